Source: an optimization exercise on an open RTL-to-GDS flow (aim: small area). Production flows keep margins and buffers that such runs may drop.
RTL that was checked went through simulation tests only; none was proved equivalent to the original.
Order is by start time. A run may have started before the one above it ended, and the first run may already hold edits.
Some runs may be left out. An edit can pass the tests and still lose a function that they never use.
Function not checked in runs 2 to 4: the RTL went through the layout flow alone.
The clock input has no modelled driver; a real chip could not lean on it and would need a root buffer or a full tree.

==> design.v <==
`timescale 1ns / 1ps
module uart_tx #(
    parameter   CLK_FREQ      = 125_000_000,
    parameter   BAUD_RATE     = 115_200,
    parameter   CLKS_PER_BIT  = CLK_FREQ / BAUD_RATE
  )
  (
   input wire       iClk, iRst,
   input wire       iTxStart,
   input wire [7:0] iTxByte, 
   output wire      oTxSerial,
   output wire      oTxBusy,
   output wire      oTxDone
   );
  localparam sIDLE         = 3'b000;
  localparam sTX_START     = 3'b001;
  localparam sTX_DATA      = 3'b010;
  localparam sTX_STOP      = 3'b011;
  localparam sDONE         = 3'b100;
  reg [2:0] rFSM_Current, wFSM_Next; 
  reg [$clog2(CLKS_PER_BIT):0]   rCnt_Current, wCnt_Next;
  reg [2:0] rBit_Current, wBit_Next;
  reg [7:0] rTxData_Current, wTxData_Next;
  always @(posedge iClk)
  begin
    if (iRst==1)
      begin
        rFSM_Current <= sIDLE;
        rCnt_Current <= 0;
        rBit_Current <= 0;
        rTxData_Current <= 0;
      end
    else
      begin
        rFSM_Current <= wFSM_Next;
        rCnt_Current <= wCnt_Next;
        rBit_Current <= wBit_Next;
        rTxData_Current <= wTxData_Next;
      end
  end
  always @(*)
    begin
      case (rFSM_Current)
        sIDLE :
          begin
            wCnt_Next = 0;
            wBit_Next = 0;
            if (iTxStart == 1)
              begin
                wFSM_Next = sTX_START;
                wTxData_Next = iTxByte;    
              end
            else
             begin    
                wFSM_Next = sIDLE;
                wTxData_Next = rTxData_Current;
             end
          end 
        sTX_START :
            begin
              wTxData_Next = rTxData_Current;
              wBit_Next = 0;
              if (rCnt_Current < (CLKS_PER_BIT - 1) )
                begin
                  wFSM_Next = sTX_START;
                  wCnt_Next = rCnt_Current + 1;
                end
              else
                begin
                  wFSM_Next = sTX_DATA;
                  wCnt_Next = 0;
                end
            end 
          sTX_DATA :
            begin
              if (rCnt_Current < (CLKS_PER_BIT - 1) )
                begin
                  wFSM_Next = sTX_DATA;
                  wCnt_Next = rCnt_Current + 1;
                  wTxData_Next = rTxData_Current;
                  wBit_Next = rBit_Current;
                end
              else
                begin
                  wCnt_Next = 0;
                  if (rBit_Current != 7)
                    begin
                      wFSM_Next = sTX_DATA;
                      wBit_Next = rBit_Current + 1;
                      wTxData_Next = { 1'b0, rTxData_Current[7:1] };  
                    end
                  else
                    begin
                      wFSM_Next = sTX_STOP;
                      wBit_Next = 0;
                      wTxData_Next = rTxData_Current;
                    end
                end
            end  
          sTX_STOP :
            begin
              wTxData_Next = rTxData_Current;
              wBit_Next = 0;
              if (rCnt_Current < (CLKS_PER_BIT - 1) )
                begin
                  wFSM_Next = sTX_STOP;
                  wCnt_Next = rCnt_Current + 1;
                end
              else
                begin
                  wFSM_Next = sDONE;
                  wCnt_Next = 0;
                end
            end 
          sDONE :
            begin
              wTxData_Next = rTxData_Current;
              wBit_Next = 0;
              wCnt_Next = 0;
              wFSM_Next = sIDLE;
            end
          default :
            begin
              wFSM_Next = sIDLE;
              wCnt_Next = 0;
              wBit_Next = 0;
              wTxData_Next = 0;
            end 
        endcase
    end
  reg rTxSerial;
  always @(*)
  begin
    if (rFSM_Current == sTX_START)
      rTxSerial = 0;
    else if (rFSM_Current == sTX_DATA)
      rTxSerial = rTxData_Current[0];
    else
      rTxSerial = 1;
  end
  assign oTxSerial = rTxSerial;
  assign oTxBusy = ( (rFSM_Current == sIDLE) || (rFSM_Current == sDONE) ) ? 0 : 1;
  assign oTxDone = (rFSM_Current == sDONE) ? 1 : 0;
endmodule
`timescale 1ns / 1ps
module uart_rx #(
    parameter   CLK_FREQ      = 125_000_000,
    parameter   BAUD_RATE     = 115_200,
    parameter   CLKS_PER_BIT  = CLK_FREQ / BAUD_RATE
    )
    (
    input wire        iClk, iRst,
    input wire        iRxSerial,
    output wire [7:0] oRxByte, 
    output wire       oRxDone
    );
    localparam sIDLE         = 3'b000;
    localparam sSTART        = 3'b001;
    localparam sDATA         = 3'b010;
    localparam sSTOP         = 3'b011;
    localparam sDONE         = 3'b100;
    reg [2:0] rFSM_Current, wFSM_Next; 
    reg [$clog2(CLKS_PER_BIT):0]   rCnt_Current, wCnt_Next;
    reg [2:0] rBit_Current, wBit_Next;
    reg [7:0] rRxData_Current, rRxData_Next;
    reg rRxDone;
    reg rRx1, rRx2;
    always @(posedge iClk)
    begin
        rRx1 <= iRxSerial;
        rRx2 <= rRx1;
    end
    always @(posedge iClk)
    begin
        if (iRst==1)
        begin
            rFSM_Current <= sIDLE;
            rCnt_Current <= 0;
            rBit_Current <= 0;
            rRxData_Current <= 0;
            rRxDone <= 0;
        end
        else
        begin
            rFSM_Current <= wFSM_Next;
            rCnt_Current <= wCnt_Next;
            rBit_Current <= wBit_Next;
             rRxDone     <= (wFSM_Next == sDONE);
            rRxData_Current <= rRxData_Next;
        end
    end
  always @(*)
        begin
            wFSM_Next = rFSM_Current;
            wCnt_Next = rCnt_Current;
            wBit_Next = rBit_Current;
            rRxData_Next = rRxData_Current;
            case (rFSM_Current)
            sIDLE :
            begin
                wCnt_Next = 0;
                wBit_Next = 0;
                rRxData_Next = rRxData_Current;
                if (!rRx2)  
                begin
                    wFSM_Next = sSTART;
                end
                else
                begin    
                    wFSM_Next = sIDLE;
                end
            end 
            sSTART :
                begin
                    if (rCnt_Current < (CLKS_PER_BIT - 1) )
                    begin
                        wFSM_Next = sSTART;
                        wCnt_Next = rCnt_Current + 1;
                    end
                    else
                    begin
                        wFSM_Next = sDATA;
                        wCnt_Next = 0;
                    end
                end 
            sDATA :
                    begin
                    if (rCnt_Current < CLKS_PER_BIT - 1)
                    begin
                        wCnt_Next = rCnt_Current + 1; 
                        wFSM_Next = sDATA;
                        if (rCnt_Current == (CLKS_PER_BIT - 1) / 4)  
                        begin
                            rRxData_Next = { rRx2, rRxData_Current[7:1] };
                        end
                    end
                    else
                        if (rCnt_Current == CLKS_PER_BIT - 1)  
                        begin
                            wCnt_Next = 0;  
                            if (rBit_Current < 7)
                            begin
                                wFSM_Next = sDATA;
                                wBit_Next = rBit_Current + 1;
                            end
                            else 
                            begin
                                wFSM_Next = sSTOP;
                                wBit_Next = 0;
                            end
                        end
                end  
            sSTOP :
            begin
                if (rCnt_Current < (CLKS_PER_BIT - 1) )
                begin
                    wFSM_Next = sSTOP;
                    wCnt_Next = rCnt_Current + 1;
                end
              else
                begin
                  wFSM_Next = sDONE;
                  wCnt_Next = 0;
                end
            end 
          sDONE :
            begin
              rRxData_Next = rRxData_Current;
              wBit_Next = 0;
              wCnt_Next = 0;
              wFSM_Next = sIDLE;
            end
          default :
            begin
              wFSM_Next = sIDLE;
              wCnt_Next = 0;
              wBit_Next = 0;
              rRxData_Next = 0;
            end 
        endcase
    end
  assign oRxByte = rRxData_Current;
  assign oRxDone = rRxDone;
endmodule
`timescale 1ns / 1ps
module uart_top #(
    parameter   NBYTES        = 12,
    parameter   CLK_FREQ      = 125_000_000,
    parameter   BAUD_RATE     = 115_200
  )  
  (
    input   wire   iClk, iRst,
    input   wire   iRx,
    output  wire   oTx
  );
  reg [NBYTES*8-1:0] rBuffer;
  localparam s_IDLE         = 3'b000;
  localparam s_WAIT_RX      = 3'b001;
  localparam s_TX           = 3'b010;
  localparam s_WAIT_TX      = 3'b011;
  localparam s_DONE         = 3'b100;
  reg [2:0]   rFSM;
  reg         rTxStart;
  reg [7:0]   rTxByte;
  wire        wTxBusy, wTxDone;
  uart_tx #(.CLK_FREQ(CLK_FREQ), .BAUD_RATE(BAUD_RATE)) UART_TX_INST (
    .iClk(iClk), .iRst(iRst),
    .iTxStart(rTxStart), .iTxByte(rTxByte),
    .oTxSerial(oTx), .oTxBusy(wTxBusy), .oTxDone(wTxDone)
  );
  wire [7:0] wRxByte;
  wire       wRxDone;
  uart_rx #(.CLK_FREQ(CLK_FREQ), .BAUD_RATE(BAUD_RATE)) UART_RX_INST (
    .iClk(iClk), .iRst(iRst),
    .iRxSerial(iRx), .oRxByte(wRxByte), .oRxDone(wRxDone)
  );
  reg [$clog2(NBYTES):0] rCnt;
  always @(posedge iClk) begin
    if (iRst == 1) begin
      rFSM <= s_IDLE;
      rTxStart <= 0;
      rCnt <= 0;
      rTxByte <= 0;
      rBuffer <= 0;
    end else begin
      case (rFSM)
        s_IDLE: begin
          rFSM <= s_WAIT_RX;
          rCnt <= 0;
        end
        s_WAIT_RX: begin
          if (wRxDone && rCnt < NBYTES) begin
            rBuffer <= {rBuffer[NBYTES*8-9:0], wRxByte};  
            rCnt <= rCnt + 1;
          end
          else if (rCnt == NBYTES) begin
            rFSM <= s_TX;
            rCnt <= 0;
          end
        end
        s_TX: begin
          rTxStart <= 0;
          if (rCnt < NBYTES && !wTxBusy) begin
            rFSM <= s_WAIT_TX;
            rTxStart <= 1;
            rTxByte <= rBuffer[NBYTES*8-1:NBYTES*8-8];
            rBuffer <= {rBuffer[NBYTES*8-9:0], 8'b0};
            rCnt <= rCnt + 1;
          end else if (rCnt == NBYTES) begin
            rFSM <= s_DONE;
            rTxStart <= 0;
            rCnt <= 0;
          end
        end
        s_WAIT_TX: begin
         rTxStart <= 0;  
          if (wTxDone) begin
            rFSM <= s_TX;
            rTxStart <= 0;
          end
        end
        s_DONE: begin
          rFSM <= s_IDLE;  
        end
        default: rFSM <= s_IDLE;
      endcase
    end
  end
endmodule
==> run.sh <==
#!/bin/bash
# synth_recipe.tcl (not shown) runs the flow's synth.tcl, then flattens the netlist and writes it again
# the make line also repeats each setting of config.mk as NAME=value (left out here)
make -C /OpenROAD-flow-scripts/flow DESIGN_CONFIG=/design/flow/config.mk WORK_HOME=/design/flow/orfs CLKGATE_MAP_FILE= SYNTH_SCRIPT=/design/flow/synth_recipe.tcl finish
==> config.mk <==
export PLATFORM = sky130hd
export DESIGN_NAME = uart_top
export DESIGN_NICKNAME = uart_top
export VERILOG_FILES = /design/flow/design.v
export SDC_FILE = /design/flow/constraint.sdc
export NUM_CORES = 4
export LEC_CHECK = 0
export CAP_MARGIN = 20
export CORE_MARGIN = 2
export CORE_UTILIZATION = 40
export SLEW_MARGIN = 20
==> constraint.sdc <==
create_clock -name core_clock -period 8.0 [get_ports {iClk}]
set_input_delay 1.6000 -clock core_clock [delete_from_list [all_inputs] [get_ports {iClk}]]
set_output_delay 1.6000 -clock core_clock [all_outputs]
set_load 0.01 [all_outputs]
==> flow_summary.yaml, run 1 <==
outcome:
  outcome: "complete, no violations"
clock_tree:
  clk_root_buffer_cell: "sky130_fd_sc_hd__clkbuf_16"
  cts-root-to-sink-buffers: 2
  clock_transition_at_the_registers_of_the_reported_paths_ps: 60
  cts_setup_buffers: 0
  cts.sinks: 168
  cts_tree: "built"
  clock_latency_late_sink_ps: 420
  cts_buffers: 17
  htree_levels: 4
  post_cts.resized_instances: 0
  hold_fix_buffers_cts: 0
place:
  placement.io_buffers: 3
  gp_congestion: 0.773
  place_hpwl_mm: 7.28
floorplan:
  io-pin-count: 4
  floorplan.initialDensity_pct: 40.8
  placementRows: 47
  die_area_um2: 17900
  coreArea_um2: 16500
  die_h_um: 134
  die_width_um: 134
drt:
  drt_first_iter_violations: 407
  detailroute.via_count: 5093
  detail_route.drc_violations: 0
  detail_route.wl_per_cell_um: 12.2
  route.antenna.remaining_nets: 0
  route.final.wire_length_mm: 12.1
  drt-pass1-iter-count: 4
  detail_route.vias_per_cell: 5.15
synthesis:
  dominant_cells_by_area_after_synthesis: "sky130_fd_sc_hd__dfxtp_1 50%, sky130_fd_sc_hd__nand2_1 11%, sky130_fd_sc_hd__a21oi_1 7.8%, sky130_fd_sc_hd__mux2i_1 3.9%, sky130_fd_sc_hd__clkbuf_1 2.4%"
  synth.lib_cells_used.distinct: 65
  avgSynthCellArea_um2: 8.57
  synth-simple-area-share_pct: 21.8
  synth-edff-count: 0
  ys_top_cells_by_count: "206 x sky130_fd_sc_hd__nand2_1, 168 x sky130_fd_sc_hd__dfxtp_1, 105 x sky130_fd_sc_hd__a21oi_1"
  yosysTopAreaCell: "sky130_fd_sc_hd__dfxtp_1"
  largest_family_of_logic_cells_by_synthesized_area: "simple AND/OR/NAND/NOR gates"
  syn-num-nets: 798
  synth.ff_latch_count: 168
  synth-seq-area-share_pct: 49.9
  fraction_of_the_mapped_netlist_area_in_compound_gates_pct: 16.8
  yosys.cell_count.top_type: "sky130_fd_sc_hd__nand2_1"
  yosys-mux-area-fraction_pct: 4.03
  synth_cells: 787
  syn-cell-area_um2: 6750
  yosys.area_share.adder_pct: 1.48
  async_reset_ff_share_pct: 0
  synth_top_cell_area_share_pct: 49.9
  fraction_of_synthesized_cell_area_in_xor_and_xnor_cells_pct: 1.43
  yosys_most_used_dff: "sky130_fd_sc_hd__dfxtp_1"
  yosys_warnings: 3
sta:
  setup_tns_ps: 0
  post-route-min-period_ps: 3790
  finalClockSkew_ps: 6.16
  actual_slew_at_the_worst_max_slew_pin_ps: 1100
  final-max-slew-violation-count: 0
  timing.final.hold_violations: 0
  finalCritPeriodShare_pct: 47.4
  rsz0062_at_grt: "no"
  max_freq_mhz: 264
  timing.slew.headroom_pct: 26.5
  report.final.setup_viol: 0
layout:
  final_layout_size_suffix_gt1_share_pct: 7.02
  final_net_count: 768
  diodes: 0
  layout-area-overhead-vs-synth_pct: 10.2
worst_setup_path:
  critical_path.slowest_cell: "sky130_fd_sc_hd__dfxtp_1"
  crit_chain: "nand2b_1 -> nor2_1 -> o21bai_1 -> clkdlybuf4s50_1"
  cp_max_fo: 19
  ff2ff_path_depth: 5
  regToRegEndpoint: "rBuffer[7]"
  cp-start-kind: "flip-flop"
  cpPeakStageDelay_ps: 810
  timing_worst_setup_path_type: "flip-flop to output port"
  required_ps: 6400
  setup.reg_to_reg.worst_slack_ps: 5350
  setup.worst_path.end_class: "output port"
  timing.critical_path.arrival_ps: 2190
  timing.rr.start: "UART_TX_INST.rFSM_Current[1]"
hold_path:
  min_to: "UART_RX_INST.rRx2"
  min_path_type: "flip-flop to flip-flop"
  min_delay_path_depth: 0
  worst_hold_startpoint: "UART_RX_INST.rRx1"
global_route:
  grt-ovfl-total: 0
  grt_first_pass_wirelength_mm: 21.0
  maximum_number_of_pins_on_one_net_before_global_route_repair: 113
  grt_pass1_vias: 4679
  number_of_antenna_violations_at_the_first_check_in_global_routing: 0
  grtUsageTotal_pct: 14.2
flow_run:
  timing.max_cap.violations: 0
stage by stage:
| step | instances | hold slack [ps] | setup slack, ps | cell area, um^2 | utilization [%] |
|---|---|---|---|---|---|
| 2_1_floorplan | 787 | 310 | 5240 | 6750 | - |
| 3_5_place_dp | 958 | 318 | 4670 | 6840 | 41.4 |
| 6_report | 989 | 331 | 4210 | 7430 | 45.0 |
| 5_1_grt | 989 | 337 | 4090 | 7430 | 45.0 |
| 4_1_cts | 989 | 332 | 4190 | 7430 | 45.0 |
| 3_3_place_gp | 958 | 320 | 4700 | 6840 | 41.4 |
state kept, by name, indices dropped and copies added, names as in the netlist:
name,count
rTxByte,8
UART_TX_INST.rFSM_Current,3
UART_RX_INST.rRxData_Current,8
UART_TX_INST.rCnt_Current,12
UART_TX_INST.rBit_Current,3
rFSM,3
UART_RX_INST.rFSM_Current,3
UART_TX_INST.rTxData_Current,8
UART_RX_INST.rRx2,1
UART_RX_INST.rCnt_Current,12
rBuffer,96
rCnt,5
UART_RX_INST.rRx1,1
UART_RX_INST.rBit_Current,3
rTxStart,1
UART_RX_INST.rRxDone,1
placed cells by master (no fill, tap or decap), types with 9 or more instances in the layout:
cell and instances:
sky130_fd_sc_hd__a21oi_1 105, sky130_fd_sc_hd__clkbuf_16 17, sky130_fd_sc_hd__dfxtp_1 168, sky130_fd_sc_hd__inv_1 12, sky130_fd_sc_hd__mux2i_1 26, sky130_fd_sc_hd__nand2_1 206
sky130_fd_sc_hd__nand2b_1 16, sky130_fd_sc_hd__nand3_1 15, sky130_fd_sc_hd__nand3b_1 12, sky130_fd_sc_hd__nor2_1 34, sky130_fd_sc_hd__nor3_1 10, sky130_fd_sc_hd__o21ai_0 9
worst max-delay path, delay by kind of cell, from the launching register on:
| kind | cells | cell delay [ps] |
|---|---|---|
| flip-flops | 1 | 810 |
| AND/OR/NAND/NOR | 2 | 390 |
| AO/OA/AOI/OAI | 1 | 80 |
| buffers and inverters | 1 | 480 |
cells by family after synthesis:
| logic type | Yosys count |
|---|---|
| DFF | 168 |
| xor gates and xnor gates | 11 |
| muxes | 27 |
| other | 1 |
| adders and majority gates | 8 |
| AOI/OAI and AO/OA | 176 |
| and+or+nand+nor | 327 |
| buffers and inverters | 69 |
metal layers:
metal	up-vias	global-route usage, %	part of all wire, %
met5	-	0	0
met4	0	5.85	1.6
met3	13	4.12	2.7
met2	47	23.3	47
met1	2398	17.6	49
li1	2635	-	-
cell type report:
class                      instances  area (um^2)
clock buffer                      23          478
clock inverter                     8          120
fill                            1589         9090
inverter                          12         45.0
multi-input combinational        550         3090
sequential                       168         3360
tap                              220          275
timing repair buffer               8         65.1
worst max path at each step:
stage / startpoint / slack (ps) / to / depth (start not counted)
6_report: UART_TX_INST.rFSM_Current[1] / 4210 / oTx / 4
5_1_grt: UART_TX_INST.rFSM_Current[1] / 4090 / oTx / 4
4_1_cts: UART_TX_INST.rFSM_Current[1] / 4190 / oTx / 4
3_5_place_dp: UART_TX_INST.rFSM_Current[1] / 4670 / oTx / 4
3_3_place_gp: UART_TX_INST.rFSM_Current[1] / 4700 / oTx / 4
2_1_floorplan: iRst / 5240 / UART_TX_INST.rTxData_Current[0] / 5
Power of run 1 is not shown: the default activity estimate is doubtful for this run.
==> inputs of run 2 (changes only) <==
==> design.v (replaced) <==
`timescale 1ns / 1ps
module uart_tx (
    input  wire iTxMode,    
    input  wire iStart,     
    input  wire iData,      
    input  wire iBit,       
    output wire oTxSerial
  );
  assign oTxSerial = ~iTxMode | (~iStart & (~iData | iBit));
endmodule
`timescale 1ns / 1ps
module uart_rx (
    input  wire iClk,
    input  wire iRxSerial,
    output wire oRxSync
  );
  reg rRx1, rRx2;
  always @(posedge iClk) begin
    rRx1 <= iRxSerial;
    rRx2 <= rRx1;
  end
  assign oRxSync = rRx2;
endmodule
`timescale 1ns / 1ps
module uart_top (
    input  wire iClk, iRst,
    input  wire iRx,
    output wire oTx
  );
  localparam BIT = 1085;            
  localparam SMP = BIT - 1 - 271;   
  wire wRx;
  uart_rx UART_RX_INST (.iClk(iClk), .iRxSerial(iRx), .oRxSync(wRx));
  reg        rTx;       
  reg        rAct;      
  reg [3:0]  rFrm;      
  reg [3:0]  rPh;       
  reg [10:0] rCnt;      
  reg [95:0] rBuf;
  wire wIdle  = ~rTx & ~rAct;
  wire wTerm  = (rCnt == 0);
  wire wStart = (rPh == 0);
  wire wStop  = (rPh == 9);
  wire wData  = ~wStart & ~wStop;
  wire wLast  = (rFrm == 11);
  wire wShift = wData & (rTx ? wTerm : (rCnt == SMP));
  always @(posedge iClk) begin
    if (wShift)
      rBuf <= {wRx, rBuf[95:1]};
  end
  always @(posedge iClk) begin
    if (iRst) begin
      rTx  <= 1'b0;
      rAct <= 1'b0;
      rFrm <= 4'd0;
    end else if (wIdle) begin
      rCnt <= BIT - 1;
      rPh  <= 4'd0;
      if (!wRx)
        rAct <= 1'b1;
    end else if (wTerm) begin
      if (!wStop) begin
        rPh  <= rPh + 4'd1;
        rCnt <= (rPh == 8) ? (rTx ? BIT + 2 : BIT) : BIT - 1;
      end else begin
        rPh  <= 4'd0;
        rCnt <= BIT - 1;
        rFrm <= rFrm + 4'd1;
        if (!rTx)
          rAct <= 1'b0;
        if (wLast) begin
          rTx  <= ~rTx;
          rFrm <= {4{~rTx}};
          if (!rTx) begin
            rPh  <= 4'd9;
            rCnt <= 11'd2;
          end
        end
      end
    end else begin
      rCnt <= rCnt - 11'd1;
    end
  end
  uart_tx UART_TX_INST (.iTxMode(rTx), .iStart(wStart), .iData(wData),
                        .iBit(rBuf[0]), .oTxSerial(oTx));
endmodule
==> flow_summary.yaml, run 2 <==
outcome:
  outcome: "complete, no violations"
synthesis:
  synth.ff_latch_count: 119
  yosys_warnings: 2
  synth-edff-count: 111
  synth-seq-area-share_pct: 82.2
  yosys.area_share.adder_pct: 1.77
  synth_cells: 231
  async_reset_ff_share_pct: 0
  ys_top_cells_by_count: "111 x sky130_fd_sc_hd__edfxtp_1, 11 x sky130_fd_sc_hd__inv_1, 10 x sky130_fd_sc_hd__nor2_1"
  dominant_cells_by_area_after_synthesis: "sky130_fd_sc_hd__edfxtp_1 78%, sky130_fd_sc_hd__dfxtp_1 3.8%, sky130_fd_sc_hd__ha_1 1.8%, sky130_fd_sc_hd__xnor2_1 1.6%, sky130_fd_sc_hd__o21ai_0 1.1%"
  yosysTopAreaCell: "sky130_fd_sc_hd__edfxtp_1"
  syn-num-nets: 240
  yosys.cell_count.top_type: "sky130_fd_sc_hd__edfxtp_1"
  yosys-mux-area-fraction_pct: 0.236
  synth-simple-area-share_pct: 7.24
  synth.lib_cells_used.distinct: 40
  fraction_of_the_mapped_netlist_area_in_compound_gates_pct: 4.98
  largest_family_of_logic_cells_by_synthesized_area: "simple AND/OR/NAND/NOR gates"
  yosys_most_used_dff: "sky130_fd_sc_hd__edfxtp_1"
  synth_top_cell_area_share_pct: 78.4
  syn-cell-area_um2: 4250
  fraction_of_synthesized_cell_area_in_xor_and_xnor_cells_pct: 2.06
  avgSynthCellArea_um2: 18.4
worst_setup_path:
  cpPeakStageDelay_ps: 550
  timing.critical_path.arrival_ps: 2050
  required_ps: 6400
  setup.worst_path.end_class: "output port"
  crit_chain: "inv_1 -> ha_1 -> nand2b_1 -> a21oi_1 -> o21ai_0 -> clkdlybuf4s50_1"
  cp_max_fo: 5
  ff2ff_path_depth: 6
  critical_path.slowest_cell: "sky130_fd_sc_hd__clkdlybuf4s50_1"
  timing_worst_setup_path_type: "flip-flop to output port"
  cp-start-kind: "flip-flop"
  setup.reg_to_reg.worst_slack_ps: 5270
clock_tree:
  cts-root-to-sink-buffers: 2
  cts_buffers: 17
  cts_setup_buffers: 0
  cts_tree: "built"
  post_cts.resized_instances: 0
  cts.sinks: 119
  clock_latency_late_sink_ps: 510
  hold_fix_buffers_cts: 0
  clk_root_buffer_cell: "sky130_fd_sc_hd__clkbuf_8"
  clock_transition_at_the_registers_of_the_reported_paths_ps: 50
  htree_levels: 4
sta:
  setup_tns_ps: 0
  report.final.setup_viol: 0
  rsz0062_at_grt: "no"
  timing.slew.headroom_pct: 44.4
  finalClockSkew_ps: 11.4
  final-max-slew-violation-count: 0
  post-route-min-period_ps: 3650
  max_freq_mhz: 274
  timing.final.hold_violations: 0
  actual_slew_at_the_worst_max_slew_pin_ps: 834
  finalCritPeriodShare_pct: 45.7
drt:
  wl_met1_mm: 3.20
  detail_route.drc_violations: 0
  detailroute.via_count: 1963
  route.final.wire_length_mm: 5.84
  routed-wl-met3_um: 201
  drt_first_iter_violations: 189
  detail_route.wl_per_cell_um: 14.6
  route.antenna.remaining_nets: 0
  routed-wl-met2_mm: 2.31
  detail_route.vias_per_cell: 4.92
  drt-pass1-iter-count: 4
  top_sig_layer: "met4"
global_route:
  grt-ovfl-total: 0
  grtUsageTotal_pct: 11.4
  grt_pass1_vias: 1825
  grt_first_pass_wirelength_mm: 9.43
  number_of_antenna_violations_at_the_first_check_in_global_routing: 0
  maximum_number_of_pins_on_one_net_before_global_route_repair: 97
layout:
  final_layout_size_suffix_gt1_share_pct: 12.5
  diodes: 0
  biggestRegsByFlops: "rBuf: 96 flops, rCnt: 11 flops"
  fillerInstances: 854
  multi_input_comb_area_um2: 704
  max_flop_register: "rBuf"
  layout.area.seq_um2: 3490
  layout.cells.most_common: "sky130_fd_sc_hd__edfxtp_1"
  layout_common_cells: "111 x sky130_fd_sc_hd__edfxtp_1, 16 x sky130_fd_sc_hd__clkbuf_16, 11 x sky130_fd_sc_hd__inv_1, 10 x sky130_fd_sc_hd__nor2_1, 9 x sky130_fd_sc_hd__o21ai_0"
  final_net_count: 259
  layout-area-overhead-vs-synth_pct: 16.9
  largest_reg_flops: 96
flow_run:
  timing.max_cap.violations: 0
place:
  placement.io_buffers: 3
  gp_congestion: 0.808
  place_hpwl_mm: 3.03
floorplan:
  io-pin-count: 4
  die_area_um2: 11500
  die_h_um: 107
  die_width_um: 107
  placementRows: 37
  coreArea_um2: 10300
  floorplan.initialDensity_pct: 41.2
hold_path:
  min_path_type: "flip-flop to flip-flop"
  min_delay_path_depth: 0
==> run 2: changes by cell type after synthesis, sizes merged, moves of 6 or more <==
cell     delta
o2bb2ai     -8
nor2       -23
a21oi     -101
buf        -13
edfxtp    +111
nand2b     -14
mux2i      -25
nand3      -12
nand3b     -12
nand2     -199
dfxtp     -160
a2111oi     -6
clkbuf     -40
==> run 2: cell type report <==
class	count	share of cell area, %
flip-flops and latches	119	70.3
repair buffers	4	0.831
well taps	136	3.43
inverters	11	0.831
multi-input cells	97	14.2
clock inverters	9	1.59
clock buffers	23	8.79
==> run 2: stage by stage <==
stage	utilization (%)	area (um^2)	std cells	hold slack [ps]	setup slack [ps]
2_1_floorplan	-	4250	231	310	2410
3_3_place_gp	43.1	4450	367	313	4820
3_5_place_dp	43.1	4450	367	315	4750
4_1_cts	48.1	4960	399	327	4290
5_1_grt	48.1	4970	399	336	4200
6_report	48.1	4970	399	325	4350
==> run 2: logic make-up after synthesis <==
kind of cell,count (synthesis)
fa+ha+maj,6
buf+inv,15
simple gates,49
compound gates,31
mux,1
xor+xnor,10
flops,119
==> run 2: worst paths after layout <==
path	start	endpoint
setup / recovery	rPh[0]	oTx
hold / removal	UART_RX_INST.rRx1	UART_RX_INST.rRx2
setup reg to reg	rCnt[0]	rBuf[72]
hold reg to reg	UART_RX_INST.rRx1	UART_RX_INST.rRx2
==> run 2: metal layers <==
metal | global-route usage, % | up-vias
met5 | 0 | -
met4 | 7.42 | 0
met3 | 5.47 | 10
met2 | 13.4 | 36
met1 | 16.4 | 979
li1 | - | 938
==> run 2: critical path, delay by kind of cell, from the launching register on <==
kind | cells | cell delay [ps]
AOI/OAI and AO/OA | 2 | 230
adders and majority gates | 1 | 210
buffers and inverters | 2 | 610
DFF | 1 | 410
and+or+nand+nor | 1 | 90
Power of run 2 is not shown: the default activity estimate is doubtful for this run.
==> inputs of run 3 (changes only) <==
--- a/config.mk
+++ b/config.mk
@@ -7,5 +7,7 @@
 export LEC_CHECK = 0
 export CAP_MARGIN = 20
 export CORE_MARGIN = 2
-export CORE_UTILIZATION = 40
+export CORE_UTILIZATION = 60
+export CTS_BUF_LIST = sky130_fd_sc_hd__clkbuf_4
+export CTS_CLUSTER_SIZE = 30
 export SLEW_MARGIN = 20
==> flow_summary.yaml, run 3 <==
worst_setup_path:
  setup.worst_path.end_class: "output port"
  required_ps: 6400
  timing.critical_path.arrival_ps: 2040
  timing.rr.start: "rCnt[0]"
  timing_worst_setup_path_type: "flip-flop to output port"
  regToRegEndpoint: "rBuf[71]"
  crit_start: "rPh[0]"
  ff2ff_path_depth: 6
  setup.reg_to_reg.worst_slack_ps: 5260
  cp_max_fo: 5
  cp-start-kind: "flip-flop"
synthesis:
  syn-num-nets: 240
  yosysTopAreaCell: "sky130_fd_sc_hd__edfxtp_1"
  avgSynthCellArea_um2: 18.4
  dominant_cells_by_area_after_synthesis: "sky130_fd_sc_hd__edfxtp_1 78%, sky130_fd_sc_hd__dfxtp_1 3.8%, sky130_fd_sc_hd__ha_1 1.8%, sky130_fd_sc_hd__xnor2_1 1.6%, sky130_fd_sc_hd__o21ai_0 1.1%"
  syn-cell-area_um2: 4250
  yosys_most_used_dff: "sky130_fd_sc_hd__edfxtp_1"
  synth.lib_cells_used.distinct: 40
  synth_top_cell_area_share_pct: 78.4
  yosys.cell_count.top_type: "sky130_fd_sc_hd__edfxtp_1"
  synth-seq-area-share_pct: 82.2
  async_reset_ff_share_pct: 0
  ys_top_cells_by_count: "111 x sky130_fd_sc_hd__edfxtp_1, 11 x sky130_fd_sc_hd__inv_1, 10 x sky130_fd_sc_hd__nor2_1"
  yosys_warnings: 2
  synth_cells: 231
  synth.ff_latch_count: 119
  synth-edff-count: 111
global_route:
  maximum_number_of_pins_on_one_net_before_global_route_repair: 97
  grt-ovfl-total: 0
  grt_first_pass_wirelength_mm: 9.37
  grt_pass1_vias: 1900
  number_of_antenna_violations_at_the_first_check_in_global_routing: 0
  grtUsageTotal_pct: 17.1
sta:
  post-route-min-period_ps: 3640
  timing.final.hold_violations: 0
  report.final.setup_viol: 0
  finalCritPeriodShare_pct: 45.5
  setup_tns_ps: 0
  final-max-slew-violation-count: 0
  actual_slew_at_the_worst_max_slew_pin_ps: 782
  timing.slew.headroom_pct: 47.9
  max_freq_mhz: 275
  rsz0062_at_grt: "no"
  finalClockSkew_ps: 13.6
layout:
  final_layout_size_suffix_gt1_share_pct: 14.8
  final_net_count: 259
  count_of_non_filler_cells_in_the_finished_layout: 359
  layout.cells.most_common: "sky130_fd_sc_hd__edfxtp_1"
  largest_reg_flops: 96
  max_flop_register: "rBuf"
  biggestRegsByFlops: "rBuf: 96 flops, rCnt: 11 flops"
  layout-area-overhead-vs-synth_pct: 11.2
  layout_common_cells: "111 x sky130_fd_sc_hd__edfxtp_1, 20 x sky130_fd_sc_hd__clkbuf_4, 11 x sky130_fd_sc_hd__inv_1, 10 x sky130_fd_sc_hd__nor2_1, 9 x sky130_fd_sc_hd__o21ai_0"
  diodes: 0
drt:
  detailroute.via_count: 1966
  drt-pass1-iter-count: 4
  detail_route.vias_per_cell: 5.48
  drt_first_iter_violations: 157
  route.antenna.remaining_nets: 0
  detail_route.wl_per_cell_um: 15.9
  detail_route.drc_violations: 0
  route.final.wire_length_mm: 5.72
hold_path:
  min_to: "UART_RX_INST.rRx2"
  worst_hold_startpoint: "UART_RX_INST.rRx1"
  min_delay_path_depth: 0
  min_path_type: "flip-flop to flip-flop"
clock_tree:
  cts.sinks: 119
  post_cts.resized_instances: 0
  htree_levels: 4
  hold_fix_buffers_cts: 0
  cts_buffers: 17
  cts_setup_buffers: 0
  cts-root-to-sink-buffers: 2
  cts_tree: "built"
  clk_root_buffer_cell: "sky130_fd_sc_hd__clkbuf_4"
  clock_transition_at_the_registers_of_the_reported_paths_ps: 100
  clock_latency_late_sink_ps: 480
floorplan:
  coreArea_um2: 6830
  io-pin-count: 4
  die_width_um: 88.2
  die_h_um: 88.2
  die_area_um2: 7770
  placementRows: 30
  floorplan.initialDensity_pct: 62.2
place:
  place_hpwl_mm: 3.22
  placement.io_buffers: 3
  placed_cells: 327
  gp_congestion: 0.800
outcome:
  outcome: "complete, no violations"
flow_run:
  timing.max_cap.violations: 0
run 3: cell counts after synthesis:
No cell type changed its count.
run 3: logic make-up after synthesis:
family,share of synthesized area [%]
flops,82.2
simple gates,7.24
compound gates,4.98
buf+inv,1.50
xor+xnor,2.06
fa+ha+maj,1.77
mux,0.236
run 3: how the worst max path moves through the flow:
stage          slack, ps      end
5_1_grt             4200      oTx
2_1_floorplan       2410  rBuf[0]
6_report            4360      oTx
4_1_cts             4320      oTx
3_5_place_dp        4740   rPh[1]
3_3_place_gp        4840   rPh[0]
run 3: layer usage:
| layer | up-vias | routed length, um | GRT usage, % |
|---|---|---|---|
| met5 | - | 0 | 0 |
| met4 | 0 | 159 | 7.71 |
| met3 | 18 | 238 | 7.63 |
| met2 | 39 | 2460 | 22.7 |
| met1 | 961 | 2860 | 24.6 |
| li1 | 948 | - | - |
run 3: worst max-delay path: stages, from the launching register on:
cell	delay [ps]
sky130_fd_sc_hd__edfxtp_1	420
sky130_fd_sc_hd__inv_1	60
sky130_fd_sc_hd__ha_1	200
sky130_fd_sc_hd__nand2b_1	100
sky130_fd_sc_hd__a21oi_1	70
sky130_fd_sc_hd__o21ai_0	150
sky130_fd_sc_hd__clkdlybuf4s50_1	560
run 3: cell type report:
type | count | area [um^2]
Timing Repair Buffer | 4 | 41.3
Sequential cell | 119 | 3490
Clock inverter | 12 | 175
Inverter | 11 | 41.3
Multi-Input combinational cell | 97 | 704
Clock buffer | 20 | 150
Fill cell | 453 | 2110
Tap cell | 96 | 120
run 3: stage by stage:
step / area, um^2 / setup slack (ps) / hold slack, ps / utilization (%)
after floorplan: 4250 / 2410 / 310 / -
after global placement: 4400 / 4840 / 313 / 64.4
after detailed placement: 4400 / 4740 / 314 / 64.4
after CTS: 4720 / 4320 / 337 / 69.1
after global routing: 4730 / 4200 / 351 / 69.2
final: 4730 / 4360 / 334 / 69.2
Power of run 3 is not shown: the default activity estimate is doubtful for this run.
==> inputs of run 4 (changes only) <==
--- a/config.mk
+++ b/config.mk
@@ -8,6 +8,6 @@
 export CAP_MARGIN = 20
 export CORE_MARGIN = 2
 export CORE_UTILIZATION = 60
-export CTS_BUF_LIST = sky130_fd_sc_hd__clkbuf_4
-export CTS_CLUSTER_SIZE = 30
+export CTS_BUF_LIST = sky130_fd_sc_hd__clkbuf_2 sky130_fd_sc_hd__clkbuf_4
+export CTS_CLUSTER_SIZE = 20
 export SLEW_MARGIN = 20
==> flow_summary.yaml, run 4 <==
place:
  gp_congestion: 0.800
  place_hpwl_mm: 3.22
  placement.io_buffers: 3
drt:
  route.final.wire_length_mm: 5.72
  detail_route.wl_per_cell_um: 15.9
  detail_route.vias_per_cell: 5.48
  detailroute.via_count: 1966
  route.antenna.remaining_nets: 0
  drt-pass1-iter-count: 4
  detail_route.drc_violations: 0
  drt_first_iter_violations: 157
worst_setup_path:
  timing.critical_path.arrival_ps: 2040
  required_ps: 6400
  ff2ff_path_depth: 6
  cp-start-kind: "flip-flop"
  setup.worst_path.end_class: "output port"
  timing_worst_setup_path_type: "flip-flop to output port"
  cp_max_fo: 5
sta:
  report.final.setup_viol: 0
  finalClockSkew_ps: 13.6
  actual_slew_at_the_worst_max_slew_pin_ps: 782
  rsz0062_at_grt: "no"
  max_freq_mhz: 275
  final-max-slew-violation-count: 0
  setup_tns_ps: 0
  timing.slew.headroom_pct: 47.9
  timing.final.hold_violations: 0
  post-route-min-period_ps: 3640
  finalCritPeriodShare_pct: 45.5
synthesis:
  synth-edff-count: 111
  synth_cells: 231
  synth_top_cell_area_share_pct: 78.4
  synth-seq-area-share_pct: 82.2
  async_reset_ff_share_pct: 0
  synth.lib_cells_used.distinct: 40
  avgSynthCellArea_um2: 18.4
  syn-num-nets: 240
  syn-cell-area_um2: 4250
  ys_top_cells_by_count: "111 x sky130_fd_sc_hd__edfxtp_1, 11 x sky130_fd_sc_hd__inv_1, 10 x sky130_fd_sc_hd__nor2_1"
  yosys.cell_count.top_type: "sky130_fd_sc_hd__edfxtp_1"
  yosys_warnings: 2
  yosysTopAreaCell: "sky130_fd_sc_hd__edfxtp_1"
  synth.ff_latch_count: 119
  yosys_most_used_dff: "sky130_fd_sc_hd__edfxtp_1"
  dominant_cells_by_area_after_synthesis: "sky130_fd_sc_hd__edfxtp_1 78%, sky130_fd_sc_hd__dfxtp_1 3.8%, sky130_fd_sc_hd__ha_1 1.8%, sky130_fd_sc_hd__xnor2_1 1.6%, sky130_fd_sc_hd__o21ai_0 1.1%"
global_route:
  grt_pass1_vias: 1900
  grt-ovfl-total: 0
  grt_first_pass_wirelength_mm: 9.37
  maximum_number_of_pins_on_one_net_before_global_route_repair: 97
  use_met3_pct: 7.63
  grtUsageTotal_pct: 17.1
  number_of_antenna_violations_at_the_first_check_in_global_routing: 0
  grtUsageMet1_pct: 24.6
  grt.busiest_layer: "met1"
  use_met2_pct: 22.7
floorplan:
  placementRows: 30
  io-pin-count: 4
  die_area_um2: 7770
  die_width_um: 88.2
  coreArea_um2: 6830
  die_h_um: 88.2
  floorplan.initialDensity_pct: 62.2
outcome:
  outcome: "complete, no violations"
layout:
  layout-area-overhead-vs-synth_pct: 11.2
  layout.cells.most_common: "sky130_fd_sc_hd__edfxtp_1"
  diodes: 0
  biggestRegsByFlops: "rBuf: 96 flops, rCnt: 11 flops"
  fillerInstances: 453
  layout_common_cells: "111 x sky130_fd_sc_hd__edfxtp_1, 20 x sky130_fd_sc_hd__clkbuf_4, 11 x sky130_fd_sc_hd__inv_1, 10 x sky130_fd_sc_hd__nor2_1, 9 x sky130_fd_sc_hd__o21ai_0"
  final_net_count: 259
  max_flop_register: "rBuf"
  final_layout_size_suffix_gt1_share_pct: 14.8
  largest_reg_flops: 96
clock_tree:
  cts.sinks: 119
  cts_buffers: 17
  post_cts.resized_instances: 0
  htree_levels: 4
  cts_setup_buffers: 0
  clock_latency_late_sink_ps: 480
  cts_tree: "built"
  clock_transition_at_the_registers_of_the_reported_paths_ps: 100
  cts-root-to-sink-buffers: 2
  hold_fix_buffers_cts: 0
  clk_root_buffer_cell: "sky130_fd_sc_hd__clkbuf_4"
hold_path:
  min_delay_path_depth: 0
  min_path_type: "flip-flop to flip-flop"
flow_run:
  timing.max_cap.violations: 0
==> run 4: cell type report <==
cell class              count  area (um^2)  share of cell area (%)
clock buffers              20          150                    3.18
multi-input cells          97          704                    14.9
well taps                  96          120                    2.54
repair buffers              4         41.3                   0.874
inverters                  11         41.3                   0.874
clock inverters            12          175                    3.71
flip-flops and latches    119         3490                    73.9
==> run 4: metrics by stage <==
stage	hold slack, ps	cell area, um^2	worst slack (ps)	std cells	util (%)
floorplan	310	4250	2410	231	-
global placement	313	4400	4840	327	64.4
detailed placement	314	4400	4740	327	64.4
CTS	337	4720	4320	359	69.1
global route	351	4730	4200	359	69.2
finish	334	4730	4360	359	69.2
==> run 4: worst max-delay path, cell delays in order, from the launching register on <==
cell,delay [ps]
sky130_fd_sc_hd__edfxtp_1,420
sky130_fd_sc_hd__inv_1,60
sky130_fd_sc_hd__ha_1,200
sky130_fd_sc_hd__nand2b_1,100
sky130_fd_sc_hd__a21oi_1,70
sky130_fd_sc_hd__o21ai_0,150
sky130_fd_sc_hd__clkdlybuf4s50_1,560
==> run 4: path summary, 6_finish.rpt <==
check                          from                 to  slack (ps)
hold reg to reg   UART_RX_INST.rRx1  UART_RX_INST.rRx2         330
setup / recovery             rPh[0]                oTx        4360
hold / removal    UART_RX_INST.rRx1  UART_RX_INST.rRx2         330
setup reg to reg            rCnt[0]           rBuf[71]        5260
==> run 4: routing by layer <==
metal,share of wire [%],wire (um),vias up
li1,-,-,948
met1,50,2860,961
met2,43,2460,39
met3,4.2,238,18
met4,2.8,159,0
met5,0,0,-
==> run 4: logic make-up after synthesis <==
group                    count (synthesis)  synth area share, %
flip-flops                             119                 82.2
AND/OR/NAND/NOR                         49                 7.24
AO/OA/AOI/OAI                           31                 4.98
buffers and inverters                   15                 1.50
XOR/XNOR                                10                 2.06
adder cells (fa/ha/maj)                  6                 1.77
multiplexers                             1                0.236
Power of run 4 is not shown: the default activity estimate is doubtful for this run.
==> inputs of run 5 (changes only) <==
==> design.v (replaced) <==
`timescale 1ns / 1ps
module uart_tx (
    input  wire iTxMode,    
    input  wire iStart,     
    input  wire iStop,      
    input  wire iBit,       
    output wire oTxSerial
  );
  assign oTxSerial = ~iTxMode | (~iStart & (iStop | iBit));
endmodule
`timescale 1ns / 1ps
module uart_rx (
    input  wire iClk,
    input  wire iRxSerial,
    output wire oRxSync
  );
  reg rRx1, rRx2;
  always @(posedge iClk) begin
    rRx1 <= iRxSerial;
    rRx2 <= rRx1;
  end
  assign oRxSync = rRx2;
endmodule
`timescale 1ns / 1ps
module uart_top (
    input  wire iClk, iRst,
    input  wire iRx,
    output wire oTx
  );
  localparam BIT = 1085;                  
  localparam [10:0] TERM = 11'b11001011101;   
  function [10:0] lfsr_next(input [10:0] s);
    lfsr_next = {s[9:0], s[10] ^ s[8]};
  endfunction
  function [10:0] lfsr_before(input integer k);
    integer i;
    reg [10:0] s;
    begin
      s = TERM;
      for (i = 0; i < k; i = i + 1)
        s = {s[0] ^ s[9], s[10:1]};
      lfsr_before = s;
    end
  endfunction
  localparam [10:0] L_IDLE = lfsr_before(BIT + 271);              
  localparam [10:0] L_BIT  = lfsr_before(BIT - 1);
  localparam [10:0] L_TXST = lfsr_before(BIT + 2);                
  localparam [10:0] L_RXST = lfsr_before((BIT - 272) + BIT);      
  localparam [10:0] L_RXLS = lfsr_before((BIT - 272) + BIT + 3);  
  wire wRx;
  uart_rx UART_RX_INST (.iClk(iClk), .iRxSerial(iRx), .oRxSync(wRx));
  reg        rTx;       
  reg [3:0]  rFrm;      
  reg [3:0]  rPh;       
  reg [10:0] rCnt;      
  reg [95:0] rBuf;
  wire wTerm = (rCnt == TERM);
  wire wPh0  = (rPh == 0);
  wire wPh9  = (rPh == 9);
  wire wPh8  = (rPh == 8);
  wire wIdle = ~rTx & wPh0;
  wire wLast = (rFrm == 11);
  wire wShift = wTerm & ~wPh0 & ~wPh9;
  reg [10:0] wLoad;
  always @(*) begin
    if (wIdle)
      wLoad = L_IDLE;
    else if (wPh8)
      wLoad = rTx ? L_TXST : wLast ? L_RXLS : L_RXST;
    else
      wLoad = L_BIT;
  end
  always @(posedge iClk) begin
    if (wShift)
      rBuf <= {wRx, rBuf[95:1]};
  end
  always @(posedge iClk) begin
    if (wIdle | wTerm)
      rCnt <= wLoad;
    else
      rCnt <= lfsr_next(rCnt);
  end
  always @(posedge iClk) begin
    if (iRst) begin
      rTx  <= 1'b0;
      rFrm <= 4'd0;
      rPh  <= 4'd0;
    end else if (wIdle ? ~wRx : wTerm) begin
      rPh <= wPh9 ? 4'd0 : rPh + 4'd1;
      if (wPh9) begin
        rFrm <= wLast ? 4'd0 : rFrm + 4'd1;
        if (wLast)
          rTx <= ~rTx;
      end
    end
  end
  uart_tx UART_TX_INST (.iTxMode(rTx), .iStart(wPh0), .iStop(wPh9),
                        .iBit(rBuf[0]), .oTxSerial(oTx));
endmodule
--- a/config.mk
+++ b/config.mk
@@ -7,7 +7,8 @@
 export LEC_CHECK = 0
 export CAP_MARGIN = 20
 export CORE_MARGIN = 2
-export CORE_UTILIZATION = 60
-export CTS_BUF_LIST = sky130_fd_sc_hd__clkbuf_2 sky130_fd_sc_hd__clkbuf_4
-export CTS_CLUSTER_SIZE = 20
+export CORE_UTILIZATION = 70
+export CTS_BUF_LIST = sky130_fd_sc_hd__clkbuf_8
+export CTS_CLUSTER_DIAMETER = 500
+export CTS_CLUSTER_SIZE = 60
 export SLEW_MARGIN = 20
==> flow_summary.yaml, run 5 <==
worst_setup_path:
  required_ps: 6400
  timing.critical_path.arrival_ps: 2120
  cp_max_fo: 11
  setup.worst_path.end_class: "output port"
  timing_worst_setup_path_type: "flip-flop to output port"
  crit_start: "rPh[0]"
  cpPeakStageDelay_ps: 570
  cp-start-kind: "flip-flop"
  ff2ff_path_depth: 4
  setup.reg_to_reg.worst_slack_ps: 5820
  timing.rr.start: "rCnt[4]"
  crit_chain: "inv_1 -> nand2_1 -> a21oi_1 -> o21ai_0 -> clkdlybuf4s50_1"
  critical_path.slowest_cell: "sky130_fd_sc_hd__dfxtp_1"
layout:
  largest_reg_flops: 96
  layout-area-overhead-vs-synth_pct: 13.6
  layout.cells.most_common: "sky130_fd_sc_hd__edfxtp_1"
  max_flop_register: "rBuf"
  final_net_count: 224
  diodes: 0
  final_layout_size_suffix_gt1_share_pct: 16.3
  biggestRegsByFlops: "rBuf: 96 flops, rCnt: 11 flops"
  layout_common_cells: "96 x sky130_fd_sc_hd__edfxtp_1, 22 x sky130_fd_sc_hd__dfxtp_1, 17 x sky130_fd_sc_hd__clkbuf_8, 12 x sky130_fd_sc_hd__nand2_1, 11 x sky130_fd_sc_hd__a21oi_1"
clock_tree:
  clock_transition_at_the_registers_of_the_reported_paths_ps: 60
  hold_fix_buffers_cts: 0
  clock_latency_late_sink_ps: 410
  cts_buffers: 17
  htree_levels: 4
  cts-root-to-sink-buffers: 2
  cts_setup_buffers: 0
  cts_tree: "built"
  post_cts.resized_instances: 0
  clk_root_buffer_cell: "sky130_fd_sc_hd__clkbuf_8"
  cts.sinks: 118
drt:
  drt-pass1-iter-count: 5
  route.antenna.remaining_nets: 0
  detail_route.vias_per_cell: 6.08
  drt_first_iter_violations: 159
  route.final.wire_length_mm: 6.17
  detail_route.drc_violations: 0
  detail_route.wl_per_cell_um: 20.2
  detailroute.via_count: 1853
flow_run:
  timing.max_cap.violations: 0
global_route:
  grt_pass1_vias: 1742
  grtUsageTotal_pct: 22.8
  grt-ovfl-total: 0
  maximum_number_of_pins_on_one_net_before_global_route_repair: 97
  number_of_antenna_violations_at_the_first_check_in_global_routing: 0
  grt_first_pass_wirelength_mm: 9.60
place:
  gp_congestion: 0.898
  placement.io_buffers: 3
  place_hpwl_mm: 3.13
floorplan:
  io-pin-count: 4
  die_h_um: 78.4
  die_area_um2: 6140
  placementRows: 27
  floorplan.initialDensity_pct: 71.2
  coreArea_um2: 5440
  die_width_um: 78.4
sta:
  finalClockSkew_ps: 8.70
  setup_tns_ps: 0
  max_freq_mhz: 269
  report.final.setup_viol: 0
  post-route-min-period_ps: 3720
  finalCritPeriodShare_pct: 46.5
  actual_slew_at_the_worst_max_slew_pin_ps: 819
  timing.final.hold_violations: 0
  timing.slew.headroom_pct: 45.4
  rsz0062_at_grt: "no"
  final-max-slew-violation-count: 0
synthesis:
  synth.lib_cells_used.distinct: 39
  ys_top_cells_by_count: "96 x sky130_fd_sc_hd__edfxtp_1, 22 x sky130_fd_sc_hd__dfxtp_1, 12 x sky130_fd_sc_hd__a21oi_1, 12 x sky130_fd_sc_hd__nand2_1, 6 x sky130_fd_sc_hd__o21ai_0"
  async_reset_ff_share_pct: 0
  synth_top_cell_area_share_pct: 74.4
  dominant_cells_by_area_after_synthesis: "sky130_fd_sc_hd__edfxtp_1 74%, sky130_fd_sc_hd__dfxtp_1 11%, sky130_fd_sc_hd__a21oi_1 1.6%, sky130_fd_sc_hd__nand2_1 1.2%, sky130_fd_sc_hd__o21ai_0 0.78%"
  syn-num-nets: 206
  synth-edff-count: 96
  synth.ff_latch_count: 118
  syn-cell-area_um2: 3870
  synth-seq-area-share_pct: 85.8
  yosys_warnings: 2
  yosys.cell_count.top_type: "sky130_fd_sc_hd__edfxtp_1"
  avgSynthCellArea_um2: 19.2
  yosys_most_used_dff: "sky130_fd_sc_hd__edfxtp_1"
  synth_cells: 202
  yosysTopAreaCell: "sky130_fd_sc_hd__edfxtp_1"
outcome:
  outcome: "complete, no violations"
hold_path:
  min_delay_path_depth: 0
  worst_hold_startpoint: "UART_RX_INST.rRx1"
  min_path_type: "flip-flop to flip-flop"
[run 5: cell count changes after synthesis, sizes merged, moves of 5 or more]
| cell | before | now |
|---|---|---|
| nor2 | 11 | 5 |
| dfxtp | 8 | 22 |
| inv | 11 | 4 |
| nand2 | 7 | 12 |
| a21oi | 5 | 12 |
| xnor2 | 8 | 2 |
| ha | 6 | 1 |
| edfxtp | 111 | 96 |
[run 5: critical path: cells and delay by family, from the launching register on]
kind	cells	cell delay, ps
and+or+nand+nor	1	140
buffers and inverters	2	760
DFF	1	570
AOI/OAI and AO/OA	2	260
[run 5: cell type report]
cell class,instances,area [um^2]
sequential,118,3320
timing repair buffer,4,41.3
tap,72,90.1
fill,254,1040
clock inverter,15,186
clock buffer,17,234
inverter,4,15.0
multi-input combinational,75,512
[run 5: logic make-up (layout without fill, tap and decap cells)]
kind of cell	after synthesis	in the layout	share of synthesized area [%]
fa+ha+maj	1	1	0.323
flops	118	118	85.8
compound gates	30	30	4.81
simple gates	42	42	7.33
xor+xnor	2	2	0.452
buf+inv	9	40	1.29
[run 5: final timing paths]
path / to
worst min register to register: UART_RX_INST.rRx2
worst max register to register: rBuf[70]
worst min-delay path: UART_RX_INST.rRx2
worst max-delay path: oTx
[run 5: per-stage QoR]
stage / util, % / cell area [um^2] / hold WS, ps / worst slack, ps / instances
floorplan: - / 3870 / 310 / 1970 / 202
global placement: 73.1 / 3980 / 310 / 4920 / 273
detailed placement: 73.1 / 3980 / 312 / 4790 / 273
CTS: 80.9 / 4400 / 330 / 4310 / 305
global route: 80.9 / 4400 / 327 / 4100 / 305
finish: 80.9 / 4400 / 328 / 4280 / 305
[run 5: routing by layer]
layer,GRT usage (%),wire [um]
met5,0,0
met4,8.95,100
met3,7.70,357
met2,33.7,2960
met1,32.1,2750
Power of run 5 is not shown: the default activity estimate is doubtful for this run.
==> inputs of run 6 (changes only) <==
--- a/config.mk
+++ b/config.mk
@@ -8,7 +8,7 @@
 export CAP_MARGIN = 20
 export CORE_MARGIN = 2
 export CORE_UTILIZATION = 70
-export CTS_BUF_LIST = sky130_fd_sc_hd__clkbuf_8
+export CTS_BUF_LIST = sky130_fd_sc_hd__clkbuf_4
 export CTS_CLUSTER_DIAMETER = 500
-export CTS_CLUSTER_SIZE = 60
+export CTS_CLUSTER_SIZE = 40
 export SLEW_MARGIN = 20
==> flow_summary.yaml, run 6 <==
outcome:
  outcome: "complete, no violations"
synthesis:
  synth.ff_latch_count: 118
  synth_top_cell_area_share_pct: 74.4
  yosys_warnings: 2
  synth-simple-area-share_pct: 7.33
  yosys-mux-area-fraction_pct: 0
  synth.lib_cells_used.distinct: 39
  dominant_cells_by_area_after_synthesis: "sky130_fd_sc_hd__edfxtp_1 74%, sky130_fd_sc_hd__dfxtp_1 11%, sky130_fd_sc_hd__a21oi_1 1.6%, sky130_fd_sc_hd__nand2_1 1.2%, sky130_fd_sc_hd__o21ai_0 0.78%"
  ys_top_cells_by_count: "96 x sky130_fd_sc_hd__edfxtp_1, 22 x sky130_fd_sc_hd__dfxtp_1, 12 x sky130_fd_sc_hd__a21oi_1, 12 x sky130_fd_sc_hd__nand2_1, 6 x sky130_fd_sc_hd__o21ai_0"
  synth-seq-area-share_pct: 85.8
  yosys.cell_count.top_type: "sky130_fd_sc_hd__edfxtp_1"
  yosys_most_used_dff: "sky130_fd_sc_hd__edfxtp_1"
  async_reset_ff_share_pct: 0
  synth_cells: 202
  fraction_of_synthesized_cell_area_in_xor_and_xnor_cells_pct: 0.452
  syn-cell-area_um2: 3870
  largest_family_of_logic_cells_by_synthesized_area: "simple AND/OR/NAND/NOR gates"
  avgSynthCellArea_um2: 19.2
  yosys.area_share.adder_pct: 0.323
  fraction_of_the_mapped_netlist_area_in_compound_gates_pct: 4.81
  yosysTopAreaCell: "sky130_fd_sc_hd__edfxtp_1"
  syn-num-nets: 206
  synth-edff-count: 96
sta:
  finalClockSkew_ps: 14.3
  timing.slew.headroom_pct: 47.4
  setup_tns_ps: 0
  post-route-min-period_ps: 3770
  rsz0062_at_grt: "no"
  timing.final.hold_violations: 0
  actual_slew_at_the_worst_max_slew_pin_ps: 789
  final-max-slew-violation-count: 0
  finalCritPeriodShare_pct: 47.1
  max_freq_mhz: 265
  report.final.setup_viol: 0
worst_setup_path:
  cp-start-kind: "flip-flop"
  critical_path.slowest_cell: "sky130_fd_sc_hd__dfxtp_1"
  cp.buffers_inverters: 2
  critical_path.top_delay_family: "buffers and inverters"
  cp_max_fo: 11
  setup.reg_to_reg.worst_slack_ps: 5850
  crit_chain: "inv_1 -> nand2_1 -> a21oi_1 -> o21ai_0 -> clkdlybuf4s50_1"
  cpPeakStageDelay_ps: 560
  timing.critical_path.arrival_ps: 2170
  required_ps: 6400
  setup.worst_path.end_class: "output port"
  timing_worst_setup_path_type: "flip-flop to output port"
layout:
  layout_common_cells: "96 x sky130_fd_sc_hd__edfxtp_1, 22 x sky130_fd_sc_hd__dfxtp_1, 18 x sky130_fd_sc_hd__clkbuf_4, 12 x sky130_fd_sc_hd__nand2_1, 11 x sky130_fd_sc_hd__a21oi_1"
  biggestRegsByFlops: "rBuf: 96 flops, rCnt: 11 flops"
  final_layout_size_suffix_gt1_share_pct: 16.7
  diodes: 0
  post-route-cell-area_um2: 4300
  layout-area-overhead-vs-synth_pct: 11.0
  layout.cells.most_common: "sky130_fd_sc_hd__edfxtp_1"
  max_flop_register: "rBuf"
  final_net_count: 224
  largest_reg_flops: 96
drt:
  route.antenna.remaining_nets: 0
  detail_route.wl_per_cell_um: 19.4
  drt-pass1-iter-count: 5
  route.final.wire_length_mm: 5.91
  detailroute.via_count: 1801
  detail_route.vias_per_cell: 5.90
  drt_first_iter_violations: 215
  detail_route.drc_violations: 0
hold_path:
  min_path_type: "flip-flop to flip-flop"
place:
  place_hpwl_mm: 3.13
  placement.io_buffers: 3
  cell_area_reported_after_detailed_placement_um2: 3980
  gp_congestion: 0.898
clock_tree:
  cts-root-to-sink-buffers: 2
  cts.sinks: 118
  hold_fix_buffers_cts: 0
  clock_transition_at_the_registers_of_the_reported_paths_ps: 100
  clk_root_buffer_cell: "sky130_fd_sc_hd__clkbuf_4"
  post_cts.resized_instances: 0
  cts_tree: "built"
  cts_setup_buffers: 0
  htree_levels: 4
  clock_latency_late_sink_ps: 490
  cts_buffers: 17
floorplan:
  die_width_um: 78.4
  die_h_um: 78.4
  io-pin-count: 4
  die_area_um2: 6140
  coreArea_um2: 5440
  placementRows: 27
  floorplan.initialDensity_pct: 71.2
global_route:
  number_of_antenna_violations_at_the_first_check_in_global_routing: 0
  grtUsageTotal_pct: 22.0
  grt_first_pass_wirelength_mm: 9.29
  grt_pass1_vias: 1723
  grt-ovfl-total: 0
  maximum_number_of_pins_on_one_net_before_global_route_repair: 97
flow_run:
  timing.max_cap.violations: 0
[run 6: cell count changes in the layout (fill, tap and decap cells not counted)]
| cell | before | now |
|---|---|---|
| sky130_fd_sc_hd__clkbuf_4 | 0 | 18 |
| sky130_fd_sc_hd__clkbuf_8 | 17 | 0 |
| sky130_fd_sc_hd__inv_1 | 5 | 4 |
[run 6: path summary, 6_finish.rpt]
| kind | from | to | cells after the start |
|---|---|---|---|
| hold reg to reg | UART_RX_INST.rRx1 | UART_RX_INST.rRx2 | 0 |
| setup reg to reg | rCnt[4] | rBuf[85] | 4 |
| hold / removal | UART_RX_INST.rRx1 | UART_RX_INST.rRx2 | 0 |
| setup / recovery | rPh[0] | oTx | 5 |
[run 6: worst register-to-register path, stage by stage (launching register included)]
cell and delay (ps):
sky130_fd_sc_hd__dfxtp_1 350, sky130_fd_sc_hd__nor3b_4 340, sky130_fd_sc_hd__nand3_4 240, sky130_fd_sc_hd__a21oi_4 180, sky130_fd_sc_hd__buf_6 620
[run 6: logic make-up (layout without fill, tap and decap cells)]
logic type | Yosys count | after routing
buffers and inverters | 9 | 40
flip-flops | 118 | 118
AO/OA/AOI/OAI | 30 | 30
AND/OR/NAND/NOR | 42 | 42
XOR/XNOR | 2 | 2
adder cells (fa/ha/maj) | 1 | 1
[run 6: metal layers]
layer  global-route usage, %  wire [um]  up-vias
li1                        -          -      833
met1                    30.8       2620      891
met2                    32.6       2840       71
met3                    6.78        398        6
met4                    9.65         53        0
met5                       0          0        -
[run 6: area by class of cell]
class / count / area (um^2)
sequential: 118 / 3320
fill: 268 / 1140
multi-input combinational: 75 / 512
clock inverter: 14 / 183
clock buffer: 18 / 135
tap: 72 / 90.1
timing repair buffer: 4 / 41.3
inverter: 4 / 15.0
[run 6: per-stage QoR]
stage          instances  setup WS (ps)  utilization [%]  hold slack (ps)
6_report             305           4230             79.0              338
5_1_grt              305           4040             79.0              335
4_1_cts              305           4220             79.0              339
3_5_place_dp         273           4790             73.1              312
3_3_place_gp         273           4920             73.1              310
2_1_floorplan        202           1970                -              310
Power of run 6 is not shown: the default activity estimate is doubtful for this run.
==> inputs of run 7 (changes only) <==
==> flow/run.sh (new file) <==
#!/bin/bash
# Standard ORFS layout, with clock tree synthesis told not to add dummy
# loads (cells that only balance the tree) and to use clkbuf_4 buffers,
# and with the smallest buffer on the ports.
set -euo pipefail
bash standard.sh \
  "CTS_ARGS=-sink_clustering_enable -repair_clock_nets -dont_use_dummy_load -buf_list sky130_fd_sc_hd__clkbuf_4" \
  "BUFFER_PORTS_ARGS=-buffer_cell sky130_fd_sc_hd__buf_1" \
  finish > standard.log 2>&1
==> standard.sh (new file) <==
#!/bin/bash
# synth_recipe.tcl (not shown) runs the flow's synth.tcl, then flattens the netlist and writes it again
# the make line also repeats each setting of config.mk as NAME=value (left out here)
make -C /OpenROAD-flow-scripts/flow DESIGN_CONFIG=/design/flow/config.mk WORK_HOME=/design/flow/orfs CLKGATE_MAP_FILE= SYNTH_SCRIPT=/design/flow/synth_recipe.tcl "${@:-finish}"
--- a/config.mk
+++ b/config.mk
@@ -8,7 +8,4 @@
 export CAP_MARGIN = 20
 export CORE_MARGIN = 2
 export CORE_UTILIZATION = 70
-export CTS_BUF_LIST = sky130_fd_sc_hd__clkbuf_4
-export CTS_CLUSTER_DIAMETER = 500
-export CTS_CLUSTER_SIZE = 40
 export SLEW_MARGIN = 20
removed: run.sh
==> flow_summary.yaml, run 7 <==
global_route:
  grt.busiest_layer: "met1"
  use_met2_pct: 26.4
  grt_first_pass_wirelength_mm: 8.22
  grt-ovfl-total: 0
  grtUsageTotal_pct: 19.4
  grtUsageMet1_pct: 28.2
  maximum_number_of_pins_on_one_net_before_global_route_repair: 97
  grt_pass1_vias: 1644
  use_met3_pct: 8.16
  number_of_antenna_violations_at_the_first_check_in_global_routing: 0
worst_setup_path:
  cp.buffers_inverters: 1
  crit_chain: "nor2_1 -> nand2_1 -> a21oi_1 -> o21ai_0 -> buf_1"
  setup.worst_path.end_class: "output port"
  timing_worst_setup_path_type: "flip-flop to output port"
  cpPeakStageDelay_ps: 390
  ff2ff_path_depth: 4
  depth_of_the_critical_timing_path_with_buffers_and_inverters_included: 5
  cp-start-kind: "flip-flop"
  cp_max_fo: 10
  critical_path.slowest_cell: "sky130_fd_sc_hd__dfxtp_1"
  timing.critical_path.arrival_ps: 1660
  critical_path.top_delay_family: "simple AND/OR/NAND/NOR gates"
  required_ps: 6400
clock_tree:
  post_cts.resized_instances: 0
  clk_root_buffer_cell: "sky130_fd_sc_hd__clkbuf_4"
  cts-root-to-sink-buffers: 2
  cts.sinks: 118
  cts_buffers: 17
  cts_setup_buffers: 0
  clock_transition_at_the_registers_of_the_reported_paths_ps: 90
  htree_levels: 4
  clock_latency_late_sink_ps: 480
  cts_tree: "built"
  hold_fix_buffers_cts: 0
floorplan:
  placementRows: 27
  die_width_um: 78.4
  die_area_um2: 6140
  die_h_um: 78.4
  floorplan.initialDensity_pct: 71.2
  io-pin-count: 4
  coreArea_um2: 5440
sta:
  holdWs_ps: 361
  finalClockSkew_ps: 30.4
  setup_tns_ps: 0
  max_freq_mhz: 307
  final_critical_path_setup_slack_ps: 4740
  finalCritPeriodShare_pct: 40.7
  report.final.setup_viol: 0
  timing.final.hold_violations: 0
  rsz0062_at_grt: "no"
  final-max-slew-violation-count: 0
  timing.slew.headroom_pct: 46.9
  actual_slew_at_the_worst_max_slew_pin_ps: 796
  post-route-min-period_ps: 3260
flow_run:
  timing.max_cap.violations: 0
synthesis:
  avgSynthCellArea_um2: 19.2
  yosys.cell_count.top_type: "sky130_fd_sc_hd__edfxtp_1"
  syn-num-nets: 206
  yosys_most_used_dff: "sky130_fd_sc_hd__edfxtp_1"
  synth.lib_cells_used.distinct: 39
  yosys_warnings: 2
  synth-edff-count: 96
  async_reset_ff_share_pct: 0
  syn-cell-area_um2: 3870
  synth_cells: 202
  synth.ff_latch_count: 118
  dominant_cells_by_area_after_synthesis: "sky130_fd_sc_hd__edfxtp_1 74%, sky130_fd_sc_hd__dfxtp_1 11%, sky130_fd_sc_hd__a21oi_1 1.6%, sky130_fd_sc_hd__nand2_1 1.2%, sky130_fd_sc_hd__o21ai_0 0.78%"
  synth_top_cell_area_share_pct: 74.4
  yosysTopAreaCell: "sky130_fd_sc_hd__edfxtp_1"
  ys_top_cells_by_count: "96 x sky130_fd_sc_hd__edfxtp_1, 22 x sky130_fd_sc_hd__dfxtp_1, 12 x sky130_fd_sc_hd__a21oi_1, 12 x sky130_fd_sc_hd__nand2_1, 6 x sky130_fd_sc_hd__o21ai_0"
  synth-seq-area-share_pct: 85.8
place:
  gp_congestion: 0.885
  placement.io_buffers: 3
  place_hpwl_mm: 2.86
  preCtsSetupSlack_ps: 5260
drt:
  route.antenna.remaining_nets: 0
  detail_route.vias_per_cell: 5.91
  drt_first_iter_violations: 156
  drt-pass1-iter-count: 5
  route.final.wire_length_mm: 5.19
  detail_route.wl_per_cell_um: 17.9
  detailroute.via_count: 1714
  detail_route.drc_violations: 0
layout:
  layout-area-overhead-vs-synth_pct: 5.59
  diodes: 0
  final_net_count: 224
  layout_common_cells: "96 x sky130_fd_sc_hd__edfxtp_1, 22 x sky130_fd_sc_hd__dfxtp_1, 17 x sky130_fd_sc_hd__clkbuf_4, 12 x sky130_fd_sc_hd__nand2_1, 11 x sky130_fd_sc_hd__a21oi_1"
  layout.cells.most_common: "sky130_fd_sc_hd__edfxtp_1"
  biggestRegsByFlops: "rBuf: 96 flops, rCnt: 11 flops"
  max_flop_register: "rBuf"
  final_layout_size_suffix_gt1_share_pct: 11.9
  largest_reg_flops: 96
outcome:
  outcome: "complete, no violations"
hold_path:
  min_path_type: "flip-flop to flip-flop"
  min_delay_path_depth: 0
-- run 7: layer usage --
layer / vias up / share of wire, %
met3: 8 / 5.5
li1: 819 / -
met5: - / 0
met4: 0 / 1.2
met1: 837 / 48
met2: 50 / 46
-- run 7: worst reg2reg max path, stage by stage (launching register included) --
cell and delay [ps]:
sky130_fd_sc_hd__dfxtp_1 340, sky130_fd_sc_hd__nor3b_4 320, sky130_fd_sc_hd__nand3_4 210, sky130_fd_sc_hd__a21oi_4 160, sky130_fd_sc_hd__buf_6 600
-- run 7: metrics by stage --
step | util [%] | cell area (um^2) | cells
floorplan | - | 3870 | 202
global placement | 72.8 | 3960 | 273
detailed placement | 72.8 | 3960 | 273
CTS | 75.1 | 4090 | 290
global route | 75.2 | 4090 | 290
finish | 75.2 | 4090 | 290
-- run 7: final timing paths --
kind	end	from	slack, ps
hold / removal	UART_RX_INST.rRx2	UART_RX_INST.rRx1	360
hold reg to reg	UART_RX_INST.rRx2	UART_RX_INST.rRx1	360
setup / recovery	oTx	rPh[1]	4740
setup reg to reg	rBuf[60]	rCnt[5]	5900
-- run 7: cell type report --
| type | count | area, um^2 |
|---|---|---|
| flip-flops and latches | 118 | 3320 |
| multi-input cells | 75 | 512 |
| clock buffers | 17 | 128 |
| repair buffers | 4 | 22.5 |
| well taps | 72 | 90.1 |
| inverters | 4 | 15.0 |
| fillers | 305 | 1350 |
-- run 7: cells by family after synthesis --
family / synth area share (%)
buffers and inverters: 1.29
adder cells (fa/ha/maj): 0.323
XOR/XNOR: 0.452
flip-flops: 85.8
AND/OR/NAND/NOR: 7.33
AO/OA/AOI/OAI: 4.81
Power of run 7 is not shown: the default activity estimate is doubtful for this run.
==> inputs of run 8 (changes only) <==
--- a/design.v
+++ b/design.v
@@ -27,8 +27,8 @@
     input  wire iRx,
     output wire oTx
   );
-  localparam BIT = 1085;                  
-  localparam [10:0] TERM = 11'b11001011101;   
+  localparam BIT = 1085;                       
+  localparam [10:0] TERM = 11'b11001011101;    
   function [10:0] lfsr_next(input [10:0] s);
     lfsr_next = {s[9:0], s[10] ^ s[8]};
   endfunction
@@ -50,17 +50,23 @@
   wire wRx;
   uart_rx UART_RX_INST (.iClk(iClk), .iRxSerial(iRx), .oRxSync(wRx));
   reg        rTx;       
-  reg [3:0]  rFrm;      
   reg [3:0]  rPh;       
   reg [10:0] rCnt;      
-  reg [95:0] rBuf;
-  wire wTerm = (rCnt == TERM);
-  wire wPh0  = (rPh == 0);
-  wire wPh9  = (rPh == 9);
-  wire wPh8  = (rPh == 8);
-  wire wIdle = ~rTx & wPh0;
-  wire wLast = (rFrm == 11);
-  wire wShift = wTerm & ~wPh0 & ~wPh9;
+  reg [3:0]  rFrm;      
+  reg [4:0]  rDistA;    
+  reg [1:0]  rDistB;    
+  reg [95:0] rRing;
+  reg        rHold;     
+  reg        rOut;      
+  wire wTerm  = (rCnt == TERM);
+  wire wPh0   = (rPh == 0);
+  wire wPh9   = (rPh == 9);
+  wire wPh8   = (rPh == 8);
+  wire wData  = ~wPh0 & ~wPh9;
+  wire wIdle  = ~rTx & wPh0;
+  wire wBump  = wTerm & wData;                
+  wire wMatch = ~|rDistA & ~|rDistB;
+  wire wLast  = (rFrm == 11);
   reg [10:0] wLoad;
   always @(*) begin
     if (wIdle)
@@ -71,10 +77,6 @@
       wLoad = L_BIT;
   end
   always @(posedge iClk) begin
-    if (wShift)
-      rBuf <= {wRx, rBuf[95:1]};
-  end
-  always @(posedge iClk) begin
     if (wIdle | wTerm)
       rCnt <= wLoad;
     else
@@ -83,8 +85,8 @@
   always @(posedge iClk) begin
     if (iRst) begin
       rTx  <= 1'b0;
+      rPh  <= 4'd0;
       rFrm <= 4'd0;
-      rPh  <= 4'd0;
     end else if (wIdle ? ~wRx : wTerm) begin
       rPh <= wPh9 ? 4'd0 : rPh + 4'd1;
       if (wPh9) begin
@@ -94,6 +96,30 @@
       end
     end
   end
+  always @(posedge iClk) begin
+    if (iRst) begin
+      rDistA <= 5'd0;
+      rDistB <= 2'd0;
+    end else if (!wBump) begin
+      rDistA <= {rDistA[3:0], rDistA[4] ^ rDistA[2] ^ ~|rDistA[3:0]};
+      rDistB <= {rDistB[0], ~|rDistB};
+    end
+  end
+  always @(posedge iClk) begin
+    rRing <= {(~rTx & wMatch) ? rHold : rRing[0], rRing[95:1]};
+  end
+  always @(posedge iClk) begin
+    if (~rTx) begin
+      if (wBump)
+        rHold <= wRx;                         
+    end else if (wMatch) begin
+      rHold <= wData ? rRing[2] : rRing[1];
+    end
+  end
+  always @(posedge iClk) begin
+    if (wTerm)
+      rOut <= rHold;
+  end
   uart_tx UART_TX_INST (.iTxMode(rTx), .iStart(wPh0), .iStop(wPh9),
-                        .iBit(rBuf[0]), .oTxSerial(oTx));
+                        .iBit(rOut), .oTxSerial(oTx));
 endmodule
--- a/flow/run.sh
+++ b/flow/run.sh
@@ -6,4 +6,5 @@
 bash standard.sh \
   "CTS_ARGS=-sink_clustering_enable -repair_clock_nets -dont_use_dummy_load -buf_list sky130_fd_sc_hd__clkbuf_4" \
   "BUFFER_PORTS_ARGS=-buffer_cell sky130_fd_sc_hd__buf_1" \
+  RECOVER_POWER=100 \
   finish > standard.log 2>&1
==> flow_summary.yaml, run 8 <==
drt:
  routed-wl-met3_um: 202
  drt-pass1-iter-count: 4
  detail_route.drc_violations: 0
  routed-wl-met2_mm: 2.22
  top_sig_layer: "met4"
  detail_route.wl_per_cell_um: 15.1
  detailroute.via_count: 1715
  route.final.wire_length_mm: 4.68
  wl_met1_mm: 2.16
  detail_route.vias_per_cell: 5.55
  drt_first_iter_violations: 86
  route.antenna.remaining_nets: 0
worst_setup_path:
  timing.critical_path.arrival_ps: 1660
  cp_max_fo: 10
  ff2ff_path_depth: 4
  timing_worst_setup_path_type: "flip-flop to output port"
  cp-start-kind: "flip-flop"
  crit_start: "rPh[1]"
  setup.reg_to_reg.worst_slack_ps: 5890
  required_ps: 6400
  timing.rr.start: "rPh[1]"
  setup.worst_path.end_class: "output port"
  regToRegEndpoint: "rDistA[0]"
synthesis:
  async_reset_ff_share_pct: 0
  yosys-mux-area-fraction_pct: 3.90
  avgSynthCellArea_um2: 13.9
  syn-num-nets: 246
  largest_family_of_logic_cells_by_synthesized_area: "simple AND/OR/NAND/NOR gates"
  yosys_most_used_dff: "sky130_fd_sc_hd__dfxtp_1"
  ys_top_cells_by_count: "125 x sky130_fd_sc_hd__dfxtp_1, 17 x sky130_fd_sc_hd__nor2_1, 12 x sky130_fd_sc_hd__mux2i_1"
  yosys_warnings: 2
  fraction_of_the_mapped_netlist_area_in_compound_gates_pct: 5.88
  synth.ff_latch_count: 127
  synth.lib_cells_used.distinct: 46
  synth_cells: 242
  synth-seq-area-share_pct: 76.2
  syn-cell-area_um2: 3360
  synth-simple-area-share_pct: 10.5
  fraction_of_synthesized_cell_area_in_xor_and_xnor_cells_pct: 0.521
  synth-edff-count: 2
  yosysTopAreaCell: "sky130_fd_sc_hd__dfxtp_1"
  yosys.cell_count.top_type: "sky130_fd_sc_hd__dfxtp_1"
  yosys.area_share.adder_pct: 0.372
  synth_top_cell_area_share_pct: 74.4
  dominant_cells_by_area_after_synthesis: "sky130_fd_sc_hd__dfxtp_1 74%, sky130_fd_sc_hd__mux2i_1 3.6%, sky130_fd_sc_hd__nor2_1 1.9%, sky130_fd_sc_hd__edfxtp_1 1.8%, sky130_fd_sc_hd__a21oi_1 1.2%"
place:
  placement.io_buffers: 3
  place_hpwl_mm: 3.07
  gp_congestion: 0.876
clock_tree:
  hold_fix_buffers_cts: 0
  clk_root_buffer_cell: "sky130_fd_sc_hd__clkbuf_4"
  post_cts.resized_instances: 0
  clock_latency_late_sink_ps: 480
  clock_transition_at_the_registers_of_the_reported_paths_ps: 90
  cts_tree: "built"
  cts-root-to-sink-buffers: 2
  cts_buffers: 17
  htree_levels: 4
  cts_setup_buffers: 0
  cts.sinks: 127
sta:
  timing.final.hold_violations: 0
  final-max-slew-violation-count: 0
  post-route-min-period_ps: 3260
  rsz0062_at_grt: "no"
  setup_tns_ps: 0
  actual_slew_at_the_worst_max_slew_pin_ps: 1040
  report.final.setup_viol: 0
  timing.slew.headroom_pct: 30.7
  holdWs_ps: 308
  finalClockSkew_ps: 34.5
  finalCritPeriodShare_pct: 40.8
  max_freq_mhz: 307
layout:
  biggestRegsByFlops: "rRing: 96 flops, rCnt: 11 flops, rDistA: 5 flops"
  layout_common_cells: "125 x sky130_fd_sc_hd__dfxtp_1, 17 x sky130_fd_sc_hd__nor2_1, 17 x sky130_fd_sc_hd__clkbuf_4, 12 x sky130_fd_sc_hd__mux2i_1"
  largest_reg_flops: 96
  max_flop_register: "rRing"
  layout-area-overhead-vs-synth_pct: 3.42
  diodes: 0
  fillerInstances: 301
  final_layout_size_suffix_gt1_share_pct: 11.0
  layout.core_utilization_pct: 74.2
  layout.cells.most_common: "sky130_fd_sc_hd__dfxtp_1"
  final_net_count: 261
floorplan:
  die_width_um: 73.3
  die_h_um: 73.3
  floorplan.initialDensity_pct: 71.7
  coreArea_um2: 4690
  placementRows: 25
  io-pin-count: 4
  die_area_um2: 5380
global_route:
  number_of_antenna_violations_at_the_first_check_in_global_routing: 0
  maximum_number_of_pins_on_one_net_before_global_route_repair: 17
  grt_pass1_vias: 1741
  grt-ovfl-total: 0
  grt_first_pass_wirelength_mm: 8.07
  grtUsageTotal_pct: 21.0
flow_run:
  timing.max_cap.violations: 0
hold_path:
  min_path_type: "flip-flop to flip-flop"
  min_delay_path_depth: 0
  worst_hold_startpoint: "rRing[59]"
  min_to: "rRing[58]"
outcome:
  outcome: "complete, no violations"
## run 8: changes by cell type after synthesis, sizes merged, moves of 2 or more
cell,previous run,this run
a211oi,3,1
a21oi,12,8
a31oi,0,2
and4,2,0
dfxtp,22,125
edfxtp,96,2
inv,4,8
mux2i,0,12
nand2,12,8
nand3,2,5
nor2,5,19
o22ai,0,2
o31ai,2,0
or3,1,4
## run 8: worst max-delay path by stage
stage               endpoint  slack, ps  cells past startpoint
finish                   oTx       4740                      4
CTS                      oTx       4740                      4
detailed placement       oTx       5250                      4
floorplan                oTx       5360                      4
global placement         oTx       5300                      4
global route             oTx       4610                      4
## run 8: through the flow
stage / worst slack (ps) / instances / instance area (um^2)
2_1_floorplan: 5360 / 242 / 3360
4_1_cts: 4740 / 309 / 3510
3_5_place_dp: 5250 / 292 / 3380
5_1_grt: 4610 / 309 / 3480
6_report: 4740 / 309 / 3480
3_3_place_gp: 5300 / 292 / 3380
## run 8: routing by layer
layer,vias to the layer above,track usage (%)
met5,-,0
met4,0,11.9
met3,9,8.37
met2,43,31.1
met1,825,26.1
li1,838,-
## run 8: final cells by class
| type | instances | area [um^2] | area share, % |
|---|---|---|---|
| Sequential cell | 127 | 2560 | 73.6 |
| Clock buffer | 17 | 128 | 3.67 |
| Multi-Input combinational cell | 100 | 681 | 19.6 |
| Inverter | 8 | 30.0 | 0.863 |
| Tap cell | 54 | 67.6 | 1.94 |
| Timing Repair Buffer | 3 | 11.3 | 0.324 |
## run 8: cells by family after synthesis
group / count (synthesis)
mux: 13
fa+ha+maj: 1
compound gates: 27
xor+xnor: 2
buf+inv: 15
simple gates: 57
flops: 127
## run 8: critical path, stage by stage, from the launching register on
cell	delay [ps]
sky130_fd_sc_hd__dfxtp_1	380
sky130_fd_sc_hd__or2_0	310
sky130_fd_sc_hd__nor3_1	240
sky130_fd_sc_hd__o21ai_0	130
sky130_fd_sc_hd__buf_1	150
Power of run 8 is not shown: the default activity estimate is doubtful for this run.
==> inputs of run 9 (changes only) <==
--- a/flow/run.sh
+++ b/flow/run.sh
@@ -6,5 +6,4 @@
 bash standard.sh \
   "CTS_ARGS=-sink_clustering_enable -repair_clock_nets -dont_use_dummy_load -buf_list sky130_fd_sc_hd__clkbuf_4" \
   "BUFFER_PORTS_ARGS=-buffer_cell sky130_fd_sc_hd__buf_1" \
-  RECOVER_POWER=100 \
   finish > standard.log 2>&1
==> flow_summary.yaml, run 9 <==
sta:
  finalClockSkew_ps: 34.2
  max_freq_mhz: 308
  post-route-min-period_ps: 3250
  finalCritPeriodShare_pct: 40.6
  actual_slew_at_the_worst_max_slew_pin_ps: 525
  setup_tns_ps: 0
  timing.final.hold_violations: 0
  rsz0062_at_grt: "no"
  timing.slew.headroom_pct: 65.0
  final-max-slew-violation-count: 0
  report.final.setup_viol: 0
synthesis:
  synth-seq-area-share_pct: 76.2
  synth.lib_cells_used.distinct: 46
  synth_cells: 242
  dominant_cells_by_area_after_synthesis: "sky130_fd_sc_hd__dfxtp_1 74%, sky130_fd_sc_hd__mux2i_1 3.6%, sky130_fd_sc_hd__nor2_1 1.9%, sky130_fd_sc_hd__edfxtp_1 1.8%, sky130_fd_sc_hd__a21oi_1 1.2%"
  yosys_warnings: 2
  yosys.cell_count.top_type: "sky130_fd_sc_hd__dfxtp_1"
  syn-cell-area_um2: 3360
  synth.ff_latch_count: 127
  yosys_most_used_dff: "sky130_fd_sc_hd__dfxtp_1"
  ys_top_cells_by_count: "125 x sky130_fd_sc_hd__dfxtp_1, 17 x sky130_fd_sc_hd__nor2_1, 12 x sky130_fd_sc_hd__mux2i_1"
  avgSynthCellArea_um2: 13.9
  yosysTopAreaCell: "sky130_fd_sc_hd__dfxtp_1"
  synth-edff-count: 2
  async_reset_ff_share_pct: 0
  syn-num-nets: 246
  synth_top_cell_area_share_pct: 74.4
worst_setup_path:
  cp_max_fo: 8
  timing.critical_path.arrival_ps: 1650
  setup.worst_path.end_class: "output port"
  required_ps: 6400
  timing_worst_setup_path_type: "flip-flop to output port"
  cp-start-kind: "flip-flop"
place:
  placed_cells: 292
  gp_congestion: 0.876
  placement.io_buffers: 3
  place_hpwl_mm: 3.07
global_route:
  maximum_number_of_pins_on_one_net_before_global_route_repair: 17
  number_of_antenna_violations_at_the_first_check_in_global_routing: 0
  grt_pass1_vias: 1741
  grt_first_pass_wirelength_mm: 8.07
  grtUsageTotal_pct: 21.0
  grt-ovfl-total: 0
clock_tree:
  cts_setup_buffers: 0
  cts_buffers: 17
  cts_tree: "built"
  hold_fix_buffers_cts: 0
  cts-root-to-sink-buffers: 2
  cts.sinks: 127
  post_cts.resized_instances: 0
  clk_root_buffer_cell: "sky130_fd_sc_hd__clkbuf_4"
  clock_transition_at_the_registers_of_the_reported_paths_ps: 90
  htree_levels: 4
  clock_latency_late_sink_ps: 480
layout:
  final_net_count: 261
  largest_reg_flops: 96
  layout.cells.most_common: "sky130_fd_sc_hd__dfxtp_1"
  diodes: 0
  final_layout_size_suffix_gt1_share_pct: 12.9
  count_of_non_filler_cells_in_the_finished_layout: 309
  fillerInstances: 293
  layout-area-overhead-vs-synth_pct: 4.35
  biggestRegsByFlops: "rRing: 96 flops, rCnt: 11 flops, rDistA: 5 flops"
  layout_common_cells: "125 x sky130_fd_sc_hd__dfxtp_1, 17 x sky130_fd_sc_hd__nor2_1, 17 x sky130_fd_sc_hd__clkbuf_4, 12 x sky130_fd_sc_hd__mux2i_1"
  max_flop_register: "rRing"
drt:
  drt-pass1-iter-count: 6
  detail_route.wl_per_cell_um: 15.2
  route.final.wire_length_mm: 4.69
  route.antenna.remaining_nets: 0
  detail_route.drc_violations: 0
  detailroute.via_count: 1702
  drt_first_iter_violations: 115
  detail_route.vias_per_cell: 5.51
floorplan:
  die_h_um: 73.3
  placementRows: 25
  floorplan.initialDensity_pct: 71.7
  io-pin-count: 4
  die_width_um: 73.3
  coreArea_um2: 4690
  die_area_um2: 5380
hold_path:
  min_path_type: "flip-flop to flip-flop"
outcome:
  outcome: "complete, no violations"
flow_run:
  timing.max_cap.violations: 0
-- run 9: cell counts after synthesis --
Identical to the previous run, type by type.
-- run 9: critical path: stages (launching register included) --
cell	delay (ps)
sky130_fd_sc_hd__dfxtp_1	520
sky130_fd_sc_hd__and4bb_4	320
sky130_fd_sc_hd__nor2_1	50
sky130_fd_sc_hd__o21ai_0	140
sky130_fd_sc_hd__buf_1	170
-- run 9: final timing paths --
check	depth (start not counted)	slack, ps	to	start
worst max-delay path	4	4750	oTx	rPh[3]
worst min-delay path	0	310	rRing[58]	rRing[59]
worst max register to register	4	6230	rCnt[4]	rCnt[8]
worst min register to register	0	310	rRing[58]	rRing[59]
-- run 9: area by class of cell --
cell class / instances / area (um^2) / share of cell area, %
Tap cell: 54 / 67.6 / 1.92
Sequential cell: 127 / 2560 / 73.0
Multi-Input combinational cell: 100 / 712 / 20.3
Inverter: 8 / 30.0 / 0.855
Timing Repair Buffer: 3 / 11.3 / 0.321
Clock buffer: 17 / 128 / 3.64
-- run 9: layer usage --
metal  vias up  routed length, um  GRT usage (%)
li1        841                  -              -
met4         0                 92           11.9
met1       816               2150           26.1
met3         8                211           8.37
met2        37               2230           31.1
met5         -                  0              0
-- run 9: logic make-up (layout without fill, tap and decap cells) --
| kind of cell | after synthesis | after routing | share of synthesized area, % |
|---|---|---|---|
| flip-flops | 127 | 127 | 76.2 |
| buffers and inverters | 15 | 28 | 2.68 |
| AND/OR/NAND/NOR | 57 | 57 | 10.5 |
| adder cells (fa/ha/maj) | 1 | 1 | 0.372 |
| AO/OA/AOI/OAI | 27 | 27 | 5.88 |
| multiplexers | 13 | 13 | 3.90 |
| XOR/XNOR | 2 | 2 | 0.521 |
-- run 9: per-stage QoR --
step | setup WS, ps | hold slack (ps) | utilization [%] | cell area, um^2
2_1_floorplan | 5360 | 310 | - | 3360
3_3_place_gp | 5300 | 314 | 72.1 | 3380
3_5_place_dp | 5250 | 312 | 72.1 | 3380
4_1_cts | 4740 | 308 | 74.8 | 3510
5_1_grt | 4620 | 301 | 74.8 | 3510
6_report | 4750 | 307 | 74.8 | 3510
Power of run 9 is not shown: the default activity estimate is doubtful for this run.
==> inputs of run 10 (changes only) <==
==> flow/run.sh (replaced) <==
#!/bin/bash
# Standard ORFS layout, with:
#  - clock tree synthesis told not to add dummy loads (cells that only
#    balance the tree) and to use clkbuf_4 buffers;
#  - the smallest buffer on the ports;
#  - before clock tree synthesis, every logic cell swapped for the smallest
#    cell of its family, then slew, capacitance and timing repaired
#    (flow/downsize.tcl);
#  - power recovery at global routing, which downsizes cells off the
#    critical paths.
set -euo pipefail
here=$(pwd)
bash standard.sh \
  "CTS_ARGS=-sink_clustering_enable -repair_clock_nets -dont_use_dummy_load -buf_list sky130_fd_sc_hd__clkbuf_4" \
  "BUFFER_PORTS_ARGS=-buffer_cell sky130_fd_sc_hd__buf_1" \
  "PRE_CTS_TCL=$here/flow/downsize.tcl" \
  RECOVER_POWER=100 \
  finish > standard.log 2>&1
==> flow/downsize.tcl (new file) <==
# Area recovery before clock tree synthesis: swap each logic cell for the
# smallest cell of its family (same function, lowest drive), then let
# repair_design and repair_timing restore any slew, capacitance or timing
# limit that the swap breaks.
set ds_count 0
set ds_saved 0.0
foreach inst [get_cells *] {
  set ref [get_property $inst ref_name]
  set lc [get_lib_cells -quiet $ref]
  if {$lc eq ""} { continue }
  set name [get_property $lc name]
  if {![regexp {^(sky130_fd_sc_hd__[a-z0-9]+)_([0-9]+)$} $name -> base drv]} { continue }
  if {[regexp {dfxtp|dfrtp|edfxtp|clkbuf|clkinv|tapvpwr|fill|decap|conb} $base]} { continue }
  set best $name
  set best_area [get_property $lc area]
  foreach c [get_lib_cells ${base}_*] {
    set cn [get_property $c name]
    if {![regexp "^${base}_\[0-9\]+\$" $cn]} { continue }
    if {[get_property $c dont_use]} { continue }
    set a [get_property $c area]
    if {$a < $best_area} { set best $cn; set best_area $a }
  }
  if {$best ne $name} {
    set ds_saved [expr {$ds_saved + [get_property $lc area] - $best_area}]
    replace_cell $inst $best
    incr ds_count
  }
}
puts "downsize: $ds_count cells swapped, [format %.1f $ds_saved] um2 saved"
estimate_parasitics -placement
repair_design
repair_timing -setup
==> flow_summary.yaml, run 10 <==
outcome:
  outcome: "complete, no violations"
floorplan:
  die_h_um: 73.3
  die_area_um2: 5380
  coreArea_um2: 4690
  io-pin-count: 4
  die_width_um: 73.3
  placementRows: 25
  floorplan.initialDensity_pct: 71.7
sta:
  actual_slew_at_the_worst_max_slew_pin_ps: 1030
  setup_tns_ps: 0
  rsz0062_at_grt: "no"
  post-route-min-period_ps: 3240
  final-max-slew-violation-count: 0
  finalClockSkew_ps: 34.6
  finalCritPeriodShare_pct: 40.5
  timing.slew.headroom_pct: 31.0
  max_freq_mhz: 308
  timing.final.hold_violations: 0
  report.final.setup_viol: 0
layout:
  largest_reg_flops: 96
  final_net_count: 261
  layout_common_cells: "125 x sky130_fd_sc_hd__dfxtp_1, 19 x sky130_fd_sc_hd__nor2_1, 17 x sky130_fd_sc_hd__clkbuf_4, 12 x sky130_fd_sc_hd__mux2i_1"
  diodes: 0
  biggestRegsByFlops: "rRing: 96 flops, rCnt: 11 flops, rDistA: 5 flops"
  final_layout_size_suffix_gt1_share_pct: 7.45
  layout.cells.most_common: "sky130_fd_sc_hd__dfxtp_1"
  max_flop_register: "rRing"
  multi_input_comb_area_um2: 644
  layout-area-overhead-vs-synth_pct: 2.34
  fillerInstances: 314
  layout.area.seq_um2: 2560
global_route:
  grt-ovfl-total: 0
  number_of_antenna_violations_at_the_first_check_in_global_routing: 0
  maximum_number_of_pins_on_one_net_before_global_route_repair: 17
  grtUsageTotal_pct: 21.2
  grt_first_pass_wirelength_mm: 8.16
  grt_pass1_vias: 1756
synthesis:
  yosys-mux-area-fraction_pct: 3.90
  largest_family_of_logic_cells_by_synthesized_area: "simple AND/OR/NAND/NOR gates"
  yosys_warnings: 2
  yosys.area_share.adder_pct: 0.372
  synth.ff_latch_count: 127
  synth-seq-area-share_pct: 76.2
  synth.lib_cells_used.distinct: 46
  synth-edff-count: 2
  yosys.cell_count.top_type: "sky130_fd_sc_hd__dfxtp_1"
  yosys_most_used_dff: "sky130_fd_sc_hd__dfxtp_1"
  avgSynthCellArea_um2: 13.9
  yosysTopAreaCell: "sky130_fd_sc_hd__dfxtp_1"
  synth_top_cell_area_share_pct: 74.4
  async_reset_ff_share_pct: 0
  fraction_of_the_mapped_netlist_area_in_compound_gates_pct: 5.88
  ys_top_cells_by_count: "125 x sky130_fd_sc_hd__dfxtp_1, 17 x sky130_fd_sc_hd__nor2_1, 12 x sky130_fd_sc_hd__mux2i_1"
  synth_cells: 242
  syn-cell-area_um2: 3360
  dominant_cells_by_area_after_synthesis: "sky130_fd_sc_hd__dfxtp_1 74%, sky130_fd_sc_hd__mux2i_1 3.6%, sky130_fd_sc_hd__nor2_1 1.9%, sky130_fd_sc_hd__edfxtp_1 1.8%, sky130_fd_sc_hd__a21oi_1 1.2%"
  synth-simple-area-share_pct: 10.5
  syn-num-nets: 246
  fraction_of_synthesized_cell_area_in_xor_and_xnor_cells_pct: 0.521
clock_tree:
  post_cts.resized_instances: 0
  cts.sinks: 127
  cts_buffers: 17
  cts_tree: "built"
  cts_setup_buffers: 0
  clock_latency_late_sink_ps: 480
  clock_transition_at_the_registers_of_the_reported_paths_ps: 90
  hold_fix_buffers_cts: 0
place:
  place_hpwl_mm: 3.07
  gp_congestion: 0.876
  placement.io_buffers: 3
worst_setup_path:
  cp_max_fo: 10
  required_ps: 6400
  timing.critical_path.arrival_ps: 1640
  setup.worst_path.end_class: "output port"
  cp-start-kind: "flip-flop"
  timing_worst_setup_path_type: "flip-flop to output port"
drt:
  detail_route.vias_per_cell: 5.52
  route.antenna.remaining_nets: 0
  detail_route.drc_violations: 0
  drt-pass1-iter-count: 4
  detail_route.wl_per_cell_um: 15.3
  drt_first_iter_violations: 86
  detailroute.via_count: 1705
  route.final.wire_length_mm: 4.73
hold_path:
  min_path_type: "flip-flop to flip-flop"
flow_run:
  timing.max_cap.violations: 0
[run 10: cell counts after synthesis]
No cell type changed its count.
[run 10: worst max-delay path, stage by stage, from the launching register on]
cell and delay (ps):
sky130_fd_sc_hd__dfxtp_1 380, sky130_fd_sc_hd__or2_0 310, sky130_fd_sc_hd__nor3_1 230, sky130_fd_sc_hd__o21ai_0 130, sky130_fd_sc_hd__buf_1 150
[run 10: worst paths after layout]
kind,startpoint,end,slack [ps],depth (start not counted)
setup / recovery,rPh[1],oTx,4760,4
hold / removal,rRing[59],rRing[58],310,0
setup reg to reg,rPh[1],rDistA[0],5920,4
hold reg to reg,rRing[59],rRing[58],310,0
[run 10: final cells by class]
cell class	instances	area share (%)
well taps	54	1.96
clock buffers	17	3.71
multi-input cells	100	18.7
repair buffers	3	0.327
flip-flops and latches	127	74.4
inverters	8	0.872
[run 10: cell families after synthesis]
logic type               Yosys count
XOR/XNOR                           2
adder cells (fa/ha/maj)            1
AND/OR/NAND/NOR                   57
buffers and inverters             15
multiplexers                      13
AO/OA/AOI/OAI                     27
flip-flops                       127
[run 10: layer usage]
layer	wire length [um]	track usage [%]	part of all wire [%]	vias to the layer above
met2	2240	31.3	47	40
li1	-	-	-	837
met1	2180	26.4	46	819
met5	0	0	0	-
met4	100	12.1	2.1	0
met3	206	8.37	4.4	9
[run 10: stage by stage]
step	std cells	setup slack, ps	utilization, %	hold slack, ps	area [um^2]
floorplan	242	5360	-	310	3360
global placement	292	5300	72.1	314	3380
detailed placement	292	5250	72.1	312	3380
CTS	309	4720	73.4	308	3440
global route	309	4610	73.4	301	3440
finish	309	4760	73.4	308	3440
Power of run 10 is not shown: the default activity estimate is doubtful for this run.
==> inputs of run 11 (changes only) <==
--- a/design.v
+++ b/design.v
@@ -28,7 +28,7 @@
     output wire oTx
   );
   localparam BIT = 1085;                       
-  localparam [10:0] TERM = 11'b11001011101;    
+  localparam [10:0] TERM = 11'b00101110111;    
   function [10:0] lfsr_next(input [10:0] s);
     lfsr_next = {s[9:0], s[10] ^ s[8]};
   endfunction
@@ -59,14 +59,14 @@
   reg        rHold;     
   reg        rOut;      
   wire wTerm  = (rCnt == TERM);
-  wire wPh0   = (rPh == 0);
-  wire wPh9   = (rPh == 9);
-  wire wPh8   = (rPh == 8);
-  wire wData  = ~wPh0 & ~wPh9;
+  wire wData  = |rPh[2:0];
+  wire wPh0   = ~rPh[3] & ~wData;
+  wire wPh9   = rPh[3] & ~wData;
+  wire wPh8   = rPh[2] & ~rPh[1] & ~rPh[0];
   wire wIdle  = ~rTx & wPh0;
   wire wBump  = wTerm & wData;                
   wire wMatch = ~|rDistA & ~|rDistB;
-  wire wLast  = (rFrm == 11);
+  wire wLast  = (rFrm == 4'b1010);
   reg [10:0] wLoad;
   always @(*) begin
     if (wIdle)
@@ -88,21 +88,18 @@
       rPh  <= 4'd0;
       rFrm <= 4'd0;
     end else if (wIdle ? ~wRx : wTerm) begin
-      rPh <= wPh9 ? 4'd0 : rPh + 4'd1;
+      rPh <= {rPh[2:0], (rPh[0] | ~rPh[2]) ^ rPh[3]};
       if (wPh9) begin
-        rFrm <= wLast ? 4'd0 : rFrm + 4'd1;
+        rFrm <= {rFrm[2], ~rFrm[3], rFrm[0], ~|rFrm[1:0]};
         if (wLast)
           rTx <= ~rTx;
       end
     end
   end
   always @(posedge iClk) begin
-    if (iRst) begin
-      rDistA <= 5'd0;
-      rDistB <= 2'd0;
-    end else if (!wBump) begin
-      rDistA <= {rDistA[3:0], rDistA[4] ^ rDistA[2] ^ ~|rDistA[3:0]};
-      rDistB <= {rDistB[0], ~|rDistB};
+    if (iRst | ~wBump) begin
+      rDistA <= {rDistA[3:0], rDistA[4] ^ rDistA[2] ^ ~|rDistA[3:0]} & {5{~iRst}};
+      rDistB <= {rDistB[0], ~|rDistB} & {2{~iRst}};
     end
   end
   always @(posedge iClk) begin
==> flow_summary.yaml, run 11 <==
global_route:
  grt_pass1_vias: 1469
  maximum_number_of_pins_on_one_net_before_global_route_repair: 19
  grt_first_pass_wirelength_mm: 7.18
  number_of_antenna_violations_at_the_first_check_in_global_routing: 0
  grt-ovfl-total: 0
  grtUsageTotal_pct: 20.2
layout:
  final_net_count: 235
  count_of_non_filler_cells_in_the_finished_layout: 282
  max_flop_register: "rRing"
  biggestRegsByFlops: "rRing: 96 flops, rCnt: 11 flops, rDistA: 5 flops"
  layout.cells.most_common: "sky130_fd_sc_hd__dfxtp_1"
  layout_common_cells: "118 x sky130_fd_sc_hd__dfxtp_1, 17 x sky130_fd_sc_hd__clkbuf_4, 12 x sky130_fd_sc_hd__nor2_1, 11 x sky130_fd_sc_hd__nand2_1, 9 x sky130_fd_sc_hd__edfxtp_1"
  diodes: 0
  largest_reg_flops: 96
  final_layout_size_suffix_gt1_share_pct: 8.26
  layout-area-overhead-vs-synth_pct: 4.95
  fillerInstances: 262
sta:
  finalCritPeriodShare_pct: 41.3
  report.final.setup_viol: 0
  final-max-slew-violation-count: 0
  finalClockSkew_ps: 35.0
  setup_tns_ps: 0
  rsz0062_at_grt: "no"
  post-route-min-period_ps: 3300
  actual_slew_at_the_worst_max_slew_pin_ps: 1150
  max_freq_mhz: 303
  timing.slew.headroom_pct: 22.4
  timing.final.hold_violations: 0
worst_setup_path:
  crit_chain: "or4b_1 -> nand3_1 -> buf_1"
  cpPeakStageDelay_ps: 600
  critical_path.top_delay_family: "simple AND/OR/NAND/NOR gates"
  cp-start-kind: "flip-flop"
  timing.critical_path.arrival_ps: 1700
  cp.buffers_inverters: 1
  required_ps: 6400
  cp_max_fo: 10
  timing_worst_setup_path_type: "flip-flop to output port"
  setup.worst_path.end_class: "output port"
  critical_path.slowest_cell: "sky130_fd_sc_hd__or4b_1"
synthesis:
  synth_cells: 215
  synth.ff_latch_count: 127
  avgSynthCellArea_um2: 14.8
  ys_top_cells_by_count: "118 x sky130_fd_sc_hd__dfxtp_1, 12 x sky130_fd_sc_hd__nor2_1, 11 x sky130_fd_sc_hd__nand2_1"
  dominant_cells_by_area_after_synthesis: "sky130_fd_sc_hd__dfxtp_1 74%, sky130_fd_sc_hd__edfxtp_1 8.5%, sky130_fd_sc_hd__nor2_1 1.4%, sky130_fd_sc_hd__nand2_1 1.3%, sky130_fd_sc_hd__mux2i_1 1.3%"
  syn-num-nets: 218
  yosysTopAreaCell: "sky130_fd_sc_hd__dfxtp_1"
  synth-edff-count: 9
  synth-seq-area-share_pct: 82.6
  synth.lib_cells_used.distinct: 34
  synth_top_cell_area_share_pct: 74.2
  yosys.cell_count.top_type: "sky130_fd_sc_hd__dfxtp_1"
  syn-cell-area_um2: 3190
  async_reset_ff_share_pct: 0
  yosys_most_used_dff: "sky130_fd_sc_hd__dfxtp_1"
  yosys_warnings: 2
drt:
  detailroute.via_count: 1478
  drt_first_iter_violations: 50
  route.final.wire_length_mm: 4.33
  detail_route.wl_per_cell_um: 15.4
  detail_route.drc_violations: 0
  drt-pass1-iter-count: 4
  route.antenna.remaining_nets: 0
  detail_route.vias_per_cell: 5.24
clock_tree:
  clock_transition_at_the_registers_of_the_reported_paths_ps: 100
  cts_tree: "built"
  cts_buffers: 17
  clock_latency_late_sink_ps: 480
  post_cts.resized_instances: 0
  cts_setup_buffers: 0
  cts.sinks: 127
  hold_fix_buffers_cts: 0
floorplan:
  coreArea_um2: 4380
  die_width_um: 71.5
  die_area_um2: 5110
  placementRows: 24
  io-pin-count: 4
  floorplan.initialDensity_pct: 72.7
  die_h_um: 71.5
hold_path:
  min_path_type: "flip-flop to flip-flop"
place:
  place_hpwl_mm: 2.69
  gp_congestion: 0.732
  placed_cells: 265
  placement.io_buffers: 3
flow_run:
  timing.max_cap.violations: 0
outcome:
  outcome: "complete, no violations"
==> run 11: cell count changes after synthesis, moves of 6 or more <==
cell,change
sky130_fd_sc_hd__dfxtp_1,-7
sky130_fd_sc_hd__edfxtp_1,+7
sky130_fd_sc_hd__mux2i_1,-8
sky130_fd_sc_hd__o21ai_0,-6
sky130_fd_sc_hd__inv_1,-7
==> run 11: final timing paths <==
kind             start  slack (ps)  depth (start not counted)         to
max             rPh[2]        4700                          3        oTx
min          rRing[91]         310                          0  rRing[90]
max reg2reg     rPh[2]        5630                          4    rFrm[1]
min reg2reg  rRing[91]         310                          0  rRing[90]
==> run 11: cell families after synthesis <==
family                    synth area share, %
muxes                                    1.61
xor gates and xnor gates                0.550
and+or+nand+nor                          10.2
buffers and inverters                   0.982
DFF                                      82.6
AOI/OAI and AO/OA                        4.05
==> run 11: cell type report <==
class | instances | area, um^2 | share of cell area [%]
Clock buffer | 17 | 128 | 3.82
Timing Repair Buffer | 3 | 11.3 | 0.337
Sequential cell | 127 | 2630 | 78.7
Multi-Input combinational cell | 82 | 503 | 15.0
Tap cell | 52 | 65.1 | 1.95
Inverter | 1 | 3.75 | 0.112
==> run 11: metrics by stage <==
step | hold slack (ps) | area, um^2 | utilization [%] | setup WS (ps)
global placement | 313 | 3230 | 73.8 | 5200
detailed placement | 312 | 3230 | 73.8 | 5160
CTS | 317 | 3340 | 76.3 | 4660
global route | 320 | 3340 | 76.3 | 4600
floorplan | 310 | 3190 | - | 5290
finish | 312 | 3340 | 76.3 | 4700
==> run 11: routing by layer <==
metal | track usage, % | part of all wire [%] | vias to the layer above
met5 | 0 | 0 | -
met3 | 9.70 | 4.3 | 9
met1 | 25.9 | 48 | 688
met2 | 27.7 | 45 | 33
met4 | 11.9 | 2.3 | 0
li1 | - | - | 748
Power of run 11 is not shown: the default activity estimate is doubtful for this run.
==> inputs of run 12 (changes only) <==
--- a/config.mk
+++ b/config.mk
@@ -7,5 +7,5 @@
 export LEC_CHECK = 0
 export CAP_MARGIN = 20
 export CORE_MARGIN = 2
-export CORE_UTILIZATION = 70
+export CORE_UTILIZATION = 85
 export SLEW_MARGIN = 20
==> flow_summary.yaml, run 12 <==
synthesis:
  syn-num-nets: 218
  synth.ff_latch_count: 127
  synth.lib_cells_used.distinct: 34
  synth-edff-count: 9
  yosys_warnings: 2
  synth_top_cell_area_share_pct: 74.2
  async_reset_ff_share_pct: 0
  syn-cell-area_um2: 3190
  dominant_cells_by_area_after_synthesis: "sky130_fd_sc_hd__dfxtp_1 74%, sky130_fd_sc_hd__edfxtp_1 8.5%, sky130_fd_sc_hd__nor2_1 1.4%, sky130_fd_sc_hd__nand2_1 1.3%, sky130_fd_sc_hd__mux2i_1 1.3%"
  ys_top_cells_by_count: "118 x sky130_fd_sc_hd__dfxtp_1, 12 x sky130_fd_sc_hd__nor2_1, 11 x sky130_fd_sc_hd__nand2_1"
  avgSynthCellArea_um2: 14.8
  synth-seq-area-share_pct: 82.6
  yosys.cell_count.top_type: "sky130_fd_sc_hd__dfxtp_1"
  yosys_most_used_dff: "sky130_fd_sc_hd__dfxtp_1"
  synth_cells: 215
  yosysTopAreaCell: "sky130_fd_sc_hd__dfxtp_1"
outcome:
  lastStage: "detailed placement"
  tool.error: "Error: detail_place.tcl, 38 bad optional access"
  outcome: "aborted with a tool error"
floorplan:
  die_width_um: 65.2
  placementRows: 22
  die_h_um: 65.2
  floorplan.initialDensity_pct: 87.7
  io-pin-count: 4
place:
  gp_congestion: 0.778
  placement.io_buffers: 3
## run 12: cell counts after synthesis
Identical to the previous run, type by type.
## run 12: metrics by stage
stage | hold slack [ps] | setup slack [ps]
3_3_place_gp | 313 | 5210
2_1_floorplan | 310 | 5290
## run 12: kinds of logic after synthesis
family / Yosys count / share of synthesized area [%]
simple gates: 56 / 10.2
mux: 5 / 1.61
xor+xnor: 2 / 0.550
flops: 127 / 82.6
compound gates: 19 / 4.05
buf+inv: 6 / 0.982
## run 12: worst max-delay path by stage
stage,start,slack [ps],endpoint,cells past startpoint
after floorplan,rPh[2],5290,oTx,3
after global placement,rPh[2],5210,oTx,3
==> inputs of run 13 (changes only) <==
--- a/config.mk
+++ b/config.mk
@@ -7,5 +7,5 @@
 export LEC_CHECK = 0
 export CAP_MARGIN = 20
 export CORE_MARGIN = 2
-export CORE_UTILIZATION = 85
+export CORE_UTILIZATION = 78
 export SLEW_MARGIN = 20
==> flow_summary.yaml, run 13 <==
synthesis:
  synth-seq-area-share_pct: 82.6
  synth_cells: 215
  syn-num-nets: 218
  synth_top_cell_area_share_pct: 74.2
  syn-cell-area_um2: 3190
  avgSynthCellArea_um2: 14.8
  synth-edff-count: 9
  yosys.cell_count.top_type: "sky130_fd_sc_hd__dfxtp_1"
  fraction_of_synthesized_cell_area_in_xor_and_xnor_cells_pct: 0.550
  yosys_most_used_dff: "sky130_fd_sc_hd__dfxtp_1"
  synth.ff_latch_count: 127
  ys_top_cells_by_count: "118 x sky130_fd_sc_hd__dfxtp_1, 12 x sky130_fd_sc_hd__nor2_1, 11 x sky130_fd_sc_hd__nand2_1"
  dominant_cells_by_area_after_synthesis: "sky130_fd_sc_hd__dfxtp_1 74%, sky130_fd_sc_hd__edfxtp_1 8.5%, sky130_fd_sc_hd__nor2_1 1.4%, sky130_fd_sc_hd__nand2_1 1.3%, sky130_fd_sc_hd__mux2i_1 1.3%"
  yosys.area_share.adder_pct: 0
  largest_family_of_logic_cells_by_synthesized_area: "simple AND/OR/NAND/NOR gates"
  fraction_of_the_mapped_netlist_area_in_compound_gates_pct: 4.05
  yosys-mux-area-fraction_pct: 1.61
  yosys_warnings: 2
  async_reset_ff_share_pct: 0
  synth.lib_cells_used.distinct: 34
  synth-simple-area-share_pct: 10.2
  yosysTopAreaCell: "sky130_fd_sc_hd__dfxtp_1"
clock_tree:
  hold_fix_buffers_cts: 0
  cts_buffers: 17
  cts.sinks: 127
  post_cts.resized_instances: 0
  cts_setup_buffers: 0
  clock_transition_at_the_registers_of_the_reported_paths_ps: 100
  clock_latency_late_sink_ps: 450
  cts_tree: "built"
layout:
  layout_common_cells: "118 x sky130_fd_sc_hd__dfxtp_1, 17 x sky130_fd_sc_hd__clkbuf_4, 12 x sky130_fd_sc_hd__nor2_1, 11 x sky130_fd_sc_hd__nand2_1, 9 x sky130_fd_sc_hd__edfxtp_1"
  biggestRegsByFlops: "rRing: 96 flops, rCnt: 11 flops, rDistA: 5 flops"
  final_layout_size_suffix_gt1_share_pct: 7.83
  fillerInstances: 204
  post-route-cell-area_um2: 3340
  largest_reg_flops: 96
  max_flop_register: "rRing"
  final_net_count: 235
  layout.core_utilization_pct: 84.1
  layout.cells.most_common: "sky130_fd_sc_hd__dfxtp_1"
  diodes: 0
  layout-area-overhead-vs-synth_pct: 4.87
sta:
  post-route-min-period_ps: 3330
  finalCritPeriodShare_pct: 41.7
  final_critical_path_setup_slack_ps: 4670
  actual_slew_at_the_worst_max_slew_pin_ps: 1260
  rsz0062_at_grt: "no"
  timing.slew.headroom_pct: 15.1
  max_freq_mhz: 300
  report.final.setup_viol: 0
  timing.final.hold_violations: 0
  final-max-slew-violation-count: 0
  finalClockSkew_ps: 22.2
  setup_tns_ps: 0
worst_setup_path:
  required_ps: 6400
  setup.worst_path.end_class: "output port"
  ff2ff_path_depth: 4
  timing.rr.start: "rPh[2]"
  cp_max_fo: 10
  timing_worst_setup_path_type: "flip-flop to output port"
  critical_path.slowest_cell: "sky130_fd_sc_hd__or4b_1"
  setup.reg_to_reg.worst_slack_ps: 5460
  crit_chain: "or4b_1 -> nand3_1 -> buf_1"
  regToRegEndpoint: "rFrm[3]"
  cpPeakStageDelay_ps: 600
  cp-start-kind: "flip-flop"
  timing.critical_path.arrival_ps: 1730
outcome:
  outcome: "complete, no violations"
drt:
  detailroute.via_count: 1491
  route.final.wire_length_mm: 4.38
  detail_route.wl_per_cell_um: 15.7
  detail_route.vias_per_cell: 5.33
  route.antenna.remaining_nets: 0
  drt_first_iter_violations: 89
  detail_route.drc_violations: 0
  drt-pass1-iter-count: 4
hold_path:
  worst_hold_startpoint: "rRing[18]"
  min_delay_path_depth: 0
  min_to: "rRing[17]"
  min_path_type: "flip-flop to flip-flop"
global_route:
  grt-ovfl-total: 0
  number_of_antenna_violations_at_the_first_check_in_global_routing: 0
  grt_first_pass_wirelength_mm: 6.93
  grt_pass1_vias: 1484
  grtUsageTotal_pct: 22.6
  maximum_number_of_pins_on_one_net_before_global_route_repair: 19
place:
  gp_congestion: 0.915
  cell_area_reported_after_detailed_placement_um2: 3230
  place_hpwl_mm: 2.77
  preCtsSetupSlack_ps: 5100
  placement.io_buffers: 3
floorplan:
  die_width_um: 67.9
  floorplan.initialDensity_pct: 80.2
  die_h_um: 67.9
  coreArea_um2: 3970
  io-pin-count: 4
  placementRows: 23
  die_area_um2: 4610
flow_run:
  timing.max_cap.violations: 0
[run 13: cell type report]
class | instances | area (um^2) | share of cell area (%)
Clock buffer | 17 | 128 | 3.82
Inverter | 1 | 3.75 | 0.112
Multi-Input combinational cell | 82 | 503 | 15.1
Sequential cell | 127 | 2630 | 78.8
Tap cell | 50 | 62.6 | 1.87
Timing Repair Buffer | 3 | 11.3 | 0.337
[run 13: worst max path at each step]
stage	from	endpoint	slack, ps	cells past startpoint
5_1_grt	rPh[2]	oTx	4520	3
3_3_place_gp	rPh[2]	oTx	5170	3
6_report	rPh[2]	oTx	4670	3
3_5_place_dp	iRst	rDistB[0]	5100	2
4_1_cts	rPh[2]	oTx	4600	3
2_1_floorplan	rPh[2]	oTx	5290	3
[run 13: stage by stage]
step	instances	hold slack [ps]
2_1_floorplan	215	310
3_3_place_gp	263	310
3_5_place_dp	263	312
4_1_cts	280	307
5_1_grt	280	315
6_report	280	310
[run 13: cell families after synthesis]
| family | Yosys count |
|---|---|
| buffers and inverters | 6 |
| and+or+nand+nor | 56 |
| AOI/OAI and AO/OA | 19 |
| muxes | 5 |
| DFF | 127 |
| xor gates and xnor gates | 2 |
[run 13: critical path: cells and delay by family (launching register included)]
| family | cells | cell delay (ps) |
|---|---|---|
| buffers and inverters | 1 | 160 |
| and+or+nand+nor | 2 | 730 |
| DFF | 1 | 400 |
[run 13: per-layer routing]
layer	vias to the layer above	GRT usage (%)	part of all wire, %
li1	754	-	-
met1	706	28.1	49
met2	25	32.2	46
met3	6	9.87	2.7
met4	0	14.8	2.1
met5	-	0	0
Power of run 13 is not shown: the default activity estimate is doubtful for this run.
==> inputs of run 14 (changes only) <==
--- a/flow/run.sh
+++ b/flow/run.sh
@@ -1,5 +1,8 @@
 #!/bin/bash
 # Standard ORFS layout, with:
+#  - synthesis as standard, except that ABC maps the logic for area
+#    (flow/abc_area.script in place of ORFS's abc_speed.script; the
+#    registers are mapped before ABC runs, so they are the standard ones);
 #  - clock tree synthesis told not to add dummy loads (cells that only
 #    balance the tree) and to use clkbuf_4 buffers;
 #  - the smallest buffer on the ports;
@@ -10,6 +13,10 @@
 #    critical paths.
 set -euo pipefail
 here=$(pwd)
+rm -rf "$here/scripts_area"
+cp -r "$FLOW_HOME/scripts" "$here/scripts_area"
+cp "$here/flow/abc_area.script" "$here/scripts_area/abc_speed.script"
+bash standard.sh "SCRIPTS_DIR=$here/scripts_area" synth > synth.log 2>&1
 bash standard.sh \
   "CTS_ARGS=-sink_clustering_enable -repair_clock_nets -dont_use_dummy_load -buf_list sky130_fd_sc_hd__clkbuf_4" \
   "BUFFER_PORTS_ARGS=-buffer_cell sky130_fd_sc_hd__buf_1" \
==> flow/abc_area.script (new file) <==
strash
dch
amap
topo
dnsize -c
--- a/config.mk
+++ b/config.mk
@@ -7,5 +7,5 @@
 export LEC_CHECK = 0
 export CAP_MARGIN = 20
 export CORE_MARGIN = 2
-export CORE_UTILIZATION = 78
+export CORE_UTILIZATION = 70
 export SLEW_MARGIN = 20
==> flow_summary.yaml, run 14 <==
hold_path:
  min_delay_path_depth: 0
  worst_hold_startpoint: "rRing[72]"
  min_path_type: "flip-flop to flip-flop"
  min_to: "rRing[71]"
layout:
  biggestRegsByFlops: "rRing: 96 flops, rCnt: 11 flops, rDistA: 5 flops"
  largest_reg_flops: 96
  layout.cells.most_common: "sky130_fd_sc_hd__dfxtp_1"
  fillerInstances: 264
  final_layout_size_suffix_gt1_share_pct: 7.14
  layout-area-overhead-vs-synth_pct: 6.60
  final_net_count: 243
  count_of_non_filler_cells_in_the_finished_layout: 290
  max_flop_register: "rRing"
  layout_common_cells: "118 x sky130_fd_sc_hd__dfxtp_1, 17 x sky130_fd_sc_hd__clkinv_1, 17 x sky130_fd_sc_hd__clkbuf_4, 12 x sky130_fd_sc_hd__nor2_1, 10 x sky130_fd_sc_hd__a21oi_1"
  layout.core_utilization_pct: 76.7
  diodes: 0
floorplan:
  die_width_um: 70.5
  placementRows: 24
  die_area_um2: 4960
  coreArea_um2: 4290
  floorplan.initialDensity_pct: 72.0
  die_h_um: 70.5
  io-pin-count: 4
clock_tree:
  clock_latency_late_sink_ps: 480
  cts_setup_buffers: 0
  post_cts.resized_instances: 0
  hold_fix_buffers_cts: 0
  cts.sinks: 127
  clock_transition_at_the_registers_of_the_reported_paths_ps: 100
  cts_tree: "built"
  cts_buffers: 17
synthesis:
  dominant_cells_by_area_after_synthesis: "sky130_fd_sc_hd__dfxtp_1 76%, sky130_fd_sc_hd__edfxtp_1 8.7%, sky130_fd_sc_hd__clkinv_1 2.1%, sky130_fd_sc_hd__a21oi_1 1.6%, sky130_fd_sc_hd__o21ai_0 1.5%"
  async_reset_ff_share_pct: 0
  synth-seq-area-share_pct: 85.1
  synth.ff_latch_count: 127
  synth_cells: 218
  synth-edff-count: 9
  yosys_most_used_dff: "sky130_fd_sc_hd__dfxtp_1"
  yosysTopAreaCell: "sky130_fd_sc_hd__dfxtp_1"
  ys_top_cells_by_count: "118 x sky130_fd_sc_hd__dfxtp_1, 17 x sky130_fd_sc_hd__clkinv_1, 12 x sky130_fd_sc_hd__nor2_1"
  avgSynthCellArea_um2: 14.2
  yosys_warnings: 2
  yosys.cell_count.top_type: "sky130_fd_sc_hd__dfxtp_1"
  synth_top_cell_area_share_pct: 76.4
  syn-cell-area_um2: 3090
  synth.lib_cells_used.distinct: 21
  syn-num-nets: 221
sta:
  finalClockSkew_ps: 34.7
  setup_tns_ps: 0
  actual_slew_at_the_worst_max_slew_pin_ps: 778
  timing.final.hold_violations: 0
  timing.slew.headroom_pct: 47.6
  post-route-min-period_ps: 3420
  final-max-slew-violation-count: 0
  rsz0062_at_grt: "no"
  max_freq_mhz: 293
  final_critical_path_setup_slack_ps: 4580
  finalCritPeriodShare_pct: 42.7
  report.final.setup_viol: 0
drt:
  drt_first_iter_violations: 83
  route.final.wire_length_mm: 4.05
  detail_route.wl_per_cell_um: 14.0
  detail_route.vias_per_cell: 5.19
  detailroute.via_count: 1506
  detail_route.drc_violations: 0
  drt-pass1-iter-count: 4
  route.antenna.remaining_nets: 0
worst_setup_path:
  setup.worst_path.end_class: "output port"
  critical_path.slowest_cell: "sky130_fd_sc_hd__dfxtp_1"
  crit_chain: "nor3_1 -> clkinv_1 -> nor2_1 -> a21oi_1 -> nand2_1 -> buf_1"
  cp-start-kind: "flip-flop"
  timing_worst_setup_path_type: "flip-flop to output port"
  regToRegEndpoint: "rTx"
  cp.buffers_inverters: 2
  cpPeakStageDelay_ps: 350
  timing.critical_path.arrival_ps: 1820
  cp_max_fo: 6
  setup.reg_to_reg.worst_slack_ps: 5160
  critical_path.top_delay_family: "simple AND/OR/NAND/NOR gates"
  required_ps: 6400
  timing.rr.start: "rCnt[6]"
  crit_start: "rPh[1]"
  ff2ff_path_depth: 9
global_route:
  maximum_number_of_pins_on_one_net_before_global_route_repair: 17
  grt-ovfl-total: 0
  grt_pass1_vias: 1540
  grtUsageTotal_pct: 19.9
  grt_first_pass_wirelength_mm: 7.01
  number_of_antenna_violations_at_the_first_check_in_global_routing: 0
place:
  place_hpwl_mm: 2.50
  placed_cells: 273
  placement.io_buffers: 3
  preCtsSetupSlack_ps: 5090
  gp_congestion: 0.905
outcome:
  outcome: "complete, no violations"
flow_run:
  timing.max_cap.violations: 0
## run 14: final cells by class
class	instances	area, um^2	area share, %
well taps	52	65.1	1.97
flip-flops and latches	127	2630	79.9
inverters	17	63.8	1.94
clock buffers	17	128	3.87
multi-input cells	74	395	12.0
repair buffers	3	11.3	0.342
## run 14: cells by family after synthesis
kind of cell	synth area share, %
buf+inv	2.06
flops	85.1
compound gates	5.71
simple gates	7.08
## run 14: metrics by stage
stage               cell area, um^2  hold slack [ps]
global placement               3170              314
CTS                            3300              318
detailed placement             3170              312
finish                         3300              316
global route                   3300              321
floorplan                      3090              310
## run 14: worst max path at each step
stage	depth (start not counted)	to	slack [ps]
floorplan	5	oTx	5400
global placement	3	rDistA[0]	5170
detailed placement	3	rDistA[2]	5090
CTS	6	oTx	4560
global route	6	oTx	4400
finish	6	oTx	4580
## run 14: layer usage
layer	part of all wire (%)	global-route usage [%]	up-vias	wire, um
met4	0.99	10.3	0	40
met5	0	0	-	0
li1	-	-	758	-
met3	5.4	11.0	7	219
met1	47	24.0	703	1900
met2	47	28.8	38	1900
Power of run 14 is not shown: the default activity estimate is doubtful for this run.
==> inputs of run 15 (changes only) <==
--- a/design.v
+++ b/design.v
@@ -97,9 +97,12 @@
     end
   end
   always @(posedge iClk) begin
-    if (iRst | ~wBump) begin
-      rDistA <= {rDistA[3:0], rDistA[4] ^ rDistA[2] ^ ~|rDistA[3:0]} & {5{~iRst}};
-      rDistB <= {rDistB[0], ~|rDistB} & {2{~iRst}};
+    if (iRst) begin
+      rDistA <= 5'd0;
+      rDistB <= 2'd0;
+    end else if (!wBump) begin
+      rDistA <= {rDistA[3:0], rDistA[4] ^ rDistA[2] ^ ~|rDistA[3:0]};
+      rDistB <= {rDistB[0], ~|rDistB};
     end
   end
   always @(posedge iClk) begin
==> flow_summary.yaml, run 15 <==
outcome:
  outcome: "complete, no violations"
clock_tree:
  cts_tree: "built"
  cts_setup_buffers: 0
  post_cts.resized_instances: 0
  hold_fix_buffers_cts: 0
  clock_latency_late_sink_ps: 470
  cts_buffers: 17
  cts.sinks: 127
  clock_transition_at_the_registers_of_the_reported_paths_ps: 90
hold_path:
  worst_hold_startpoint: "rRing[93]"
  min_to: "rRing[92]"
  min_delay_path_depth: 0
  min_path_type: "flip-flop to flip-flop"
sta:
  setup_tns_ps: 0
  finalCritPeriodShare_pct: 41.8
  actual_slew_at_the_worst_max_slew_pin_ps: 663
  timing.slew.headroom_pct: 55.4
  max_freq_mhz: 299
  holdWs_ps: 317
  post-route-min-period_ps: 3350
  final-max-slew-violation-count: 0
  rsz0062_at_grt: "no"
  timing.final.hold_violations: 0
  report.final.setup_viol: 0
  finalClockSkew_ps: 31.9
place:
  placement.io_buffers: 3
  gp_congestion: 0.849
  place_hpwl_mm: 2.63
synthesis:
  yosys_warnings: 2
  syn-num-nets: 221
  syn-cell-area_um2: 3050
  yosys.area_share.adder_pct: 0
  dominant_cells_by_area_after_synthesis: "sky130_fd_sc_hd__dfxtp_1 82%, sky130_fd_sc_hd__o221a_1 2.2%, sky130_fd_sc_hd__clkinv_1 2.1%, sky130_fd_sc_hd__edfxtp_1 2.0%, sky130_fd_sc_hd__a21oi_1 1.6%"
  yosys_most_used_dff: "sky130_fd_sc_hd__dfxtp_1"
  fraction_of_synthesized_cell_area_in_xor_and_xnor_cells_pct: 0
  ys_top_cells_by_count: "125 x sky130_fd_sc_hd__dfxtp_1, 17 x sky130_fd_sc_hd__clkinv_1, 12 x sky130_fd_sc_hd__nor2_1"
  async_reset_ff_share_pct: 0
  yosys-mux-area-fraction_pct: 0
  synth.lib_cells_used.distinct: 22
  synth.ff_latch_count: 127
  yosysTopAreaCell: "sky130_fd_sc_hd__dfxtp_1"
  largest_family_of_logic_cells_by_synthesized_area: "compound AO/OA/AOI/OAI gates"
  avgSynthCellArea_um2: 14.0
  yosys.cell_count.top_type: "sky130_fd_sc_hd__dfxtp_1"
  synth_top_cell_area_share_pct: 81.9
  synth-edff-count: 2
  synth-seq-area-share_pct: 83.9
  synth-simple-area-share_pct: 6.02
  fraction_of_the_mapped_netlist_area_in_compound_gates_pct: 7.99
  synth_cells: 218
drt:
  route.final.wire_length_mm: 4.21
  detail_route.drc_violations: 0
  route.antenna.remaining_nets: 0
  detail_route.vias_per_cell: 5.24
  detailroute.via_count: 1521
  drt-pass1-iter-count: 5
  detail_route.wl_per_cell_um: 14.5
  drt_first_iter_violations: 56
layout:
  layout.cells.most_common: "sky130_fd_sc_hd__dfxtp_1"
  final_net_count: 243
  final_layout_size_suffix_gt1_share_pct: 7.14
  layout_common_cells: "125 x sky130_fd_sc_hd__dfxtp_1, 17 x sky130_fd_sc_hd__clkinv_1, 17 x sky130_fd_sc_hd__clkbuf_4, 12 x sky130_fd_sc_hd__nor2_1, 10 x sky130_fd_sc_hd__a21oi_1"
  diodes: 0
  biggestRegsByFlops: "rRing: 96 flops, rCnt: 11 flops, rDistA: 5 flops"
  layout-area-overhead-vs-synth_pct: 6.68
  largest_reg_flops: 96
  max_flop_register: "rRing"
worst_setup_path:
  critical_path.slowest_cell: "sky130_fd_sc_hd__dfxtp_1"
  setup.worst_path.end_class: "output port"
  cp_max_fo: 5
  timing.critical_path.arrival_ps: 1750
  cp-start-kind: "flip-flop"
  regToRegEndpoint: "rTx"
  timing.rr.start: "rCnt[6]"
  ff2ff_path_depth: 9
  cpPeakStageDelay_ps: 340
  cp.buffers_inverters: 2
  required_ps: 6400
  crit_chain: "nor3_1 -> clkinv_1 -> nor2_1 -> a21oi_1 -> nand2_1 -> buf_1"
  critical_path.top_delay_family: "simple AND/OR/NAND/NOR gates"
  timing_worst_setup_path_type: "flip-flop to output port"
  setup.reg_to_reg.worst_slack_ps: 5280
global_route:
  number_of_antenna_violations_at_the_first_check_in_global_routing: 0
  grt_first_pass_wirelength_mm: 7.40
  maximum_number_of_pins_on_one_net_before_global_route_repair: 17
  grtUsageTotal_pct: 20.7
  grt_pass1_vias: 1626
  grt-ovfl-total: 0
floorplan:
  coreArea_um2: 4260
  die_area_um2: 4910
  io-pin-count: 4
  die_h_um: 70.1
  die_width_um: 70.1
  placementRows: 24
  floorplan.initialDensity_pct: 71.6
flow_run:
  timing.max_cap.violations: 0
==> run 15: changes by cell type after synthesis <==
cell                       change
sky130_fd_sc_hd__or2_0         -1
sky130_fd_sc_hd__nor3_1        -1
sky130_fd_sc_hd__edfxtp_1      -7
sky130_fd_sc_hd__nor2b_1       -4
sky130_fd_sc_hd__dfxtp_1       +7
sky130_fd_sc_hd__nor4_1        +1
sky130_fd_sc_hd__o221a_1       +6
sky130_fd_sc_hd__nand3_1       -1
==> run 15: area by class of cell <==
type                    count  area (um^2)
well taps                  52         65.1
inverters                  17         63.8
flip-flops and latches    127         2560
repair buffers              3         11.3
multi-input cells          74          428
fillers                   250         1010
clock buffers              17          128
==> run 15: routing by layer <==
layer / up-vias / global-route usage [%] / part of all wire [%]
met3: 16 / 9.09 / 4.1
li1: 770 / - / -
met2: 29 / 29.3 / 46
met4: 0 / 13.0 / 2.9
met1: 706 / 25.9 / 47
met5: - / 0 / 0
==> run 15: logic make-up after synthesis <==
kind of cell	after synthesis
and+or+nand+nor	38
AOI/OAI and AO/OA	36
DFF	127
buffers and inverters	17
==> run 15: worst max-delay path by stage <==
stage | from | to | slack [ps] | depth (start not counted)
2_1_floorplan | rPh[0] | oTx | 5410 | 5
3_3_place_gp | rPh[0] | oTx | 5230 | 6
3_5_place_dp | rPh[0] | oTx | 5150 | 6
4_1_cts | rPh[0] | oTx | 4630 | 6
5_1_grt | rPh[0] | oTx | 4520 | 6
6_report | rPh[0] | oTx | 4650 | 6
==> run 15: stage by stage <==
stage	instance area, um^2	setup WS [ps]	cells	utilization, %
CTS	3260	4630	290	76.4
finish	3260	4650	290	76.4
global route	3260	4520	290	76.4
detailed placement	3130	5150	273	73.4
floorplan	3050	5410	218	-
global placement	3130	5230	273	73.4
Power of run 15 is not shown: the default activity estimate is doubtful for this run.
==> inputs of run 16 (changes only) <==
--- a/flow/run.sh
+++ b/flow/run.sh
@@ -21,5 +21,6 @@
   "CTS_ARGS=-sink_clustering_enable -repair_clock_nets -dont_use_dummy_load -buf_list sky130_fd_sc_hd__clkbuf_4" \
   "BUFFER_PORTS_ARGS=-buffer_cell sky130_fd_sc_hd__buf_1" \
   "PRE_CTS_TCL=$here/flow/downsize.tcl" \
+  "POST_CTS_TCL=$here/flow/clkmerge.tcl" \
   RECOVER_POWER=100 \
   finish > standard.log 2>&1
==> flow/clkmerge.tcl (new file) <==
set cm_limit 0.110
proc cm_leaf_buffers {} {
  set res {}
  foreach inst [[ord::get_db_block] getInsts] {
    if {![string match *clkbuf* [[$inst getMaster] getName]]} continue
    set net [[$inst findITerm X] getNet]
    if {$net eq "NULL"} continue
    set leaf 1
    foreach it [$net getITerms] {
      if {[$it getInst] == $inst} continue
      if {[string match *clkbuf* [[[$it getInst] getMaster] getName]]} { set leaf 0 }
    }
    if {$leaf} { lappend res $inst }
  }
  return $res
}
proc cm_center {inst} {
  set bb [$inst getBBox]
  return [list [expr {([$bb xMin]+[$bb xMax])/2}] [expr {([$bb yMin]+[$bb yMax])/2}]]
}
proc cm_max_sink_slew {net} {
  set w 0.0
  set p [get_pins -quiet -of_objects [get_nets [$net getName]] -filter "direction==input"]
  foreach q $p { set s [get_property $q slew_max]; if {$s > $w} { set w $s } }
  return $w
}
set cm_merged 0
set again 1
while {$again} {
  set again 0
  set ls [cm_leaf_buffers]
  set pairs {}
  foreach a $ls {
    foreach b $ls {
      if {$a == $b} continue
      set ca [cm_center $a]; set cb [cm_center $b]
      set d [expr {abs([lindex $ca 0]-[lindex $cb 0]) + abs([lindex $ca 1]-[lindex $cb 1])}]
      lappend pairs [list $d $a $b]
    }
  }
  foreach pr [lsort -integer -index 0 $pairs] {
    set a [lindex $pr 1]; set b [lindex $pr 2]
    set anet [[$a findITerm X] getNet]; set bnet [[$b findITerm X] getNet]
    set moved {}
    foreach it [$anet getITerms] {
      if {[$it getInst] == $a} continue
      lappend moved $it
    }
    foreach it $moved { $it disconnect; $it connect $bnet }
    estimate_parasitics -placement
    if {[cm_max_sink_slew $bnet] <= $cm_limit} {
      [$a findITerm A] disconnect
      [$a findITerm X] disconnect
      odb::dbInst_destroy $a
      odb::dbNet_destroy $anet
      incr cm_merged
      set again 1
      break
    }
    foreach it $moved { $it disconnect; $it connect $anet }
  }
}
estimate_parasitics -placement
puts "clkmerge: $cm_merged leaf clock buffers merged away"
==> flow_summary.yaml, run 16 <==
drt:
  detail_route.wl_per_cell_um: 14.5
  drt_first_iter_violations: 57
  drt-pass1-iter-count: 4
  detail_route.drc_violations: 0
  route.antenna.remaining_nets: 0
  detail_route.vias_per_cell: 5.28
  route.final.wire_length_mm: 4.20
  detailroute.via_count: 1527
global_route:
  grt.busiest_layer: "met2"
  use_met2_pct: 29.3
  grt_first_pass_wirelength_mm: 7.44
  grt-ovfl-total: 0
  use_met3_pct: 9.52
  grtUsageMet1_pct: 26.1
  grt_pass1_vias: 1604
  grtUsageTotal_pct: 20.8
  number_of_antenna_violations_at_the_first_check_in_global_routing: 0
  maximum_number_of_pins_on_one_net_before_global_route_repair: 16
layout:
  layout-area-overhead-vs-synth_pct: 6.43
  fillerInstances: 250
  final_layout_size_suffix_gt1_share_pct: 6.75
  diodes: 0
  layout_common_cells: "125 x sky130_fd_sc_hd__dfxtp_1, 17 x sky130_fd_sc_hd__clkinv_1, 16 x sky130_fd_sc_hd__clkbuf_4, 12 x sky130_fd_sc_hd__nor2_1, 10 x sky130_fd_sc_hd__a21oi_1"
  final_net_count: 242
  biggestRegsByFlops: "rRing: 96 flops, rCnt: 11 flops, rDistA: 5 flops"
  max_flop_register: "rRing"
  layout.cells.most_common: "sky130_fd_sc_hd__dfxtp_1"
  largest_reg_flops: 96
floorplan:
  placementRows: 24
  die_h_um: 70.1
  floorplan.initialDensity_pct: 71.6
  die_area_um2: 4910
  io-pin-count: 4
  die_width_um: 70.1
  coreArea_um2: 4260
synthesis:
  synth_top_cell_area_share_pct: 81.9
  ys_top_cells_by_count: "125 x sky130_fd_sc_hd__dfxtp_1, 17 x sky130_fd_sc_hd__clkinv_1, 12 x sky130_fd_sc_hd__nor2_1"
  synth.ff_latch_count: 127
  yosys.cell_count.top_type: "sky130_fd_sc_hd__dfxtp_1"
  synth-seq-area-share_pct: 83.9
  synth-edff-count: 2
  async_reset_ff_share_pct: 0
  dominant_cells_by_area_after_synthesis: "sky130_fd_sc_hd__dfxtp_1 82%, sky130_fd_sc_hd__o221a_1 2.2%, sky130_fd_sc_hd__clkinv_1 2.1%, sky130_fd_sc_hd__edfxtp_1 2.0%, sky130_fd_sc_hd__a21oi_1 1.6%"
  syn-cell-area_um2: 3050
  yosys_most_used_dff: "sky130_fd_sc_hd__dfxtp_1"
  yosys_warnings: 2
  yosysTopAreaCell: "sky130_fd_sc_hd__dfxtp_1"
  avgSynthCellArea_um2: 14.0
  synth_cells: 218
  synth.lib_cells_used.distinct: 22
  syn-num-nets: 221
worst_setup_path:
  cp-start-kind: "flip-flop"
  cpPeakStageDelay_ps: 350
  critical_path.slowest_cell: "sky130_fd_sc_hd__dfxtp_1"
  setup.worst_path.end_class: "output port"
  required_ps: 6400
  cp_max_fo: 5
  timing.critical_path.arrival_ps: 1780
  cp.buffers_inverters: 2
  timing_worst_setup_path_type: "flip-flop to output port"
  critical_path.top_delay_family: "simple AND/OR/NAND/NOR gates"
  crit_chain: "nor3_1 -> clkinv_1 -> nor2_1 -> a21oi_1 -> nand2_1 -> buf_1"
sta:
  timing.final.hold_violations: 0
  setup_tns_ps: 0
  finalCritPeriodShare_pct: 42.2
  rsz0062_at_grt: "no"
  final-max-slew-violation-count: 0
  finalClockSkew_ps: 36.3
  post-route-min-period_ps: 3380
  timing.slew.headroom_pct: 55.7
  max_freq_mhz: 296
  report.final.setup_viol: 0
  actual_slew_at_the_worst_max_slew_pin_ps: 658
outcome:
  outcome: "complete, no violations"
hold_path:
  min_path_type: "flip-flop to flip-flop"
clock_tree:
  clock_transition_at_the_registers_of_the_reported_paths_ps: 110
  cts.sinks: 127
  clock_latency_late_sink_ps: 470
place:
  placement.io_buffers: 3
  place_hpwl_mm: 2.63
  gp_congestion: 0.849
flow_run:
  timing.max_cap.violations: 0
==> run 16: cell type report <==
type / instances / area, um^2 / area share [%]
multi-input cells: 74 / 428 / 13.2
repair buffers: 3 / 11.3 / 0.346
inverters: 17 / 63.8 / 1.96
clock buffers: 16 / 120 / 3.70
flip-flops and latches: 127 / 2560 / 78.8
well taps: 52 / 65.1 / 2.00
==> run 16: final timing paths <==
kind	startpoint	to	slack [ps]	cells after the start
max	rPh[1]	oTx	4620	6
min	rRing[94]	rRing[93]	320	0
max reg2reg	rCnt[6]	rTx	5270	9
min reg2reg	rRing[94]	rRing[93]	320	0
==> run 16: through the flow <==
stage / utilization [%] / instances / hold WS (ps) / cell area [um^2] / setup WS [ps]
2_1_floorplan: - / 218 / 310 / 3050 / 5410
3_3_place_gp: 73.4 / 273 / 314 / 3130 / 5230
3_5_place_dp: 73.4 / 273 / 312 / 3130 / 5150
5_1_grt: 76.2 / 289 / 316 / 3250 / 4480
6_report: 76.2 / 289 / 316 / 3250 / 4620
==> run 16: cells by family after synthesis <==
logic type	after synthesis	share of synthesized area, %
AOI/OAI and AO/OA	36	7.99
DFF	127	83.9
buffers and inverters	17	2.09
and+or+nand+nor	38	6.02
==> run 16: layer usage <==
metal | vias up | routed length, um
met4 | 0 | 138
met5 | - | 0
li1 | 764 | -
met1 | 712 | 1960
met3 | 16 | 175
met2 | 35 | 1930
Power of run 16 is not shown: the default activity estimate is doubtful for this run.
==> inputs of run 17 (changes only) <==
--- a/flow/clkmerge.tcl
+++ b/flow/clkmerge.tcl
@@ -1,4 +1,4 @@
-set cm_limit 0.110
+set cm_limit 0.115
 proc cm_leaf_buffers {} {
   set res {}
   foreach inst [[ord::get_db_block] getInsts] {
==> flow_summary.yaml, run 17 <==
outcome:
  outcome: "complete, no violations"
layout:
  layout.cells.most_common: "sky130_fd_sc_hd__dfxtp_1"
  max_flop_register: "rRing"
  final_net_count: 241
  final_layout_size_suffix_gt1_share_pct: 6.36
  fillerInstances: 251
  diodes: 0
  layout_common_cells: "125 x sky130_fd_sc_hd__dfxtp_1, 17 x sky130_fd_sc_hd__clkinv_1, 15 x sky130_fd_sc_hd__clkbuf_4, 12 x sky130_fd_sc_hd__nor2_1, 10 x sky130_fd_sc_hd__a21oi_1"
  biggestRegsByFlops: "rRing: 96 flops, rCnt: 11 flops, rDistA: 5 flops"
  largest_reg_flops: 96
  layout-area-overhead-vs-synth_pct: 6.19
sta:
  timing.slew.headroom_pct: 55.8
  final-max-slew-violation-count: 0
  setup_tns_ps: 0
  rsz0062_at_grt: "no"
  final_critical_path_setup_slack_ps: 4650
  holdWs_ps: 310
  max_freq_mhz: 298
  finalClockSkew_ps: 38.4
  post-route-min-period_ps: 3350
  finalCritPeriodShare_pct: 41.9
  report.final.setup_viol: 0
  actual_slew_at_the_worst_max_slew_pin_ps: 657
  timing.final.hold_violations: 0
floorplan:
  die_width_um: 70.1
  die_area_um2: 4910
  floorplan.initialDensity_pct: 71.6
  coreArea_um2: 4260
  placementRows: 24
  die_h_um: 70.1
  io-pin-count: 4
synthesis:
  syn-num-nets: 221
  yosysTopAreaCell: "sky130_fd_sc_hd__dfxtp_1"
  synth-seq-area-share_pct: 83.9
  synth.ff_latch_count: 127
  yosys_most_used_dff: "sky130_fd_sc_hd__dfxtp_1"
  syn-cell-area_um2: 3050
  ys_top_cells_by_count: "125 x sky130_fd_sc_hd__dfxtp_1, 17 x sky130_fd_sc_hd__clkinv_1, 12 x sky130_fd_sc_hd__nor2_1"
  yosys_warnings: 2
  synth-edff-count: 2
  synth_cells: 218
  yosys.cell_count.top_type: "sky130_fd_sc_hd__dfxtp_1"
  synth_top_cell_area_share_pct: 81.9
  synth.lib_cells_used.distinct: 22
  async_reset_ff_share_pct: 0
  dominant_cells_by_area_after_synthesis: "sky130_fd_sc_hd__dfxtp_1 82%, sky130_fd_sc_hd__o221a_1 2.2%, sky130_fd_sc_hd__clkinv_1 2.1%, sky130_fd_sc_hd__edfxtp_1 2.0%, sky130_fd_sc_hd__a21oi_1 1.6%"
  avgSynthCellArea_um2: 14.0
worst_setup_path:
  setup.worst_path.end_class: "output port"
  required_ps: 6400
  timing_worst_setup_path_type: "flip-flop to output port"
  timing.critical_path.arrival_ps: 1750
  cp-start-kind: "flip-flop"
  cp_max_fo: 5
drt:
  drt-pass1-iter-count: 4
  route.antenna.remaining_nets: 0
  drt_first_iter_violations: 65
  detail_route.wl_per_cell_um: 14.6
  route.final.wire_length_mm: 4.21
  detail_route.drc_violations: 0
  detailroute.via_count: 1519
  detail_route.vias_per_cell: 5.27
place:
  place_hpwl_mm: 2.63
  placement.io_buffers: 3
  preCtsSetupSlack_ps: 5150
  gp_congestion: 0.849
flow_run:
  timing.max_cap.violations: 0
hold_path:
  min_path_type: "flip-flop to flip-flop"
clock_tree:
  cts.sinks: 127
  clock_transition_at_the_registers_of_the_reported_paths_ps: 110
  clock_latency_late_sink_ps: 470
global_route:
  grt-ovfl-total: 0
  maximum_number_of_pins_on_one_net_before_global_route_repair: 15
  grt_first_pass_wirelength_mm: 7.41
  grt_pass1_vias: 1596
  grtUsageTotal_pct: 20.6
  number_of_antenna_violations_at_the_first_check_in_global_routing: 0
run 17: cells by family (layout without fill, tap and decap cells):
| group | after synthesis | count (layout) | share of synthesized area (%) |
|---|---|---|---|
| DFF | 127 | 127 | 83.9 |
| and+or+nand+nor | 38 | 38 | 6.02 |
| buffers and inverters | 17 | 35 | 2.09 |
| AOI/OAI and AO/OA | 36 | 36 | 7.99 |
run 17: cell type report:
| cell class | instances | area [um^2] | share of cell area (%) |
|---|---|---|---|
| Sequential cell | 127 | 2560 | 79.0 |
| Multi-Input combinational cell | 74 | 428 | 13.2 |
| Clock buffer | 15 | 113 | 3.47 |
| Inverter | 17 | 63.8 | 1.97 |
| Timing Repair Buffer | 3 | 11.3 | 0.347 |
| Tap cell | 52 | 65.1 | 2.01 |
run 17: stage by stage:
step | cells | area (um^2) | utilization (%)
3_3_place_gp | 273 | 3130 | 73.4
3_5_place_dp | 273 | 3130 | 73.4
5_1_grt | 288 | 3240 | 76.1
2_1_floorplan | 218 | 3050 | -
6_report | 288 | 3240 | 76.1
run 17: worst max-delay path, cell delays in order (launching register included):
cell and delay, ps:
sky130_fd_sc_hd__dfxtp_1 360, sky130_fd_sc_hd__nor3_1 280, sky130_fd_sc_hd__clkinv_1 210, sky130_fd_sc_hd__nor2_1 160
sky130_fd_sc_hd__a21oi_1 60, sky130_fd_sc_hd__nand2_1 70, sky130_fd_sc_hd__buf_1 160
run 17: worst paths after layout:
path | startpoint | endpoint | slack [ps] | depth (start not counted)
setup / recovery | rPh[1] | oTx | 4650 | 6
hold / removal | rRing[88] | rRing[87] | 310 | 0
setup reg to reg | rCnt[6] | rTx | 5300 | 9
hold reg to reg | rRing[88] | rRing[87] | 310 | 0
run 17: layer usage:
layer	GRT usage [%]	share of wire [%]	vias up
met2	29.4	47	39
met4	9.83	1.6	0
met5	0	0	-
met1	25.9	46	705
met3	10.8	4.8	11
li1	-	-	764
Power of run 17 is not shown: the default activity estimate is doubtful for this run.

==> afterwards: timing with drivers on the ports <==
The results above use ideal ports. As a check the final layouts listed here were re-extracted and re-timed, cells and wires unchanged.
Step 1 sets driving cells, clkbuf_16 on the clock port and buf_2 on the other inputs (assumed; they add their load-dependent delay and slew).
Step 2 adds t to the input delays and takes it off the output delays; t is the mean of the earliest and latest rising clock arrival at the registers after step 1. Input paths then give back, and output paths get back, about the clock's delay inside the block.
Slacks: ideal / step 1 / step 2; pairs: ideal / step 1.
| run | shift t [ns] | setup slack, ns | clock arrival spread, ns |
|---|---|---|---|
| run 1 | 0.462 | 4.210 / 4.166 / 4.628 | 0.006 / 0.006 |
| run 2 | 0.538 | 4.346 / 4.316 / 4.756 | 0.011 / 0.011 |
| run 3 | 0.500 | 4.361 / 4.334 / 4.742 | 0.014 / 0.014 |
| run 4 | 0.500 | 4.361 / 4.334 / 4.742 | 0.014 / 0.014 |
| run 5 | 0.435 | 4.280 / 4.252 / 4.687 | 0.009 / 0.008 |
| run 6 | 0.512 | 4.231 / 4.206 / 4.719 | 0.015 / 0.015 |
| run 7 | 0.494 | 4.742 / 4.714 / 5.208 | 0.030 / 0.030 |
| run 8 | 0.490 | 4.738 / 4.711 / 5.201 | 0.042 / 0.042 |
| run 9 | 0.487 | 4.754 / 4.727 / 5.214 | 0.041 / 0.040 |
| run 10 | 0.490 | 4.757 / 4.730 / 5.220 | 0.042 / 0.042 |
| run 11 | 0.486 | 4.697 / 4.670 / 5.115 | 0.038 / 0.038 |
| run 13 | 0.474 | 4.666 / 4.638 / 5.071 | 0.027 / 0.027 |
| run 14 | 0.487 | 4.581 / 4.558 / 5.045 | 0.037 / 0.038 |
| run 15 | 0.478 | 4.654 / 4.629 / 5.107 | 0.032 / 0.032 |
| run 16 | 0.481 | 4.622 / 4.597 / 5.078 | 0.037 / 0.037 |
| run 17 | 0.474 | 4.649 / 4.625 / 5.099 | 0.039 / 0.038 |
After both steps setup and hold are still met in every run listed.
